Context: an optimization exercise on an open-source flow, tuned for small area and a short achievable clock period. The choices shown serve that exercise and are no tape-out recipe. At most, simulation tests tie the RTL to the original design; equivalence was not proved. The runs stand in the order in which they began. Some may have run side by side, so a run need not build on the results above it, and the first need not be the original design. Not every run is shown, and edits may drop behaviour that the tests do not exercise. No functional check of the RTL was part of runs 2, 5, 17, 18 and 20.

==> flow/design.v <==
module multiply
(
    input [0:15] delay_x, coef,
    output [0:31] acc
);
    wire [0:15] mul_1, mul_2;
    wire [0:32] num;
    assign mul_1 = (delay_x[0] == 1'b1) ? (~delay_x + 1'b1) : delay_x;
    assign mul_2 = (coef[0] == 1'b1) ? (~coef + 1'b1) : coef;
    assign num = mul_1 * mul_2;
    assign acc = (delay_x[0] ^ coef[0] == 1) ? (~num + 1'b1) : num;
endmodule
module Filter_block_1
#(
    parameter n = 63,
    parameter signed [0:16*n-1] coef = 
    {
    16'b1111111111111111,
    16'b1111111111111111,
    16'b1111111111111111,
    16'b1111111111111110,
    16'b1111111111111110,
    16'b1111111111111110,
    16'b1111111111111111,
    16'b0000000000000000,
    16'b0000000000000001,
    16'b0000000000000010,
    16'b0000000000000100,
    16'b0000000000000101,
    16'b0000000000000101,
    16'b0000000000000101,
    16'b0000000000000011,
    16'b1111111111111111,
    16'b1111111111111011,
    16'b1111111111110110,
    16'b1111111111110001,
    16'b1111111111101101,
    16'b1111111111101100,
    16'b1111111111101110,
    16'b1111111111110100,
    16'b0000000000000000,
    16'b0000000000001111,
    16'b0000000000100010,
    16'b0000000000110111,
    16'b0000000001001100,
    16'b0000000001100000,
    16'b0000000001101111,
    16'b0000000001111001,
    16'b0000000001111101,
    16'b0000000001111001,
    16'b0000000001101111,
    16'b0000000001100000,
    16'b0000000001001100,
    16'b0000000000110111,
    16'b0000000000100010,
    16'b0000000000001111,
    16'b0000000000000000,
    16'b1111111111110100,
    16'b1111111111101110,
    16'b1111111111101100,
    16'b1111111111101101,
    16'b1111111111110001,
    16'b1111111111110110,
    16'b1111111111111011,
    16'b1111111111111111,
    16'b0000000000000011,
    16'b0000000000000101,
    16'b0000000000000101,
    16'b0000000000000101,
    16'b0000000000000100,
    16'b0000000000000010,
    16'b0000000000000001,
    16'b0000000000000000,
    16'b1111111111111111,
    16'b1111111111111110,
    16'b1111111111111110,
    16'b1111111111111110,
    16'b1111111111111111,
    16'b1111111111111111,
    16'b1111111111111111
    }
)
(
    input clk, 
    input rst_n,
    input ena, 
    input signed [0:15] x_in,
    output reg signed [0:31] y_out
);  
    wire signed [0:32*n-1] acc_tmp;
    reg [0:31] y_tmp;
    reg signed [0:32*n-1] acc;
    reg signed [0:16*n-1] delay_x;
    integer i, j, k, test;
    always @(posedge clk or negedge rst_n) begin
        if(!rst_n) begin
            for(i=0; i<n; i=i+1) begin
                delay_x[16*i +: 16] <= 0;
            end
        end
        else begin
            if(ena) begin
                delay_x[0:15] <= x_in;
                for(i=1; i<n; i=i+1) begin
                    delay_x[16*i+: 16] <= delay_x[16*(i-1) +: 16];
                end
            end
            else begin
                for(i=0; i<n; i=i+1) begin
                    delay_x[16*i +: 16] <= delay_x[16*i +: 16];
                end
            end
        end
    end
    multiply mul_1(.delay_x(delay_x[0:15]), .coef(coef[0:15]), .acc(acc_tmp[0:31]));     
    multiply mul_2(.delay_x(delay_x[16:31]), .coef(coef[16:31]), .acc(acc_tmp[32:63]));  
    multiply mul_3(.delay_x(delay_x[32:47]), .coef(coef[32:47]), .acc(acc_tmp[64:95]));  
    multiply mul_4(.delay_x(delay_x[48:63]), .coef(coef[48:63]), .acc(acc_tmp[96:127])); 
    multiply mul_5(.delay_x(delay_x[64:79]), .coef(coef[64:79]), .acc(acc_tmp[128:159]));
    multiply mul_6(.delay_x(delay_x[80:95]), .coef(coef[80:95]), .acc(acc_tmp[160:191]));
    multiply mul_7(.delay_x(delay_x[96:111]), .coef(coef[96:111]), .acc(acc_tmp[192:223]));
    multiply mul_8(.delay_x(delay_x[112:127]), .coef(coef[112:127]), .acc(acc_tmp[224:255]));
    multiply mul_9(.delay_x(delay_x[128:143]), .coef(coef[128:143]), .acc(acc_tmp[256:287]));
    multiply mul_10(.delay_x(delay_x[144:159]), .coef(coef[144:159]), .acc(acc_tmp[288:319]));
    multiply mul_11(.delay_x(delay_x[160:175]), .coef(coef[160:175]), .acc(acc_tmp[320:351]));
    multiply mul_12(.delay_x(delay_x[176:191]), .coef(coef[176:191]), .acc(acc_tmp[352:383]));
    multiply mul_13(.delay_x(delay_x[192:207]), .coef(coef[192:207]), .acc(acc_tmp[384:415]));
    multiply mul_14(.delay_x(delay_x[208:223]), .coef(coef[208:223]), .acc(acc_tmp[416:447]));
    multiply mul_15(.delay_x(delay_x[224:239]), .coef(coef[224:239]), .acc(acc_tmp[448:479]));
    multiply mul_16(.delay_x(delay_x[240:255]), .coef(coef[240:255]), .acc(acc_tmp[480:511]));
    multiply mul_17(.delay_x(delay_x[256:271]), .coef(coef[256:271]), .acc(acc_tmp[512:543]));
    multiply mul_18(.delay_x(delay_x[272:287]), .coef(coef[272:287]), .acc(acc_tmp[544:575]));
    multiply mul_19(.delay_x(delay_x[288:303]), .coef(coef[288:303]), .acc(acc_tmp[576:607]));
    multiply mul_20(.delay_x(delay_x[304:319]), .coef(coef[304:319]), .acc(acc_tmp[608:639]));
    multiply mul_21(.delay_x(delay_x[320:335]), .coef(coef[320:335]), .acc(acc_tmp[640:671]));
    multiply mul_22(.delay_x(delay_x[336:351]), .coef(coef[336:351]), .acc(acc_tmp[672:703]));
    multiply mul_23(.delay_x(delay_x[352:367]), .coef(coef[352:367]), .acc(acc_tmp[704:735]));
    multiply mul_24(.delay_x(delay_x[368:383]), .coef(coef[368:383]), .acc(acc_tmp[736:767]));
    multiply mul_25(.delay_x(delay_x[384:399]), .coef(coef[384:399]), .acc(acc_tmp[768:799]));
    multiply mul_26(.delay_x(delay_x[400:415]), .coef(coef[400:415]), .acc(acc_tmp[800:831]));
    multiply mul_27(.delay_x(delay_x[416:431]), .coef(coef[416:431]), .acc(acc_tmp[832:863]));
    multiply mul_28(.delay_x(delay_x[432:447]), .coef(coef[432:447]), .acc(acc_tmp[864:895]));
    multiply mul_29(.delay_x(delay_x[448:463]), .coef(coef[448:463]), .acc(acc_tmp[896:927]));
    multiply mul_30(.delay_x(delay_x[464:479]), .coef(coef[464:479]), .acc(acc_tmp[928:959]));
    multiply mul_31(.delay_x(delay_x[480:495]), .coef(coef[480:495]), .acc(acc_tmp[960:991]));
    multiply mul_32(.delay_x(delay_x[496:511]), .coef(coef[496:511]), .acc(acc_tmp[992:1023]));
    multiply mul_33(.delay_x(delay_x[512:527]), .coef(coef[512:527]), .acc(acc_tmp[1024:1055]));
    multiply mul_34(.delay_x(delay_x[528:543]), .coef(coef[528:543]), .acc(acc_tmp[1056:1087]));
    multiply mul_35(.delay_x(delay_x[544:559]), .coef(coef[544:559]), .acc(acc_tmp[1088:1119]));
    multiply mul_36(.delay_x(delay_x[560:575]), .coef(coef[560:575]), .acc(acc_tmp[1120:1151]));
    multiply mul_37(.delay_x(delay_x[576:591]), .coef(coef[576:591]), .acc(acc_tmp[1152:1183]));
    multiply mul_38(.delay_x(delay_x[592:607]), .coef(coef[592:607]), .acc(acc_tmp[1184:1215]));
    multiply mul_39(.delay_x(delay_x[608:623]), .coef(coef[608:623]), .acc(acc_tmp[1216:1247]));
    multiply mul_40(.delay_x(delay_x[624:639]), .coef(coef[624:639]), .acc(acc_tmp[1248:1279]));
    multiply mul_41(.delay_x(delay_x[640:655]), .coef(coef[640:655]), .acc(acc_tmp[1280:1311]));
    multiply mul_42(.delay_x(delay_x[656:671]), .coef(coef[656:671]), .acc(acc_tmp[1312:1343]));
    multiply mul_43(.delay_x(delay_x[672:687]), .coef(coef[672:687]), .acc(acc_tmp[1344:1375]));
    multiply mul_44(.delay_x(delay_x[688:703]), .coef(coef[688:703]), .acc(acc_tmp[1376:1407]));
    multiply mul_45(.delay_x(delay_x[704:719]), .coef(coef[704:719]), .acc(acc_tmp[1408:1439]));
    multiply mul_46(.delay_x(delay_x[720:735]), .coef(coef[720:735]), .acc(acc_tmp[1440:1471]));
    multiply mul_47(.delay_x(delay_x[736:751]), .coef(coef[736:751]), .acc(acc_tmp[1472:1503]));
    multiply mul_48(.delay_x(delay_x[752:767]), .coef(coef[752:767]), .acc(acc_tmp[1504:1535]));
    multiply mul_49(.delay_x(delay_x[768:783]), .coef(coef[768:783]), .acc(acc_tmp[1536:1567]));
    multiply mul_50(.delay_x(delay_x[784:799]), .coef(coef[784:799]), .acc(acc_tmp[1568:1599]));
    multiply mul_51(.delay_x(delay_x[800:815]), .coef(coef[800:815]), .acc(acc_tmp[1600:1631]));
    multiply mul_52(.delay_x(delay_x[816:831]), .coef(coef[816:831]), .acc(acc_tmp[1632:1663]));
    multiply mul_53(.delay_x(delay_x[832:847]), .coef(coef[832:847]), .acc(acc_tmp[1664:1695]));
    multiply mul_54(.delay_x(delay_x[848:863]), .coef(coef[848:863]), .acc(acc_tmp[1696:1727]));
    multiply mul_55(.delay_x(delay_x[864:879]), .coef(coef[864:879]), .acc(acc_tmp[1728:1759]));
    multiply mul_56(.delay_x(delay_x[880:895]), .coef(coef[880:895]), .acc(acc_tmp[1760:1791]));
    multiply mul_57(.delay_x(delay_x[896:911]), .coef(coef[896:911]), .acc(acc_tmp[1792:1823]));
    multiply mul_58(.delay_x(delay_x[912:927]), .coef(coef[912:927]), .acc(acc_tmp[1824:1855]));
    multiply mul_59(.delay_x(delay_x[928:943]), .coef(coef[928:943]), .acc(acc_tmp[1856:1887]));
    multiply mul_60(.delay_x(delay_x[944:959]), .coef(coef[944:959]), .acc(acc_tmp[1888:1919]));
    multiply mul_61(.delay_x(delay_x[960:975]), .coef(coef[960:975]), .acc(acc_tmp[1920:1951]));
    multiply mul_62(.delay_x(delay_x[976:991]), .coef(coef[976:991]), .acc(acc_tmp[1952:1983]));
    multiply mul_63(.delay_x(delay_x[992:1007]), .coef(coef[992:1007]), .acc(acc_tmp[1984:2015]));
    always @(posedge clk) begin
        if(ena) begin
            for(j=0; j<n; j=j+1) begin
                acc[32*j +: 32] <= acc_tmp[32*j +: 32];
            end
        end
        else begin
            for(j=0; j<n; j=j+1) begin
                acc[32*j +: 32] <= acc[32*j +: 32];
            end
        end
    end
    always @(posedge clk) begin
        if(ena)
            y_out <= acc_tmp[0:31] + acc_tmp[32:63] + acc_tmp[64:95] + acc_tmp[96:127] + acc_tmp[128:159] + acc_tmp[160:191] + acc_tmp[192:223] + acc_tmp[224:255] + acc_tmp[256:287] + acc_tmp[288:319] + acc_tmp[320:351] + acc_tmp[352:383] + acc_tmp[384:415] + acc_tmp[416:447] + acc_tmp[448:479] + acc_tmp[480:511] + acc_tmp[512:543] + acc_tmp[544:575] + acc_tmp[576:607] + acc_tmp[608:639] + acc_tmp[640:671] + acc_tmp[672:703] + acc_tmp[704:735] + acc_tmp[736:767] + acc_tmp[768:799] + acc_tmp[800:831] + acc_tmp[832:863] + acc_tmp[864:895] + acc_tmp[896:927] + acc_tmp[928:959] + acc_tmp[960:991] + acc_tmp[992:1023] + acc_tmp[1024:1055] + acc_tmp[1056:1087] + acc_tmp[1088:1119] + acc_tmp[1120:1151] + acc_tmp[1152:1183] + acc_tmp[1184:1215] + acc_tmp[1216:1247] + acc_tmp[1248:1279] + acc_tmp[1280:1311] + acc_tmp[1312:1343] + acc_tmp[1344:1375] + acc_tmp[1376:1407] + acc_tmp[1408:1439] + acc_tmp[1440:1471] + acc_tmp[1472:1503] + acc_tmp[1504:1535] + acc_tmp[1536:1567] + acc_tmp[1568:1599] + acc_tmp[1600:1631] + acc_tmp[1632:1663] + acc_tmp[1664:1695] + acc_tmp[1696:1727] + acc_tmp[1728:1759] + acc_tmp[1760:1791] + acc_tmp[1792:1823] + acc_tmp[1824:1855] + acc_tmp[1856:1887] + acc_tmp[1888:1919] + acc_tmp[1920:1951] + acc_tmp[1952:1983] + acc_tmp[1984:2015];
        else 
            y_out <= y_out; 
    end
endmodule
==> flow/run.sh <==
#!/bin/bash
# synth_recipe.tcl (not shown) runs the flow's synth.tcl, then flattens the netlist and writes it again
# the make line also repeats each setting of config.mk as NAME=value (left out here)
make -C /OpenROAD-flow-scripts/flow DESIGN_CONFIG=/design/flow/config.mk WORK_HOME=/design/flow/orfs CLKGATE_MAP_FILE= SYNTH_SCRIPT=/design/flow/synth_recipe.tcl finish
==> flow/config.mk <==
export PLATFORM = sky130hd
export DESIGN_NAME = Filter_block_1
export DESIGN_NICKNAME = Filter_block_1
export VERILOG_FILES = /design/flow/design.v
export SDC_FILE = /design/flow/constraint.sdc
export NUM_CORES = 4
export LEC_CHECK = 0
export CAP_MARGIN = 20
export CORE_MARGIN = 2
export CORE_UTILIZATION = 40
export SLEW_MARGIN = 20
==> flow/constraint.sdc <==
create_clock -name core_clock -period 16.0 [get_ports {clk}]
set_input_delay 3.2000 -clock core_clock [delete_from_list [all_inputs] [get_ports {clk}]]
set_output_delay 3.2000 -clock core_clock [all_outputs]
set_load 0.01 [all_outputs]
==> summary.txt, run 1 <==
starting DRC count in detailed routing approximately 10000; Syn Std Cell Area 0.165 mm^2; async set-or-reset flop fraction in the synthesized netlist 0.969; Site Rows 235; Post-DP HPWL between 400 and 500 mm; final hold vios 0; Seq/Total Area, Yosys 0.159; slowest CP cell fa_1; Required @ worst endpoint 16630 ps; synthesized flop and latch total 1040; Syn Nets 20800; drt total wl 534 mm; clock-pin slew on the worst setup and hold paths 80 ps; TritonCTS clock tree done; # nets final 20600; critical setup path kind reg -> reg; Slew Viols, Final 0; DIE AREA 0.417 mm^2; Worst setup SP type register; Max Clk Rate 65.7 MHz; RSZ-0062 raised after global routing true; Clock Sinks 1040; DRC viols 0; fin crit share 0.952; most frequent CP cell xnor2_1; later-pin clock latency in the skew report ~900 ps; routed vias/inst 5.48; endpoints failing setup 0; first-pass GRT wire length 801 mm; 1st-pass router iterations 8; vias in the first global route 124000; GPL Wtd Cong 1.02; worst slew pin tran around 1200 ps; Num CTS Buffers 144; Placement Setup Slack about 420 ps; number of flops mapped to enable cells by yosys 32; Synth Area per Inst 9.49 um^2; status timing/DRC/antenna clean; Root Driver clkbuf_16; Worst Path Arrival 15860 ps; die height between 600 and 700 um; CTS Buffer Depth 4; htree depth 4; Slew headroom 0.178; synthesized instance count between 15000 and 20000; Starting Density 0.402; Worst Path Max Fanout 6; total negative slack 0 ps; Boundary Pins 51; via count 124000; Most used DFF post-synth dfrtp_1; Routed Antenna Nets 0; Core Area 0.410 mm^2; antenna violations before repair 21; share of layout cells above drive strength 1 0.0891; Critical Path Sink Type register; MaxCap Viol Count 0; die width 646 um; HP Class reg -> reg; CP max stage delay approximately 560 ps; Tmin final 15230 ps; Port Buf Inserts 50; GR Util All Layers 0.256; Setup Skew ~100 ps; Overflow after GRT 0; number of distinct library cells after synthesis 113; Routed wire per std cell 23.5 um; PnR worst setup slack around 770 ps; largest net degree at the start of global routing approximately 160; CTS hold repair buffers 0; Area growth syn-to-layout 7.04%; Yosys warning count 1; fillers 40100
==> cell usage in the layout (no fill, tap or decap), types with 38 or more instances in the layout <==
master	netlist	routed
nand3b_1	45	45
o41ai_1	146	142
nor2b_1	172	172
nand2_1	1101	1101
and2_1	54	54
or4_1	77	77
a31o_2	72	72
mux2_2	894	894
or2_2	85	85
buf_4	0	160
inv_1	2484	2484
clkbuf_16	0	146
clkdlybuf4s50_1	0	48
nand4_1	48	48
xnor2_1	1568	1560
o21bai_1	77	77
and3_1	75	75
dfrtp_1	1008	1008
a41oi_1	48	47
a211oi_1	39	38
mux2i_1	70	70
a21boi_0	50	49
o31ai_1	292	289
nor3_1	334	332
xor2_1	599	599
a41o_1	57	57
or3_1	201	199
o21ai_0	812	809
nand3_1	176	176
o21a_1	124	124
a21oi_1	566	564
o21ai_1	68	69
a31oi_1	119	118
ha_1	1331	1331
nor2_1	768	768
nand2b_1	244	244
nor4_1	119	118
fa_1	2144	2144
a21o_1	238	238
==> worst max-delay path: cells and delay by family (launching register included) <==
kind / cells / cell delay [ps]
buf+inv: 10 / 890
simple gates: 7 / 2240
compound gates: 4 / 1160
xor+xnor: 19 / 3690
fa+ha+maj: 14 / 6600
flops: 1 / 410
==> metrics by stage <==
step                      hold WS (ps)  cell area [um^2]   util  cells
after floorplan                    449            165000      -  17300
after global placement             456            171000  0.417  22400
after detailed placement           464            171000  0.418  22400
after CTS                          468            176000  0.430  22700
after global routing               517            176000  0.430  22700
final                              462            176000  0.430  22700
==> kinds of logic after synthesis <==
group | synth area share
flip-flops | 0.159
AO/OA/AOI/OAI | 0.117
adder cells (fa/ha/maj) | 0.362
buffers and inverters | 0.0703
AND/OR/NAND/NOR | 0.110
XOR/XNOR | 0.117
multiplexers | 0.0654
==> Yosys cell counts (27+ instances only) <==
cell	instances	area, um^2
inv_1	2484	9320
fa_1	2144	42900
xnor2_1	1568	13700
ha_1	1331	16700
nand2_1	1101	4130
dfrtp_1	1008	25200
mux2_2	894	10100
o21ai_0	812	4060
nor2_1	768	2880
xor2_1	599	5250
a21oi_1	566	2830
clkbuf_1	541	2030
nor3_1	334	1670
o31ai_1	292	2190
nand2b_1	244	1530
a21o_1	238	1790
or3_1	201	1260
nand3_1	176	881
nor2b_1	172	1080
o41ai_1	146	1280
o21a_1	124	931
a31oi_1	119	744
nor4_1	119	744
or2_2	85	532
o21bai_1	77	578
or4_1	77	578
and3_1	75	469
a31o_2	72	631
mux2i_1	70	701
o21ai_1	68	340
a41o_1	57	571
and2_1	54	338
a21boi_0	50	375
a41oi_1	48	420
nand4_1	48	300
nand3b_1	45	338
a211oi_1	39	293
buf_1	36	135
o31a_1	33	289
edfxtp_1	32	961
nor3b_1	31	233
o211ai_1	27	203
==> what timing repair did <==
item	4_1_cts	5_1_grt
setup endpoints to repair	0	2
resized for setup	0	23
setup buffers	0	3
==> per-layer routing <==
metal | track usage | wire, um | vias up
li1 | - | - | 57400
met1 | 0.350 | 231000 | 62600
met2 | 0.406 | 242000 | 3603
met3 | 0.0418 | 36700 | 740
met4 | 0.0959 | 23700 | 16
met5 | 0 | 97 | -
==> path summary, 6_finish.rpt <==
path | slack [ps] | from | to | cells past startpoint
worst min-delay path | 460 | delay_x[368] | delay_x[384] | 2
min in group asynchronous | 2270 | rst_n | delay_x[845] | 1
max in group asynchronous | 10690 | rst_n | delay_x[499] | 4
worst min register to register | 460 | delay_x[368] | delay_x[384] | 2
worst max-delay path | 770 | delay_x[540] | y_out[0] | 54
worst max register to register | 770 | delay_x[540] | y_out[0] | 54
==> flip-flops by register name, indices dropped and copies added, names as in the netlist <==
name     count
delay_x   1008
y_out       32
==> final cells by class <==
type	count	area, um^2	area share
Antenna cell	8	20.0	0.000114
Tap cell	5451	6820	0.0387
Clock buffer	188	4020	0.0228
Inverter	2493	9360	0.0531
Timing Repair Buffer	216	1830	0.0104
Multi-Input combinational cell	13200	127000	0.721
Clock inverter	69	935	0.00530
Sequential cell	1040	26200	0.149
Power of run 1 is left out: the tool's default activity adds up to more than one toggle a clock period on the data nets, which glitch-free logic cannot reach.
==> run 2: too many edits to list; what changed since run 1 <==
flow/design.v: 196 -> 8052 lines; modules unchanged: 0
  Filter_block_1: edited, 184 -> 8052 lines, shown in part
  removed: multiply
==> module Filter_block_1 as of run 2, first 94 of 8052 lines <==
module Filter_block_1 (
    input clk,
    input rst_n,
    input ena,
    input signed [0:15] x_in,
    output reg signed [0:31] y_out
);
  wire [15:0] x_le = x_in;    
  reg [15:0] h0;
  reg [15:0] h1;
  reg [15:0] h2;
  reg [15:0] h3;
  reg [15:0] h4;
  reg [15:0] h5;
  reg [15:0] h6;
  reg [15:0] h7;
  reg [15:0] h8;
  reg [15:0] h9;
  reg [15:0] h10;
  reg [15:0] h11;
  reg [15:0] h12;
  reg [15:0] h13;
  reg [15:0] h14;
  reg [15:0] h15;
  reg [15:0] h16;
  reg [15:0] h17;
  reg [15:0] h18;
  reg [15:0] h19;
  reg [15:0] h20;
  reg [15:0] h21;
  reg [15:0] h22;
  reg [15:0] h23;
  reg [15:0] h24;
  reg [15:0] h25;
  reg [15:0] h26;
  reg [15:0] h27;
  reg [15:0] h28;
  reg [15:0] h29;
  reg [15:0] h30;
  reg [15:0] h31;
  reg [15:0] h32;
  reg [15:0] h33;
  reg [15:0] h34;
  reg [15:0] h35;
  reg [15:0] h36;
  reg [15:0] h37;
  reg [15:0] h38;
  reg [15:0] h39;
  reg [15:0] h40;
  reg [15:0] h41;
  reg [15:0] h42;
  reg [15:0] h43;
  reg [15:0] h44;
  reg [15:0] h45;
  reg [15:0] h46;
  reg [15:0] h47;
  reg [15:0] h48;
  reg [15:0] h49;
  reg [15:0] h50;
  reg [15:0] h51;
  reg [15:0] h52;
  reg [15:0] h53;
  reg [15:0] h54;
  reg [15:0] h55;
  reg [15:0] h56;
  reg [15:0] h57;
  reg [15:0] h58;
  always @(posedge clk or negedge rst_n) begin
    if (!rst_n) begin
      h0 <= 16'd0;
      h1 <= 16'd0;
      h2 <= 16'd0;
      h3 <= 16'd0;
      h4 <= 16'd0;
      h5 <= 16'd0;
      h6 <= 16'd0;
      h7 <= 16'd0;
      h8 <= 16'd0;
      h9 <= 16'd0;
      h10 <= 16'd0;
      h11 <= 16'd0;
      h12 <= 16'd0;
      h13 <= 16'd0;
      h14 <= 16'd0;
      h15 <= 16'd0;
      h16 <= 16'd0;
      h17 <= 16'd0;
      h18 <= 16'd0;
      h19 <= 16'd0;
      h20 <= 16'd0;
      h21 <= 16'd0;
      h22 <= 16'd0;
      h23 <= 16'd0;
      h24 <= 16'd0;
==> summary.txt, run 2 <==
Routed wire per std cell ~19 um; Yosys top cell by area fa_1; Hold Crit Endpoint h52[5]; Seq/Total Area, Yosys 0.343; # nets final 8535; Worst Path Arrival 6610 ps; Post-DP HPWL approximately 140 mm; commonest non-fill, non-tap cell in the layout inv_1; synthesized flop and latch total 1169; final hold vios 0; Slew Viols, Final 0; RSZ-0062 raised after global routing false; endpoints failing setup 0; Clock Sinks 1169; TritonCTS clock tree done; top cells by area, synth fa_1 (39%), dfrtp_1 (31%), mux2_2 (12%); count leader, synth inv_1; status timing/DRC/antenna clean; R2R cell count 13; Site Rows 170; htree depth 4; Routed Antenna Nets 0; Critical Path Sink Type register; Overflow after GRT 0; drt total wl 180 mm; first-pass GRT wire length around 290 mm; GPL Wtd Cong 0.864; share of layout cells above drive strength 1 0.179; DIE AREA 0.219 mm^2; Num CTS Buffers 138; CTS hold repair buffers 0; number of flops mapped to enable cells by yosys 27; Largest Register r1; WHS about 470 ps; Boundary Pins ~50; worst slew pin tran 1250 ps; Worst setup SP type input pin; synthesized instance count 6692; Syn Std Cell Area 0.0859 mm^2; fin crit share 0.372; Port Buf Inserts 50; Required @ worst endpoint 16670 ps; Slew headroom 0.167; via count about 45000; Area growth syn-to-layout 9.83%; Reg-to-Reg End r2[33]; number of distinct library cells after synthesis 48; Syn Nets 8488; WHS Path Cells 2; Post-synth top cells inv_1 (2062), fa_1 (1660), dfrtp_1 (1051); reg2reg setup slack 10700 ps; 1st-pass router iterations 5; async set-or-reset flop fraction in the synthesized netlist 0.977; Starting Density 0.402; Worst Path Max Fanout 180; critical setup path kind in -> reg; die width 467 um; Core Area 0.214 mm^2; antenna violations before repair 2; CTS Buffer Depth 3; Synth Area per Inst around 13 um^2; biggest regs r1: 53 flops, r2: 52 flops, r3: 50 flops; Setup Skew approximately 35 ps; MaxCap Viol Count 0; GR Util All Layers 0.173; starting DRC count in detailed routing 2615; Max Clk Rate 168 MHz; vias in the first global route 51000; worst r2r src h28[11]; Largest register FFs 53; commonest non-fill, non-tap cells in the layout inv_1 (2062), fa_1 (1660), dfrtp_1 (1051); HP Class reg -> reg; hold wc startpoint h51[5]; die height between 400 and 500 um; later-pin clock latency in the skew report 810 ps; clock-pin slew on the worst setup and hold paths roughly 60 ps; Tmin final 5940 ps; Most used DFF post-synth dfrtp_1; DRC viols 0; total negative slack 0 ps; Yosys top cell area share 0.387; Post-CTS Setup Repair Bufs 0; Yosys warning count 1; largest net degree at the start of global routing 194; routed vias/inst 4.60; Gates resized, CTS repair 0; Root Driver clkbuf_16
run 2: cell count changes after synthesis, moves of 537 or more:
cell | before | now
nand2_1 | 1101 | 234
xnor2_1 | 1568 | 13
ha_1 | 1331 | 117
a21oi_1 | 566 | 29
xor2_1 | 599 | 9
o21ai_0 | 812 | 224
nor2_1 | 768 | 12
run 2: through the flow:
stage / utilization / std cells / area [um^2] / worst slack (ps)
after floorplan: - / 6692 / 85900 / 11350
after global placement: 0.419 / 9437 / 89600 / 9270
after detailed placement: 0.419 / 9437 / 89600 / 9210
after CTS: 0.441 / 9693 / 94400 / 10090
after global routing: 0.441 / 9694 / 94400 / 9830
final: 0.441 / 9694 / 94400 / 10060
run 2: final cells by class:
class                           instances  area [um^2]
Antenna cell                            1         2.50
Clock buffer                          195         3950
Clock inverter                         61          856
Fill cell                           19700       120000
Inverter                             2062         7740
Multi-Input combinational cell       3299        48000
Sequential cell                      1169        29500
Tap cell                             2838         3550
Timing Repair Buffer                   69          788
run 2: worst max-delay path by stage:
stage               slack, ps    start  cells after the start  endpoint
global route             9830      ena                      5    h11[4]
CTS                     10090      ena                      5     h9[5]
detailed placement       9210      ena                      5    h11[4]
floorplan               11350  h28[11]                     13    r2[33]
global placement         9270      ena                      5     h7[5]
finish                  10060      ena                      5    h56[5]
run 2: per-layer routing:
layer,vias up,wire length [um],GRT usage
met5,-,0,0
met4,0,3940,0.0429
met3,250,6160,0.0275
met2,552,90500,0.291
met1,24000,79100,0.235
li1,19800,-,-
run 2: critical path: stages:
cell and delay [ps]:
buf_12 470, buf_4 730, buf_12 600, buf_12 680, mux2_2 420
run 2: cells by family after synthesis:
| logic type | synth area share |
|---|---|
| flip-flops | 0.343 |
| buffers and inverters | 0.0982 |
| XOR/XNOR | 0.00224 |
| AO/OA/AOI/OAI | 0.0186 |
| AND/OR/NAND/NOR | 0.0136 |
| multiplexers | 0.120 |
| adder cells (fa/ha/maj) | 0.404 |
Power of run 2 is left out for the same reason.
## Run 3: large edit since run 2, in outline
flow/design.v: 8052 -> 6187 lines; modules unchanged: 0
  fa_cell: new, 10 lines
  ha_cell: new, 9 lines
  hai_cell: new, 9 lines
  Filter_block_1: edited, 8052 -> 6159 lines, shown in part
==> module fa_cell as of run 3 <==
module fa_cell (
    input a,
    input b,
    input c,
    output s,
    output co
);
  assign s = a ^ b ^ c;
  assign co = (a & b) | (c & (a ^ b));
endmodule
==> module ha_cell as of run 3 <==
module ha_cell (
    input a,
    input b,
    output s,
    output co
);
  assign s = a ^ b;
  assign co = a & b;
endmodule
==> module hai_cell as of run 3 <==
module hai_cell (
    input a,
    input b,
    output s,
    output co
);
  assign s = a ^ b;
  assign co = ~(a | b);
endmodule
==> module Filter_block_1 as of run 3, first 94 of 6159 lines <==
module Filter_block_1 (
    input clk,
    input rst_n,
    input ena,
    input signed [0:15] x_in,
    output reg signed [0:31] y_out
);
  wire [15:0] x_le = x_in;    
  reg [15:0] h0;
  reg [15:0] h1;
  reg [15:0] h2;
  reg [15:0] h3;
  reg [15:0] h4;
  reg [15:0] h5;
  reg [15:0] h6;
  reg [15:0] h7;
  reg [15:0] h8;
  reg [15:0] h9;
  reg [15:0] h10;
  reg [15:0] h11;
  reg [15:0] h12;
  reg [15:0] h13;
  reg [15:0] h14;
  reg [15:0] h15;
  reg [15:0] h16;
  reg [15:0] h17;
  reg [15:0] h18;
  reg [15:0] h19;
  reg [15:0] h20;
  reg [15:0] h21;
  reg [15:0] h22;
  reg [15:0] h23;
  reg [15:0] h24;
  reg [15:0] h25;
  reg [15:0] h26;
  reg [15:0] h27;
  reg [15:0] h28;
  reg [15:0] h29;
  reg [15:0] h30;
  reg [15:0] h31;
  reg [15:0] h32;
  reg [15:0] h33;
  reg [15:0] h34;
  reg [15:0] h35;
  reg [15:0] h36;
  reg [15:0] h37;
  reg [15:0] h38;
  reg [15:0] h39;
  reg [15:0] h40;
  reg [15:0] h41;
  reg [15:0] h42;
  reg [15:0] h43;
  reg [15:0] h44;
  reg [15:0] h45;
  reg [15:0] h46;
  reg [15:0] h47;
  reg [15:0] h48;
  reg [15:0] h49;
  reg [15:0] h50;
  reg [15:0] h51;
  reg [15:0] h52;
  reg [15:0] h53;
  reg [15:0] h54;
  reg [15:0] h55;
  reg [15:0] h56;
  reg [15:0] h57;
  reg [15:0] h58;
  always @(posedge clk or negedge rst_n) begin
    if (!rst_n) begin
      h0 <= 16'd0;
      h1 <= 16'd0;
      h2 <= 16'd0;
      h3 <= 16'd0;
      h4 <= 16'd0;
      h5 <= 16'd0;
      h6 <= 16'd0;
      h7 <= 16'd0;
      h8 <= 16'd0;
      h9 <= 16'd0;
      h10 <= 16'd0;
      h11 <= 16'd0;
      h12 <= 16'd0;
      h13 <= 16'd0;
      h14 <= 16'd0;
      h15 <= 16'd0;
      h16 <= 16'd0;
      h17 <= 16'd0;
      h18 <= 16'd0;
      h19 <= 16'd0;
      h20 <= 16'd0;
      h21 <= 16'd0;
      h22 <= 16'd0;
      h23 <= 16'd0;
      h24 <= 16'd0;
removed: flow/run.sh
==> flow/flow/run.sh (new file) <==
#!/bin/bash
# Standard layout (standard.sh: ORFS synth .. finish), with repair_timing
# asked to keep a setup margin, so that the timing repair after placement, CTS and
# global routing works on paths longer than (period - margin). The SDC, the clock
# period and every other setting are the design's.
set -euo pipefail
MARGIN=$(cat flow/margin.txt)
bash standard.sh SETUP_SLACK_MARGIN=$MARGIN finish > standard_make.log 2>&1
==> flow/flow/margin.txt (new file) <==
11.5
==> flow/standard.sh (new file) <==
#!/bin/bash
# synth_recipe.tcl (not shown) runs the flow's synth.tcl, then flattens the netlist and writes it again
# the make line also repeats each setting of config.mk as NAME=value (left out here)
make -C /OpenROAD-flow-scripts/flow DESIGN_CONFIG=/design/flow/config.mk WORK_HOME=/design/flow/orfs CLKGATE_MAP_FILE= SYNTH_SCRIPT=/design/flow/synth_recipe.tcl "${@:-finish}"
--- a/flow/config.mk
+++ b/flow/config.mk
@@ -7,5 +7,7 @@
 export LEC_CHECK = 0
-export CAP_MARGIN = 20
+export CAP_MARGIN = 70
 export CORE_MARGIN = 2
 export CORE_UTILIZATION = 40
-export SLEW_MARGIN = 20
+export SLEW_MARGIN = 70
+export SYNTH_HIERARCHICAL = 1
+export SYNTH_MINIMUM_KEEP_SIZE = 0
==> summary.txt, run 3 <==
status timing/DRC/antenna clean; routed vias/inst 4.95; Core Area between 0.15 and 0.2 mm^2; multi-input logic area 0.0490 mm^2; Port Buf Inserts 50; Boundary Pins 51; Reg-to-Reg End r3[23]; vias in the first global route 47400; Required @ worst endpoint 16660 ps; starting DRC count in detailed routing 2055; clock-pin slew on the worst setup and hold paths 60 ps; RSZ-0062 raised after global routing true; Tmin final 4730 ps; Largest register FFs 53; DIE AREA 0.205 mm^2; Syn Std Cell Area 0.0804 mm^2; Overflow after GRT 0; Clock Sinks 1169; Max Clk Rate 212 MHz; Routed wire per std cell 22.6 um; Yosys warning count 7; Most used DFF post-synth dfrtp_1; largest net degree at the start of global routing 58; critical setup path kind reg -> reg; top cells by area, synth fa_1 (41%), dfrtp_1 (33%), mux2_2 (16%); Slew headroom 0.704; async set-or-reset flop fraction in the synthesized netlist 0.977; via count 39100; CTS Buffer Depth 3; Routed Antenna Nets 0; CTS hold repair buffers 0; Root Driver clkbuf_16; Site Rows approximately 160; worst slew pin tran around 440 ps; reg2reg setup slack 11270 ps; # nets final 6930; worst r2r src r4[21]; Post-synth top cells fa_1 (1660), mux2_2 (1113), dfrtp_1 (1056); GR Util All Layers 0.187; htree depth 4; Post-DP HPWL 139 mm; Most Crowded Layer GR met2; Critical Path Sink Type register; MaxCap Viol Count 0; Yosys top cell by area fa_1; Hold Crit Endpoint h22[9]; fillers 17400; TritonCTS clock tree done; Synth Area per Inst roughly 16 um^2; hold wc startpoint h21[9]; fin crit share 0.295; endpoints failing setup 0; Area growth syn-to-layout 13.9%; synthesized instance count 4915; biggest regs r1: 53 flops, r2: 52 flops, r3: 50 flops; drt total wl roughly 180 mm; synthesized flop and latch total 1169; number of distinct library cells after synthesis 52; 1st-pass router iterations 5; Worst Path Max Fanout 2; Num CTS Buffers between 100 and 150; number of flops mapped to enable cells by yosys 27; commonest non-fill, non-tap cells in the layout fa_1 (1565), mux2_2 (1106), dfrtp_1 (967); die width roughly 450 um; count leader, synth fa_1; GPL Wtd Cong 0.855; final hold vios 0; first-pass GRT wire length ~290 mm; met2 GRT Util 0.313; DRC viols 0; HP Class reg -> reg; Yosys top cell area share 0.413; Setup Skew 37.6 ps; Worst setup SP type register; Slew Viols, Final 0; R2R cell count 10; Worst Path Arrival between 5000 and 6000 ps; Starting Density 0.402; later-pin clock latency in the skew report 780 ps; commonest non-fill, non-tap cell in the layout fa_1; Largest Register r1; met3 usage 0.0256; die height 452 um; WHS Path Cells 1; FF/Latch Area 0.0296 mm^2; met1 GRT Util 0.260; Seq/Total Area, Yosys 0.367; Syn Nets 6712; total negative slack 0 ps; share of layout cells above drive strength 1 0.348; antenna violations before repair 1
==> run 3: cell count changes in the layout (fill, tap and decap cells not counted), moves of 84 or more <==
cell | previous run | this run
fa_2 | 0 | 95
fa_1 | 1660 | 1565
dfrtp_1 | 1051 | 967
mux2_2 | 885 | 1106
inv_1 | 2062 | 442
nand2_1 | 234 | 53
o21ai_0 | 224 | 39
==> run 3: kinds of logic after synthesis <==
kind of cell / count (synthesis) / share of synthesized area
AOI/OAI and AO/OA: 107 / 0.00807
muxes: 1118 / 0.156
buffers and inverters: 599 / 0.0282
DFF: 1169 / 0.367
adders and majority gates: 1778 / 0.431
and+or+nand+nor: 127 / 0.00731
xor gates and xnor gates: 17 / 0.00185
==> run 3: Yosys stat by module (local to each module, per instance) <==
module	cell area, um^2	cells inside	copies in the design	flops+latches
Filter_block_1	45900	3096	1	1169
fa_cell	20.0	1	1659	0
ha_cell	12.5	1	40	0
hai_cell	20.0	3	40	0
==> run 3: layout make-up <==
cell class / instances / area share
clock inverters: 42 / 0.00736
diodes: 1 / 0.0000273
inverters: 459 / 0.0188
well taps: 2656 / 0.0363
repair buffers: 218 / 0.0339
multi-input cells: 3147 / 0.535
clock buffers: 213 / 0.0446
flip-flops and latches: 1169 / 0.324
==> run 3: metrics by stage <==
step | hold WS, ps | util | cells | instance area [um^2] | worst slack [ps]
5_1_grt | 509 | 0.458 | 7905 | 91600 | 11200
6_report | 477 | 0.458 | 7905 | 91600 | 11270
2_1_floorplan | 449 | - | 4915 | 80500 | 11480
4_1_cts | 478 | 0.455 | 7871 | 90900 | 11280
3_5_place_dp | 479 | 0.427 | 7556 | 85300 | 9740
3_3_place_gp | 465 | 0.420 | 7508 | 84000 | 9000
==> run 3: how the worst max path moves through the flow <==
stage,from,endpoint,slack [ps]
floorplan,r4[21],r3[23],11480
global placement,ena,h34[11],9000
finish,r4[21],r3[23],11270
global route,r4[21],r3[23],11200
CTS,r4[21],r3[23],11280
detailed placement,ena,r4[32],9740
==> run 3: routing by layer <==
layer,routed length (um),share of wire
met5,0,0
met4,3180,0.018
met3,5180,0.029
met2,90600,0.51
met1,79400,0.45
==> run 3: critical path, cell delays in order (launching register included) <==
cell     delay, ps
dfstp_2        540
fa_2           460
fa_2           550
fa_2           440
fa_2           360
fa_1           470
fa_1           510
inv_2           50
fa_1           520
fa_2           440
mux2_2         270
==> run 3: what timing repair did <==
| action | 4_1_cts | 5_1_grt |
|---|---|---|
| cloned | 13 | 5 |
| resized for setup | 217 | 106 |
| pin swaps | 30 | 56 |
| buffers inserted | 47 | 27 |
| endpoints found under the setup margin | 337 | 213 |
Power of run 3 is left out for the same reason.
==> run 4: changes to the inputs <==
==> flow/run.sh (new file) <==
#!/bin/bash
# synth_recipe.tcl (not shown) runs the flow's synth.tcl, then flattens the netlist and writes it again
# the make line also repeats each setting of config.mk as NAME=value (left out here)
make -C /OpenROAD-flow-scripts/flow DESIGN_CONFIG=/design/flow/config.mk WORK_HOME=/design/flow/orfs CLKGATE_MAP_FILE= SYNTH_SCRIPT=/design/flow/synth_recipe.tcl finish
removed: flow/flow/run.sh
removed: flow/flow/margin.txt
removed: flow/standard.sh
==> summary.txt, run 4 <==
R2R cell count 12; Tmin final 5140 ps; CTS Buffer Depth 3; count leader, synth fa_1; largest net degree at the start of global routing 60; RSZ-0062 raised after global routing false; Slew Viols, Final 0; endpoints failing setup 0; # nets final between 6000 and 7000; synthesized instance count 4915; 1st-pass router iterations 5; slowest CP cell mux2_2; CP max stage delay around 370 ps; later-pin clock latency in the skew report slightly below 800 ps; Site Rows 164; Most Crowded Layer GR met2; total negative slack 0 ps; DRC viols 0; drt total wl around 170 mm; Largest Register r1; top cells by area, synth fa_1 (41%), dfrtp_1 (33%), mux2_2 (16%); commonest non-fill, non-tap cell in the layout fa_1; DIE AREA 0.205 mm^2; Root Driver clkbuf_16; post-layout util 0.452; Yosys top cell area share 0.413; critical setup path kind in -> reg; GPL Wtd Cong 0.858; Port Buf Inserts 50; TritonCTS clock tree done; worst slew pin tran 452 ps; CTS hold repair buffers 0; crit-path leading delay family buffers and inverters; Setup Skew 34.6 ps; met3 usage 0.0259; Placement Setup Slack 10070 ps; Critical Path Sink Type register; via count 38600; crit path cell chain buf_12 > buf_12 > buf_16 > buf_12 > buf_16 > buf_12 > buf_8 > buf_12 > mux2_2; Yosys warning count 7; clock-pin slew on the worst setup and hold paths 60 ps; number of distinct library cells after synthesis 52; Boundary Pins 51; WHS Path Cells 2; antenna violations before repair 2; Area growth syn-to-layout 12.4%; Num CTS Buffers 138; Seq/Total Area, Yosys 0.367; Routed wire per std cell between 20 and 25 um; WP depth 9; Starting Density 0.402; Placed Instance Area around 0.085 mm^2; Routed Antenna Nets 0; met1 GRT Util 0.260; PnR worst setup slack 10860 ps; Most used DFF post-synth dfrtp_1; Worst Path Buf+Inv 8; fin crit share 0.321; Required @ worst endpoint about 17000 ps; most frequent CP cell buf_12; share of layout cells above drive strength 1 0.307; Worst setup SP type input pin; commonest non-fill, non-tap cells in the layout fa_1 (1660), mux2_2 (1113), dfrtp_1 (995); biggest regs r1: 53 flops, r2: 52 flops, r3: 50 flops; Post-synth top cells fa_1 (1660), mux2_2 (1113), dfrtp_1 (1056); starting DRC count in detailed routing 1801; final hold vios 0; Slew headroom 0.698; GR Util All Layers 0.182; number of flops mapped to enable cells by yosys 27; Largest register FFs 53; Clock Sinks 1169; Gates resized, CTS repair 0; fillers 17500; die width roughly 450 um; met2 GRT Util 0.300; Overflow after GRT 0; Inserted Diodes 0; Syn Nets 6712; Worst Path Arrival 5810 ps; MaxCap Viol Count 0; HP Class reg -> reg; Syn Std Cell Area approximately 0.08 mm^2; async set-or-reset flop fraction in the synthesized netlist 0.977; Worst Path Max Fanout 55; die height 452 um; final instance area about 0.090 mm^2; Post-CTS Setup Repair Bufs 0; Max Clk Rate 195 MHz; synthesized flop and latch total 1169; routed vias/inst 4.94; Yosys top cell by area fa_1; vias in the first global route 46500; Post-DP HPWL 138 mm; Core Area 0.200 mm^2; Synth Area per Inst between 15 and 20 um^2; status timing/DRC/antenna clean; first-pass GRT wire length 285 mm; htree depth 4
## run 4: cell counts after synthesis
No cell type changed its count.
## run 4: cell families after synthesis
group,share of synthesized area
and+or+nand+nor,0.00731
buffers and inverters,0.0282
AOI/OAI and AO/OA,0.00807
xor gates and xnor gates,0.00185
adders and majority gates,0.431
muxes,0.156
DFF,0.367
## run 4: final timing paths
kind	slack, ps	start	end
min	480	h21[0]	h22[0]
min in group asynchronous	2250	rst_n	h52[0]
max reg2reg	11110	h28[8]	r2[23]
max in group asynchronous	11360	rst_n	r1[43]
min reg2reg	480	h21[0]	h22[0]
max	10860	ena	h49[14]
## run 4: per-stage QoR
stage	std cells	hold slack, ps
floorplan	4915	449
global placement	7509	464
detailed placement	7559	471
CTS	7817	481
global route	7819	488
finish	7819	483
## run 4: layout make-up
type	count	area, um^2	area share
multi-input cells	3147	48800	0.540
flip-flops and latches	1169	29600	0.327
clock buffers	200	4070	0.0451
well taps	2656	3320	0.0368
repair buffers	130	2040	0.0225
inverters	459	1720	0.0191
clock inverters	58	880	0.00973
## run 4: worst min-delay path: cells and delay by family (launching register included)
kind             cells  cell delay, ps
AO/OA/AOI/OAI        1              60
flip-flops           1             340
AND/OR/NAND/NOR      1              50
## run 4: per-layer routing
layer,vias up,routed length [um]
met1,21600,78400
met5,-,0
met2,523,85900
li1,16300,-
met3,195,5680
met4,0,2870
## run 4: modules after synthesis (local to each module, per instance)
module | cells inside | flip-flops and latches | times used | cell area [um^2]
Filter_block_1 | 3096 | 1169 | 1 | 45900
fa_cell | 1 | 0 | 1659 | 20.0
ha_cell | 1 | 0 | 40 | 12.5
hai_cell | 3 | 0 | 40 | 20.0
Power of run 4 is left out for the same reason.
--- run 5: outline of the changes from run 4 ---
flow/design.v: 6187 -> 6334 lines; modules unchanged: 3
  Filter_block_1: edited, 6159 -> 6306 lines, shown in part
==> module Filter_block_1, changes in run 5, first 124 of 9348 lines <==
@@ -192,4 +192,4 @@
   reg [51:0] r2;
-  reg [49:0] r3;
-  reg [42:0] r4;
+  reg [48:0] r3;
+  reg [41:0] r4;
   wire s1;
@@ -344,16 +344,16 @@
   wire c150;
-  wire s151;
-  wire c152;
-  wire s153;
-  wire c154;
-  wire s155;
-  wire c156;
-  wire s157;
-  wire c158;
-  wire s159;
-  wire c160;
-  wire s161;
-  wire c162;
-  wire s163;
-  wire c164;
+  wire n151;
+  wire s152;
+  wire c153;
+  wire s154;
+  wire c155;
+  wire s156;
+  wire c157;
+  wire s158;
+  wire c159;
+  wire s160;
+  wire c161;
+  wire s162;
+  wire c163;
+  wire n164;
   wire s165;
@@ -370,16 +370,16 @@
   wire c176;
-  wire s177;
-  wire c178;
-  wire s179;
-  wire c180;
-  wire s181;
-  wire c182;
-  wire s183;
-  wire c184;
-  wire s185;
-  wire c186;
-  wire s187;
-  wire c188;
-  wire s189;
-  wire c190;
+  wire n177;
+  wire s178;
+  wire c179;
+  wire s180;
+  wire c181;
+  wire s182;
+  wire c183;
+  wire s184;
+  wire c185;
+  wire s186;
+  wire c187;
+  wire s188;
+  wire c189;
+  wire n190;
   wire s191;
@@ -396,16 +396,16 @@
   wire c202;
-  wire s203;
-  wire c204;
-  wire s205;
-  wire c206;
-  wire s207;
-  wire c208;
-  wire s209;
-  wire c210;
-  wire s211;
-  wire c212;
-  wire s213;
-  wire c214;
-  wire s215;
-  wire c216;
+  wire n203;
+  wire s204;
+  wire c205;
+  wire s206;
+  wire c207;
+  wire s208;
+  wire c209;
+  wire s210;
+  wire c211;
+  wire s212;
+  wire c213;
+  wire s214;
+  wire c215;
+  wire n216;
   wire s217;
@@ -422,16 +422,16 @@
   wire c228;
-  wire s229;
-  wire c230;
-  wire s231;
-  wire c232;
-  wire s233;
-  wire c234;
-  wire s235;
-  wire c236;
-  wire s237;
-  wire c238;
-  wire s239;
-  wire c240;
-  wire s241;
-  wire c242;
+  wire n229;
+  wire s230;
+  wire c231;
+  wire s232;
+  wire c233;
+  wire s234;
+  wire c235;
+  wire s236;
removed: flow/run.sh
==> flow/flow/run.sh (new file) <==
#!/bin/bash
# Standard layout (standard.sh: ORFS synth .. finish), with repair_timing
# asked to keep a setup margin, so that the timing repair after placement, CTS and
# global routing works on paths longer than (period - margin). The SDC, the clock
# period and every other setting are the design's.
set -euo pipefail
MARGIN=$(cat flow/margin.txt)
bash standard.sh SETUP_SLACK_MARGIN=$MARGIN finish > standard_make.log 2>&1
==> flow/flow/margin.txt (new file) <==
11.5
==> flow/standard.sh (new file) <==
#!/bin/bash
# synth_recipe.tcl (not shown) runs the flow's synth.tcl, then flattens the netlist and writes it again
# the make line also repeats each setting of config.mk as NAME=value (left out here)
make -C /OpenROAD-flow-scripts/flow DESIGN_CONFIG=/design/flow/config.mk WORK_HOME=/design/flow/orfs CLKGATE_MAP_FILE= SYNTH_SCRIPT=/design/flow/synth_recipe.tcl "${@:-finish}"
--- a/flow/config.mk
+++ b/flow/config.mk
@@ -9,3 +9,3 @@
 export CORE_MARGIN = 2
-export CORE_UTILIZATION = 40
+export CORE_UTILIZATION = 55
 export SLEW_MARGIN = 70
==> summary.txt, run 5 <==
later-pin clock latency in the skew report 760 ps; Post-synth top cells fa_1 (1662), mux2_2 (1120), dfrtp_1 (1075); Syn Std Cell Area roughly 0.081 mm^2; starting DRC count in detailed routing 1878; MaxCap Viol Count 0; synthesized flop and latch total 1167; Setup Skew 24.9 ps; hold wc startpoint h51[0]; Overflow after GRT 0; vias in the first global route 47000; via count 40100; Worst setup SP type register; Worst Path Max Fanout 4; htree depth 4; die width 387 um; Boundary Pins 51; Synth Area per Inst approximately 16 um^2; Placement Setup Slack 9830 ps; CTS Buffer Depth 3; GPL Wtd Cong 0.869; Reg-to-Reg End y_out[5]; WHS Path Cells 2; Core Area 0.146 mm^2; # nets final 7094; first-pass GRT wire length roughly 300 mm; clock-pin slew on the worst setup and hold paths 60 ps; 1st-pass router iterations 7; commonest non-fill, non-tap cell in the layout fa_1; Routed wire per std cell 26.2 um; R2R cell count 17; DRC viols 0; Routed Antenna Nets 0; Starting Density 0.554; Area growth syn-to-layout 14.5%; status timing/DRC/antenna clean; Seq/Total Area, Yosys 0.363; Clock Sinks around 1200; antenna violations before repair 3; routed vias/inst 5.48; Port Buf Inserts 50; Hold Crit Endpoint h52[0]; PnR worst setup slack 11230 ps; Required @ worst endpoint 16640 ps; die height 387 um; WHS 490 ps; met1 GRT Util 0.371; worst slew pin tran 442 ps; fin crit share 0.298; Yosys top cell area share 0.412; Worst Path Arrival 5410 ps; RSZ-0062 raised after global routing true; share of layout cells above drive strength 1 0.363; post-layout util 0.634; Yosys warning count 7; HP Class reg -> reg; Yosys top cell by area fa_1; endpoints failing setup 0; worst r2r src r1[6]; number of distinct library cells after synthesis 48; Root Driver clkbuf_16; met3 usage 0.0338; drt total wl 192 mm; Slew headroom 0.705; Slew Viols, Final 0; CTS hold repair buffers 0; synthesized instance count ~5000; commonest non-fill, non-tap cells in the layout fa_1 (1611), mux2_2 (1113), dfrtp_1 (958); GR Util All Layers 0.268; Site Rows 140; Syn Nets 6803; top cells by area, synth fa_1 (41%), dfrtp_1 (33%), mux2_2 (16%); Max Clk Rate 210 MHz; number of flops mapped to enable cells by yosys 0; Post-DP HPWL 148 mm; fillers 10900; met2 GRT Util 0.460; Num CTS Buffers 137; final hold vios 0; Most used DFF post-synth dfrtp_1; Largest Register r1; largest net degree at the start of global routing 59; TritonCTS clock tree done; critical setup path kind reg -> reg; count leader, synth fa_1; Most Crowded Layer GR met2; async set-or-reset flop fraction in the synthesized netlist 1.00; reg2reg setup slack 11230 ps; total negative slack 0 ps; DIE AREA 0.150 mm^2; Tmin final ~4800 ps; Inserted Diodes 0; Critical Path Sink Type register; Largest register FFs 53; biggest regs r1: 53 flops, r2: 52 flops, r3: 49 flops
-- run 5: timing repair --
item	in CTS	in global routing
buffers inserted	41	99
gates cloned	24	14
pin swaps	25	96
setup endpoints to repair	766	441
gates resized for setup	266	178
-- run 5: how the worst max path moves through the flow --
stage	startpoint	end	slack (ps)
5_1_grt	r1[9]	y_out[5]	11110
2_1_floorplan	r1[6]	y_out[5]	11320
3_3_place_gp	ena	h51[12]	9060
6_report	r1[6]	y_out[5]	11230
4_1_cts	r1[6]	y_out[5]	11250
3_5_place_dp	ena	h42[2]	9830
-- run 5: kinds of logic (layout without fill, tap and decap cells) --
kind of cell    Yosys count  in the layout  synth area share
buf+inv                 683           1089            0.0320
simple gates            113            113           0.00630
flops                  1167           1167             0.363
mux                    1121           1121             0.156
fa+ha+maj              1781           1781             0.431
compound gates          117            117           0.00858
xor+xnor                 21             21           0.00228
-- run 5: per-module statistics from Yosys, one instance, submodules excluded --
module,cells inside,times used
fa_cell,1,1661
hai_cell,3,29
Filter_block_1,3200,1
ha_cell,1,55
-- run 5: area by class of cell --
cell class              instances  area, um^2  area share
clock buffers                 213        4030      0.0436
repair buffers                302        4460      0.0483
inverters                     533        2000      0.0217
multi-input cells            3153       49400       0.535
well taps                    1917        2400      0.0260
flip-flops and latches       1167       29500       0.319
clock inverters                41         520     0.00564
-- run 5: worst max-delay path, stage by stage, from the launching register on --
cell and delay (ps):
dfstp_2 530, inv_2 50, ha_4 250, inv_2 30, fa_1 450, fa_2 350
inv_2 60, fa_1 420, fa_1 510, inv_2 50, ha_4 220, a21o_1 180
a221o_2 420, a41oi_4 220, o211ai_4 140, a31o_4 280, and4_4 170, or3_1 340
-- run 5: per-stage QoR --
stage          cell area (um^2)  cells
5_1_grt                   92300   7326
2_1_floorplan             81000   5003
4_1_cts                   90700   7212
3_5_place_dp              84600   6893
3_3_place_gp              83300   6850
6_report                  92300   7326
-- run 5: routing by layer --
layer | share of wire | vias to the layer above
met1 | 0.43 | 22500
met5 | 0.000068 | -
met2 | 0.52 | 625
li1 | - | 16800
met4 | 0.023 | 2
met3 | 0.032 | 253
Power of run 5 is left out for the same reason.
==> run 6: too many edits to list; what changed since run 5 <==
flow/design.v: 6334 -> 6236 lines; modules unchanged: 3
  Filter_block_1: edited, 6306 -> 6208 lines, shown in part
==> module Filter_block_1, changes in run 6, first 124 of 9116 lines <==
@@ -192,4 +192,4 @@
   reg [51:0] r2;
-  reg [48:0] r3;
-  reg [41:0] r4;
+  reg [49:0] r3;
+  reg [42:0] r4;
   wire s1;
@@ -344,16 +344,16 @@
   wire c150;
-  wire n151;
-  wire s152;
-  wire c153;
-  wire s154;
-  wire c155;
-  wire s156;
-  wire c157;
-  wire s158;
-  wire c159;
-  wire s160;
-  wire c161;
-  wire s162;
-  wire c163;
-  wire n164;
+  wire s151;
+  wire c152;
+  wire s153;
+  wire c154;
+  wire s155;
+  wire c156;
+  wire s157;
+  wire c158;
+  wire s159;
+  wire c160;
+  wire s161;
+  wire c162;
+  wire s163;
+  wire c164;
   wire s165;
@@ -370,16 +370,16 @@
   wire c176;
-  wire n177;
-  wire s178;
-  wire c179;
-  wire s180;
-  wire c181;
-  wire s182;
-  wire c183;
-  wire s184;
-  wire c185;
-  wire s186;
-  wire c187;
-  wire s188;
-  wire c189;
-  wire n190;
+  wire s177;
+  wire c178;
+  wire s179;
+  wire c180;
+  wire s181;
+  wire c182;
+  wire s183;
+  wire c184;
+  wire s185;
+  wire c186;
+  wire s187;
+  wire c188;
+  wire s189;
+  wire c190;
   wire s191;
@@ -396,16 +396,16 @@
   wire c202;
-  wire n203;
-  wire s204;
-  wire c205;
-  wire s206;
-  wire c207;
-  wire s208;
-  wire c209;
-  wire s210;
-  wire c211;
-  wire s212;
-  wire c213;
-  wire s214;
-  wire c215;
-  wire n216;
+  wire s203;
+  wire c204;
+  wire s205;
+  wire c206;
+  wire s207;
+  wire c208;
+  wire s209;
+  wire c210;
+  wire s211;
+  wire c212;
+  wire s213;
+  wire c214;
+  wire s215;
+  wire c216;
   wire s217;
@@ -422,16 +422,16 @@
   wire c228;
-  wire n229;
-  wire s230;
-  wire c231;
-  wire s232;
-  wire c233;
-  wire s234;
-  wire c235;
-  wire s236;
-  wire c237;
-  wire s238;
-  wire c239;
-  wire s240;
-  wire c241;
-  wire n242;
+  wire s229;
+  wire c230;
+  wire s231;
+  wire c232;
+  wire s233;
+  wire c234;
+  wire s235;
+  wire c236;
--- a/flow/config.mk
+++ b/flow/config.mk
@@ -10,2 +10,5 @@
 export CORE_UTILIZATION = 55
+export CTS_BUF_LIST = sky130_fd_sc_hd__clkbuf_8 sky130_fd_sc_hd__clkbuf_16
+export CTS_CLUSTER_DIAMETER = 50
+export CTS_CLUSTER_SIZE = 20
 export SLEW_MARGIN = 70
==> summary.txt, run 6 <==
status timing/DRC/antenna clean; GPL Wtd Cong about 0.90; RSZ-0062 raised after global routing true; GR Util All Layers 0.278; number of flops mapped to enable cells by yosys 0; Starting Density 0.555; Largest Register r1; WHS Path Cells 1; Critical Path Sink Type output port; Placement Setup Slack 10070 ps; worst r2r src h5[11]; FF/Latch Area 0.0296 mm^2; Overflow after GRT 0; Worst Path Max Fanout 2; critical setup path kind reg -> out; async set-or-reset flop fraction in the synthesized netlist 1.00; Seq/Total Area, Yosys 0.363; Placed Instance Area 0.0850 mm^2; CTS Buffer Depth 3; Max Clk Rate around 220 MHz; total negative slack 0 ps; Clock Sinks 1172; share of layout cells above drive strength 1 0.354; Routed wire per std cell roughly 27 um; count leader, synth fa_1; Largest register FFs 53; Post-DP HPWL 155 mm; via count 40500; endpoints failing setup 0; die width slightly below 400 um; Slew headroom 0.652; # nets final 7083; CP startpoint y_out[19]; commonest non-fill, non-tap cells in the layout fa_1 (1607), mux2_2 (1111), dfrtp_1 (953); Routed Antenna Nets 0; top cells by area, synth fa_1 (41%), dfrtp_1 (33%), mux2_2 (15%); Area growth syn-to-layout 13.2%; Yosys top cell by area fa_1; Most used DFF post-synth dfrtp_1; DRC viols 0; fin crit share 0.283; Setup Skew ~27 ps; reg2reg setup slack 11550 ps; Syn Nets 6840; final hold vios 0; PnR worst setup slack between 10000 and 15000 ps; Post-synth top cells fa_1 (1663), mux2_2 (1115), dfrtp_1 (1083); Num CTS Buffers approximately 150; R2R cell count 10; biggest regs r1: 53 flops, r2: 52 flops, r3: 50 flops; Core Area 0.146 mm^2; Syn Std Cell Area roughly 0.081 mm^2; fillers about 11000; die height approximately 390 um; 1st-pass router iterations 8; slowest CP cell dfrtp_1; Tmin final approximately 4500 ps; commonest non-fill, non-tap cell in the layout fa_1; first-pass GRT wire length about 300 mm; clock-pin slew on the worst setup and hold paths 60 ps; Yosys warning count 7; routed vias/inst 5.53; CP max stage delay 400 ps; Required @ worst endpoint ~13000 ps; Worst Path Arrival 1330 ps; final instance area 0.0919 mm^2; Synth Area per Inst 16.1 um^2; Reg-to-Reg End r1[23]; worst slew pin tran 518 ps; starting DRC count in detailed routing 2124; Root Driver clkbuf_16; Worst setup SP type register; Yosys top cell area share 0.410; TritonCTS clock tree done; Slew Viols, Final 0; DIE AREA around 0.15 mm^2; vias in the first global route 47600; antenna violations before repair 3; number of distinct library cells after synthesis 61; Boundary Pins 51; Hold Crit Endpoint y_out[28]; crit-path leading delay family flip-flops; MaxCap Viol Count 0; Worst Path Buf+Inv 1; multi-input logic area between 0.04 and 0.05 mm^2; drt total wl just under 200 mm; synthesized flop and latch total 1172; Site Rows 140; synthesized instance count 5045; HP Class reg -> reg; htree depth 4; crit path cell chain buf_2; Port Buf Inserts 50; hold wc startpoint y_out[28]; later-pin clock latency in the skew report 790 ps; largest net degree at the start of global routing 57
-- run 6: changes by cell type after synthesis, sizes merged, moves of 5 or more --
cell,delta
xnor2,-6
a211oi,+6
or3,+6
inv,-25
nand2,+11
mux2,-5
nor2,+6
dfrtp,+8
ha,-6
clkbuf,-97
a21oi,+9
buf,+102
-- run 6: worst max-delay path by stage --
stage,end,slack [ps],cells after the start
CTS,y_out[19],11420,1
detailed placement,h25[11],10070,10
floorplan,h0[0],11450,5
global placement,h50[9],9000,5
global route,y_out[27],11420,1
finish,y_out[19],11470,1
-- run 6: stage by stage --
| stage | hold slack, ps | instances | utilization |
|---|---|---|---|
| 2_1_floorplan | 450 | 5045 | - |
| 3_3_place_gp | 467 | 6895 | 0.573 |
| 3_5_place_dp | 468 | 6942 | 0.582 |
| 4_1_cts | 478 | 7262 | 0.622 |
| 5_1_grt | 500 | 7329 | 0.629 |
| 6_report | 474 | 7330 | 0.629 |
-- run 6: repair_timing --
item / CTS / global route
resized for setup: 168 / 152
setup endpoints to repair: 212 / 270
buffers inserted: 36 / 60
pin swaps: 15 / 49
cloned: 10 / 5
hold buffers: 0 / 0
-- run 6: modules after synthesis, one instance, submodules excluded --
module / flip-flops and latches / times used / cells
hai_cell: 0 / 33 / 3
Filter_block_1: 1172 / 1 / 3240
ha_cell: 0 / 44 / 1
fa_cell: 0 / 1662 / 1
-- run 6: cell families after synthesis --
logic type                 count (synthesis)  share of synthesized area
AOI/OAI and AO/OA                        159                     0.0125
xor gates and xnor gates                  12                    0.00130
adders and majority gates               1776                      0.428
buffers and inverters                    662                     0.0322
DFF                                     1172                      0.363
muxes                                   1118                      0.155
and+or+nand+nor                          146                    0.00834
-- run 6: layout make-up --
type	count	area share
Antenna cell	1	0.0000272
Clock buffer	167	0.0437
Clock inverter	107	0.0137
Inverter	507	0.0207
Multi-Input combinational cell	3211	0.537
Sequential cell	1172	0.323
Tap cell	1917	0.0261
Timing Repair Buffer	248	0.0361
-- run 6: per-layer routing --
metal,global-route usage,vias to the layer above,routed length (um)
li1,-,16900,-
met1,0.371,22700,79500
met2,0.475,647,102000
met3,0.0385,292,6280
met4,0.0918,2,7090
met5,0,-,13
Power of run 6 is left out for the same reason.
==> run 7: changes to the inputs <==
--- a/flow/config.mk
+++ b/flow/config.mk
@@ -10,5 +10,2 @@
 export CORE_UTILIZATION = 55
-export CTS_BUF_LIST = sky130_fd_sc_hd__clkbuf_8 sky130_fd_sc_hd__clkbuf_16
-export CTS_CLUSTER_DIAMETER = 50
-export CTS_CLUSTER_SIZE = 20
 export SLEW_MARGIN = 70
==> summary.txt, run 7 <==
Post-DP HPWL 155 mm; endpoints failing setup 0; Yosys warning count 7; worst slew pin tran 531 ps; Port Buf Inserts 50; FF/Latch Area 0.0296 mm^2; die height just under 400 um; Site Rows 140; Max Clk Rate 222 MHz; critical setup path kind reg -> out; crit-path leading delay family flip-flops; Syn Nets 6840; Worst Path Max Fanout 4; Most used DFF post-synth dfrtp_1; Largest Register r1; biggest regs r1: 53 flops, r2: 52 flops, r3: 50 flops; Yosys top cell by area fa_1; Worst Path Buf+Inv 1; commonest non-fill, non-tap cells in the layout fa_1 (1610), mux2_2 (1112), dfrtp_1 (946); fillers 11100; commonest non-fill, non-tap cell in the layout fa_1; HP Class reg -> reg; CTS hold repair buffers 0; TritonCTS clock tree done; Worst setup SP type register; synthesized instance count just over 5000; Slew Viols, Final 0; Overflow after GRT 0; MaxCap Viol Count 0; status timing/DRC/antenna clean; GPL Wtd Cong 0.898; CTS Buffer Depth 3; 1st-pass router iterations 5; later-pin clock latency in the skew report 770 ps; Root Driver clkbuf_16; Starting Density 0.555; routed vias/inst 5.54; clock-pin slew on the worst setup and hold paths 60 ps; die width 388 um; drt total wl 195 mm; Area growth syn-to-layout 12.6%; Critical Path Sink Type output port; Syn Std Cell Area between 0.08 and 0.09 mm^2; # nets final 7079; worst r2r src h29[8]; Hold Crit Endpoint y_out[28]; antenna violations before repair 3; Tmin final 4510 ps; fin crit share 0.282; Seq/Total Area, Yosys 0.363; share of layout cells above drive strength 1 0.348; DIE AREA 0.151 mm^2; RSZ-0062 raised after global routing true; synthesized flop and latch total 1172; total negative slack 0 ps; DRC viols 0; Post-synth top cells fa_1 (1663), mux2_2 (1115), dfrtp_1 (1083); async set-or-reset flop fraction in the synthesized netlist 1.00; CP max stage delay approximately 400 ps; Reg-to-Reg End r3[19]; Synth Area per Inst 16.1 um^2; Routed wire per std cell approximately 27 um; hold wc startpoint y_out[28]; number of distinct library cells after synthesis 61; reg2reg setup slack 11540 ps; top cells by area, synth fa_1 (41%), dfrtp_1 (33%), mux2_2 (15%); number of flops mapped to enable cells by yosys 0; slowest CP cell dfrtp_1; via count 40600; htree depth 4; Required @ worst endpoint 12800 ps; GR Util All Layers 0.278; count leader, synth fa_1; Inserted Diodes 0; starting DRC count in detailed routing 2286; Slew headroom 0.644; vias in the first global route 47500; Largest register FFs 53; Worst Path Arrival between 1000 and 1500 ps; Routed Antenna Nets 0; Num CTS Buffers 137; Core Area 0.146 mm^2; multi-input logic area 0.0493 mm^2; Yosys top cell area share 0.410; R2R cell count 9; first-pass GRT wire length slightly above 300 mm; crit path cell chain buf_2; WHS Path Cells 1; Clock Sinks around 1200; Setup Skew 27.2 ps; Boundary Pins 51; largest net degree at the start of global routing 57; final hold vios 0
==> run 7: logic make-up (layout without fill, tap and decap cells) <==
kind of cell | Yosys count | count (layout) | share of synthesized area
adder cells (fa/ha/maj) | 1776 | 1776 | 0.428
AND/OR/NAND/NOR | 146 | 146 | 0.00834
XOR/XNOR | 12 | 12 | 0.00130
flip-flops | 1172 | 1172 | 0.363
AO/OA/AOI/OAI | 159 | 159 | 0.0125
buffers and inverters | 662 | 1015 | 0.0322
multiplexers | 1118 | 1118 | 0.155
==> run 7: metrics by stage <==
stage / instance area [um^2] / std cells / hold WS (ps) / util / worst slack [ps]
CTS: 90300 / 7239 / 478 / 0.618 / 11430
finish: 91300 / 7315 / 475 / 0.625 / 11490
detailed placement: 85000 / 6942 / 468 / 0.582 / 10070
global placement: 83700 / 6895 / 467 / 0.573 / 9000
floorplan: 81200 / 5045 / 450 / - / 11450
global route: 91300 / 7315 / 500 / 0.625 / 11430
==> run 7: worst max path at each step <==
stage                   start   endpoint  cells past startpoint
floorplan                 ena      h0[0]                      5
global placement          ena     h50[9]                      5
detailed placement        ena    h25[11]                     10
CTS                 y_out[19]  y_out[19]                      1
global route         y_out[2]   y_out[1]                      1
finish               y_out[2]   y_out[2]                      1
==> run 7: layout make-up <==
type	instances	area share
clock buffer	206	0.0446
inverter	507	0.0209
sequential	1172	0.325
timing repair buffer	255	0.0367
multi-input combinational	3211	0.540
clock inverter	47	0.00701
tap	1917	0.0263
==> run 7: repair_timing <==
action	4_1_cts	5_1_grt
gates resized for setup	171	156
pin swaps	12	56
cloned	10	4
setup buffers	34	70
endpoints found under the setup margin	241	274
==> run 7: metal layers <==
metal / wire, um / GRT usage
met5: 13 / 0
met4: 6900 / 0.0955
met3: 6770 / 0.0399
met2: 102000 / 0.472
met1: 79700 / 0.370
==> run 7: per-module statistics from Yosys, one instance, submodules excluded <==
module,cell area (um^2),times used
Filter_block_1,46700,1
fa_cell,20.0,1662
ha_cell,12.5,44
hai_cell,20.0,33
Power of run 7 is left out for the same reason.
==> run 8: changes to the inputs <==
--- a/flow/config.mk
+++ b/flow/config.mk
@@ -7,6 +7,7 @@
 export LEC_CHECK = 0
-export CAP_MARGIN = 70
+export CAP_MARGIN = 20
 export CORE_MARGIN = 2
 export CORE_UTILIZATION = 55
-export SLEW_MARGIN = 70
+export CTS_BUF_LIST = sky130_fd_sc_hd__clkbuf_8
+export SLEW_MARGIN = 20
 export SYNTH_HIERARCHICAL = 1
==> summary.txt, run 8 <==
Routed wire per std cell 26.2 um; TritonCTS clock tree done; htree depth 4; Placed Instance Area 0.0837 mm^2; crit-path leading delay family flip-flops; Core Area around 0.15 mm^2; Tmin final between 4000 and 5000 ps; DIE AREA 0.151 mm^2; antenna violations before repair 3; total negative slack 0 ps; Overflow after GRT 0; critical setup path kind reg -> out; biggest regs r1: 53 flops, r2: 52 flops, r3: 50 flops; crit path cell chain buf_2; final hold vios 0; GR Util All Layers 0.276; share of layout cells above drive strength 1 0.351; Num CTS Buffers 206; Required @ worst endpoint 12800 ps; Largest register FFs 53; Largest Register r1; synthesized flop and latch total about 1200; vias in the first global route 47600; GPL Wtd Cong approximately 0.9; endpoints failing setup 0; CP max stage delay 400 ps; Post-DP HPWL 151 mm; status timing/DRC/antenna clean; later-pin clock latency in the skew report 930 ps; Starting Density 0.555; Worst Path Max Fanout 2; Syn Std Cell Area around 0.08 mm^2; Most used DFF post-synth dfrtp_1; async set-or-reset flop fraction in the synthesized netlist 1.00; Root Driver clkbuf_8; fin crit share 0.292; Routed Antenna Nets 0; starting DRC count in detailed routing just over 2000; Yosys top cell area share 0.410; number of distinct library cells after synthesis 61; Clock Sinks 1172; Yosys warning count 7; Max Clk Rate ~210 MHz; drt total wl 194 mm; Port Buf Inserts 50; Worst setup SP type register; CTS hold repair buffers 0; Syn Nets 6840; worst slew pin tran 966 ps; Site Rows 140; worst r2r src h29[14]; number of flops mapped to enable cells by yosys 0; # nets final between 7000 and 8000; synthesized instance count 5045; Seq/Total Area, Yosys 0.363; largest net degree at the start of global routing 160; Synth Area per Inst 16.1 um^2; slowest CP cell dfrtp_1; CP startpoint y_out[17]; die height 388 um; count leader, synth fa_1; commonest non-fill, non-tap cell in the layout fa_1; Post-synth top cells fa_1 (1663), mux2_2 (1115), dfrtp_1 (1083); final instance area 0.0896 mm^2; fillers ~11000; Slew headroom 0.356; WHS about 470 ps; Boundary Pins a little over 50; Worst Path Buf+Inv 1; DRC viols 0; commonest non-fill, non-tap cells in the layout fa_1 (1605), mux2_2 (1112), dfrtp_1 (935); Worst Path Arrival 1480 ps; Area growth syn-to-layout 10.4%; clock-pin slew on the worst setup and hold paths 60 ps; die width 388 um; top cells by area, synth fa_1 (41%), dfrtp_1 (33%), mux2_2 (15%); Setup Skew 46.2 ps; CTS Buffer Depth 3; Critical Path Sink Type output port; Yosys top cell by area fa_1; hold wc startpoint y_out[28]; first-pass GRT wire length between 300 and 400 mm; HP Class reg -> reg; routed vias/inst 5.47; MaxCap Viol Count 0; via count 40500; RSZ-0062 raised after global routing true; 1st-pass router iterations 5; Slew Viols, Final 0
-- run 8: layer usage --
layer	GRT usage	part of all wire
met3	0.0365	0.029
met2	0.476	0.53
met4	0.0724	0.026
met1	0.372	0.41
met5	0	0
-- run 8: timing repair --
item / 4_1_cts / 5_1_grt
setup endpoints to repair: 1033 / 689
gates cloned: 3 / 1
resized for setup: 240 / 185
pin swaps: 11 / 59
buffers inserted: 39 / 79
-- run 8: path summary, 6_finish.rpt --
check,end,slack [ps],cells after the start
max,y_out[17],11320,1
min,y_out[28],470,1
max reg2reg,r3[35],11500,11
min reg2reg,y_out[28],470,1
max in group asynchronous,h45[10],11880,4
min in group asynchronous,h21[7],2210,1
-- run 8: cell type report --
| type | count | area (um^2) | area share |
|---|---|---|---|
| Clock inverter | 144 | 892 | 0.00996 |
| Multi-Input combinational cell | 3211 | 49300 | 0.550 |
| Antenna cell | 3 | 7.51 | 0.0000838 |
| Sequential cell | 1172 | 29700 | 0.331 |
| Inverter | 507 | 1900 | 0.0212 |
| Tap cell | 1917 | 2400 | 0.0268 |
| Clock buffer | 245 | 3370 | 0.0377 |
| Timing Repair Buffer | 210 | 2030 | 0.0226 |
-- run 8: cells by family after synthesis --
group           Yosys count  synth area share
mux                    1118             0.155
fa+ha+maj              1776             0.428
compound gates          159            0.0125
buf+inv                 662            0.0322
flops                  1172             0.363
simple gates            146           0.00834
xor+xnor                 12           0.00130
-- run 8: stage by stage --
step	utilization	instances	setup slack [ps]
floorplan	-	5045	11450
global placement	0.573	6895	9000
detailed placement	0.573	6895	9000
CTS	0.606	7326	11230
global route	0.613	7407	11240
finish	0.613	7409	11320
-- run 8: modules after synthesis, one instance, submodules excluded --
module	times used	cell area (um^2)	cells	flops+latches
Filter_block_1	1	46700	3240	1172
fa_cell	1662	20.0	1	0
hai_cell	33	20.0	3	0
ha_cell	44	12.5	1	0
Power of run 8 is left out for the same reason.
==> run 9: changes to the inputs <==
==> flow/flow/run.sh (replaced) <==
#!/bin/bash
# Standard layout (standard.sh: ORFS synth .. finish) with two changes:
#  - repair_timing is asked to keep a setup margin (flow/margin.txt), so that the timing
#    repair after placement, CTS and global routing works on paths longer than
#    (period - margin);
#  - after placement, the buffer trees of the high-fanout inputs ena and rst_n are rebuilt
#    as balanced two-level trees (flow/hfn2.tcl); their port buffers stay.
# The SDC, the clock period and every other setting are the design's.
set -euo pipefail
MARGIN=$(cat flow/margin.txt)
RES=orfs/results/sky130hd/Filter_block_1/base
bash standard.sh SETUP_SLACK_MARGIN=$MARGIN place > standard_place.log 2>&1
PLATFORM_DIR=$FLOW_HOME/platforms/sky130hd HFN_IN=$RES/3_place.odb HFN_SDC=$RES/3_place.sdc \
  HFN_PORTS="ena rst_n" HFN_LEAVES=40 HFN_MIDS=6 \
  HFN_LEAF_CELL=sky130_fd_sc_hd__buf_8 HFN_MID_CELL=sky130_fd_sc_hd__buf_16 \
  HFN_OUT=$RES/3_place_hfn.odb \
  openroad -no_init -exit flow/hfn2.tcl > hfn.log 2>&1
mv $RES/3_place_hfn.odb $RES/3_place.odb
bash standard.sh SETUP_SLACK_MARGIN=$MARGIN finish > standard_finish.log 2>&1
==> flow/flow/hfn2.tcl (new file) <==
# Rebuild the buffer trees of the high-fanout input nets (HFN_PORTS) after placement.
# Each port keeps its port buffer; the buffers chained behind it are removed, and its loads
# are split by location into about HFN_LEAVES groups, each driven by a leaf buffer at the
# group's centre; the leaf buffers are driven through HFN_MIDS middle buffers.
set platform_dir $::env(PLATFORM_DIR)
read_liberty $platform_dir/lib/sky130_fd_sc_hd__tt_025C_1v80.lib
read_db $::env(HFN_IN)
read_sdc $::env(HFN_SDC)
source $platform_dir/setRC.tcl
set db [ord::get_db]
set blk [ord::get_db_block]
proc tree_bufs {net} {
  set out {}
  foreach it [$net getITerms] {
    if {[$it isOutputSignal]} continue
    set inst [$it getInst]
    set m [[$inst getMaster] getName]
    if {[regexp {__buf_|__bufbuf_|__clkbuf_|__clkdlybuf|__dlygate|__dlymetal|__bufinv} $m]} {
      lappend out [$inst getName]
      set on [[$inst findITerm X] getNet]
      set out [concat $out [tree_bufs $on]]
    }
  }
  return $out
}
proc loc {it} {
  set inst [$it getInst]
  set b [$inst getBBox]
  return [list [expr {([$b xMin] + [$b xMax]) / 2}] [expr {([$b yMin] + [$b yMax]) / 2}]]
}
# split items (each {x y payload}) into about n groups by location
proc split_groups {items n} {
  set nx [expr {max(1, int(round(sqrt($n))))}]
  set ny [expr {max(1, int(ceil(double($n) / $nx)))}]
  set items [lsort -integer -index 0 $items]
  set per [expr {int(ceil(double([llength $items]) / $nx))}]
  set groups {}
  for {set i 0} {$i < [llength $items]} {incr i $per} {
    set col [lsort -integer -index 1 [lrange $items $i [expr {$i + $per - 1}]]]
    set per2 [expr {int(ceil(double([llength $col]) / $ny))}]
    for {set k 0} {$k < [llength $col]} {incr k $per2} {
      lappend groups [lrange $col $k [expr {$k + $per2 - 1}]]
    }
  }
  return $groups
}
proc centre {group} {
  set sx 0; set sy 0
  foreach e $group { incr sx [lindex $e 0]; incr sy [lindex $e 1] }
  set n [llength $group]
  return [list [expr {$sx / $n}] [expr {$sy / $n}]]
}
set cnt 0
proc mkbuf {master innet} {
  global blk cnt
  incr cnt
  set inst [odb::dbInst_create $blk $master "hfnbuf_$cnt"]
  set net [odb::dbNet_create $blk "hfnnet_$cnt"]
  [$inst findITerm A] connect $innet
  [$inst findITerm X] connect $net
  return [list $inst $net]
}
set leafm [$db findMaster $::env(HFN_LEAF_CELL)]
set midm [$db findMaster $::env(HFN_MID_CELL)]
foreach p $::env(HFN_PORTS) {
  set pn [[$blk findBTerm $p] getNet]
  set pb ""
  foreach it [$pn getITerms] { if {[$it isInputSignal]} { set pb [$it getInst] } }
  set onet [[$pb findITerm X] getNet]
  set names [tree_bufs $onet]
  puts "HFN $p: port buffer [$pb getName], removing [llength $names] tree buffers"
  if {[llength $names]} { remove_buffers {*}$names }
  set onet [[$pb findITerm X] getNet]
  set items {}
  foreach it [$onet getITerms] {
    if {[$it isOutputSignal]} continue
    lappend items [concat [loc $it] [list $it]]
  }
  puts "HFN $p: [llength $items] loads"
  set leaves {}
  foreach g [split_groups $items $::env(HFN_LEAVES)] {
    lassign [mkbuf $leafm $onet] inst net
    foreach e $g { set it [lindex $e 2]; $it disconnect; $it connect $net }
    lassign [centre $g] x y
    $inst setLocation $x $y
    $inst setPlacementStatus PLACED
    lappend leaves [list $x $y $inst]
  }
  foreach g [split_groups $leaves $::env(HFN_MIDS)] {
    lassign [mkbuf $midm $onet] inst net
    foreach e $g { set it [[lindex $e 2] findITerm A]; $it disconnect; $it connect $net }
    lassign [centre $g] x y
    $inst setLocation $x $y
    $inst setPlacementStatus PLACED
  }
}
detailed_placement
estimate_parasitics -placement
foreach p $::env(HFN_PORTS) {
  report_checks -from [get_ports $p] -fields {fanout cap slew}
}
report_design_area
write_db $::env(HFN_OUT)
--- a/flow/config.mk
+++ b/flow/config.mk
@@ -7,7 +7,6 @@
 export LEC_CHECK = 0
-export CAP_MARGIN = 20
+export CAP_MARGIN = 70
 export CORE_MARGIN = 2
 export CORE_UTILIZATION = 55
-export CTS_BUF_LIST = sky130_fd_sc_hd__clkbuf_8
-export SLEW_MARGIN = 20
+export SLEW_MARGIN = 70
 export SYNTH_HIERARCHICAL = 1
==> summary.txt, run 9 <==
Boundary Pins 51; worst slew pin tran roughly 520 ps; count leader, synth fa_1; htree depth 4; first-pass GRT wire length 309 mm; fin crit share 0.284; Yosys top cell by area fa_1; Port Buf Inserts 50; xor and xnor area share after synthesis 0.00130; Syn Std Cell Area 0.0811 mm^2; Worst Path Buf+Inv 1; Critical Path Sink Type output port; later-pin clock latency in the skew report about 790 ps; commonest non-fill, non-tap cells in the layout fa_1 (1593), mux2_2 (1113), dfrtp_1 (944); via count 40600; Most used DFF post-synth dfrtp_1; MaxCap Viol Count 0; commonest non-fill, non-tap cell in the layout fa_1; HP Class reg -> reg; Largest register FFs 53; die width 388 um; total negative slack 0 ps; Synth Area in Adders 0.428; Routed Antenna Nets 0; Post-DP HPWL 155 mm; Starting Density 0.555; Max Clk Rate 220 MHz; CTS hold repair buffers 0; number of distinct library cells after synthesis 61; WHS Path Cells 1; Area growth syn-to-layout 12.0%; clock-pin slew on the worst setup and hold paths 60 ps; Worst Path Arrival 1350 ps; Worst Path Max Fanout 4; slowest CP cell dfrtp_1; post-synthesis simple-gate area fraction 0.00834; Required @ worst endpoint 12800 ps; synthesized flop and latch total 1172; crit-path leading delay family flip-flops; Tmin final about 4500 ps; largest family of logic cells by synthesized area adder cells; Clock Sinks approximately 1200; top cells by area, synth fa_1 (41%), dfrtp_1 (33%), mux2_2 (15%); CTS Buffer Depth 3; Slew headroom 0.652; Root Driver clkbuf_16; Synth Area per Inst 16.1 um^2; Placement Setup Slack 10070 ps; Inserted Diodes 0; # nets final 7070; DRC viols 0; Syn Nets 6840; Num CTS Buffers approximately 140; Setup Skew 24.5 ps; share of layout cells above drive strength 1 0.351; PnR worst setup slack 11450 ps; critical setup path kind reg -> out; synthesized instance count 5045; Post-synth top cells fa_1 (1663), mux2_2 (1115), dfrtp_1 (1083); Yosys top cell area share 0.410; 1st-pass router iterations 5; endpoints failing setup 0; post-synthesis compound-gate area fraction 0.0125; Largest Register r1; Routed wire per std cell 27.0 um; biggest regs r1: 53 flops, r2: 52 flops, r3: 50 flops; vias in the first global route 47500; drt total wl 197 mm; final hold vios 0; starting DRC count in detailed routing 2017; Slew Viols, Final 0; antenna violations before repair 2; Site Rows between 100 and 150; die height a little under 400 um; crit path cell chain buf_2; GR Util All Layers 0.281; number of flops mapped to enable cells by yosys 0; Worst setup SP type register; routed vias/inst 5.55; post-synthesis mux area share 0.155; R2R cell count 10; largest net degree at the start of global routing 30; status timing/DRC/antenna clean; Seq/Total Area, Yosys 0.363; DIE AREA between 0.15 and 0.2 mm^2; WP depth 1; async set-or-reset flop fraction in the synthesized netlist 1.00; RSZ-0062 raised after global routing true; GPL Wtd Cong 0.898; CP max stage delay 410 ps; Core Area 0.146 mm^2; Yosys warning count 7; Overflow after GRT 0; TritonCTS clock tree done
## run 9: metal layers
| layer | global-route usage | vias to the layer above | share of wire |
|---|---|---|---|
| met5 | 0 | - | 0 |
| met4 | 0.0778 | 0 | 0.031 |
| met3 | 0.0297 | 277 | 0.027 |
| met2 | 0.489 | 572 | 0.53 |
| met1 | 0.379 | 22800 | 0.41 |
| li1 | - | 16900 | - |
## run 9: what timing repair did
action | 4_1_cts | 5_1_grt
setup endpoints to repair | 52 | 98
endpoints found under the hold margin | 0 | 0
cloned | 0 | 0
pin swaps | 5 | 60
gates resized for setup | 149 | 171
setup buffers | 26 | 63
## run 9: path summary, 6_finish.rpt
check / end / from / slack [ps]
max reg2reg: r2[31] / h29[15] / 11510
min in group asynchronous: h2[2] / rst_n / 2750
max in group asynchronous: r4[7] / rst_n / 12950
max: y_out[2] / y_out[2] / 11450
min: y_out[28] / y_out[28] / 470
min reg2reg: y_out[28] / y_out[28] / 470
## run 9: cell type report
class / instances / area [um^2]
fillers: 11200 / 55200
multi-input cells: 3211 / 49300
flip-flops and latches: 1172 / 29700
clock buffers: 201 / 4010
well taps: 1917 / 2400
inverters: 507 / 1910
plain buffers: 96 / 1590
repair buffers: 150 / 1160
clock inverters: 52 / 822
## run 9: cells by family after synthesis
group                    after synthesis
adder cells (fa/ha/maj)             1776
flip-flops                          1172
multiplexers                        1118
AO/OA/AOI/OAI                        159
buffers and inverters                662
AND/OR/NAND/NOR                      146
XOR/XNOR                              12
## run 9: per-stage QoR
step           area (um^2)  hold slack, ps  utilization  std cells
2_1_floorplan        81200             450            -       5045
3_3_place_gp         83700             467        0.573       6895
3_5_place_dp         85000             468        0.582       6942
4_1_cts              90000             476        0.616       7242
5_1_grt              90900             499        0.622       7306
6_report             90900             473        0.622       7306
## run 9: per-module statistics from Yosys, one instance, submodules excluded
module / cell area [um^2] / copies in the design / flops+latches / cells inside
Filter_block_1: 46700 / 1 / 1172 / 3240
fa_cell: 20.0 / 1662 / 0 / 1
hai_cell: 20.0 / 33 / 0 / 3
ha_cell: 12.5 / 44 / 0 / 1
Power of run 9 is left out for the same reason.
==> run 10: changes to the inputs <==
==> flow/flow/margin.txt (replaced) <==
11.8
==> summary.txt, run 10 <==
first-pass GRT wire length between 300 and 400 mm; Required @ worst endpoint about 17000 ps; async set-or-reset flop fraction in the synthesized netlist 1.00; Boundary Pins around 50; Most used DFF post-synth dfrtp_1; most frequent CP cell fa_2; slowest CP cell fa_2; Site Rows 140; Root Driver clkbuf_16; MaxCap Viol Count 0; Tmin final 4570 ps; via count 41100; crit path cell chain buf_12 > fa_2 > fa_1 > fa_1 > inv_2 > fa_2 > fa_2 > inv_2 > fa_2 > fa_2 > mux2_2; synthesized instance count between 5000 and 6000; Core Area 0.146 mm^2; clock-pin slew on the worst setup and hold paths 70 ps; share of layout cells above drive strength 1 0.462; critical setup path kind reg -> reg; die width around 390 um; DIE AREA roughly 0.15 mm^2; Worst Path Max Fanout 4; Starting Density 0.555; Post-synth top cells fa_1 (1663), mux2_2 (1115), dfrtp_1 (1083); CP startpoint h29[14]; Seq/Total Area, Yosys 0.363; Worst setup SP type register; Area growth syn-to-layout 17.6%; worst r2r src h29[14]; vias in the first global route just under 50000; TritonCTS clock tree done; HP Class reg -> reg; Setup Skew 36.0 ps; Port Buf Inserts 50; starting DRC count in detailed routing 2277; Reg-to-Reg End r3[35]; 1st-pass router iterations 5; count leader, synth fa_1; routed vias/inst between 5 and 6; later-pin clock latency in the skew report 770 ps; drt total wl just over 200 mm; Overflow after GRT 0; Routed Antenna Nets 0; R2R cell count 11; synthesized flop and latch total 1172; CP endpoint r3[35]; Slew Viols, Final 0; CTS Buffer Depth 3; Slew headroom 0.708; Synth Area per Inst 16.1 um^2; final hold vios 0; GPL Wtd Cong 0.898; Routed wire per std cell 27.3 um; top cells by area, synth fa_1 (41%), dfrtp_1 (33%), mux2_2 (15%); Largest register FFs 53; commonest non-fill, non-tap cells in the layout fa_1 (1358), dfrtp_1 (793), mux2_2 (604); reg2reg setup slack between 10000 and 15000 ps; GR Util All Layers 0.291; Worst Path Arrival ~5300 ps; Yosys top cell by area fa_1; Yosys top cell area share 0.410; # nets final 7217; RSZ-0062 raised after global routing true; Largest Register r1; htree depth 4; fin crit share 0.286; Clock Sinks 1172; biggest regs r1: 53 flops, r2: 52 flops, r3: 50 flops; Num CTS Buffers between 100 and 150; status timing/DRC/antenna clean; DRC viols 0; commonest non-fill, non-tap cell in the layout fa_1; number of flops mapped to enable cells by yosys 0; endpoints failing setup 0; number of distinct library cells after synthesis between 60 and 70; antenna violations before repair 4; Yosys warning count 7; Critical Path Sink Type register; largest net degree at the start of global routing 30; Post-DP HPWL 156 mm; Max Clk Rate roughly 220 MHz; die height 388 um; worst slew pin tran approximately 440 ps; Syn Nets 6840; Syn Std Cell Area 0.0811 mm^2; total negative slack 0 ps; CP max stage delay 550 ps
-- run 10: cell count changes in the layout (fill, tap and decap cells not counted), sizes merged --
cell / previous run / this run
buf: 229 / 374
clkbuf: 202 / 210
bufinv: 16 / 10
inv: 512 / 517
clkinv: 30 / 26
diode: 0 / 2
clkinvlp: 1 / 2
-- run 10: cells by family after synthesis --
kind of cell | after synthesis | synth area share
adder cells (fa/ha/maj) | 1776 | 0.428
flip-flops | 1172 | 0.363
multiplexers | 1118 | 0.155
buffers and inverters | 662 | 0.0322
AO/OA/AOI/OAI | 159 | 0.0125
AND/OR/NAND/NOR | 146 | 0.00834
XOR/XNOR | 12 | 0.00130
-- run 10: worst min path at each step --
stage                   start        end  slack, ps  depth (start not counted)
global placement    y_out[13]  y_out[13]        480                          2
detailed placement  y_out[13]  y_out[13]        480                          2
floorplan               h2[0]      h3[0]        450                          2
finish                h21[13]    h22[13]        490                          1
global route           h51[6]     h52[6]        520                          1
CTS                   h21[13]    h22[13]        500                          1
-- run 10: what timing repair did --
item	4_1_cts	5_1_grt
buffers inserted	170	67
hold buffers	0	0
gates cloned	0	0
resized for setup	720	239
pin swaps	209	228
hold endpoints to repair	0	0
setup endpoints to repair	160	161
-- run 10: Yosys stat by module, one instance, submodules excluded --
module	flip-flops and latches	copies in the design
fa_cell	0	1662
Filter_block_1	1172	1
hai_cell	0	33
ha_cell	0	44
-- run 10: layout make-up --
| type | count | area (um^2) |
|---|---|---|
| Fill cell | 10500 | 50700 |
| Tap cell | 1917 | 2400 |
| Antenna cell | 2 | 5.00 |
| Clock inverter | 48 | 613 |
| Inverter | 507 | 1910 |
| Clock buffer | 210 | 4130 |
| Buffer | 96 | 1590 |
| Sequential cell | 1172 | 29800 |
| Timing Repair Buffer | 294 | 2670 |
| Multi-Input combinational cell | 3211 | 52300 |
-- run 10: worst max-delay path, delay by kind of cell, from the launching register on --
family | cells | cell delay, ps
buf+inv | 3 | 290
flops | 1 | 540
mux | 1 | 280
fa+ha+maj | 7 | 3400
-- run 10: metal layers --
metal  GRT usage  share of wire
met1       0.415           0.43
met5           0              0
met2       0.477           0.50
met3      0.0328          0.029
met4      0.0850          0.035
-- run 10: through the flow --
step / hold slack, ps / utilization / cells / setup WS [ps] / instance area (um^2)
after floorplan: 450 / - / 5045 / 11720 / 84100
after global placement: 481 / 0.585 / 6889 / 9090 / 85400
after detailed placement: 475 / 0.594 / 6937 / 9980 / 86700
after CTS: 497 / 0.645 / 7388 / 11390 / 94300
after global routing: 517 / 0.653 / 7457 / 11370 / 95400
final: 491 / 0.653 / 7457 / 11430 / 95400
Power of run 10 is left out for the same reason.
==> run 11: changes to the inputs <==
==> flow/flow/margin.txt (replaced) <==
11.5
--- a/flow/config.mk
+++ b/flow/config.mk
@@ -9,3 +9,4 @@
 export CORE_MARGIN = 2
-export CORE_UTILIZATION = 55
+export CORE_UTILIZATION = 65
+export PLACE_DENSITY = 0.75
 export SLEW_MARGIN = 70
==> summary.txt, run 11 <==
share of layout cells above drive strength 1 0.351; largest net degree at the start of global routing 30; Max Clk Rate 221 MHz; Most Crowded Layer GR met2; Critical Path Sink Type output port; biggest regs r1: 53 flops, r2: 52 flops, r3: 50 flops; Post-synth top cells fa_1 (1663), mux2_2 (1115), dfrtp_1 (1083); # nets final a little over 7000; Slew Viols, Final 0; RSZ-0062 raised after global routing true; commonest non-fill, non-tap cell in the layout fa_1; top cells by area, synth fa_1 (41%), dfrtp_1 (33%), mux2_2 (15%); clock-pin slew on the worst setup and hold paths roughly 50 ps; Overflow after GRT 0; Largest Register r1; starting DRC count in detailed routing 2876; met2 GRT Util 0.477; commonest non-fill, non-tap cells in the layout fa_1 (1611), mux2_2 (1111), dfrtp_1 (947); met1 GRT Util 0.452; Yosys warning count 7; synthesized flop and latch total between 1000 and 1500; worst slew pin tran 462 ps; vias in the first global route approximately 48000; GR Util All Layers 0.312; HP Class reg -> reg; Worst Path Max Fanout 2; Required @ worst endpoint 12800 ps; crit-path leading delay family flip-flops; status timing/DRC/antenna clean; die width 357 um; count leader, synth fa_1; Worst setup SP type register; Worst Path Buf+Inv 1; Yosys top cell by area fa_1; later-pin clock latency in the skew report 780 ps; number of distinct library cells after synthesis between 60 and 70; async set-or-reset flop fraction in the synthesized netlist 1.00; antenna violations before repair 1; Synth Area per Inst 16.1 um^2; fin crit share 0.283; Clock Sinks between 1000 and 1500; Num CTS Buffers ~130; 1st-pass router iterations 5; Yosys top cell area share 0.410; MaxCap Viol Count 0; first-pass GRT wire length 292 mm; Area growth syn-to-layout 11.7%; total negative slack 0 ps; CTS Buffer Depth 3; Worst Path Arrival between 1000 and 1500 ps; slowest CP cell dfrtp_1; via count approximately 41000; Tmin final 4530 ps; Slew headroom 0.691; critical setup path kind reg -> out; Largest register FFs between 50 and 60; Seq/Total Area, Yosys 0.363; Site Rows 129; met3 usage 0.0790; Routed Antenna Nets 0; Post-DP HPWL 138 mm; CP max stage delay 420 ps; drt total wl 181 mm; final hold vios 0; crit path cell chain buf_6; htree depth 4; GPL Wtd Cong 0.916; TritonCTS clock tree done; Routed wire per std cell 25.7 um; endpoints failing setup 0; Root Driver clkbuf_16; DRC viols 0; Syn Std Cell Area 0.0811 mm^2; Most used DFF post-synth dfrtp_1; Syn Nets 6840; Starting Density 0.655; number of flops mapped to enable cells by yosys 0; Boundary Pins 51; Setup Skew 29.4 ps; synthesized instance count a little over 5000; CTS hold repair buffers 0; die height ~360 um; DIE AREA 0.128 mm^2; Port Buf Inserts 50; routed vias/inst roughly 6; Core Area 0.124 mm^2
[run 11: layout make-up]
class	instances	area [um^2]
Antenna cell	2	5.00
Buffer	96	1590
Clock buffer	199	3960
Clock inverter	47	702
Fill cell	7672	33200
Inverter	507	1910
Multi-Input combinational cell	3211	49300
Sequential cell	1172	29600
Tap cell	1637	2050
Timing Repair Buffer	170	1460
[run 11: routing by layer]
layer,wire [um],share of wire
met4,5150,0.028
met2,86900,0.48
met1,76700,0.42
met3,12200,0.067
met5,0,0
[run 11: final timing paths]
kind | start | to | slack [ps] | cells past startpoint
worst max-delay path | y_out[17] | y_out[17] | 11470 | 1
worst min-delay path | y_out[9] | y_out[9] | 490 | 2
worst max register to register | h32[11] | r3[29] | 11530 | 12
worst min register to register | y_out[9] | y_out[9] | 490 | 2
max in group asynchronous | rst_n | r3[27] | 12960 | 3
min in group asynchronous | rst_n | h32[0] | 2720 | 3
[run 11: what timing repair did]
action | 4_1_cts | 5_1_grt
endpoints found under the setup margin | 50 | 87
pin swaps | 21 | 65
gates resized for setup | 169 | 138
buffers inserted | 41 | 76
[run 11: metrics by stage]
step                hold WS [ps]   util  std cells  instance area (um^2)  worst slack (ps)
floorplan                    450      -       5045                 81200             11450
global placement             468  0.672       6599                 83200              9200
detailed placement           473  0.683       6645                 84500              9660
CTS                          495  0.724       6962                 89700             11420
global route                 508  0.732       7039                 90600             11430
finish                       493  0.732       7041                 90600             11470
[run 11: logic make-up (layout without fill, tap and decap cells)]
kind of cell | Yosys count | after routing | share of synthesized area
xor gates and xnor gates | 12 | 12 | 0.00130
and+or+nand+nor | 146 | 146 | 0.00834
DFF | 1172 | 1172 | 0.363
buffers and inverters | 662 | 1019 | 0.0322
muxes | 1118 | 1118 | 0.155
adders and majority gates | 1776 | 1776 | 0.428
other | 0 | 2 | 0
AOI/OAI and AO/OA | 159 | 159 | 0.0125
[run 11: Yosys stat by module, one instance, submodules excluded]
module	cell area, um^2	flip-flops and latches
fa_cell	20.0	0
Filter_block_1	46700	1172
ha_cell	12.5	0
hai_cell	20.0	0
Power of run 11 is left out for the same reason.
==> run 12: changes to the inputs <==
--- a/flow/config.mk
+++ b/flow/config.mk
@@ -7,7 +7,6 @@
 export LEC_CHECK = 0
-export CAP_MARGIN = 70
+export CAP_MARGIN = 20
 export CORE_MARGIN = 2
-export CORE_UTILIZATION = 65
-export PLACE_DENSITY = 0.75
-export SLEW_MARGIN = 70
+export CORE_UTILIZATION = 55
+export SLEW_MARGIN = 20
 export SYNTH_HIERARCHICAL = 1
==> summary.txt, run 12 <==
status timing/DRC/antenna clean; Synth Area per Inst 16.1 um^2; crit-path leading delay family flip-flops; Overflow after GRT 0; RSZ-0062 raised after global routing true; Routed wire per std cell 26.8 um; Tmin final 4520 ps; die width 388 um; Worst Path Buf+Inv 1; die height a little under 400 um; worst slew pin tran 885 ps; Seq/Total Area, Yosys 0.363; worst r2r src h29[12]; vias in the first global route 47400; async set-or-reset flop fraction in the synthesized netlist 1.00; biggest regs r1: 53 flops, r2: 52 flops, r3: 50 flops; WHS Path Cells 1; CP max stage delay between 400 and 500 ps; Largest Register r1; crit path cell chain buf_2; count leader, synth fa_1; Critical Path Sink Type output port; Site Rows 140; R2R cell count 10; GPL Wtd Cong roughly 0.9; routed vias/inst 5.51; Worst Path Max Fanout 4; MaxCap Viol Count 0; Largest register FFs between 50 and 60; Worst setup SP type register; Inserted Diodes 0; antenna violations before repair 1; Port Buf Inserts 50; critical setup path kind reg -> out; synthesized instance count 5045; slowest CP cell dfrtp_1; synthesized flop and latch total 1172; largest net degree at the start of global routing 30; Clock Sinks 1172; Yosys warning count 7; clock-pin slew on the worst setup and hold paths about 60 ps; endpoints failing setup 0; Most used DFF post-synth dfrtp_1; Starting Density 0.555; Placement Setup Slack 9000 ps; hold wc startpoint y_out[28]; Syn Nets 6840; total negative slack 0 ps; # nets final approximately 7000; share of layout cells above drive strength 1 0.349; Routed Antenna Nets 0; commonest non-fill, non-tap cells in the layout fa_1 (1606), mux2_2 (1113), dfrtp_1 (944); reg2reg setup slack 11540 ps; Boundary Pins 51; TritonCTS clock tree done; number of distinct library cells after synthesis between 60 and 70; first-pass GRT wire length 307 mm; htree depth 4; Post-synth top cells fa_1 (1663), mux2_2 (1115), dfrtp_1 (1083); final hold vios 0; CTS Buffer Depth 3; DIE AREA 0.151 mm^2; drt total wl 197 mm; Non-Filler Instances 7329; Setup Skew 41.8 ps; top cells by area, synth fa_1 (41%), dfrtp_1 (33%), mux2_2 (15%); Area growth syn-to-layout 12.0%; 1st-pass router iterations 5; Yosys top cell area share 0.410; Slew headroom 0.409; later-pin clock latency in the skew report 770 ps; Yosys top cell by area fa_1; GR Util All Layers 0.280; number of flops mapped to enable cells by yosys 0; Slew Viols, Final 0; Num CTS Buffers between 100 and 150; Reg-to-Reg End r3[27]; commonest non-fill, non-tap cell in the layout fa_1; Post-DP HPWL 151 mm; Syn Std Cell Area 0.0811 mm^2; HP Class reg -> reg; PnR worst setup slack approximately 11000 ps; via count 40400; fin crit share 0.283; Max Clk Rate 221 MHz; placed insts 6895; Root Driver clkbuf_16; Required @ worst endpoint 12800 ps; starting DRC count in detailed routing around 2100; Worst Path Arrival 1320 ps; Hold Crit Endpoint y_out[28]; DRC viols 0; WHS 474 ps; Core Area 0.146 mm^2
## run 12: cell counts after synthesis
No cell type changed its count.
## run 12: worst max-delay path by stage
stage               from   endpoint  slack (ps)  depth (start not counted)
2_1_floorplan        ena      h0[0]       11450                          5
3_3_place_gp         ena     h50[9]        9000                          5
3_5_place_dp         ena     h51[9]        9000                          5
4_1_cts        y_out[31]  y_out[31]       11310                          1
5_1_grt         y_out[2]   y_out[2]       11430                          1
6_report        y_out[2]   y_out[2]       11480                          1
## run 12: repair_timing
action | CTS | global route
pin swaps | 7 | 59
setup buffers | 33 | 79
hold buffers | 0 | 0
gates resized for setup | 188 | 178
endpoints found under the setup margin | 115 | 99
## run 12: final cells by class
cell class	count	area, um^2
Fill cell	11200	55200
Multi-Input combinational cell	3211	49300
Sequential cell	1172	29600
Clock buffer	200	3970
Tap cell	1917	2400
Inverter	507	1900
Buffer	96	1590
Timing Repair Buffer	172	1410
Clock inverter	54	654
## run 12: kinds of logic (layout without fill, tap and decap cells)
kind of cell,Yosys count,after routing,share of synthesized area
compound gates,159,159,0.0125
simple gates,146,146,0.00834
mux,1118,1118,0.155
buf+inv,662,1029,0.0322
flops,1172,1172,0.363
xor+xnor,12,12,0.00130
fa+ha+maj,1776,1776,0.428
## run 12: per-stage QoR
stage          instance area, um^2  utilization
5_1_grt                      90900        0.622
3_3_place_gp                 83700        0.573
2_1_floorplan                81200            -
6_report                     90900        0.622
3_5_place_dp                 83700        0.573
4_1_cts                      89900        0.615
## run 12: per-module statistics from Yosys (local to each module, per instance)
| module | area, um^2 | copies in the design | flip-flops and latches |
|---|---|---|---|
| Filter_block_1 | 46700 | 1 | 1172 |
| hai_cell | 20.0 | 33 | 0 |
| ha_cell | 12.5 | 44 | 0 |
| fa_cell | 20.0 | 1662 | 0 |
## run 12: routing by layer
layer	track usage	up-vias	routed length, um
met5	0	-	0
met4	0.0941	0	7160
met2	0.476	671	103000
met1	0.373	22500	79900
met3	0.0417	292	6990
li1	-	16900	-
Power of run 12 is left out for the same reason.
==> run 13: changes to the inputs <==
==> flow/flow/margin.txt (replaced) <==
11.3
--- a/flow/config.mk
+++ b/flow/config.mk
@@ -7,6 +7,6 @@
 export LEC_CHECK = 0
-export CAP_MARGIN = 20
+export CAP_MARGIN = 70
 export CORE_MARGIN = 2
 export CORE_UTILIZATION = 55
-export SLEW_MARGIN = 20
+export SLEW_MARGIN = 70
 export SYNTH_HIERARCHICAL = 1
==> summary.txt, run 13 <==
synthesized flop and latch total between 1000 and 1500; Syn Std Cell Area between 0.08 and 0.09 mm^2; R2R cell count 9; worst slew pin tran 458 ps; DRC viols 0; Starting Density 0.555; antenna violations before repair 3; Yosys top cell area share 0.410; CTS Buffer Depth 3; biggest regs r1: 53 flops, r2: 52 flops, r3: 50 flops; DIE AREA 0.151 mm^2; fin crit share 0.293; vias in the first global route 47400; final hold vios 0; Post-DP HPWL 155 mm; count leader, synth fa_1; Routed wire per std cell about 27 um; Worst Path Arrival 5370 ps; drt total wl 195 mm; Core Area 0.146 mm^2; Port Buf Inserts 50; GR Util All Layers 0.280; Yosys top cell by area fa_1; Reg-to-Reg End r4[15]; clock-pin slew on the worst setup and hold paths 60 ps; Tmin final 4680 ps; synthesized instance count 5045; Overflow after GRT 0; Clock Sinks 1172; commonest non-fill, non-tap cells in the layout fa_1 (1654), mux2_2 (1115), dfrtp_1 (1031); Worst Path Max Fanout 7; Worst setup SP type register; # nets final 6993; top cells by area, synth fa_1 (41%), dfrtp_1 (33%), mux2_2 (15%); WHS 471 ps; reg2reg setup slack 11320 ps; starting DRC count in detailed routing 2205; number of distinct library cells after synthesis 61; Yosys warning count 7; Most used DFF post-synth dfrtp_1; Site Rows 140; RSZ-0062 raised after global routing true; Boundary Pins 51; Max Clk Rate 213 MHz; critical setup path kind reg -> reg; later-pin clock latency in the skew report 760 ps; first-pass GRT wire length 308 mm; share of layout cells above drive strength 1 0.306; total negative slack 0 ps; Setup Skew 24.8 ps; HP Class reg -> reg; routed vias/inst 5.54; largest net degree at the start of global routing 30; htree depth 4; number of flops mapped to enable cells by yosys 0; Routed Antenna Nets 0; TritonCTS clock tree done; Seq/Total Area, Yosys 0.363; PnR worst setup slack 11320 ps; GPL Wtd Cong 0.883; commonest non-fill, non-tap cell in the layout fa_1; Hold Crit Endpoint y_out[28]; Largest register FFs 53; placed insts 6943; WHS Path Cells 1; status timing/DRC/antenna clean; Slew headroom 0.695; endpoints failing setup 0; via count 40000; Num CTS Buffers 139; CTS hold repair buffers 0; CP max stage delay 640 ps; die height 388 um; Root Driver clkbuf_16; die width 388 um; MaxCap Viol Count 0; Required @ worst endpoint 16690 ps; Syn Nets 6840; most frequent CP cell fa_1; Post-synth top cells fa_1 (1663), mux2_2 (1115), dfrtp_1 (1083); Largest Register r1; Placement Setup Slack 10070 ps; Area growth syn-to-layout 10.9%; crit path cell chain fa_1 > fa_1 > fa_1 > fa_1 > fa_1 > inv_1 > fa_1 > fa_1 > mux2_2; Slew Viols, Final 0; hold wc startpoint y_out[28]; Critical Path Sink Type register; Synth Area per Inst between 15 and 20 um^2; slowest CP cell fa_1; 1st-pass router iterations 7; worst r2r src h39[6]; Non-Filler Instances between 7000 and 8000; async set-or-reset flop fraction in the synthesized netlist 1.00
==> run 13: cell counts after synthesis <==
Identical to the previous run, type by type.
==> run 13: per-stage QoR <==
stage | utilization | cell area [um^2]
after floorplan | - | 81100
after global placement | 0.573 | 83700
after detailed placement | 0.582 | 85000
after CTS | 0.615 | 89900
after global routing | 0.616 | 90000
final | 0.616 | 90000
==> run 13: worst max-delay path by stage <==
stage,endpoint,startpoint,slack (ps),cells past startpoint
2_1_floorplan,h0[0],ena,11380,5
3_3_place_gp,h36[5],ena,8950,5
3_5_place_dp,h32[0],ena,10070,9
4_1_cts,y_out[31],y_out[31],11280,1
5_1_grt,r4[19],h39[7],11290,9
6_report,r4[15],h39[6],11320,9
==> run 13: worst max-delay path: cells and delay by family, from the launching register on <==
family     cells  cell delay [ps]
fa+ha+maj      7             3580
flops          1              610
mux            1              340
buf+inv        1               80
==> run 13: kinds of logic (layout without fill, tap and decap cells) <==
group | count (synthesis) | in the layout | synth area share
other cells | 0 | 1 | 0
compound gates | 159 | 159 | 0.0125
fa+ha+maj | 1776 | 1776 | 0.428
simple gates | 146 | 146 | 0.00834
buf+inv | 662 | 928 | 0.0322
flops | 1172 | 1172 | 0.363
mux | 1118 | 1118 | 0.155
xor+xnor | 12 | 12 | 0.00130
==> run 13: what timing repair did <==
item	CTS	global route
setup buffers	2	8
endpoints found under the setup margin	40	7
resized for setup	53	6
==> run 13: Yosys stat by module (local to each module, per instance) <==
module / cell area [um^2] / cells inside / flip-flops and latches
fa_cell: 20.0 / 1 / 0
Filter_block_1: 46700 / 3240 / 1172
ha_cell: 12.5 / 1 / 0
hai_cell: 20.0 / 3 / 0
==> run 13: area by class of cell <==
class	instances	area, um^2
Fill cell	11200	56100
Buffer	96	1590
Inverter	507	1910
Multi-Input combinational cell	3211	49200
Clock inverter	45	572
Sequential cell	1172	29500
Clock buffer	209	4170
Timing Repair Buffer	71	654
Tap cell	1917	2400
Antenna cell	1	2.50
==> run 13: metal layers <==
layer	up-vias	GRT usage	wire length, um
li1	16800	-	-
met3	231	0.0417	6920
met5	-	0	0
met1	22400	0.382	81700
met4	0	0.0823	6360
met2	595	0.471	99800
Power of run 13 is left out for the same reason.
==> run 14: changes to the inputs <==
==> flow/flow/margin.txt (replaced) <==
11.5
--- a/flow/config.mk
+++ b/flow/config.mk
@@ -7,6 +7,7 @@
 export LEC_CHECK = 0
-export CAP_MARGIN = 70
+export CAP_MARGIN = 20
 export CORE_MARGIN = 2
-export CORE_UTILIZATION = 55
-export SLEW_MARGIN = 70
+export CORE_UTILIZATION = 65
+export PLACE_DENSITY = 0.75
+export SLEW_MARGIN = 20
 export SYNTH_HIERARCHICAL = 1
==> summary.txt, run 14 <==
status timing/DRC/antenna clean; Starting Density 0.655; Most Crowded Layer GR met2; Critical Path Sink Type output port; Largest register FFs 53; Overflow after GRT 0; Syn Std Cell Area 0.0811 mm^2; Yosys top cell area share 0.410; slowest CP cell dfrtp_1; synthesized flop and latch total roughly 1200; number of distinct library cells after synthesis 61; count leader, synth fa_1; WHS Path Cells 2; commonest non-fill, non-tap cell in the layout fa_1; CTS hold repair buffers 0; Yosys top cell by area fa_1; Synth Area per Inst 16.1 um^2; first-pass GRT wire length a little under 300 mm; crit path cell chain buf_2; TritonCTS clock tree done; die width 357 um; hold wc startpoint y_out[9]; Reg-to-Reg End r2[31]; clock-pin slew on the worst setup and hold paths 60 ps; met3 usage 0.0782; htree depth 4; worst r2r src h29[14]; total negative slack 0 ps; reg2reg setup slack around 11000 ps; # nets final 7092; share of layout cells above drive strength 1 0.349; Slew Viols, Final 0; worst slew pin tran 894 ps; Site Rows 129; commonest non-fill, non-tap cells in the layout fa_1 (1615), mux2_2 (1113), dfrtp_1 (954); WP depth 1; Hold Crit Endpoint y_out[9]; Worst Path Max Fanout 2; MaxCap Viol Count 0; WHS 491 ps; final instance area roughly 0.09 mm^2; Post-synth top cells fa_1 (1663), mux2_2 (1115), dfrtp_1 (1083); Num CTS Buffers 134; via count a little over 40000; post-layout util 0.732; routed vias/inst 5.84; Clock Sinks approximately 1200; Slew headroom 0.404; fillers about 7700; met1 GRT Util 0.453; Worst setup SP type register; 1st-pass router iterations 6; endpoints failing setup 0; RSZ-0062 raised after global routing true; async set-or-reset flop fraction in the synthesized netlist 1.00; Most used DFF post-synth dfrtp_1; Max Clk Rate 220 MHz; die height roughly 360 um; Routed wire per std cell roughly 26 um; DIE AREA 0.128 mm^2; later-pin clock latency in the skew report 780 ps; Setup Skew 30.6 ps; Seq/Total Area, Yosys 0.363; top cells by area, synth fa_1 (41%), dfrtp_1 (33%), mux2_2 (15%); multi-input logic area approximately 0.05 mm^2; Worst Path Buf+Inv 1; number of flops mapped to enable cells by yosys 0; Boundary Pins 51; Core Area 0.124 mm^2; Tmin final 4540 ps; Yosys warning count 7; CP max stage delay a little over 400 ps; fin crit share 0.284; GPL Wtd Cong 0.916; synthesized instance count approximately 5000; critical setup path kind reg -> out; vias in the first global route 48400; met2 GRT Util 0.477; Largest Register r1; starting DRC count in detailed routing 2872; CTS Buffer Depth 3; Placed Instance Area 0.0832 mm^2; DRC viols 0; biggest regs r1: 53 flops, r2: 52 flops, r3: 50 flops; antenna violations before repair 3; largest net degree at the start of global routing 30; R2R cell count 10; Routed Antenna Nets 0; final hold vios 0; Port Buf Inserts 50; GR Util All Layers 0.312; Required @ worst endpoint 12800 ps; HP Class reg -> reg; drt total wl roughly 180 mm; Area growth syn-to-layout 11.7%; crit-path leading delay family flip-flops; Syn Nets 6840; Post-DP HPWL 133 mm; FF/Latch Area 0.0296 mm^2; Worst Path Arrival 1340 ps; Root Driver clkbuf_16
-- run 14: cell counts after synthesis --
Identical to the previous run, type by type.
-- run 14: cells by family after synthesis --
| family | Yosys count | share of synthesized area |
|---|---|---|
| adder cells (fa/ha/maj) | 1776 | 0.428 |
| flip-flops | 1172 | 0.363 |
| multiplexers | 1118 | 0.155 |
| buffers and inverters | 662 | 0.0322 |
| AO/OA/AOI/OAI | 159 | 0.0125 |
| AND/OR/NAND/NOR | 146 | 0.00834 |
| XOR/XNOR | 12 | 0.00130 |
-- run 14: worst max path at each step --
stage               startpoint         to  slack, ps
CTS                  y_out[17]  y_out[17]      11410
finish               y_out[17]  y_out[17]      11460
detailed placement         ena     h40[6]       9200
global route         y_out[17]  y_out[17]      11420
floorplan                  ena      h0[0]      11450
global placement           ena     h58[6]       9200
-- run 14: layer usage --
layer / vias up / wire length (um)
met2: 1037 / 86400
li1: 16900 / -
met3: 308 / 12100
met5: - / 0
met1: 22800 / 76600
met4: 0 / 5480
-- run 14: stage by stage --
step                      worst slack (ps)  instances
after floorplan                      11450       5045
final                                11460       7047
after CTS                            11410       6968
after global routing                 11420       7046
after global placement                9200       6599
after detailed placement              9200       6599
-- run 14: layout make-up --
cell class / instances / area share
Clock inverter: 47 / 0.00671
Buffer: 96 / 0.0176
Clock buffer: 201 / 0.0450
Timing Repair Buffer: 175 / 0.0162
Inverter: 507 / 0.0210
Antenna cell: 1 / 0.0000276
Tap cell: 1637 / 0.0226
Multi-Input combinational cell: 3211 / 0.544
Sequential cell: 1172 / 0.327
-- run 14: repair_timing --
action,4_1_cts,5_1_grt
gates resized for setup,204,156
setup buffers,46,78
endpoints found under the setup margin,91,106
pin swaps,16,45
-- run 14: modules after synthesis (local to each module, per instance) --
| module | cell area (um^2) | times used |
|---|---|---|
| Filter_block_1 | 46700 | 1 |
| fa_cell | 20.0 | 1662 |
| hai_cell | 20.0 | 33 |
| ha_cell | 12.5 | 44 |
Power of run 14 is left out for the same reason.
==> run 15: changes to the inputs <==
--- a/flow/config.mk
+++ b/flow/config.mk
@@ -9,4 +9,6 @@
 export CORE_MARGIN = 2
-export CORE_UTILIZATION = 65
-export PLACE_DENSITY = 0.75
+export CORE_UTILIZATION = 55
+export CTS_BUF_LIST = sky130_fd_sc_hd__clkbuf_16
+export CTS_CLUSTER_DIAMETER = 80
+export CTS_CLUSTER_SIZE = 26
 export SLEW_MARGIN = 20
==> summary.txt, run 15 <==
worst slew pin tran 885 ps; crit-path leading delay family flip-flops; post-layout util 0.611; Post-DP HPWL 151 mm; critical setup path kind reg -> out; die height ~390 um; synthesized instance count between 5000 and 6000; clock-pin slew on the worst setup and hold paths 90 ps; number of distinct library cells after synthesis 61; Most used DFF post-synth dfrtp_1; fin crit share 0.279; routed vias/inst 5.56; fillers 11300; 1st-pass router iterations 8; status timing/DRC/antenna clean; drt total wl 196 mm; Starting Density 0.555; Largest register FFs 53; Tmin final 4460 ps; top cells by area, synth fa_1 (41%), dfrtp_1 (33%), mux2_2 (15%); Overflow after GRT 0; multi-input logic area 0.0494 mm^2; crit path cell chain buf_2; htree depth 3; Yosys warning count 7; largest net degree at the start of global routing 30; synthesized flop and latch total between 1000 and 1500; async set-or-reset flop fraction in the synthesized netlist 1.00; DRC viols 0; Worst Path Arrival ~1300 ps; slowest CP cell dfrtp_1; Max Clk Rate 224 MHz; Yosys top cell by area fa_1; Slew Viols, Final 0; Syn Std Cell Area 0.0811 mm^2; Syn Nets roughly 6800; PnR worst setup slack 11540 ps; MaxCap Viol Count 0; final hold vios 0; vias in the first global route 46900; Required @ worst endpoint about 13000 ps; Port Buf Inserts 50; Seq/Total Area, Yosys 0.363; CP max stage delay 410 ps; Inserted Diodes 0; Critical Path Sink Type output port; TritonCTS clock tree done; HP Class reg -> reg; Clock Sinks 1172; Setup Skew 29.8 ps; Worst Path Max Fanout 2; endpoints failing setup 0; CTS Buffer Depth 3; Routed wire per std cell 27.1 um; later-pin clock latency in the skew report around 710 ps; number of flops mapped to enable cells by yosys 0; RSZ-0062 raised after global routing true; antenna violations before repair 2; via count 40100; CTS hold repair buffers 0; DIE AREA 0.151 mm^2; Synth Area per Inst 16.1 um^2; Routed Antenna Nets 0; commonest non-fill, non-tap cell in the layout fa_1; Site Rows 140; GR Util All Layers 0.277; first-pass GRT wire length 307 mm; commonest non-fill, non-tap cells in the layout fa_1 (1597), mux2_2 (1112), dfrtp_1 (951); starting DRC count in detailed routing 2020; Root Driver clkbuf_16; Post-synth top cells fa_1 (1663), mux2_2 (1115), dfrtp_1 (1083); Worst setup SP type register; Boundary Pins 51; Largest Register r1; Worst Path Buf+Inv 1; Slew headroom 0.410; GPL Wtd Cong 0.898; count leader, synth fa_1; share of layout cells above drive strength 1 0.344; Placement Setup Slack 9000 ps; Area growth syn-to-layout 10.1%; Num CTS Buffers 83; Core Area 0.146 mm^2; FF/Latch Area just under 0.03 mm^2; total negative slack 0 ps; die width 388 um; Yosys top cell area share 0.410; biggest regs r1: 53 flops, r2: 52 flops, r3: 50 flops; # nets final approximately 7000
[run 15: cell counts after synthesis]
No cell type changed its count.
[run 15: per-layer routing]
layer,GRT usage,wire length (um),vias to the layer above
met5,0,0,-
met4,0.0733,5860,0
met3,0.0242,4720,213
met2,0.481,104000,526
met1,0.382,81500,22600
li1,-,-,16800
[run 15: what timing repair did]
item	CTS	global route
gates resized for setup	195	192
pin swaps	3	66
setup endpoints to repair	116	76
setup buffers	38	70
[run 15: layout make-up]
cell class | instances | share of cell area
flip-flops and latches | 1172 | 0.332
well taps | 1917 | 0.0269
inverters | 507 | 0.0213
plain buffers | 96 | 0.0178
repair buffers | 168 | 0.0153
clock inverters | 68 | 0.0104
clock buffers | 85 | 0.0238
multi-input cells | 3211 | 0.553
[run 15: kinds of logic after synthesis]
| family | after synthesis | share of synthesized area |
|---|---|---|
| fa+ha+maj | 1776 | 0.428 |
| flops | 1172 | 0.363 |
| mux | 1118 | 0.155 |
| buf+inv | 662 | 0.0322 |
| compound gates | 159 | 0.0125 |
| simple gates | 146 | 0.00834 |
| xor+xnor | 12 | 0.00130 |
[run 15: worst reg2reg max path, delay by kind of cell (launching register included)]
family	cells	cell delay, ps
adder cells (fa/ha/maj)	7	3470
flip-flops	1	510
multiplexers	1	270
buffers and inverters	2	110
[run 15: worst paths after layout]
kind,endpoint,slack (ps),depth (start not counted),startpoint
max reg2reg,r2[31],11540,10,h19[11]
min in group asynchronous,h21[7],2800,3,rst_n
min reg2reg,y_out[28],480,1,y_out[28]
max,y_out[27],11540,1,y_out[27]
min,y_out[28],480,1,y_out[28]
max in group asynchronous,r2[41],12880,3,rst_n
[run 15: Yosys stat by module (local to each module, per instance)]
module | times used | flops+latches | cells
Filter_block_1 | 1 | 1172 | 3240
fa_cell | 1662 | 0 | 1
hai_cell | 33 | 0 | 3
ha_cell | 44 | 0 | 1
[run 15: metrics by stage]
stage / hold slack, ps / area [um^2] / std cells
after floorplan: 450 / 81200 / 5045
after global placement: 467 / 83700 / 6895
after detailed placement: 468 / 83700 / 6895
after CTS: 485 / 88300 / 7154
after global routing: 508 / 89300 / 7224
final: 481 / 89300 / 7224
Power of run 15 is left out for the same reason.
==> run 16: changes to the inputs <==
--- a/flow/config.mk
+++ b/flow/config.mk
@@ -11,4 +11,4 @@
 export CTS_BUF_LIST = sky130_fd_sc_hd__clkbuf_16
-export CTS_CLUSTER_DIAMETER = 80
-export CTS_CLUSTER_SIZE = 26
+export CTS_CLUSTER_DIAMETER = 100
+export CTS_CLUSTER_SIZE = 22
 export SLEW_MARGIN = 20
==> summary.txt, run 16 <==
Root Driver clkbuf_16; Port Buf Inserts 50; worst slew pin tran between 800 and 900 ps; Worst setup SP type register; Yosys top cell by area fa_1; Post-synth top cells fa_1 (1663), mux2_2 (1115), dfrtp_1 (1083); final instance area between 0.08 and 0.09 mm^2; Syn Nets 6840; Synth Area in Adders 0.428; Seq/Total Area, Yosys 0.363; async set-or-reset flop fraction in the synthesized netlist 1.00; starting DRC count in detailed routing ~2100; die width around 390 um; number of distinct library cells after synthesis 61; via count ~40000; GR Util All Layers 0.276; endpoints failing setup 0; critical setup path kind reg -> reg; reg2reg setup slack 11490 ps; Most used DFF post-synth dfrtp_1; synthesized flop and latch total approximately 1200; Routed Antenna Nets 0; fillers 11400; share of layout cells above drive strength 1 0.342; commonest non-fill, non-tap cell in the layout fa_1; biggest regs r1: 53 flops, r2: 52 flops, r3: 50 flops; # nets final 7044; number of flops mapped to enable cells by yosys 0; count leader, synth fa_1; largest family of logic cells by synthesized area adder cells; Yosys warning count 7; Area growth syn-to-layout 9.07%; Worst Path Arrival roughly 5100 ps; DRC viols 0; Tmin final about 4500 ps; Site Rows 140; post-synthesis simple-gate area fraction 0.00834; fin crit share 0.282; 1st-pass router iterations 7; HP Class reg -> reg; commonest non-fill, non-tap cells in the layout fa_1 (1587), mux2_2 (1111), dfrtp_1 (930); die height between 300 and 400 um; Core Area 0.146 mm^2; uppermost routed layer met4; GPL Wtd Cong 0.898; Yosys top cell area share 0.410; Worst Path Max Fanout 4; DIE AREA 0.151 mm^2; Setup Skew 24.7 ps; Max Clk Rate 222 MHz; antenna violations before repair 1; post-synthesis mux area share 0.155; xor and xnor area share after synthesis 0.00130; Routed wire per std cell ~27 um; Inserted Diodes 0; Boundary Pins 51; Largest Register r1; first-pass GRT wire length around 300 mm; top cells by area, synth fa_1 (41%), dfrtp_1 (33%), mux2_2 (15%); post-synthesis compound-gate area fraction 0.0125; largest net degree at the start of global routing 30; synthesized instance count around 5000; final hold vios 0; CTS Buffer Depth 3; routed vias/inst 5.52; TritonCTS clock tree done; WHS 480 ps; later-pin clock latency in the skew report 700 ps; Slew Viols, Final 0; post-layout util 0.606; total negative slack 0 ps; clock-pin slew on the worst setup and hold paths roughly 90 ps; wire length on met1 about 80 mm; MaxCap Viol Count 0; R2R cell count 10; Largest register FFs 53; Slew headroom 0.411; RSZ-0062 raised after global routing true; vias in the first global route 46400; Num CTS Buffers 66; Synth Area per Inst around 16 um^2; drt total wl 195 mm; DR WL met3 around 6.8 mm; WHS Path Cells 1; met2 wire len about 100 mm; Syn Std Cell Area 0.0811 mm^2; htree depth 3; Overflow after GRT 0; Placed Instance Area 0.0837 mm^2; Required @ worst endpoint 16580 ps; status timing/DRC/antenna clean; Starting Density 0.555; Clock Sinks 1172; Critical Path Sink Type register; Post-DP HPWL 151 mm
==> run 16: cell types whose count changed in the layout (fill, tap and decap cells not counted), moves of 10 or more <==
| cell | before | now |
|---|---|---|
| clkbuf_16 | 85 | 68 |
| inv_1 | 501 | 529 |
| buf_4 | 110 | 130 |
| fa_1 | 1597 | 1587 |
| fa_2 | 66 | 76 |
| dfrtp_1 | 951 | 930 |
| dfrtp_2 | 119 | 141 |
==> run 16: cell families after synthesis <==
family                     after synthesis
xor gates and xnor gates                12
AOI/OAI and AO/OA                      159
buffers and inverters                  662
and+or+nand+nor                        146
muxes                                 1118
adders and majority gates             1776
DFF                                   1172
==> run 16: per-module statistics from Yosys, one instance, submodules excluded <==
module	cells	copies in the design	flops+latches
hai_cell	3	33	0
Filter_block_1	3240	1	1172
fa_cell	1	1662	0
ha_cell	1	44	0
==> run 16: layer usage <==
| metal | track usage | up-vias |
|---|---|---|
| met1 | 0.371 | 22300 |
| met3 | 0.0371 | 199 |
| li1 | - | 16700 |
| met5 | 0 | - |
| met2 | 0.474 | 574 |
| met4 | 0.0836 | 0 |
==> run 16: what timing repair did <==
item                                    4_1_cts  5_1_grt
buffers inserted                             39       96
hold buffers                                  0        0
endpoints found under the setup margin      115       72
resized for setup                           194      209
pin swaps                                     6       74
cloned                                        0        0
==> run 16: worst max-delay path, cell delays in order (launching register included) <==
cell and delay, ps:
dfrtp_4 550, buf_12 160, fa_1 490, fa_1 440, fa_1 500, inv_1 60, fa_1 510, fa_2 470
fa_1 520, fa_2 430, mux2_2 260
==> run 16: path summary, 6_finish.rpt <==
kind                                start   endpoint
worst max-delay path               h29[8]     r3[31]
worst min-delay path            y_out[28]  y_out[28]
worst max register to register     h29[8]     r3[31]
worst min register to register  y_out[28]  y_out[28]
max in group asynchronous           rst_n     r3[35]
min in group asynchronous           rst_n    h42[11]
==> run 16: metrics by stage <==
stage	setup slack (ps)	std cells
floorplan	11450	5045
global placement	9000	6895
detailed placement	9000	6895
CTS	11460	7120
global route	11380	7216
finish	11490	7216
==> run 16: final cells by class <==
type	count	area (um^2)	area share
Clock inverter	50	294	0.00332
Clock buffer	68	1700	0.0192
Buffer	96	1590	0.0180
Tap cell	1917	2400	0.0271
Sequential cell	1172	29700	0.335
Multi-Input combinational cell	3211	49300	0.558
Timing Repair Buffer	195	1610	0.0182
Inverter	507	1900	0.0215
Power of run 16 is left out for the same reason.
==> run 17: too many edits to list; what changed since run 16 <==
flow/design.v: 6236 -> 6252 lines; modules unchanged: 3
  Filter_block_1: edited, 6208 -> 6224 lines, shown in part
==> module Filter_block_1, changes in run 17, first 124 of 8658 lines <==
@@ -489,16 +489,16 @@
   wire c295;
-  wire s296;
-  wire c297;
-  wire s298;
-  wire c299;
-  wire s300;
-  wire c301;
-  wire s302;
-  wire c303;
-  wire s304;
-  wire c305;
-  wire s306;
-  wire c307;
-  wire s308;
-  wire c309;
+  wire n296;
+  wire s297;
+  wire c298;
+  wire s299;
+  wire c300;
+  wire s301;
+  wire c302;
+  wire s303;
+  wire c304;
+  wire s305;
+  wire c306;
+  wire s307;
+  wire c308;
+  wire n309;
   wire s310;
@@ -513,5 +513,5 @@
   wire c319;
-  wire n320;
-  wire s321;
-  wire c322;
+  wire s320;
+  wire c321;
+  wire n322;
   wire s323;
@@ -526,5 +526,5 @@
   wire c332;
-  wire n333;
-  wire s334;
-  wire c335;
+  wire s333;
+  wire c334;
+  wire n335;
   wire s336;
@@ -539,5 +539,5 @@
   wire c345;
-  wire n346;
-  wire s347;
-  wire c348;
+  wire s346;
+  wire c347;
+  wire n348;
   wire s349;
@@ -552,5 +552,5 @@
   wire c358;
-  wire n359;
-  wire s360;
-  wire c361;
+  wire s359;
+  wire c360;
+  wire n361;
   wire s362;
@@ -565,5 +565,5 @@
   wire c371;
-  wire n372;
-  wire s373;
-  wire c374;
+  wire s372;
+  wire c373;
+  wire n374;
   wire s375;
@@ -578,5 +578,5 @@
   wire c384;
-  wire n385;
-  wire s386;
-  wire c387;
+  wire s385;
+  wire c386;
+  wire n387;
   wire s388;
@@ -591,5 +591,5 @@
   wire c397;
-  wire n398;
-  wire s399;
-  wire c400;
+  wire s398;
+  wire c399;
+  wire n400;
   wire s401;
@@ -618,33 +618,33 @@
   wire c424;
-  wire s425;
-  wire c426;
-  wire s427;
-  wire c428;
-  wire s429;
-  wire c430;
-  wire s431;
-  wire c432;
-  wire s433;
-  wire c434;
-  wire s435;
-  wire c436;
-  wire s437;
-  wire c438;
-  wire s439;
-  wire c440;
-  wire s441;
-  wire c442;
-  wire s443;
-  wire c444;
-  wire s445;
-  wire c446;
-  wire s447;
-  wire c448;
-  wire s449;
-  wire c450;
-  wire s451;
-  wire c452;
==> summary.txt, run 17 <==
status timing/DRC/antenna clean; share of layout cells above drive strength 1 0.353; Max Clk Rate ~210 MHz; Seq/Total Area, Yosys 0.368; die width between 300 and 400 um; count leader, synth fa_1; Inserted Diodes 0; Slew headroom 0.595; Worst Path Max Fanout 5; Area growth syn-to-layout 9.18%; largest net degree at the start of global routing 30; DIE AREA 0.149 mm^2; 1st-pass router iterations 5; die height roughly 390 um; vias in the first global route 45100; Yosys top cell area share 0.415; TritonCTS clock tree done; Syn Std Cell Area 0.0804 mm^2; Routed wire per std cell 27.4 um; MaxCap Viol Count 0; Clock Sinks about 1200; worst slew pin tran about 610 ps; fin crit share 0.294; synthesized flop and latch total 1171; clock-pin slew on the worst setup and hold paths 90 ps; met1 GRT Util 0.357; Worst setup SP type register; endpoints failing setup 0; Site Rows 140; Post-DP HPWL ~150 mm; CP max stage delay 630 ps; total negative slack 0 ps; biggest regs r1: 53 flops, r2: 52 flops, r3: 50 flops; GR Util All Layers 0.276; number of distinct library cells after synthesis 53; FF/Latch Area about 0.03 mm^2; GPL Wtd Cong between 0.8 and 0.9; slowest CP cell dfrtp_1; Post-synth top cells fa_1 (1664), mux2_2 (1117), dfrtp_1 (1061); routed vias/inst about 5.5; Num CTS Buffers 67; Overflow after GRT 0; DRC viols 0; Worst Path Arrival 5290 ps; critical setup path kind reg -> reg; first-pass GRT wire length around 300 mm; final hold vios 0; Tmin final 4710 ps; Largest Register r1; number of flops mapped to enable cells by yosys 29; HP Class reg -> reg; starting DRC count in detailed routing 1900; # nets final 6826; Yosys top cell by area fa_1; met3 usage 0.0280; async set-or-reset flop fraction in the synthesized netlist 0.975; multi-input logic area 0.0489 mm^2; Yosys warning count 7; final instance area 0.0877 mm^2; Slew Viols, Final 0; Largest register FFs 53; Most used DFF post-synth dfrtp_1; top cells by area, synth fa_1 (41%), dfrtp_1 (33%), mux2_2 (16%); CTS Buffer Depth 3; Required @ worst endpoint around 17000 ps; crit path cell chain fa_1 > fa_1 > fa_1 > fa_1 > fa_2 > inv_2 > fa_2 > fa_2 > mux2_4; commonest non-fill, non-tap cells in the layout fa_1 (1585), mux2_2 (1107), dfrtp_1 (919); Starting Density 0.553; Boundary Pins just over 50; fillers 11300; Root Driver clkbuf_16; later-pin clock latency in the skew report 730 ps; via count 38600; commonest non-fill, non-tap cell in the layout fa_1; Most Crowded Layer GR met2; met2 GRT Util 0.496; htree depth 3; most frequent CP cell fa_1; RSZ-0062 raised after global routing true; Placed Instance Area 0.0830 mm^2; Core Area 0.145 mm^2; Synth Area per Inst about 17 um^2; Critical Path Sink Type register; Port Buf Inserts 50; antenna violations before repair 3; drt total wl 192 mm; Syn Nets 6630; synthesized instance count 4834; Routed Antenna Nets 0; CTS hold repair buffers 0; Setup Skew 42.4 ps
run 17: cell types whose count changed in the layout (fill, tap and decap cells not counted), moves of 7 or more:
cell / delta
nand2_1: -31
dfstp_2: -8
xor2_1: +7
dfrtp_1: -11
edfxtp_1: +29
nor2_1: -13
o21ai_0: -23
buf_4: -26
a21oi_1: -14
dfrtp_2: -16
or3_1: -7
inv_1: -87
nand4_1: -10
run 17: cells by family after synthesis:
group | after synthesis | synth area share
adder cells (fa/ha/maj) | 1777 | 0.432
flip-flops | 1171 | 0.368
multiplexers | 1117 | 0.157
buffers and inverters | 563 | 0.0280
AO/OA/AOI/OAI | 104 | 0.00841
AND/OR/NAND/NOR | 78 | 0.00458
XOR/XNOR | 24 | 0.00262
run 17: critical path, delay by kind of cell (launching register included):
kind	cells	cell delay, ps
adders and majority gates	7	3650
DFF	1	630
muxes	1	290
buffers and inverters	1	40
run 17: what timing repair did:
action | in CTS | in global routing
hold endpoints to repair | 0 | 0
setup buffers | 47 | 59
endpoints found under the setup margin | 143 | 93
gates resized for setup | 273 | 144
pin swaps | 28 | 79
run 17: stage by stage:
step | utilization | setup slack, ps | instances | hold slack, ps
3_5_place_dp | 0.571 | 8890 | 6698 | 468
5_1_grt | 0.603 | 11250 | 7001 | 513
3_3_place_gp | 0.571 | 8900 | 6698 | 468
2_1_floorplan | - | 11510 | 4834 | 450
6_report | 0.603 | 11290 | 7001 | 484
4_1_cts | 0.598 | 11310 | 6942 | 490
run 17: metal layers:
layer	up-vias	wire, um
met5	-	45
met4	6	5950
met3	206	4600
met2	430	105000
met1	21800	76500
li1	16100	-
run 17: path summary, 6_finish.rpt:
kind	start	endpoint	slack [ps]	cells past startpoint
hold / removal	h2[1]	h3[1]	480	2
setup reg to reg	h27[7]	r2[31]	11290	9
min in group asynchronous	rst_n	h50[9]	2810	3
setup / recovery	h27[7]	r2[31]	11290	9
max in group asynchronous	rst_n	r3[24]	12850	3
hold reg to reg	h2[1]	h3[1]	480	2
run 17: final cells by class:
cell class | instances | area share
buffer | 96 | 0.0181
clock buffer | 69 | 0.0197
clock inverter | 54 | 0.00445
inverter | 427 | 0.0183
multi-input combinational | 3100 | 0.557
sequential | 1171 | 0.339
tap | 1917 | 0.0273
timing repair buffer | 167 | 0.0155
run 17: Yosys stat by module, one instance, submodules excluded:
module	cell area (um^2)	cells	flip-flops and latches
ha_cell	12.5	1	0
Filter_block_1	46100	3090	1171
hai_cell	20.0	3	0
fa_cell	20.0	1	0
Power of run 17 is left out for the same reason.
==> run 18: changes to the inputs <==
==> flow/flow/margin.txt (replaced) <==
11.6
==> summary.txt, run 18 <==
status timing/DRC/antenna clean; later-pin clock latency in the skew report approximately 700 ps; Critical Path Sink Type register; routed vias/inst 5.54; HP Class reg -> reg; Syn Std Cell Area 0.0804 mm^2; via count just under 40000; Root Driver clkbuf_16; number of distinct library cells after synthesis 53; Reg-to-Reg End r2[37]; Synth Area per Inst 16.6 um^2; final hold vios 0; Starting Density 0.553; CP endpoint r2[37]; Port Buf Inserts 50; slowest CP cell dfrtp_4; reg2reg setup slack ~11000 ps; Clock Sinks about 1200; biggest regs r1: 53 flops, r2: 52 flops, r3: 50 flops; CP startpoint h19[13]; starting DRC count in detailed routing 1969; fillers 11200; Yosys top cell by area fa_1; Yosys top cell area share 0.415; 1st-pass router iterations 5; Post-DP HPWL 149 mm; Setup Skew 27.4 ps; number of flops mapped to enable cells by yosys 29; Area growth syn-to-layout 10.2%; most frequent CP cell fa_2; Yosys warning count 7; Largest Register r1; Boundary Pins 51; Slew Viols, Final 0; die height 386 um; commonest non-fill, non-tap cell in the layout fa_1; Required @ worst endpoint 16620 ps; DRC viols 0; async set-or-reset flop fraction in the synthesized netlist 0.975; GPL Wtd Cong 0.873; Site Rows 140; fin crit share 0.288; FF/Latch Area approximately 0.030 mm^2; Seq/Total Area, Yosys 0.368; DIE AREA 0.149 mm^2; Routed wire per std cell 27.7 um; Post-synth top cells fa_1 (1664), mux2_2 (1117), dfrtp_1 (1061); crit path cell chain buf_6 > fa_1 > fa_2 > inv_1 > fa_2 > fa_2 > fa_2 > fa_2 > fa_2 > mux2_2; CTS Buffer Depth 3; commonest non-fill, non-tap cells in the layout fa_1 (1484), mux2_2 (1095), dfrtp_1 (846); R2R cell count 10; Worst setup SP type register; PnR worst setup slack 11390 ps; Syn Nets 6630; GR Util All Layers 0.280; synthesized flop and latch total 1171; Core Area 0.145 mm^2; drt total wl between 150 and 200 mm; die width 386 um; worst slew pin tran ~560 ps; MaxCap Viol Count 0; antenna violations before repair 13; multi-input logic area 0.0492 mm^2; # nets final 6868; top cells by area, synth fa_1 (41%), dfrtp_1 (33%), mux2_2 (16%); vias in the first global route roughly 46000; Placement Setup Slack just over 9000 ps; CP max stage delay 570 ps; Routed Antenna Nets 0; Num CTS Buffers 66; Overflow after GRT 0; first-pass GRT wire length about 300 mm; worst r2r src h19[13]; endpoints failing setup 0; htree depth 3; share of layout cells above drive strength 1 0.397; synthesized instance count about 4800; Slew headroom 0.622; WHS 487 ps; count leader, synth fa_1; Worst Path Max Fanout 3; total negative slack 0 ps; critical setup path kind reg -> reg; Worst Path Arrival around 5200 ps; clock-pin slew on the worst setup and hold paths 100 ps; Most used DFF post-synth dfrtp_1; Max Clk Rate between 200 and 250 MHz; RSZ-0062 raised after global routing true; largest net degree at the start of global routing 30; Largest register FFs 53; Tmin final 4610 ps; TritonCTS clock tree done
==> run 18: changes by cell type in the layout (fill, tap and decap cells not counted), moves of 10 or more <==
cell	delta
buf_4	+26
dfrtp_1	-73
dfrtp_2	+73
buf_6	+10
fa_1	-101
mux2_2	-12
inv_1	-24
mux2_4	+12
fa_2	+101
inv_2	+27
==> run 18: how the worst min path moves through the flow <==
stage / startpoint / endpoint / slack (ps) / cells after the start
2_1_floorplan: h2[0] / h3[0] / 450 / 2
5_1_grt: h36[13] / h37[13] / 520 / 1
3_3_place_gp: h2[0] / h3[0] / 460 / 2
4_1_cts: h2[0] / h3[0] / 500 / 2
3_5_place_dp: h2[0] / h3[0] / 470 / 2
6_report: h2[0] / h3[0] / 490 / 2
==> run 18: through the flow <==
stage	util	cell area, um^2	instances
2_1_floorplan	-	80500	4834
3_3_place_gp	0.571	83000	6700
3_5_place_dp	0.571	83000	6700
4_1_cts	0.602	87500	6973
5_1_grt	0.609	88500	7035
6_report	0.609	88500	7035
==> run 18: critical path, delay by kind of cell, from the launching register on <==
| family | cells | cell delay [ps] |
|---|---|---|
| flip-flops | 1 | 570 |
| buffers and inverters | 2 | 240 |
| adder cells (fa/ha/maj) | 7 | 3400 |
| multiplexers | 1 | 310 |
==> run 18: modules after synthesis, one instance, submodules excluded <==
module	copies in the design	flops+latches
hai_cell	4	0
Filter_block_1	1	1171
ha_cell	69	0
fa_cell	1663	0
==> run 18: what timing repair did <==
item | in CTS | in global routing
gates cloned | 0 | 0
hold buffers | 0 | 0
endpoints found under the setup margin | 158 | 152
setup buffers | 88 | 61
resized for setup | 406 | 247
pin swaps | 73 | 147
==> run 18: logic make-up after synthesis <==
family | synth area share
compound gates | 0.00841
xor+xnor | 0.00262
fa+ha+maj | 0.432
buf+inv | 0.0280
flops | 0.368
mux | 0.157
simple gates | 0.00458
==> run 18: final cells by class <==
| class | count | share of cell area |
|---|---|---|
| diodes | 1 | 0.0000283 |
| plain buffers | 96 | 0.0180 |
| clock buffers | 71 | 0.0201 |
| clock inverters | 42 | 0.00259 |
| inverters | 427 | 0.0181 |
| multi-input cells | 3100 | 0.556 |
| flip-flops and latches | 1171 | 0.337 |
| well taps | 1917 | 0.0271 |
| repair buffers | 210 | 0.0207 |
==> run 18: per-layer routing <==
metal | global-route usage | vias up | routed length, um
li1 | - | 16200 | -
met1 | 0.376 | 22100 | 79900
met2 | 0.491 | 507 | 104000
met3 | 0.0321 | 208 | 5930
met4 | 0.0725 | 6 | 5180
met5 | 0 | - | 43
Power of run 18 is left out for the same reason.
==> run 19: changes to the inputs <==
==> flow/design.v: back to that of run 6 <==
==> summary.txt, run 19 <==
status timing/DRC/antenna clean; die width between 300 and 400 um; critical setup path kind reg -> reg; Port Buf Inserts 50; DRC viols 0; Tmin final 4530 ps; Setup Skew 25.4 ps; Routed wire per std cell 27.1 um; placed insts 6895; Core Area 0.146 mm^2; Most used DFF post-synth dfrtp_1; largest net degree at the start of global routing 30; synthesized instance count 5045; Yosys top cell area share 0.410; Post-synth top cells fa_1 (1663), mux2_2 (1115), dfrtp_1 (1083); Yosys warning count 7; Syn Std Cell Area 0.0811 mm^2; CTS hold repair buffers 0; PnR worst setup slack about 11000 ps; Syn Nets 6840; endpoints failing setup 0; Placed Instance Area 0.0837 mm^2; drt total wl between 150 and 200 mm; Slew headroom 0.643; clock-pin slew on the worst setup and hold paths 90 ps; fin crit share 0.283; final hold vios 0; 1st-pass router iterations 5; Site Rows 140; HP Class reg -> reg; CTS Buffer Depth 3; antenna violations before repair 2; commonest non-fill, non-tap cell in the layout fa_1; Post-DP HPWL between 100 and 150 mm; Clock Sinks 1172; final instance area 0.0894 mm^2; die height 388 um; vias in the first global route 46800; Max Clk Rate roughly 220 MHz; biggest regs r1: 53 flops, r2: 52 flops, r3: 50 flops; number of distinct library cells after synthesis 61; GPL Wtd Cong around 0.88; share of layout cells above drive strength 1 0.385; # nets final a little over 7000; CP max stage delay 600 ps; number of flops mapped to enable cells by yosys 0; htree depth 3; Critical Path Sink Type register; crit path cell chain fa_1 > fa_1 > fa_1 > inv_2 > fa_2 > fa_2 > inv_2 > fa_2 > fa_2 > mux2_4; Placement Setup Slack approximately 8900 ps; Largest register FFs 53; routed vias/inst ~5.5; Worst Path Arrival 5100 ps; Worst Path Buf+Inv 2; starting DRC count in detailed routing about 2300; reg2reg setup slack 11470 ps; Boundary Pins 51; Seq/Total Area, Yosys 0.363; total negative slack 0 ps; Num CTS Buffers 67; later-pin clock latency in the skew report ~700 ps; first-pass GRT wire length 307 mm; Inserted Diodes 0; Worst Path Max Fanout 5; Slew Viols, Final 0; count leader, synth fa_1; Largest Register r1; Synth Area per Inst 16.1 um^2; Starting Density 0.555; worst slew pin tran about 540 ps; Worst setup SP type register; DIE AREA 0.151 mm^2; top cells by area, synth fa_1 (41%), dfrtp_1 (33%), mux2_2 (15%); Overflow after GRT 0; Non-Filler Instances 7256; synthesized flop and latch total roughly 1200; commonest non-fill, non-tap cells in the layout fa_1 (1479), mux2_2 (1099), dfrtp_1 (884); GR Util All Layers 0.278; RSZ-0062 raised after global routing true; MaxCap Viol Count 0; via count 40300; Required @ worst endpoint 16570 ps; most frequent CP cell fa_2; TritonCTS clock tree done; Root Driver clkbuf_16; Routed Antenna Nets 0; async set-or-reset flop fraction in the synthesized netlist 1.00; Area growth syn-to-layout 10.2%; Yosys top cell by area fa_1; slowest CP cell fa_1; crit-path leading delay family adder cells
-- run 19: changes by cell type after synthesis, moves of 13 or more --
| cell | change |
|---|---|
| edfxtp_1 | -29 |
| a21oi_1 | +15 |
| nand2_1 | +31 |
| inv_1 | +80 |
| o21ai_0 | +23 |
| nor2_1 | +13 |
| dfrtp_1 | +22 |
-- run 19: cell type report --
type	instances	area, um^2
buffer	96	1590
clock buffer	71	1780
multi-input combinational	3211	49700
sequential	1172	29700
fill	11200	56600
timing repair buffer	238	2040
inverter	507	1910
tap	1917	2400
clock inverter	44	300
-- run 19: through the flow --
stage               hold WS [ps]   util
floorplan                    450      -
global placement             471  0.573
detailed placement           477  0.573
CTS                          495  0.605
global route                 519  0.612
finish                       490  0.612
-- run 19: path summary, 6_finish.rpt --
path | endpoint | from | depth (start not counted)
max reg2reg | r2[31] | h28[15] | 10
max | r2[31] | h28[15] | 10
min | y_out[28] | y_out[28] | 1
min reg2reg | y_out[28] | y_out[28] | 1
max in group asynchronous | r3[25] | rst_n | 3
min in group asynchronous | r1[14] | rst_n | 3
-- run 19: modules after synthesis (local to each module, per instance) --
module | cell area, um^2 | cells | flops+latches
ha_cell | 12.5 | 1 | 0
Filter_block_1 | 46700 | 3240 | 1172
fa_cell | 20.0 | 1 | 0
hai_cell | 20.0 | 3 | 0
-- run 19: cells by family (layout without fill, tap and decap cells) --
group | count (synthesis) | count (layout) | synth area share
adders and majority gates | 1776 | 1776 | 0.428
muxes | 1118 | 1118 | 0.155
and+or+nand+nor | 146 | 146 | 0.00834
AOI/OAI and AO/OA | 159 | 159 | 0.0125
DFF | 1172 | 1172 | 0.363
buffers and inverters | 662 | 956 | 0.0322
xor gates and xnor gates | 12 | 12 | 0.00130
-- run 19: timing repair --
item	CTS	global route
setup endpoints to repair	128	127
pin swaps	104	134
gates resized for setup	398	226
buffers inserted	100	72
-- run 19: metal layers --
layer	global-route usage	wire (um)	vias to the layer above	share of wire
met2	0.472	101000	525	0.52
li1	-	-	16900	-
met4	0.0678	4720	0	0.024
met5	0	0	-	0
met3	0.0296	6220	163	0.032
met1	0.392	84300	22700	0.43
Power of run 19 is left out for the same reason.
==> run 20: too many edits to list; what changed since run 19 <==
flow/design.v: 6236 -> 6282 lines; modules unchanged: 3
  Filter_block_1: edited, 6208 -> 6254 lines, shown in part
==> module Filter_block_1, changes in run 20, first 122 of 8622 lines <==
@@ -190,6 +190,6 @@
   end
-  reg [52:0] r1;
-  reg [51:0] r2;
-  reg [49:0] r3;
-  reg [42:0] r4;
+  reg [51:0] r1;
+  reg [48:0] r2;
+  reg [45:0] r3;
+  reg [40:0] r4;
   wire s1;
@@ -489,16 +489,16 @@
   wire c295;
-  wire s296;
-  wire c297;
-  wire s298;
-  wire c299;
-  wire s300;
-  wire c301;
-  wire s302;
-  wire c303;
-  wire s304;
-  wire c305;
-  wire s306;
-  wire c307;
-  wire s308;
-  wire c309;
+  wire n296;
+  wire s297;
+  wire c298;
+  wire s299;
+  wire c300;
+  wire s301;
+  wire c302;
+  wire s303;
+  wire c304;
+  wire s305;
+  wire c306;
+  wire s307;
+  wire c308;
+  wire n309;
   wire s310;
@@ -513,5 +513,5 @@
   wire c319;
-  wire n320;
-  wire s321;
-  wire c322;
+  wire s320;
+  wire c321;
+  wire n322;
   wire s323;
@@ -526,5 +526,5 @@
   wire c332;
-  wire n333;
-  wire s334;
-  wire c335;
+  wire s333;
+  wire c334;
+  wire n335;
   wire s336;
@@ -539,5 +539,5 @@
   wire c345;
-  wire n346;
-  wire s347;
-  wire c348;
+  wire s346;
+  wire c347;
+  wire n348;
   wire s349;
@@ -552,5 +552,5 @@
   wire c358;
-  wire n359;
-  wire s360;
-  wire c361;
+  wire s359;
+  wire c360;
+  wire n361;
   wire s362;
@@ -565,5 +565,5 @@
   wire c371;
-  wire n372;
-  wire s373;
-  wire c374;
+  wire s372;
+  wire c373;
+  wire n374;
   wire s375;
@@ -578,5 +578,5 @@
   wire c384;
-  wire n385;
-  wire s386;
-  wire c387;
+  wire s385;
+  wire c386;
+  wire n387;
   wire s388;
@@ -591,5 +591,5 @@
   wire c397;
-  wire n398;
-  wire s399;
-  wire c400;
+  wire s398;
+  wire c399;
+  wire n400;
   wire s401;
@@ -618,33 +618,33 @@
   wire c424;
-  wire s425;
-  wire c426;
-  wire s427;
-  wire c428;
-  wire s429;
-  wire c430;
-  wire s431;
-  wire c432;
-  wire s433;
-  wire c434;
-  wire s435;
-  wire c436;
-  wire s437;
-  wire c438;
-  wire s439;
==> flow/flow/margin.txt (replaced) <==
11.5
==> summary.txt, run 20 <==
TritonCTS clock tree done; count leader, synth fa_1; die height a little under 400 um; critical setup path kind reg -> reg; Most used DFF post-synth dfrtp_1; clock-pin slew on the worst setup and hold paths 90 ps; # nets final 6800; final hold vios 0; drt total wl 190 mm; Syn Std Cell Area around 0.080 mm^2; Area growth syn-to-layout 8.77%; RSZ-0062 raised after global routing true; CTS Buffer Depth 3; Worst Path Arrival 5240 ps; endpoints failing setup 0; starting DRC count in detailed routing between 2000 and 2500; antenna violations before repair 4; top cells by area, synth fa_1 (42%), dfrtp_1 (33%), mux2_2 (16%); slowest CP cell dfrtp_4; first-pass GRT wire length between 200 and 300 mm; CP max stage delay 590 ps; R2R cell count 10; Site Rows between 100 and 150; Worst Path Max Fanout 4; status timing/DRC/antenna clean; crit-path leading delay family adder cells; Root Driver clkbuf_16; Seq/Total Area, Yosys 0.366; Yosys top cell area share 0.416; Worst setup SP type register; Port Buf Inserts 50; commonest non-fill, non-tap cell in the layout fa_1; Inserted Diodes 0; Largest Register r1; Num CTS Buffers 66; biggest regs r1: 52 flops, r2: 49 flops, r3: 46 flops; Max Clk Rate 214 MHz; Critical Path Sink Type register; Synth Area per Inst between 15 and 20 um^2; worst r2r src h19[11]; Hold Crit Endpoint h52[13]; later-pin clock latency in the skew report between 600 and 700 ps; total negative slack 0 ps; number of distinct library cells after synthesis between 50 and 60; crit path cell chain fa_1 > fa_1 > fa_1 > inv_1 > fa_1 > fa_1 > inv_1 > fa_1 > fa_2 > mux2_4; Clock Sinks 1161; via count 38400; Starting Density 0.552; most frequent CP cell fa_1; synthesized flop and latch total 1161; HP Class reg -> reg; htree depth 3; MaxCap Viol Count 0; Routed Antenna Nets 0; 1st-pass router iterations 6; vias in the first global route 45200; fin crit share 0.292; Routed wire per std cell 27.2 um; Required @ worst endpoint 16570 ps; Reg-to-Reg End r2[28]; Slew headroom 0.582; Yosys warning count 7; Yosys top cell by area fa_1; commonest non-fill, non-tap cells in the layout fa_1 (1605), mux2_2 (1107), dfrtp_1 (908); Syn Nets 6628; Setup Skew 38.0 ps; DIE AREA 0.149 mm^2; Worst Path Buf+Inv 2; GR Util All Layers 0.275; GPL Wtd Cong 0.868; share of layout cells above drive strength 1 0.343; synthesized instance count 4826; Post-synth top cells fa_1 (1664), mux2_2 (1113), dfrtp_1 (1046); routed vias/inst between 5 and 6; hold wc startpoint h51[13]; worst slew pin tran 625 ps; Boundary Pins 51; number of flops mapped to enable cells by yosys 29; DRC viols 0; Tmin final 4680 ps; WHS Path Cells 1; Core Area 0.145 mm^2; Largest register FFs 52; die width 386 um; reg2reg setup slack between 10000 and 15000 ps; Slew Viols, Final 0; Post-DP HPWL 147 mm; largest net degree at the start of global routing 30; async set-or-reset flop fraction in the synthesized netlist 0.975; Overflow after GRT 0
## run 20: changes by cell type after synthesis, moves of 10 or more
cell | previous run | this run
inv_1 | 507 | 441
dfrtp_1 | 1083 | 1046
nand2_1 | 71 | 34
clkbuf_1 | 46 | 15
edfxtp_1 | 0 | 29
o21ai_0 | 54 | 25
buf_2 | 93 | 114
a21oi_1 | 38 | 23
nor2_1 | 23 | 10
buf_1 | 12 | 0
nand4_1 | 12 | 2
## run 20: routing by layer
layer  track usage  wire length, um  part of all wire
met1         0.366            77200              0.41
met5             0                0                 0
met4        0.0742             6100             0.032
met3        0.0242             4150             0.022
met2         0.489           102000              0.54
## run 20: Yosys stat by module, one instance, submodules excluded
module	cell area (um^2)	cells
hai_cell	20.0	3
ha_cell	12.5	1
Filter_block_1	45800	3068
fa_cell	20.0	1
## run 20: worst reg2reg max path, cell delays in order, from the launching register on
cell     delay (ps)
dfrtp_4         590
fa_1            570
fa_1            440
fa_1            500
inv_1            60
fa_1            470
fa_1            530
inv_1            60
fa_1            520
fa_2            550
mux2_4          290
## run 20: metrics by stage
stage	instances	utilization	hold slack [ps]	instance area (um^2)	setup WS, ps
floorplan	4826	-	471	80200	11480
global placement	6694	0.570	482	82700	9250
detailed placement	6694	0.570	486	82700	9230
CTS	6924	0.597	483	86600	11310
global route	6966	0.600	513	87200	11270
finish	6966	0.600	489	87200	11320
## run 20: kinds of logic after synthesis
| kind of cell | synth area share |
|---|---|
| AOI/OAI and AO/OA | 0.00805 |
| xor gates and xnor gates | 0.00262 |
| adders and majority gates | 0.434 |
| buffers and inverters | 0.0290 |
| DFF | 0.366 |
| muxes | 0.156 |
| and+or+nand+nor | 0.00431 |
## run 20: worst max-delay path by stage
| stage | slack, ps | start | end | cells past startpoint |
|---|---|---|---|---|
| after floorplan | 11480 | ena | h0[0] | 5 |
| after global placement | 9250 | ena | h34[15] | 5 |
| after detailed placement | 9230 | ena | h31[15] | 5 |
| after CTS | 11310 | h19[11] | r2[28] | 10 |
| after global routing | 11270 | h19[11] | r2[28] | 10 |
| final | 11320 | h19[11] | r2[28] | 10 |
## run 20: final cells by class
class                      instances  area (um^2)
buffer                            96         1590
clock buffer                      70         1750
clock inverter                    49          359
fill                           11200        58000
inverter                         441         1660
multi-input combinational       3090        48800
sequential                      1161        29500
tap                             1917         2400
timing repair buffer             142         1160
## run 20: repair_timing
action	in CTS	in global routing
pin swaps	23	60
hold buffers	0	0
endpoints found under the setup margin	140	81
buffers inserted	40	42
resized for setup	256	126
Power of run 20 is left out for the same reason.

==> what the ideal ports hide <==
In the flow no input, the clock included, has a driving cell. The finished layouts below were timed again as built, in two steps.
Step 1 sets driving cells, clkbuf_16 on the clock port and buf_2 on the other inputs (assumed; they add their load-dependent delay and slew).
Step 2 times the ports against the registers' clock, not the clock port: input delays grow and output delays shrink by t, the midpoint of the rising clock arrivals with the driver on.
Three values: ideal, step 1, step 2; two values: the first two.
run | shift t [ns] | slack for setup (ns) | worst register clock-pin slew, ns | pins driven straight from the clock port
run 1 | 0.985 | 0.770 / 0.770 / 0.770 | 0.08 / 0.08 | 1
run 2 | 0.871 | 10.056 / 10.067 / 9.197 | 0.07 / 0.07 | 1
run 3 | 0.855 | 11.273 / 11.273 / 10.668 | 0.07 / 0.07 | 1
run 4 | 0.855 | 10.860 / 10.873 / 10.018 | 0.06 / 0.06 | 1
run 5 | 0.835 | 11.229 / 11.220 / 10.684 | 0.07 / 0.07 | 1
run 6 | 0.845 | 11.474 / 11.398 / 10.636 | 0.08 / 0.08 | 1
run 7 | 0.831 | 11.491 / 11.414 / 10.647 | 0.07 / 0.07 | 1
run 8 | 0.977 | 11.324 / 11.250 / 10.456 | 0.07 / 0.07 | 1
run 9 | 0.855 | 11.453 / 11.373 / 11.190 | 0.07 / 0.07 | 1
run 10 | 0.847 | 11.430 / 11.345 / 11.109 | 0.07 / 0.07 | 1
run 11 | 0.843 | 11.472 / 11.401 / 11.163 | 0.07 / 0.07 | 1
run 12 | 0.831 | 11.480 / 11.404 / 10.956 | 0.07 / 0.07 | 1
run 13 | 0.826 | 11.315 / 11.270 / 11.188 | 0.06 / 0.06 | 1
run 14 | 0.845 | 11.456 / 11.381 / 10.891 | 0.07 / 0.07 | 1
run 15 | 0.779 | 11.537 / 11.464 / 10.937 | 0.10 / 0.10 | 1
run 16 | 0.764 | 11.492 / 11.445 / 10.943 | 0.10 / 0.10 | 1
run 17 | 0.782 | 11.291 / 11.291 / 11.291 | 0.10 / 0.10 | 1
run 18 | 0.764 | 11.385 / 11.343 / 11.385 | 0.10 / 0.10 | 1
run 19 | 0.762 | 11.471 / 11.471 / 10.911 | 0.10 / 0.10 | 1
run 20 | 0.754 | 11.323 / 11.323 / 11.323 | 0.10 / 0.10 | 1
After both steps setup and hold are still met in every run listed. The setup slack of run 8, which loses most, moves by -0.074 ns with the drivers and by -0.868 ns with both steps.
